From an optimization exercise on the open Yosys and OpenROAD flow, aimed at small area and a short achievable clock period; shortcuts taken in it are not production practice.
Where RTL was checked, it was by simulation tests only, not by an equivalence proof against the original.
Order is by start time. A run may have started before the one above it ended, and the first run may already hold edits.
The series may have gaps, and a smaller design here may also do less where the tests do not look.
No functional check of the RTL was part of runs 1 to 4, 8 to 11, 13, 14, 18 to 20 and 22 to 25.
Power is estimated from default activity; no workload was simulated.

## flow/run.sh

```bash
#!/bin/bash
# synth_recipe.tcl (not shown) runs the flow's synth.tcl, then flattens the netlist and writes it again
# the make line also repeats each setting of config.mk as NAME=value (left out here)
make -C /OpenROAD-flow-scripts/flow DESIGN_CONFIG=/design/flow/config.mk WORK_HOME=/design/flow/orfs CLKGATE_MAP_FILE= SYNTH_SCRIPT=/design/flow/synth_recipe.tcl finish
```

## flow/constraint.sdc

```tcl
create_clock -name core_clock -period 4.2 [get_ports {clk}]
set_input_delay 0.8400 -clock core_clock [delete_from_list [all_inputs] [get_ports {clk}]]
set_output_delay 0.8400 -clock core_clock [all_outputs]
set_load 0.01 [all_outputs]
```

## flow/config.mk

```make
export PLATFORM = sky130hd
export DESIGN_NAME = BIST
export DESIGN_NICKNAME = BIST
export VERILOG_FILES = /design/flow/design.v
export SDC_FILE = /design/flow/constraint.sdc
export NUM_CORES = 4
export LEC_CHECK = 0
export ABC_CLOCK_PERIOD_IN_PS = 1800
export CAP_MARGIN = 20
export CORE_MARGIN = 2
export CORE_UTILIZATION = 40
export SLEW_MARGIN = 20
```

## flow/design.v

```verilog
module bist_multiplexer #(
    parameter int ADDR_WIDTH = 6,
    parameter int DATA_WIDTH = 8
) (
    input logic [ADDR_WIDTH-1:0] normal_addr,    
    input logic [DATA_WIDTH-1:0] normal_data,    
    input logic [ADDR_WIDTH-1:0] bist_addr,      
    input logic [DATA_WIDTH-1:0] bist_data,      
    input logic NbarT,                           
    output logic [ADDR_WIDTH-1:0] mem_addr,      
    output logic [DATA_WIDTH-1:0] mem_data       
);
assign mem_addr = (NbarT == 1'b0) ? normal_addr : bist_addr;
assign mem_data = (NbarT == 1'b0) ? normal_data : bist_data;
endmodule
module bist_comparator (
    input logic [7:0] data_t,     
    input logic [7:0] ramout,     
    output logic eq               
);
assign eq = (data_t == ramout);
endmodule
module bist_sram
(
    input logic [5:0] ramaddr,
    input logic [7:0] ramin,
    input logic we, clk,
    output logic [7:0] ramout
);
    logic [511:0] mem;
    logic [7:0] dec_lo, dec_hi;
    logic [7:0] grp [8];
    logic [7:0] rd;
    always_comb begin
        for (int i = 0; i < 8; i++) begin
            dec_lo[i] = (ramaddr[2:0] == i[2:0]);
            dec_hi[i] = (ramaddr[5:3] == i[2:0]);
        end
        for (int j = 0; j < 8; j++) begin
            grp[j] = '0;
            for (int i = 0; i < 8; i++)
                grp[j] = grp[j] | ({8{dec_lo[i]}} & mem[(j*8+i)*8 +: 8]);
        end
        rd = '0;
        for (int j = 0; j < 8; j++)
            rd = rd | ({8{dec_hi[j]}} & grp[j]);
    end
    always_ff @(posedge clk) begin
        for (int w = 0; w < 64; w++)
            if (we && dec_hi[w/8] && dec_lo[w%8])
                mem[w*8 +: 8] <= ramin;
        ramout <= we ? ramin : rd;
    end
endmodule
module bist_controller (
  input clk,
  input reset,
  input start,
  output [7:0] address,
  output reg write_en,
  output [3:0] data_in,
  input [3:0] data_out,
  output reg bist_done,
  output reg bist_result,
  output test_mode
);
  localparam BLANKET_0 = 3'b000, BLANKET_1 = 3'b001, CHECKERBOARD = 3'b010,
             CHECKERBOARD_INV = 3'b011, MARCH_C = 3'b100, MARCH_A = 3'b101;
  reg act, rd, direction, d1, d0;
  reg [2:0] pattern;
  reg [7:0] count;
  reg [5:0] addr;
  assign test_mode = act;
  assign address = {2'b00, addr};
  assign data_in = {d1, d0, d1, d0};
  wire last = &count;
  wire [7:0] count_inc = count + 8'd1;
  always @(posedge clk) begin
    if (reset) begin
      act <= 1'b0;
      rd <= 1'b0;
      pattern <= BLANKET_0;
      count <= 8'd0;
      addr <= 6'd0;
      write_en <= 1'b0;
      d1 <= 1'b0;
      d0 <= 1'b0;
      bist_done <= 1'b0;
      bist_result <= 1'b1;
      direction <= 1'b1;
    end else if (!act) begin
      if (start && !bist_done) begin
        act <= 1'b1;
        rd <= 1'b0;
        count <= 8'd0;
        addr <= 6'd0;
        write_en <= 1'b1;
        d1 <= 1'b0;
        d0 <= 1'b0;
      end
    end else if (!rd) begin
      if (last) begin
        rd <= 1'b1;
        count <= 8'd0;
        addr <= 6'd0;
        write_en <= 1'b0;
      end else begin
        count <= count_inc;
        addr <= direction ? count_inc[5:0] : ~count[5:0];
        if (pattern == CHECKERBOARD) begin
          d1 <= ~count[0];
          d0 <= count[0];
        end else if (pattern == CHECKERBOARD_INV) begin
          d1 <= count[0];
          d0 <= ~count[0];
        end
      end
    end else begin
      if (last) begin
        if (pattern == MARCH_A && !direction) begin
          act <= 1'b0;
          bist_done <= 1'b1;
        end else begin
          rd <= 1'b0;
          count <= 8'd0;
          write_en <= 1'b1;
          addr <= ((pattern == MARCH_C || pattern == MARCH_A) && direction) ? 6'h3f : 6'd0;
          case (pattern)
            BLANKET_0: pattern <= BLANKET_1;
            BLANKET_1: begin
              pattern <= CHECKERBOARD;
              d1 <= 1'b1;
              d0 <= 1'b1;
            end
            CHECKERBOARD: begin
              pattern <= CHECKERBOARD_INV;
              d1 <= 1'b0;
              d0 <= 1'b1;
            end
            CHECKERBOARD_INV: begin
              pattern <= MARCH_C;
              d1 <= 1'b1;
              d0 <= 1'b0;
            end
            MARCH_C: begin
              if (direction) direction <= 1'b0;
              else pattern <= MARCH_A;
              d1 <= 1'b0;
              d0 <= 1'b0;
            end
            MARCH_A: begin
              direction <= 1'b0;
              d1 <= 1'b1;
              d0 <= 1'b1;
            end
            default: ;
          endcase
        end
      end else begin
        if (data_out != data_in) bist_result <= 1'b0;
        if (pattern == MARCH_C) begin
          if (count == 8'd0) begin
            d1 <= 1'b1;
            d0 <= 1'b1;
            write_en <= 1'b1;
          end else if (count == 8'd1) begin
            if (data_out != 4'hF) bist_result <= 1'b0;
            d1 <= 1'b0;
            d0 <= 1'b0;
            write_en <= 1'b1;
          end else if (count == 8'd2) begin
            if (data_out != 4'h0) bist_result <= 1'b0;
            write_en <= 1'b0;
          end
        end else if (pattern == MARCH_A) begin
          if (count == 8'd0) begin
            if (data_out != 4'h0) bist_result <= 1'b0;
            d1 <= 1'b1;
            d0 <= 1'b1;
            write_en <= 1'b1;
          end else if (count == 8'd1) begin
            if (data_out != 4'hF) bist_result <= 1'b0;
            write_en <= 1'b0;
          end
        end
        count <= count_inc;
        addr <= direction ? count_inc[5:0] : ~count[5:0];
      end
    end
  end
endmodule
module BIST #(
  parameter int size = 6,
  parameter int length = 8
) (
  input logic start, rst, clk, rwbarin,
  input logic [size-1:0] address,
  input logic [length-1:0] datain,
  output logic [length-1:0] dataout,
  output logic fail,
  output logic bist_done,
  output logic bist_result
);
  logic NbarT, write_en, we;
  logic [7:0] bist_addr;
  logic [3:0] data_t;
  logic [length-1:0] ramin, ramout;
  logic [size-1:0] ramaddr;
  bist_multiplexer #(
    .ADDR_WIDTH(size),
    .DATA_WIDTH(length)
  ) MUX (
    .normal_addr(address),
    .normal_data(datain),
    .bist_addr(bist_addr[size-1:0]),
    .bist_data({{(length-4){1'b0}}, data_t}),
    .NbarT(NbarT),
    .mem_addr(ramaddr),
    .mem_data(ramin)
  );
  bist_controller CNTRL (
    .clk(clk),
    .reset(rst),
    .start(start),
    .address(bist_addr),
    .write_en(write_en),
    .data_in(data_t),
    .data_out(ramout[3:0]),
    .bist_done(bist_done),
    .bist_result(bist_result),
    .test_mode(NbarT)
  );
  assign we = NbarT ? write_en : ~rwbarin;
  bist_sram MEM (
    .ramaddr(ramaddr),
    .ramin(ramin),
    .we(we),
    .clk(clk),
    .ramout(ramout)
  );
  logic eq;
  bist_comparator CMP (
    .data_t({{(length-4){1'b0}}, data_t}),
    .ramout(ramout),
    .eq(eq)
  );
  always_ff @(posedge clk) begin
    fail <= NbarT & ~write_en & ~eq;
  end
  assign dataout = ramout;
endmodule
```

==> qor.yml, run 1 <==
route:
  vias: 12800
  dr.pass1.iters: 6
  remaining_drc_errors: 0
  wl_per_cell_um: 26.4
  drt_iter0_drc: 1426
  drt-vias-per-instance: 5.94
  routed_wl_um: 56900
  antenna_left: 0
grt:
  grt_pass1_wl_um: 83700
  grt-ovfl-total: 0
  grt_max_degree: 66
  antenna_found_initial: 0
  grtUsageTotal_pct: 21.1
  grt_pass1_vias: 12400
power:
  ir_worst_vdd_uv: 289
  p_leak_nw: 7.74
  p_per_area_nw_per_um2: 479
clock_network:
  cts_tree: "done"
  insertion_delay_ns: 0.60
  cts_hold_buf: 0
  h-tree-depth: 2
  clk_pin_slew_worst_paths_ns: 0.06
  clockBufferDepth: 3
  cts.sinks: 546
  cts_resized: 0
  root_buffer: "clkbuf_16"
  cts_buffers: 54
  post_cts_buffers: 0
critical_path:
  critical_path_required_ns: 4.49
  path_cells: "buf_4, buf_4, o21a_1, clkinv_1, buf_4"
  r2r_setup_slack_ns: 0.88
  arrival_ns: 3.60
  worstSetupPathType: "reg2reg"
  critPathCaptureType: "flip-flop"
  r2r_end: "MEM.mem[328]$_DFFE_PP_"
  cpPeakStageDelay_ns: 0.81
  start_kind: "flip-flop"
  r2r_start: "CNTRL.act$_SDFF_PP0_"
  crit_fanout: 40
  critPathMostFrequentCell: "buf_4"
  crit_slowest_cell: "dfxtp_2"
  r2r_cells: 5
floorplan:
  core-area_um2: 52200
  io_pins: 29
  start_util_pct: 40.2
  rows: 84
  die_x_um: 233
  die-area_um2: 54400
  die_h_um: 233
yosys:
  yosys_warnings: 4
  synth_top_area_share_pct: 73.2
  synth-seq-cells: 546
  synthArstFlopShare_pct: 0
  syn_area_um2: 21000
  synth_seq_area_share_pct: 76.4
  synth_edf_count: 512
  ys.flop_type: "edfxtp_1"
  synthDistinctLibCells: 67
  synthCells: 1311
  synth_area_leaders: "edfxtp_1, a22oi_1, dfxtp_1"
  avgSynthCellArea_um2: 16.0
  synth_top_cell_by_area: "edfxtp_1"
timing:
  max_slew.worst_pin.slew_ns: 1.02
  period_share_pct: 79.0
  clock.fmax_ghz: 0.302
  period_minus_slack_ns: 3.32
  final.setup.tns_ns: 0
  hold_viol_final: 0
  rsz0062_at_grt: "no"
  hold_ws_ns: 0.455
  maxSlewViolCount: 0
  finalSetupViolCount: 0
  skew_ns: 0.0109
  slew_headroom_pct: 31.8
cells_and_area:
  finalNetCount: 1448
  diodes: 0
  fillerInstances: 4445
  drive_gt1_share_pct: 14.4
  area_growth_pct: 16.5
place:
  hpwl_um: 34800
  port_buffers: 28
  gp_congestion: 0.879
min_path:
  min_from: "CNTRL.bist_result$_SDFFE_PP1P_"
  hold_path.class: "reg2reg"
  hold_depth: 1
  min_to: "CNTRL.bist_result$_SDFFE_PP1P_"
job:
  drv_cap: 0
run_status:
  status: "no timing/DRC/antenna violations"
synthesized netlist by cell type, types with 4 or more instances:
cell,instances
edfxtp_1,512
a22oi_1,251
nor2_1,99
nand4_1,49
nand2_1,41
dfxtp_1,34
o21ai_0,33
clkbuf_1,30
a21oi_1,27
buf_2,24
mux2i_1,20
nand3_1,20
inv_1,16
a41oi_1,10
buf_4,8
mux2_2,8
nor2b_1,7
a21o_1,6
and3_1,6
a32oi_1,5
nand2b_1,5
and2_1,4
buf_1,4
ha_1,4
nand3b_1,4
nor3_1,4
o211ai_1,4
o22a_1,4
o32a_1,4
or3_1,4
xnor2_1,4
layout by cell type, fill, tap and decap left out, types with 6 or more instances in the layout:
master / Yosys / routed
a21o_1: 6 / 6
a21oi_1: 27 / 27
a22oi_1: 251 / 251
a41oi_1: 10 / 10
and3_1: 6 / 6
buf_12: 0 / 8
buf_4: 8 / 92
clkbuf_1: 30 / 18
clkbuf_16: 0 / 57
clkdlybuf4s50_1: 0 / 28
clkinv_1: 0 / 11
clkinv_2: 0 / 6
dfxtp_1: 34 / 33
edfxtp_1: 512 / 512
inv_1: 16 / 14
mux2_2: 8 / 8
mux2i_1: 20 / 19
nand2_1: 41 / 41
nand3_1: 20 / 20
nand4_1: 49 / 49
nor2_1: 99 / 99
o21ai_0: 33 / 31
power by group:
group          internal [W]  leakage [nW]  switching (W)
sequential          0.00607          4.93      0.0000649
combinational      0.000289          1.98       0.000650
clock               0.00268         0.828        0.00199
metrics by stage:
step	area [um^2]	total power [W]	setup WS, ns	util [%]	std cells
finish	24500	0.0117	0.884	46.9	2158
global placement	22800	0.00716	0.514	43.6	2058
CTS	24500	0.0118	0.962	46.9	2158
floorplan	21000	0.00671	0.916	-	1311
detailed placement	22800	0.00717	0.433	43.6	2058
global route	24500	0.0121	0.715	46.9	2158
area by class of cell:
cell class                      instances  area [um^2]  share of cell area [%]
Tap cell                              688          861                    3.52
Clock inverter                         24          204                   0.833
Sequential cell                       546        16100                    65.6
Multi-Input combinational cell        679         4670                    19.1
Clock buffer                           76         1510                    6.16
Inverter                               17         63.8                   0.261
Timing Repair Buffer                  128         1130                    4.62
sequential cells by signal, indices dropped and copies added (netlist names), 3 cells and up:
register       count
CNTRL.count        8
MEM.ramout         8
CNTRL.pattern      3
MEM.mem          512
CNTRL.addr         6
worst max-delay path, delay by kind of cell, from the launching register on:
family,cells,cell delay [ns]
DFF,1,0.81
buffers and inverters,4,1.84
AOI/OAI and AO/OA,1,0.30
routing by layer:
layer / GRT usage [%] / share of wire [%]
met4: 6.43 / 2.3
met5: 0 / 0
met2: 32.9 / 46
met1: 29.8 / 42
met3: 4.31 / 9.3
worst max path at each step:
stage | start | to | slack, ns | depth (start not counted)
after floorplan | CNTRL.act$_SDFF_PP0_ | MEM.mem[105]$_DFFE_PP_ | 0.92 | 6
after global placement | address[1] | MEM.ramout[5]$_DFF_P_ | 0.51 | 9
after detailed placement | address[1] | MEM.ramout[6]$_DFF_P_ | 0.43 | 9
after CTS | CNTRL.act$_SDFF_PP0_ | MEM.mem[328]$_DFFE_PP_ | 0.96 | 5
after global routing | CNTRL.act$_SDFF_PP0_ | MEM.mem[328]$_DFFE_PP_ | 0.71 | 5
final | CNTRL.act$_SDFF_PP0_ | MEM.mem[328]$_DFFE_PP_ | 0.88 | 5
cell families after synthesis:
logic type / after synthesis / synth area share (%)
adders and majority gates: 4 / 0.238
muxes: 29 / 1.45
AOI/OAI and AO/OA: 379 / 13.6
buffers and inverters: 86 / 1.93
xor gates and xnor gates: 7 / 0.292
and+or+nand+nor: 260 / 6.14
DFF: 546 / 76.4
==> inputs of run 2 (changes only) <==
--- a/flow/config.mk
+++ b/flow/config.mk
@@ -10,3 +10,4 @@
 export CORE_MARGIN = 2
 export CORE_UTILIZATION = 40
+export SETUP_SLACK_MARGIN = 2.0
 export SLEW_MARGIN = 20
==> qor.yml, run 2 <==
run_status:
  status: "no timing/DRC/antenna violations"
critical_path:
  cpPeakStageDelay_ns: 0.32  # -0.49 ns
  start_kind: "input pin"
  critical_path_required_ns: 4.70  # +0.21 ns
  worstSetupPathType: "in2reg"
  arrival_ns: 3.04  # -0.56 ns
  r2r_setup_slack_ns: 1.68  # +0.80 ns
  crit_fanout: 26  # -35%
  critPathCaptureType: "flip-flop"
  path_cells: "buf_2, nand2b_4, o32ai_4, buf_12, a22oi_1, nand4_1, a22oi_2, nand3_1, o31a_1"
  crit_slowest_cell: "nand4_1"
timing:
  clock.fmax_ghz: 0.395  # +31%
  period_share_pct: 60.3  # -19 points
  max_slew.worst_pin.slew_ns: 1.08  # +0.0597 ns
  rsz0062_at_grt: "yes"
  skew_ns: 0.0166  # +0.00573 ns
  final.setup.tns_ns: 0  # unchanged
  hold_viol_final: 0  # unchanged
  slew_headroom_pct: 27.9  # -3.9 points
  maxSlewViolCount: 0  # unchanged
  period_minus_slack_ns: 2.53  # -0.784 ns
  setup_ws_ns: 1.67  # +0.784 ns
  finalSetupViolCount: 0  # unchanged
cells_and_area:
  mostFrequentLayoutCells: "edfxtp_1, a22oi_1, buf_4"
  drive_gt1_share_pct: 26.9  # +12 points
  area_growth_pct: 25.3
  design_area_um2: 26300  # +7.5%
  largest_reg_flops: 512  # unchanged
  reg_top3: "MEM.mem (512), CNTRL.count (8), MEM.ramout (8)"
  diodes: 0  # unchanged
  multi_input_area_um2: 5380  # +15%
  finalNetCount: 1520  # +5.0%
  seqCellArea_um2: 16100  # +0.16%
  max_flop_register: "MEM.mem"
  layout_commonest_cell: "edfxtp_1"
  fillerInstances: 4168  # -6.2%
route:
  vias: 13400  # +4.9%
  antenna_left: 0  # unchanged
  remaining_drc_errors: 0  # unchanged
  routed_wl_um: 62200  # +9.3%
  drt_iter0_drc: 1597  # +12%
  wl_per_cell_um: 27.8  # +5.6%
  drt-vias-per-instance: 6.02  # +1.3%
  dr.pass1.iters: 9  # +3
power:
  p_int_w: 0.00935  # +3.4%
  ir_worst_vdd_uv: 286  # -1.0%
  netSwitchingPower_w: 0.00289  # +6.8%
  seq_power_share_pct: 50.0  # -2.2 points
  power_frac_comb_pct: 9.9  # +1.9 points
  p_per_area_nw_per_um2: 465  # -3.1%
  p_leak_nw: 8.45  # +9.2%
  p_clk_share_pct: 40.1  # +0.3 points
  swShare_pct: 23.6  # +0.58 points
clock_network:
  cts_hold_buf: 0  # unchanged
  cts_tree: "done"
  root_buffer: "clkbuf_16"
  h-tree-depth: 2  # unchanged
  clockBufferDepth: 3  # unchanged
  insertion_delay_ns: 0.62  # +0.02 ns
  clk_pin_slew_worst_paths_ns: 0.07  # about the same
  cts.sinks: 546  # unchanged
  cts_buffers: 55  # +1.9%
place:
  post-place-ws_ns: 0.392  # -0.0415 ns
  dpl-instance-area_um2: 22900  # +0.73%
  gp_congestion: 0.870  # -0.94%
  port_buffers: 28  # unchanged
  hpwl_um: 35100  # +0.93%
floorplan:
  start_util_pct: 40.2  # unchanged
  core-area_um2: 52200  # unchanged
  die_x_um: 233  # unchanged
  die-area_um2: 54400  # unchanged
  io_pins: 29  # unchanged
  die_h_um: 233  # unchanged
  rows: 84  # unchanged
grt:
  grtUsageTotal_pct: 22.9  # +1.8 points
  grt_max_degree: 66  # unchanged
  antenna_found_initial: 2  # +2
  grt_pass1_vias: 13100  # +5.5%
  grt-ovfl-total: 0  # unchanged
  grt_pass1_wl_um: 89600  # +7.0%
yosys:
  synthArstFlopShare_pct: 0  # unchanged
  yosys_warnings: 4  # unchanged
  ys.flop_type: "edfxtp_1"
  synth_top_cell_by_area: "edfxtp_1"
  synthDistinctLibCells: 67  # unchanged
  synth_top_area_share_pct: 73.2  # unchanged
  avgSynthCellArea_um2: 16.0  # unchanged
  yosysMostFrequentCell: "edfxtp_1"
  synth_seq_area_share_pct: 76.4  # unchanged
  synthCells: 1311  # unchanged
  synth.top_cells.by_count: "edfxtp_1, a22oi_1, nor2_1"
  synth-seq-cells: 546  # unchanged
  syn_area_um2: 21000  # unchanged
  synth_edf_count: 512  # unchanged
  synth_area_leaders: "edfxtp_1, a22oi_1, dfxtp_1"
job:
  drv_cap: 0  # unchanged
min_path:
  hold_path.class: "reg2reg"
==> run 2: cell count changes in the layout (fill, tap and decap cells not counted), sizes merged <==
cell and change:
dlygate4sd2 +12, dlymetal6s2s +1, clkbuf -4, clkdlybuf4s50 -16
clkinv +2, bufinv +3, o22ai +1, clkinvlp +4
buf +71, bufbuf +1
==> run 2: cell families (layout without fill, tap and decap cells) <==
kind of cell             count (synthesis)  count (layout)  share of synthesized area (%)
XOR/XNOR                                 7               7                          0.292
adder cells (fa/ha/maj)                  4               4                          0.238
buffers and inverters                   86             319                           1.93
AO/OA/AOI/OAI                          379             380                           13.6
multiplexers                            29              29                           1.45
AND/OR/NAND/NOR                        260             260                           6.14
flip-flops                             546             546                           76.4
==> run 2: timing repair <==
action | 4_1_cts | 5_1_grt
pin swaps | 47 | 26
gates resized for setup | 183 | 41
gates cloned | 14 | 0
buffers inserted | 45 | 7
endpoints found under the setup margin | 798 | 405
==> run 2: power groups by stage <==
stage / registers, W / clock network (W) / logic, W
2_1_floorplan: 0.00622 / 0 / 0.000504
5_1_grt: 0.00612 / 0.00518 / 0.00126
4_1_cts: 0.00612 / 0.00496 / 0.00116
6_report: 0.00612 / 0.00491 / 0.00121
3_5_place_dp: 0.00623 / 0 / 0.000934
3_3_place_gp: 0.00623 / 0 / 0.000923
==> run 2: worst max-delay path: cells and delay by family <==
kind	cells	cell delay, ns
and+or+nand+nor	3	0.67
buffers and inverters	2	0.42
AOI/OAI and AO/OA	4	1.05
==> run 2: cell type report <==
type	instances	share of cell area (%)
multi-input combinational	680	20.4
tap	688	3.27
timing repair inverter	1	0.0190
sequential	546	61.1
clock inverter	32	1.19
clock buffer	72	5.63
inverter	17	0.271
timing repair buffer	197	8.12
==> run 2: worst paths after layout <==
path | from | end | depth (start not counted)
max | address[1] | MEM.ramout[3]$_DFF_P_ | 9
min | CNTRL.bist_result$_SDFFE_PP1P_ | CNTRL.bist_result$_SDFFE_PP1P_ | 1
max reg2reg | CNTRL.act$_SDFF_PP0_ | MEM.ramout[3]$_DFF_P_ | 9
min reg2reg | CNTRL.bist_result$_SDFFE_PP1P_ | CNTRL.bist_result$_SDFFE_PP1P_ | 1
==> run 2: per-layer routing <==
metal / track usage, % / wire [um] / up-vias
met4: 8.64 / 2360 / 2
li1: - / - / 5751
met3: 7.02 / 6590 / 146
met2: 34.9 / 28400 / 754
met1: 30.9 / 24900 / 6790
met5: 0 / 13 / -
==> run 2: stage by stage <==
| step | power [W] | util (%) | instances | hold slack (ns) |
|---|---|---|---|---|
| final | 0.0122 | 50.4 | 2233 | 0.450 |
| after global routing | 0.0126 | 50.4 | 2233 | 0.464 |
| after CTS | 0.0122 | 49.9 | 2226 | 0.449 |
| after detailed placement | 0.00717 | 43.9 | 2063 | 0.438 |
| after global placement | 0.00716 | 43.9 | 2063 | 0.435 |
| after floorplan | 0.00672 | - | 1311 | 0.446 |
==> inputs of run 3 (changes only) <==
--- a/flow/design.v
+++ b/flow/design.v
@@ -29,11 +29,12 @@
 );
     logic [511:0] mem;
-    logic [7:0] dec_lo, dec_hi;
+    logic [7:0] dec_lo, dec_hi, keep;
     logic [7:0] grp [8];
-    logic [7:0] rd;
+    logic [7:0] h0_n, h1_n, h0, h1;
     always_comb begin
         for (int i = 0; i < 8; i++) begin
             dec_lo[i] = (ramaddr[2:0] == i[2:0]);
             dec_hi[i] = (ramaddr[5:3] == i[2:0]);
+            keep[i] = dec_hi[i] & ~we;
         end
         for (int j = 0; j < 8; j++) begin
@@ -42,7 +43,10 @@
                 grp[j] = grp[j] | ({8{dec_lo[i]}} & mem[(j*8+i)*8 +: 8]);
         end
-        rd = '0;
-        for (int j = 0; j < 8; j++)
-            rd = rd | ({8{dec_hi[j]}} & grp[j]);
+        h0_n = {8{we}} & ramin;
+        h1_n = '0;
+        for (int j = 0; j < 4; j++) begin
+            h0_n = h0_n | ({8{keep[j]}} & grp[j]);
+            h1_n = h1_n | ({8{keep[j+4]}} & grp[j+4]);
+        end
     end
     always_ff @(posedge clk) begin
@@ -50,6 +54,8 @@
             if (we && dec_hi[w/8] && dec_lo[w%8])
                 mem[w*8 +: 8] <= ramin;
-        ramout <= we ? ramin : rd;
+        h0 <= h0_n;
+        h1 <= h1_n;
     end
+    assign ramout = h0 | h1;
 endmodule
 module bist_controller (
==> qor.yml, run 3 <==
cells_and_area:
  fillerInstances: 4480  # +7.5%
  area_growth_pct: 31.6
  mostFrequentLayoutCells: "edfxtp_1, nand2_1, buf_4"
  layout_commonest_cell: "edfxtp_1"
  seqCellArea_um2: 16300  # +1.1%
  max_flop_register: "MEM.mem"
  finalNetCount: 1848  # +22%
  diodes: 0  # unchanged
  drive_gt1_share_pct: 30.6  # +3.8 points
  multi_input_area_um2: 7210  # +34%
  largest_reg_flops: 512  # unchanged
route:
  remaining_drc_errors: 0  # unchanged
  vias: 16200  # +21%
  routed_wl_um: 77200  # +24%
  wl_per_cell_um: 29.3  # +5.3%
  dr.pass1.iters: 8  # -1
  drt_iter0_drc: 2198  # +38%
  drt-vias-per-instance: 6.17  # +2.5%
  antenna_left: 0  # unchanged
min_path:
  hold_path.class: "reg2reg"
  min_from: "CNTRL.bist_result$_SDFFE_PP1P_"
  min_to: "CNTRL.bist_result$_SDFFE_PP1P_"
  hold_depth: 2  # +1
clock_network:
  cts_buffers: 58  # +5.5%
  clk_pin_slew_worst_paths_ns: 0.06  # about the same
  h-tree-depth: 2  # unchanged
  clockBufferDepth: 3  # unchanged
  root_buffer: "clkbuf_16"
  insertion_delay_ns: 0.63  # about the same
  cts_tree: "done"
  cts.sinks: 554  # +1.5%
critical_path:
  r2r_cells: 10  # +1
  r2r_setup_slack_ns: 1.77  # +0.09 ns
  r2r_start: "CNTRL.act$_SDFF_PP0_"
  r2r_end: "MEM.h0[2]$_DFF_P_"
  critPathCaptureType: "flip-flop"
  crit_fanout: 11  # -58%
  critical_path_required_ns: 4.68  # -0.02 ns
  cpPeakStageDelay_ns: 0.36  # +0.04 ns
  arrival_ns: 2.95  # -0.09 ns
  start_kind: "input pin"
  path_cells: "clkdlybuf4s15_2, mux2_8, buf_4, mux2_2, a221oi_2, a21oi_1, o21ai_2, nand4_1"
  worstSetupPathType: "in2reg"
  crit_slowest_cell: "clkdlybuf4s15_2"
place:
  gp_congestion: 0.923  # +6.0%
  hpwl_um: 43500  # +24%
  post-place-ws_ns: 0.387  # -0.00516 ns
  port_buffers: 28  # unchanged
power:
  ir_worst_vdd_uv: 362  # +26%
  p_leak_nw: 9.98  # +18%
  p_per_area_nw_per_um2: 435  # -6.3%
timing:
  slew_headroom_pct: 35.2  # +7.3 points
  rsz0062_at_grt: "yes"
  clock.fmax_ghz: 0.405  # +2.6%
  hold_viol_final: 0  # unchanged
  setup_ws_ns: 1.73  # +0.0634 ns
  skew_ns: 0.0137  # -0.00288 ns
  final.setup.tns_ns: 0  # unchanged
  max_slew.worst_pin.slew_ns: 0.969  # -0.111 ns
  period_minus_slack_ns: 2.47  # -0.0634 ns
  maxSlewViolCount: 0  # unchanged
  finalSetupViolCount: 0  # unchanged
  period_share_pct: 58.8  # -1.5 points
yosys:
  avgSynthCellArea_um2: 14.2  # -11%
  synth.top_cells.by_count: "edfxtp_1, nand2_1, nor2_1"
  syn_area_um2: 22600  # +7.7%
  synth_top_cell_by_area: "edfxtp_1"
  synth_top_area_share_pct: 67.9  # -5.2 points
  synth_seq_area_share_pct: 71.7  # -4.7 points
  synthArstFlopShare_pct: 0  # unchanged
  synth_edf_count: 512  # unchanged
  yosysMostFrequentCell: "edfxtp_1"
  yosys_warnings: 4  # unchanged
  synthCells: 1595  # +22%
  synth_area_leaders: "edfxtp_1, dfxtp_1, nand2_1"
  ys.flop_type: "edfxtp_1"
  synth-seq-cells: 554  # +1.5%
  synthDistinctLibCells: 79  # +18%
floorplan:
  rows: 87  # +3.6%
  core-area_um2: 56200  # +7.5%
  io_pins: 29  # unchanged
  die_h_um: 242  # +3.7%
  die_x_um: 242  # +3.7%
  start_util_pct: 40.3  # +0.056 points
  die-area_um2: 58500  # +7.5%
job:
  drv_cap: 0  # unchanged
grt:
  grt_max_degree: 66  # unchanged
  grt-ovfl-total: 0  # unchanged
  grt_pass1_wl_um: 108000  # +21%
  antenna_found_initial: 1  # -1
  grt_pass1_vias: 15200  # +16%
  grtUsageTotal_pct: 25.4  # +2.4 points
run_status:
  status: "no timing/DRC/antenna violations"
==> run 3: cell types whose count changed in the layout (fill, tap and decap cells not counted), moves of 28 or more <==
cell / before / now
buf_12: 25 / 80
a21oi_1: 22 / 70
nand3_1: 18 / 46
nand4_1: 49 / 12
nand2_1: 31 / 147
a22oi_1: 215 / 43
nor2_4: 27 / 71
a22oi_2: 36 / 4
==> run 3: kinds of logic (layout without fill, tap and decap cells) <==
family / Yosys count / count (layout) / synth area share (%)
muxes: 79 / 80 / 4.00
xor gates and xnor gates: 3 / 3 / 0.116
and+or+nand+nor: 455 / 456 / 9.08
DFF: 554 / 554 / 71.7
adders and majority gates: 4 / 4 / 0.221
buffers and inverters: 112 / 390 / 2.39
AOI/OAI and AO/OA: 388 / 388 / 12.5
==> run 3: worst max-delay path by stage <==
stage	endpoint	cells past startpoint	startpoint	slack, ns
after global routing	MEM.h1[5]$_DFF_P_	9	CNTRL.act$_SDFF_PP0_	1.70
after floorplan	MEM.mem[100]$_DFFE_PP_	6	CNTRL.act$_SDFF_PP0_	1.78
after detailed placement	MEM.h0[1]$_DFF_P_	8	address[2]	0.39
after CTS	MEM.h1[5]$_DFF_P_	9	CNTRL.act$_SDFF_PP0_	1.81
final	MEM.h0[7]$_DFF_P_	8	address[2]	1.73
after global placement	MEM.h0[7]$_DFF_P_	8	address[2]	0.40
==> run 3: report_power, final <==
group / leakage, nW / switching, W / internal (W)
Clock: 0.941 / 0.00215 / 0.00309
Combinational: 4.04 / 0.000974 / 0.000591
Sequential: 5.00 / 0.0000370 / 0.00611
Total: 9.98 / 0.00316 / 0.00980
==> run 3: what timing repair did <==
item                                    4_1_cts  5_1_grt
resized for setup                           247       31
hold buffers                                  0        0
buffers inserted                             91       54
pin swaps                                    89       64
cloned                                        9        2
endpoints found under the setup margin      815      480
==> run 3: area by class of cell <==
cell class / instances / share of cell area (%)
Sequential cell: 554 / 54.6
Multi-Input combinational cell: 931 / 24.2
Timing Repair Buffer: 260 / 11.3
Clock buffer: 80 / 5.39
Tap cell: 756 / 3.18
Clock inverter: 29 / 1.10
Inverter: 21 / 0.281
==> run 3: metal layers <==
| layer | vias up | track usage (%) | share of wire, % |
|---|---|---|---|
| met5 | - | 0 | 0 |
| met4 | 0 | 11.9 | 5.2 |
| met3 | 222 | 5.56 | 12 |
| met2 | 1086 | 38.4 | 44 |
| met1 | 8154 | 35.0 | 39 |
| li1 | 6770 | - | - |
==> run 3: metrics by stage <==
step | cell area [um^2] | hold slack [ns] | std cells | total power (W) | util, %
after CTS | 28700 | 0.507 | 2575 | 0.0129 | 51.2
after global placement | 24700 | 0.514 | 2366 | 0.00741 | 44.0
after floorplan | 23300 | 0.460 | 1595 | 0.00691 | -
after detailed placement | 24700 | 0.496 | 2366 | 0.00742 | 44.0
after global routing | 29800 | 0.553 | 2631 | 0.0133 | 53.0
final | 29800 | 0.503 | 2631 | 0.0130 | 53.0
==> run 3: critical path: cells and delay by family <==
| family | cells | cell delay [ns] |
|---|---|---|
| mux | 2 | 0.72 |
| compound gates | 3 | 0.61 |
| buf+inv | 2 | 0.59 |
| simple gates | 1 | 0.17 |
==> inputs of run 4 (changes only) <==
--- a/flow/config.mk
+++ b/flow/config.mk
@@ -9,5 +9,6 @@
 export CAP_MARGIN = 20
 export CORE_MARGIN = 2
-export CORE_UTILIZATION = 40
+export CORE_UTILIZATION = 55
+export CTS_BUF_LIST = sky130_fd_sc_hd__clkbuf_4 sky130_fd_sc_hd__clkbuf_8
 export SETUP_SLACK_MARGIN = 2.0
 export SLEW_MARGIN = 20
==> qor.yml, run 4 <==
cells_and_area:
  seqCellArea_um2: 16300  # about the same
  area_growth_pct: 31.1
  max_flop_register: "MEM.mem"
  mostFrequentLayoutCells: "edfxtp_1, nand2_1, buf_4"
  fillerInstances: 2674  # -40%
  layout_commonest_cell: "edfxtp_1"
  drive_gt1_share_pct: 34.3  # +3.7 points
  multi_input_area_um2: 7240  # +0.42%
  final_util_pct: 72.8  # +20 points
  final_cells: 2480  # -5.7%
  finalNetCount: 1900  # +2.8%
  largest_reg_flops: 512  # unchanged
place:
  port_buffers: 28  # unchanged
  hpwl_um: 43900  # +0.89%
  gp_congestion: 0.899  # -2.5%
  post-place-ws_ns: 0.133  # -0.253 ns
  place_inst: 2146  # -9.3%
clock_network:
  clk_pin_slew_worst_paths_ns: 0.06  # about the same
  cts.sinks: 554  # unchanged
  clockBufferDepth: 3  # unchanged
  root_buffer: "clkbuf_8"
  cts_buffers: 88  # +52%
  h-tree-depth: 3  # +1
  insertion_delay_ns: 0.70  # +0.07 ns
  cts_tree: "done"
yosys:
  synth_edf_count: 512  # unchanged
  avgSynthCellArea_um2: 14.2  # unchanged
  syn_area_um2: 22600  # unchanged
  ys.flop_type: "edfxtp_1"
  synth_top_area_share_pct: 67.9  # unchanged
  synthCells: 1595  # unchanged
  synthArstFlopShare_pct: 0  # unchanged
  synth_area_leaders: "edfxtp_1, dfxtp_1, nand2_1"
  synth_seq_area_share_pct: 71.7  # unchanged
  synth.top_cells.by_count: "edfxtp_1, nand2_1, nor2_1"
  synth_top_cell_by_area: "edfxtp_1"
  synth-seq-cells: 554  # unchanged
  yosysMostFrequentCell: "edfxtp_1"
  yosys_warnings: 4  # unchanged
  synthDistinctLibCells: 79  # unchanged
job:
  drv_cap: 0  # unchanged
timing:
  period_minus_slack_ns: 2.54  # +0.0671 ns
  slew_headroom_pct: 33.3  # -2.0 points
  maxSlewViolCount: 0  # unchanged
  final.setup.tns_ns: 0  # unchanged
  rsz0062_at_grt: "yes"
  skew_ns: 0.0390  # +0.0252 ns
  setup_ws_ns: 1.66  # -0.0671 ns
  period_share_pct: 60.4  # +1.6 points
  clock.fmax_ghz: 0.394  # -2.6%
  hold_ws_ns: 0.489  # -0.0137 ns
  finalSetupViolCount: 0  # unchanged
  max_slew.worst_pin.slew_ns: 0.997  # +0.0287 ns
  hold_viol_final: 0  # unchanged
floorplan:
  die_x_um: 207  # -14%
  die_h_um: 207  # -14%
  core-area_um2: 40700  # -27%
  start_util_pct: 55.5  # +15 points
  die-area_um2: 42800  # -27%
  rows: 74  # -15%
  io_pins: 29  # unchanged
critical_path:
  worstSetupPathType: "in2reg"
  critPathCaptureType: "flip-flop"
  start_kind: "input pin"
  critical_path_required_ns: 4.83  # +0.15 ns
  arrival_ns: 3.17  # +0.22 ns
  crit_fanout: 10  # -1
route:
  remaining_drc_errors: 0  # unchanged
  drt_iter0_drc: 2281  # +3.8%
  drt-vias-per-instance: 6.61  # +7.1%
  routed_wl_um: 75600  # -2.0%
  vias: 16400  # +0.98%
  dr.pass1.iters: 6  # -2
  antenna_left: 0  # unchanged
  wl_per_cell_um: 30.5  # +3.9%
power:
  swShare_pct: 25.4  # +1.0 points
  seq_power_share_pct: 49.4  # +1.9 points
  ir_worst_vdd_uv: 342  # -5.6%
  power_frac_comb_pct: 12.6  # +0.5 points
  p_per_area_nw_per_um2: 420  # -3.4%
  netSwitchingPower_w: 0.00317  # +0.16%
  p_int_w: 0.00930  # -5.1%
  p_clk_share_pct: 38.0  # -2.5 points
  p_leak_nw: 10.1  # +1.6%
grt:
  grt_pass1_wl_um: 106000  # -2.0%
  grt_max_degree: 66  # unchanged
  grtUsageTotal_pct: 35.3  # +9.9 points
  antenna_found_initial: 1  # unchanged
  grt_pass1_vias: 15600  # +2.5%
  grt-ovfl-total: 0  # unchanged
min_path:
  hold_path.class: "reg2reg"
run_status:
  status: "no timing/DRC/antenna violations"
[run 4: changes by cell type in the layout (fill, tap and decap cells not counted), sizes merged]
cell           change
bufinv             -4
clkinvlp           +1
clkdlybuf4s50      +1
clkdlybuf4s15      -1
clkbuf            +48
diode              +1
inv                +2
bufbuf             +5
mux2               -1
clkinv             +4
buf               +18
dlygate4sd2        -1
[run 4: repair_timing]
item	CTS	global route
gates resized for setup	234	58
hold buffers	0	0
pin swaps	84	71
setup endpoints to repair	864	566
gates cloned	11	4
setup buffers	100	59
hold endpoints to repair	0	0
[run 4: power groups by stage]
stage | clock network [W] | registers (W) | logic (W)
floorplan | 0 | 0.00624 | 0.000670
global placement | 0 | 0.00628 | 0.00113
detailed placement | 0 | 0.00628 | 0.00114
CTS | 0.00477 | 0.00615 | 0.00143
global route | 0.00500 | 0.00615 | 0.00163
finish | 0.00474 | 0.00616 | 0.00157
[run 4: area by class of cell]
type / instances / area share, %
diodes: 1 / 0.00844
clock buffers: 127 / 5.20
clock inverters: 32 / 0.869
inverters: 21 / 0.287
multi-input cells: 930 / 24.4
flip-flops and latches: 554 / 54.8
well taps: 532 / 2.24
repair buffers: 283 / 12.2
[run 4: routing by layer]
metal,global-route usage [%],share of wire (%)
met2,52.0,44
met1,48.8,39
met5,0,0
met3,10.4,12
met4,16.3,4.8
[run 4: logic make-up (layout without fill, tap and decap cells)]
logic type / count (synthesis) / after routing / synth area share [%]
muxes: 79 / 79 / 4.00
DFF: 554 / 554 / 71.7
xor gates and xnor gates: 3 / 3 / 0.116
and+or+nand+nor: 455 / 456 / 9.08
buffers and inverters: 112 / 463 / 2.39
other: 0 / 1 / 0
adders and majority gates: 4 / 4 / 0.221
AOI/OAI and AO/OA: 388 / 388 / 12.5
[run 4: worst max-delay path, cell delays in order]
cell             delay [ns]
clkdlybuf4s15_1        0.34
buf_6                  0.25
o32ai_2                0.62
buf_4                  0.33
a22oi_1                0.12
o211ai_1               0.39
a22oi_2                0.14
nand3_1                0.12
[run 4: worst paths after layout]
| path | start | end | slack, ns | cells after the start |
|---|---|---|---|---|
| max | address[0] | MEM.h1[5]$_DFF_P_ | 1.66 | 8 |
| min | CNTRL.bist_result$_SDFFE_PP1P_ | CNTRL.bist_result$_SDFFE_PP1P_ | 0.49 | 2 |
| max reg2reg | CNTRL.act$_SDFF_PP0_ | MEM.h1[5]$_DFF_P_ | 1.74 | 8 |
| min reg2reg | CNTRL.bist_result$_SDFFE_PP1P_ | CNTRL.bist_result$_SDFFE_PP1P_ | 0.49 | 2 |
[run 4: per-stage QoR]
| step | power [W] | instance area, um^2 |
|---|---|---|
| 6_report | 0.0125 | 29700 |
| 3_5_place_dp | 0.00741 | 24500 |
| 3_3_place_gp | 0.00741 | 24500 |
| 2_1_floorplan | 0.00691 | 23300 |
| 5_1_grt | 0.0128 | 29700 |
| 4_1_cts | 0.0124 | 28600 |
==> inputs of run 5 (changes only) <==
--- a/flow/design.v
+++ b/flow/design.v
@@ -1,57 +1,80 @@
-module bist_multiplexer #(
-    parameter int ADDR_WIDTH = 6,
-    parameter int DATA_WIDTH = 8
-) (
-    input logic [ADDR_WIDTH-1:0] normal_addr,    
-    input logic [DATA_WIDTH-1:0] normal_data,    
-    input logic [ADDR_WIDTH-1:0] bist_addr,      
-    input logic [DATA_WIDTH-1:0] bist_data,      
-    input logic NbarT,                           
-    output logic [ADDR_WIDTH-1:0] mem_addr,      
-    output logic [DATA_WIDTH-1:0] mem_data       
-);
-assign mem_addr = (NbarT == 1'b0) ? normal_addr : bist_addr;
-assign mem_data = (NbarT == 1'b0) ? normal_data : bist_data;
+module bist_multiplexer (
+    input logic [5:0] normal_addr,
+    input logic [7:0] normal_data,
+    input logic normal_rwbar,
+    input logic [5:0] bist_addr,
+    input logic [3:0] bist_data,
+    input logic bist_we,
+    input logic NbarT,
+    output logic [7:0] lo,
+    output logic [7:0] hi,
+    output logic [7:0] keep,
+    output logic we,
+    output logic [7:0] mem_data
+);
+logic [5:0] a;
+assign a = NbarT ? bist_addr : normal_addr;
+assign we = NbarT ? bist_we : ~normal_rwbar;
+assign mem_data = NbarT ? {4'b0000, bist_data} : normal_data;
+always_comb
+    for (int i = 0; i < 8; i++) begin
+        lo[i] = (a[2:0] == i[2:0]);
+        hi[i] = (a[5:3] == i[2:0]);
+        keep[i] = hi[i] & ~we;
+    end
+endmodule
+module bist_rdhalf (
+    input logic [7:0] lo,
+    input logic [3:0] hi,
+    input logic [31:0] d,
+    input logic byp,
+    input logic byp_d,
+    output logic q
+);
+logic [3:0] g;
+always_comb begin
+    for (int j = 0; j < 4; j++)
+        g[j] = |(lo & d[j*8 +: 8]);
+    q = |(hi & g) | (byp & byp_d);
+end
 endmodule
 module bist_comparator (
-    input logic [7:0] data_t,     
-    input logic [7:0] ramout,     
-    output logic eq               
-);
-assign eq = (data_t == ramout);
+    input logic clk,
+    input logic NbarT,
+    input logic write_en,
+    input logic [3:0] data_t,
+    input logic [7:0] ramout,
+    output logic fail
+);
+always_ff @(posedge clk)
+    fail <= NbarT & ~write_en & (ramout != {4'b0000, data_t});
 endmodule
 module bist_sram
 (
-    input logic [5:0] ramaddr,
+    input logic [7:0] lo,
+    input logic [7:0] hi,
+    input logic [7:0] keep,
     input logic [7:0] ramin,
     input logic we, clk,
     output logic [7:0] ramout
 );
-    logic [511:0] mem;
-    logic [7:0] dec_lo, dec_hi, keep;
-    logic [7:0] grp [8];
+    logic [7:0] mem [64];
+    logic [31:0] col0 [8], col1 [8];
     logic [7:0] h0_n, h1_n, h0, h1;
-    always_comb begin
-        for (int i = 0; i < 8; i++) begin
-            dec_lo[i] = (ramaddr[2:0] == i[2:0]);
-            dec_hi[i] = (ramaddr[5:3] == i[2:0]);
-            keep[i] = dec_hi[i] & ~we;
-        end
-        for (int j = 0; j < 8; j++) begin
-            grp[j] = '0;
-            for (int i = 0; i < 8; i++)
-                grp[j] = grp[j] | ({8{dec_lo[i]}} & mem[(j*8+i)*8 +: 8]);
-        end
-        h0_n = {8{we}} & ramin;
-        h1_n = '0;
-        for (int j = 0; j < 4; j++) begin
-            h0_n = h0_n | ({8{keep[j]}} & grp[j]);
-            h1_n = h1_n | ({8{keep[j+4]}} & grp[j+4]);
-        end
+    always_ff @(posedge clk)
+        for (int w = 0; w < 64; w++)
+            if (we && hi[w/8] && lo[w%8])
+                mem[w] <= ramin;
+    always_comb
+        for (int b = 0; b < 8; b++)
+            for (int w = 0; w < 32; w++) begin
+                col0[b][w] = mem[w][b];
+                col1[b][w] = mem[w+32][b];
+            end
+    for (genvar b = 0; b < 8; b++) begin : g_rd
+        bist_rdhalf R0 (.lo(lo), .hi(keep[3:0]), .d(col0[b]), .byp(we), .byp_d(ramin[b]), .q(h0_n[b]));
+        bist_rdhalf R1 (.lo(lo), .hi(keep[7:4]), .d(col1[b]), .byp(1'b0), .byp_d(1'b0), .q(h1_n[b]));
     end
     always_ff @(posedge clk) begin
-        for (int w = 0; w < 64; w++)
-            if (we && dec_hi[w/8] && dec_lo[w%8])
-                mem[w*8 +: 8] <= ramin;
         h0 <= h0_n;
         h1 <= h1_n;
@@ -211,16 +234,17 @@
   logic [7:0] bist_addr;
   logic [3:0] data_t;
-  logic [length-1:0] ramin, ramout;
-  logic [size-1:0] ramaddr;
-  bist_multiplexer #(
-    .ADDR_WIDTH(size),
-    .DATA_WIDTH(length)
-  ) MUX (
+  logic [7:0] ramin, ramout, lo, hi, keep;
+  bist_multiplexer MUX (
     .normal_addr(address),
     .normal_data(datain),
-    .bist_addr(bist_addr[size-1:0]),
-    .bist_data({{(length-4){1'b0}}, data_t}),
+    .normal_rwbar(rwbarin),
+    .bist_addr(bist_addr[5:0]),
+    .bist_data(data_t),
+    .bist_we(write_en),
     .NbarT(NbarT),
-    .mem_addr(ramaddr),
+    .lo(lo),
+    .hi(hi),
+    .keep(keep),
+    .we(we),
     .mem_data(ramin)
   );
@@ -237,7 +261,8 @@
     .test_mode(NbarT)
   );
-  assign we = NbarT ? write_en : ~rwbarin;
   bist_sram MEM (
-    .ramaddr(ramaddr),
+    .lo(lo),
+    .hi(hi),
+    .keep(keep),
     .ramin(ramin),
     .we(we),
@@ -245,13 +270,12 @@
     .ramout(ramout)
   );
-  logic eq;
   bist_comparator CMP (
-    .data_t({{(length-4){1'b0}}, data_t}),
+    .clk(clk),
+    .NbarT(NbarT),
+    .write_en(write_en),
+    .data_t(data_t),
     .ramout(ramout),
-    .eq(eq)
-  );
-  always_ff @(posedge clk) begin
-    fail <= NbarT & ~write_en & ~eq;
-  end
+    .fail(fail)
+  );
   assign dataout = ramout;
 endmodule
==> flow/config.mk (replaced) <==
export PLATFORM = sky130hd
export DESIGN_NAME = BIST
export DESIGN_NICKNAME = BIST
export VERILOG_FILES = /design/flow/design.v
export SDC_FILE = /design/flow/constraint.sdc
export NUM_CORES = 4
export LEC_CHECK = 0
export CAP_MARGIN = 20
export CORE_MARGIN = 2
export CORE_UTILIZATION = 40
export SETUP_SLACK_MARGIN = 1.8
export SLEW_MARGIN = 20
export SYNTH_HIERARCHICAL = 1
==> qor.yml, run 5 <==
yosys:
  yosys_warnings: 17  # +13
  avgSynthCellArea_um2: 16.8  # +19%
  synthCells: 1257  # -21%
  syn_area_um2: 21100  # -6.6%
floorplan:
  io_pins: 29  # unchanged
  die_h_um: 234  # +13%
  rows: 84  # +14%
  start_util_pct: 40.3  # -15 points
  die-area_um2: 54700  # +28%
  core-area_um2: 52400  # +29%
  die_x_um: 234  # +13%
route:
  drt_iter0_drc: 1380  # -40%
  dr.pass1.iters: 7  # +1
  vias: 12700  # -23%
  wl_per_cell_um: 26.0  # -15%
  routed_wl_um: 55200  # -27%
  remaining_drc_errors: 0  # unchanged
  antenna_left: 0  # unchanged
  drt-vias-per-instance: 5.98  # -9.6%
place:
  port_buffers: 28  # unchanged
  place_inst: 2000  # -6.8%
  hpwl_um: 32900  # -25%
  post-place-ws_ns: 0.691  # +0.557 ns
  dpl-instance-area_um2: 23000  # -6.0%
  gp_congestion: 0.798  # -11%
timing:
  hold_viol_final: 0  # unchanged
  clock.fmax_ghz: 0.417  # +5.6%
  setup_ws_ns: 1.80  # +0.136 ns
  period_minus_slack_ns: 2.40  # -0.136 ns
  rsz0062_at_grt: "yes"
  final.setup.tns_ns: 0  # unchanged
  finalSetupViolCount: 0  # unchanged
  skew_ns: 0.0138  # -0.0252 ns
  maxSlewViolCount: 0  # unchanged
  slew_headroom_pct: 33.7  # +0.45 points
  max_slew.worst_pin.slew_ns: 0.994  # -0.00293 ns
  period_share_pct: 57.2  # -3.2 points
clock_network:
  cts_tree: "done"
  root_buffer: "clkbuf_16"
  clockBufferDepth: 3  # unchanged
  clk_pin_slew_worst_paths_ns: 0.06  # about the same
  cts_hold_buf: 0  # unchanged
  cts.sinks: 554  # unchanged
  cts_buffers: 53  # -40%
  h-tree-depth: 2  # -1
  insertion_delay_ns: 0.60  # -0.10 ns
critical_path:
  critPathTopFamily: "simple AND/OR/NAND/NOR gates"
  arrival_ns: 2.69  # -0.48 ns
  cpPeakStageDelay_ns: 0.60  # -0.02 ns
  start_kind: "input pin"
  critical_path_required_ns: 4.49  # -0.34 ns
  crit_slowest_cell: "clkdlybuf4s50_1"
  path_cells: "clkdlybuf4s50_1, or3b_4, a21oi_2, and3_4"
  r2r_setup_slack_ns: 1.82  # +0.08 ns
  crit_buf_inv: 1  # -2
  crit_fanout: 8  # -2
  critPathCaptureType: "flip-flop"
  worstSetupPathType: "in2reg"
cells_and_area:
  final_util_pct: 48.2  # -25 points
  mostFrequentLayoutCells: "edfxtp_1, a22oi_1, nand4_1"
  layout_commonest_cell: "edfxtp_1"
  drive_gt1_share_pct: 21.4  # -13 points
  fillerInstances: 4370  # +63%
  largest_reg_flops: 512  # unchanged
  finalNetCount: 1415  # -26%
  max_flop_register: "MEM.mem"
  design_area_um2: 25300  # -15%
  final_cells: 2121  # -14%
  area_growth_pct: 19.6
  diodes: 0  # -1
run_status:
  status: "no timing/DRC/antenna violations"
grt:
  grt-ovfl-total: 0  # unchanged
  antenna_found_initial: 0  # -1
  grt_max_degree: 73  # +11%
  grt_pass1_vias: 12200  # -22%
  grt_pass1_wl_um: 79900  # -25%
  grtUsageTotal_pct: 19.8  # -16 points
job:
  drv_cap: 0  # unchanged
power:
  ir_worst_vdd_uv: 307  # -10%
  p_leak_nw: 7.87  # -22%
  p_per_area_nw_per_um2: 471  # +12%
min_path:
  hold_path.class: "reg2reg"
run 5: changes by cell type in the layout (fill, tap and decap cells not counted), moves of 36 or more:
| cell | before | now |
|---|---|---|
| mux2i_1 | 39 | 3 |
| nor2_4 | 70 | 0 |
| buf_12 | 76 | 10 |
| buf_4 | 137 | 41 |
| a21oi_1 | 71 | 25 |
| nor2_1 | 67 | 20 |
| a22oi_2 | 5 | 57 |
| nand2_1 | 147 | 29 |
| clkbuf_16 | 3 | 57 |
| and3_4 | 1 | 64 |
| a22oi_1 | 42 | 224 |
| clkbuf_8 | 94 | 3 |
| nand4_1 | 12 | 66 |
run 5: metal layers:
metal	wire, um	share of wire, %	vias to the layer above	track usage, %
met5	0	0	-	0
met4	1200	2.2	0	5.76
met3	3300	6.0	78	2.93
met2	26000	47	398	31.3
met1	24600	45	6585	28.5
li1	-	-	5614	-
run 5: worst reg2reg max path: stages (launching register included):
cell and delay (ns):
dfxtp_4 0.39, buf_4 0.16, or3_4 0.42, a21oi_4 0.30
clkbuf_8 0.44, and3_4 0.37
run 5: power by group:
group | total [W] | internal [W] | switching [W]
logic | 0.000893 | 0.000291 | 0.000601
registers | 0.00614 | 0.00611 | 0.0000280
clock network | 0.00488 | 0.00286 | 0.00202
run 5: layout make-up:
type / count / area [um^2] / area share, %
sequential: 554 / 16200 / 64.2
multi-input combinational: 681 / 5440 / 21.5
clock buffer: 74 / 1470 / 5.81
timing repair buffer: 91 / 960 / 3.80
tap: 688 / 861 / 3.41
clock inverter: 21 / 283 / 1.12
inverter: 12 / 45.0 / 0.178
run 5: path summary, 6_finish.rpt:
check / depth (start not counted) / to / startpoint
max: 4 / MEM.mem[51][7]$_DFFE_PP_ / address[5]
min: 2 / CNTRL.bist_done$_SDFFE_PP0P_ / CNTRL.bist_done$_SDFFE_PP0P_
max reg2reg: 5 / MEM.mem[32][0]$_DFFE_PP_ / CNTRL.act$_SDFF_PP0_
min reg2reg: 2 / CNTRL.bist_done$_SDFFE_PP0P_ / CNTRL.bist_done$_SDFFE_PP0P_
run 5: what timing repair did:
| action | 4_1_cts | 5_1_grt |
|---|---|---|
| setup endpoints to repair | 502 | 69 |
| cloned | 3 | 3 |
| gates resized for setup | 47 | 19 |
| pin swaps | 15 | 24 |
| setup buffers | 17 | 3 |
run 5: through the flow:
stage	hold slack [ns]	total power (W)
floorplan	0.439	0.00669
global placement	0.491	0.00706
detailed placement	0.493	0.00707
CTS	0.503	0.0119
global route	0.531	0.0122
finish	0.523	0.0119
==> inputs of run 6 (changes only) <==
--- a/flow/config.mk
+++ b/flow/config.mk
@@ -9,5 +9,5 @@
 export CORE_MARGIN = 2
 export CORE_UTILIZATION = 40
-export SETUP_SLACK_MARGIN = 1.8
+export SETUP_SLACK_MARGIN = 1.5
 export SLEW_MARGIN = 20
 export SYNTH_HIERARCHICAL = 1
==> qor.yml, run 6 <==
run_status:
  status: "no timing/DRC/antenna violations"
critical_path:
  crit_end: "dataout[6]"
  critical_path_required_ns: 3.36  # -1.13 ns
  critPathCaptureType: "output port"
  r2r_end: "MEM.h0[6]$_DFF_P_"
  crit_start: "MEM.h0[6]$_DFF_P_"
  worstSetupPathType: "reg2out"
  arrival_ns: 1.83  # -0.86 ns
  r2r_start: "CNTRL.act$_SDFF_PP0_"
  start_kind: "flip-flop"
  crit_fanout: 2  # -6
  r2r_setup_slack_ns: 1.65  # -0.17 ns
  r2r_cells: 5  # unchanged
timing:
  finalSetupViolCount: 0  # unchanged
  final.setup.tns_ns: 0  # unchanged
  setup_ws_ns: 1.53  # -0.265 ns
  max_slew.worst_pin.slew_ns: 1.02  # +0.0279 ns
  slew_headroom_pct: 31.9  # -1.9 points
  skew_ns: 0.0213  # +0.00752 ns
  hold_viol_final: 0  # unchanged
  period_share_pct: 63.5  # +6.3 points
  clock.fmax_ghz: 0.375  # -9.9%
  maxSlewViolCount: 0  # unchanged
  hold_ws_ns: 0.509  # -0.0141 ns
  period_minus_slack_ns: 2.67  # +0.265 ns
  rsz0062_at_grt: "no"
clock_network:
  root_buffer: "clkbuf_16"
  h-tree-depth: 2  # unchanged
  cts_tree: "done"
  clk_pin_slew_worst_paths_ns: 0.06  # about the same
  insertion_delay_ns: 0.62  # +0.02 ns
  clockBufferDepth: 3  # unchanged
  cts_buffers: 55  # +3.8%
  cts_hold_buf: 0  # unchanged
  cts.sinks: 554  # unchanged
job:
  drv_cap: 0  # unchanged
cells_and_area:
  diodes: 0  # unchanged
  largest_reg_flops: 512  # unchanged
  mostFrequentLayoutCells: "edfxtp_1, a22oi_1, nand4_1"
  final_cells: 2122  # +0.047%
  area_growth_pct: 18.1
  max_flop_register: "MEM.mem"
  drive_gt1_share_pct: 19.4  # -2.0 points
  finalNetCount: 1409  # -0.42%
  layout_commonest_cell: "edfxtp_1"
  fillerInstances: 4349  # -0.48%
place:
  place_inst: 2005  # +0.25%
  port_buffers: 28  # unchanged
  gp_congestion: 0.805  # +0.88%
  hpwl_um: 33000  # +0.15%
  post-place-ws_ns: 0.653  # -0.0378 ns
grt:
  grtUsageTotal_pct: 19.8  # about the same
  grt_pass1_vias: 12400  # +1.6%
  grt-ovfl-total: 0  # unchanged
  grt_pass1_wl_um: 80200  # +0.37%
  antenna_found_initial: 3  # +3
  grt_max_degree: 73  # unchanged
yosys:
  avgSynthCellArea_um2: 16.8  # unchanged
  synthCells: 1257  # unchanged
  syn_area_um2: 21100  # unchanged
  yosys_warnings: 17  # unchanged
route:
  remaining_drc_errors: 0  # unchanged
  wl_per_cell_um: 25.2  # -3.1%
  drt_iter0_drc: 1289  # -6.6%
  drt-vias-per-instance: 5.92  # -0.91%
  routed_wl_um: 53500  # -3.0%
  dr.pass1.iters: 7  # unchanged
  antenna_left: 0  # unchanged
  vias: 12600  # -0.87%
power:
  ir_worst_vdd_uv: 312  # +1.7%
  p_leak_nw: 7.79  # -0.97%
  power.total_w: 0.0118  # -1.1%
  p_per_area_nw_per_um2: 472  # +0.19%
floorplan:
  rows: 84  # unchanged
  core-area_um2: 52400  # unchanged
  start_util_pct: 40.3  # unchanged
  die_x_um: 234  # unchanged
  die-area_um2: 54700  # unchanged
  io_pins: 29  # unchanged
  die_h_um: 234  # unchanged
min_path:
  hold_path.class: "reg2reg"
==> run 6: per-layer routing <==
metal	share of wire, %	routed length, um	GRT usage, %	up-vias
li1	-	-	-	5594
met1	44	23700	28.4	6446
met2	47	25100	31.2	429
met3	6.6	3560	3.19	90
met4	2.1	1110	5.48	6
met5	0.067	36	0	-
==> run 6: layout make-up <==
class,count,area [um^2],area share [%]
clock buffers,75,1460,5.86
clock inverters,29,290,1.16
inverters,12,45.0,0.180
multi-input cells,681,5280,21.2
flip-flops and latches,554,16200,65.0
well taps,688,861,3.45
repair buffers,83,796,3.19
==> run 6: critical path, cell delays in order, from the launching register on <==
cell,delay (ns)
dfxtp_1,0.37
or2_2,0.34
clkdlybuf4s50_1,0.49
==> run 6: worst min path at each step <==
stage | slack [ns] | start | cells past startpoint | endpoint
detailed placement | 0.50 | CNTRL.addr[2]$_SDFFE_PP0P_ | 2 | CNTRL.addr[2]$_SDFFE_PP0P_
CTS | 0.51 | CNTRL.addr[2]$_SDFFE_PP0P_ | 2 | CNTRL.addr[2]$_SDFFE_PP0P_
floorplan | 0.44 | CNTRL.write_en$_SDFFE_PP0P_ | 1 | CMP.fail$_DFF_P_
global route | 0.53 | CNTRL.addr[2]$_SDFFE_PP0P_ | 2 | CNTRL.addr[2]$_SDFFE_PP0P_
finish | 0.51 | CNTRL.addr[2]$_SDFFE_PP0P_ | 2 | CNTRL.addr[2]$_SDFFE_PP0P_
global placement | 0.48 | CNTRL.bist_done$_SDFFE_PP0P_ | 2 | CNTRL.bist_done$_SDFFE_PP0P_
==> run 6: repair_timing <==
item / CTS / global route
cloned: 2 / 0
endpoints found under the setup margin: 226 / 193
hold endpoints to repair: 0 / 0
pin swaps: 3 / 2
buffers inserted: 8 / 3
gates resized for setup: 6 / 11
==> run 6: stage by stage <==
step	instance area, um^2	util, %
final	25000	47.6
after global routing	25000	47.6
after CTS	24900	47.5
after detailed placement	23000	43.9
after global placement	23000	43.9
after floorplan	21600	-
==> run 6: where the power goes <==
group	leakage [nW]	internal [W]	switching, W
sequential	4.99	0.00611	0.0000354
combinational	1.96	0.000267	0.000576
clock	0.841	0.00270	0.00209
==> inputs of run 7 (changes only) <==
==> flow/flow/run.sh (new file) <==
#!/bin/bash
# The standard layout, with the port buffers made of plain buffers
# (sky130_fd_sc_hd__buf_4) instead of the resizer's default choice.
set -euo pipefail
export BUFFER_PORTS_ARGS="-buffer_cell sky130_fd_sc_hd__buf_4"
bash standard.sh finish > standard_finish.log 2>&1
==> flow/standard.sh (new file) <==
#!/bin/bash
# synth_recipe.tcl (not shown) runs the flow's synth.tcl, then flattens the netlist and writes it again
# the make line also repeats each setting of config.mk as NAME=value (left out here)
make -C /OpenROAD-flow-scripts/flow DESIGN_CONFIG=/design/flow/config.mk WORK_HOME=/design/flow/orfs CLKGATE_MAP_FILE= SYNTH_SCRIPT=/design/flow/synth_recipe.tcl "${@:-finish}"
--- a/flow/config.mk
+++ b/flow/config.mk
@@ -9,5 +9,5 @@
 export CORE_MARGIN = 2
 export CORE_UTILIZATION = 40
-export SETUP_SLACK_MARGIN = 1.5
+export SETUP_SLACK_MARGIN = 2.1
 export SLEW_MARGIN = 20
 export SYNTH_HIERARCHICAL = 1
removed: flow/run.sh
==> qor.yml, run 7 <==
clock_network:
  clk_pin_slew_worst_paths_ns: 0.06  # about the same
  cts_tree: "done"
  clockBufferDepth: 3  # unchanged
  root_buffer: "clkbuf_16"
  cts.sinks: 554  # unchanged
  cts_hold_buf: 0  # unchanged
  cts_buffers: 54  # -1.8%
  insertion_delay_ns: 0.62  # about the same
  h-tree-depth: 2  # unchanged
route:
  dr.pass1.iters: 6  # -1
  antenna_left: 0  # unchanged
  routed_wl_um: 65200  # +22%
  drt_iter0_drc: 1941  # +51%
  remaining_drc_errors: 0  # unchanged
  wl_per_cell_um: 29.2  # +16%
  drt-vias-per-instance: 6.20  # +4.7%
  vias: 13800  # +10%
cells_and_area:
  area_growth_pct: 30.8
  multi_input_area_um2: 5890  # +11%
  finalNetCount: 1523  # +8.1%
  final_util_pct: 52.7  # +5.1 points
  largest_reg_flops: 512  # unchanged
  seqCellArea_um2: 16200  # +0.12%
  drive_gt1_share_pct: 34.1  # +15 points
  design_area_um2: 27700  # +11%
  layout_commonest_cell: "edfxtp_1"
  mostFrequentLayoutCells: "edfxtp_1, a22oi_1, a22oi_2"
  max_flop_register: "MEM.mem"
  fillerInstances: 4049  # -6.9%
timing:
  finalSetupViolCount: 0  # unchanged
  final.setup.tns_ns: 0  # unchanged
  max_slew.worst_pin.slew_ns: 0.875  # -0.147 ns
  skew_ns: 0.0354  # +0.0142 ns
  clock.fmax_ghz: 0.409  # +9.0%
  hold_viol_final: 0  # unchanged
  slew_headroom_pct: 41.4  # +9.5 points
  period_share_pct: 58.2  # -5.2 points
  period_minus_slack_ns: 2.45  # -0.219 ns
  hold_ws_ns: 0.528  # +0.0195 ns
  rsz0062_at_grt: "yes"
  maxSlewViolCount: 0  # unchanged
critical_path:
  start_kind: "flip-flop"
  critical_path_required_ns: 4.68  # +1.32 ns
  crit_fanout: 27  # +25
  arrival_ns: 2.92  # +1.09 ns
  r2r_end: "MEM.h0[7]$_DFF_P_"
  critPathCaptureType: "flip-flop"
  r2r_start: "CNTRL.act$_SDFF_PP0_"
  r2r_cells: 8  # +3
  crit_end: "MEM.h0[7]$_DFF_P_"
  r2r_setup_slack_ns: 1.75  # +0.10 ns
  crit_start: "CNTRL.act$_SDFF_PP0_"
  worstSetupPathType: "reg2reg"
power:
  p_leak_nw: 8.85  # +14%
  power.total_w: 0.0122  # +4.0%
  ir_worst_vdd_uv: 290  # -7.2%
  p_per_area_nw_per_um2: 443  # -6.2%
yosys:
  avgSynthCellArea_um2: 16.8  # unchanged
  synthCells: 1257  # unchanged
  yosys_warnings: 17  # unchanged
  syn_area_um2: 21100  # unchanged
floorplan:
  io_pins: 29  # unchanged
  die_h_um: 234  # unchanged
  rows: 84  # unchanged
  start_util_pct: 40.3  # unchanged
  die-area_um2: 54700  # unchanged
  core-area_um2: 52400  # unchanged
  die_x_um: 234  # unchanged
place:
  dpl-instance-area_um2: 22900  # -0.67%
  hpwl_um: 33400  # +1.3%
  port_buffers: 28  # unchanged
  gp_congestion: 0.849  # +5.5%
grt:
  grt_pass1_vias: 13000  # +4.8%
  grt_busiest_layer: "met2"
  grt_util_met1_pct: 31.3  # +2.9 points
  grt-ovfl-total: 0  # unchanged
  grt_util_met2_pct: 35.5  # +4.3 points
  grtUsageTotal_pct: 22.3  # +2.6 points
  antenna_found_initial: 0  # -3
  grt_pass1_wl_um: 88300  # +10%
  use_met3_pct: 4.26  # +1.1 points
  grt_max_degree: 73  # unchanged
job:
  drv_cap: 0  # unchanged
min_path:
  hold_path.class: "reg2reg"
run_status:
  status: "no timing/DRC/antenna violations"
[run 7: power by group]
part | internal (W) | leakage (nW) | total, W | switching [W]
sequential | 0.00611 | 5.00 | 0.00614 | 0.0000313
combinational | 0.000561 | 3.02 | 0.00132 | 0.000762
clock | 0.00271 | 0.836 | 0.00478 | 0.00207
[run 7: how the worst min path moves through the flow]
stage                                    from  depth (start not counted)                        endpoint  slack, ns
2_1_floorplan     CNTRL.write_en$_SDFFE_PP0P_                          1                CMP.fail$_DFF_P_       0.44
3_3_place_gp       CNTRL.addr[2]$_SDFFE_PP0P_                          2      CNTRL.addr[2]$_SDFFE_PP0P_       0.49
3_5_place_dp       CNTRL.addr[0]$_SDFFE_PP0P_                          2      CNTRL.addr[0]$_SDFFE_PP0P_       0.50
4_1_cts                                 start                          3           CNTRL.rd$_SDFFE_PP0N_       0.51
5_1_grt                                 start                          3           CNTRL.rd$_SDFFE_PP0N_       0.53
6_report       CNTRL.bist_result$_SDFFE_PP1P_                          1  CNTRL.bist_result$_SDFFE_PP1P_       0.53
[run 7: layer usage]
metal  vias up  share of wire [%]
met4         0                3.8
met1      7042                 40
li1       5856                  -
met2       803                 46
met5         -                  0
met3       140                9.7
[run 7: area by class of cell]
cell class                      instances  area share, %
Sequential cell                       554           58.7
Multi-Input combinational cell        684           21.3
Timing Repair Buffer                  195           10.5
Clock buffer                           69           5.17
Tap cell                              688           3.11
Clock inverter                         29           1.00
Inverter                               12          0.163
Antenna cell                            1        0.00905
[run 7: worst max-delay path: stages, from the launching register on]
cell	delay, ns
dfxtp_4	0.38
buf_4	0.14
nand3_2	0.19
a21oi_4	0.11
buf_4	0.29
a22oi_2	0.24
nand4_1	0.19
a222oi_1	0.61
nand2_1	0.15
[run 7: what timing repair did]
item	4_1_cts	5_1_grt
pin swaps	66	112
gates resized for setup	157	107
hold endpoints to repair	0	0
gates cloned	27	18
setup endpoints to repair	654	551
setup buffers	59	33
[run 7: stage by stage]
step / setup WS (ns) / std cells
after floorplan: 1.10 / 1272
after global placement: 0.789 / 1994
after detailed placement: 0.750 / 1996
after CTS: 1.86 / 2180
after global routing: 1.75 / 2231
final: 1.75 / 2232
==> inputs of run 8 (changes only) <==
==> flow/design.v (replaced) <==
module bist_multiplexer (
    input logic [5:0] normal_addr,
    input logic [7:0] normal_data,
    input logic normal_rwbar,
    input logic [7:0] blo,
    input logic [7:0] bhi,
    input logic [3:0] bist_data,
    input logic bist_we,
    input logic NbarT,
    input logic nNbarT,
    output logic [7:0] lo,
    output logic [7:0] hi,
    output logic we,
    output logic [7:0] mem_data
);
assign we = bist_we | (nNbarT & ~normal_rwbar);
assign mem_data = NbarT ? {4'b0000, bist_data} : normal_data;
always_comb
    for (int i = 0; i < 8; i++) begin
        lo[i] = blo[i] | (nNbarT & (normal_addr[2:0] == i[2:0]));
        hi[i] = bhi[i] | (nNbarT & (normal_addr[5:3] == i[2:0]));
    end
endmodule
module bist_wordsel (
    input logic [7:0] lo,
    input logic [7:0] hi,
    input logic we,
    output logic [63:0] rsel,
    output logic [63:0] wsel
);
always_comb
    for (int w = 0; w < 64; w++) begin
        rsel[w] = hi[w / 8] & lo[w % 8] & ~we;
        wsel[w] = hi[w / 8] & lo[w % 8] & we;
    end
endmodule
module bist_rdbit (
    input logic [63:0] sel,
    input logic [63:0] d,
    input logic byp,
    input logic byp_d,
    output logic q
);
assign q = |(sel & d) | (byp & byp_d);
endmodule
module bist_comparator (
    input logic clk,
    input logic NbarT,
    input logic write_en,
    input logic [3:0] data_t,
    input logic [7:0] ramout,
    output logic fail
);
always_ff @(posedge clk)
    fail <= NbarT & ~write_en & (ramout != {4'b0000, data_t});
endmodule
module bist_sram
(
    input logic [7:0] lo,
    input logic [7:0] hi,
    input logic [7:0] ramin,
    input logic we, clk,
    output logic [7:0] ramout
);
    logic [7:0] mem [64];
    logic [63:0] rsel, wsel;
    logic [63:0] col [8];
    logic [7:0] rd;
    bist_wordsel SEL (.lo(lo), .hi(hi), .we(we), .rsel(rsel), .wsel(wsel));
    always_ff @(posedge clk)
        for (int w = 0; w < 64; w++)
            if (wsel[w])
                mem[w] <= ramin;
    always_comb
        for (int b = 0; b < 8; b++)
            for (int w = 0; w < 64; w++)
                col[b][w] = mem[w][b];
    for (genvar b = 0; b < 8; b++) begin : g_rd
        bist_rdbit R (.sel(rsel), .d(col[b]), .byp(we), .byp_d(ramin[b]), .q(rd[b]));
    end
    always_ff @(posedge clk)
        ramout <= rd;
endmodule
module bist_controller (
  input clk,
  input reset,
  input start,
  output reg [7:0] lo,
  output reg [7:0] hi,
  output reg write_en,
  output [3:0] data_in,
  input [3:0] data_out,
  output reg bist_done,
  output reg bist_result,
  output test_mode,
  output reg nact
);
  localparam BLANKET_0 = 3'b000, BLANKET_1 = 3'b001, CHECKERBOARD = 3'b010,
             CHECKERBOARD_INV = 3'b011, MARCH_C = 3'b100, MARCH_A = 3'b101;
  reg act, rd, direction, d1, d0;
  reg [2:0] pattern;
  reg [7:0] count;
  reg act_n, rd_n, dir_n, d1_n, d0_n, we_n, done_n, res_n;
  reg [2:0] pat_n;
  reg [7:0] count_n;
  reg [5:0] addr_n;
  assign test_mode = act;
  assign data_in = {d1, d0, d1, d0};
  wire last = &count;
  wire [7:0] count_inc = count + 8'd1;
  wire [5:0] addr_step = direction ? count_inc[5:0] : ~count[5:0];
  always_comb begin
    act_n = act;
    rd_n = rd;
    dir_n = direction;
    d1_n = d1;
    d0_n = d0;
    we_n = write_en;
    done_n = bist_done;
    res_n = bist_result;
    pat_n = pattern;
    count_n = count;
    addr_n = 6'd0;
    if (reset) begin
      act_n = 1'b0;
      rd_n = 1'b0;
      pat_n = BLANKET_0;
      count_n = 8'd0;
      we_n = 1'b0;
      d1_n = 1'b0;
      d0_n = 1'b0;
      done_n = 1'b0;
      res_n = 1'b1;
      dir_n = 1'b1;
    end else if (!act) begin
      if (start && !bist_done) begin
        act_n = 1'b1;
        rd_n = 1'b0;
        count_n = 8'd0;
        we_n = 1'b1;
        d1_n = 1'b0;
        d0_n = 1'b0;
      end
    end else if (!rd) begin
      if (last) begin
        rd_n = 1'b1;
        count_n = 8'd0;
        we_n = 1'b0;
      end else begin
        count_n = count_inc;
        addr_n = addr_step;
        if (pattern == CHECKERBOARD) begin
          d1_n = ~count[0];
          d0_n = count[0];
        end else if (pattern == CHECKERBOARD_INV) begin
          d1_n = count[0];
          d0_n = ~count[0];
        end
      end
    end else begin
      if (last) begin
        if (pattern == MARCH_A && !direction) begin
          act_n = 1'b0;
          done_n = 1'b1;
        end else begin
          rd_n = 1'b0;
          count_n = 8'd0;
          we_n = 1'b1;
          addr_n = ((pattern == MARCH_C || pattern == MARCH_A) && direction) ? 6'h3f : 6'd0;
          case (pattern)
            BLANKET_0: pat_n = BLANKET_1;
            BLANKET_1: begin
              pat_n = CHECKERBOARD;
              d1_n = 1'b1;
              d0_n = 1'b1;
            end
            CHECKERBOARD: begin
              pat_n = CHECKERBOARD_INV;
              d1_n = 1'b0;
              d0_n = 1'b1;
            end
            CHECKERBOARD_INV: begin
              pat_n = MARCH_C;
              d1_n = 1'b1;
              d0_n = 1'b0;
            end
            MARCH_C: begin
              if (direction) dir_n = 1'b0;
              else pat_n = MARCH_A;
              d1_n = 1'b0;
              d0_n = 1'b0;
            end
            MARCH_A: begin
              dir_n = 1'b0;
              d1_n = 1'b1;
              d0_n = 1'b1;
            end
            default: ;
          endcase
        end
      end else begin
        if (data_out != data_in) res_n = 1'b0;
        if (pattern == MARCH_C) begin
          if (count == 8'd0) begin
            d1_n = 1'b1;
            d0_n = 1'b1;
            we_n = 1'b1;
          end else if (count == 8'd1) begin
            if (data_out != 4'hF) res_n = 1'b0;
            d1_n = 1'b0;
            d0_n = 1'b0;
            we_n = 1'b1;
          end else if (count == 8'd2) begin
            if (data_out != 4'h0) res_n = 1'b0;
            we_n = 1'b0;
          end
        end else if (pattern == MARCH_A) begin
          if (count == 8'd0) begin
            if (data_out != 4'h0) res_n = 1'b0;
            d1_n = 1'b1;
            d0_n = 1'b1;
            we_n = 1'b1;
          end else if (count == 8'd1) begin
            if (data_out != 4'hF) res_n = 1'b0;
            we_n = 1'b0;
          end
        end
        count_n = count_inc;
        addr_n = addr_step;
      end
    end
  end
  always @(posedge clk) begin
    act <= act_n;
    nact <= ~act_n;
    rd <= rd_n;
    direction <= dir_n;
    d1 <= d1_n;
    d0 <= d0_n;
    write_en <= we_n;
    bist_done <= done_n;
    bist_result <= res_n;
    pattern <= pat_n;
    count <= count_n;
    for (int i = 0; i < 8; i++) begin
      lo[i] <= act_n && (addr_n[2:0] == i[2:0]);
      hi[i] <= act_n && (addr_n[5:3] == i[2:0]);
    end
  end
endmodule
module BIST #(
  parameter int size = 6,
  parameter int length = 8
) (
  input logic start, rst, clk, rwbarin,
  input logic [size-1:0] address,
  input logic [length-1:0] datain,
  output logic [length-1:0] dataout,
  output logic fail,
  output logic bist_done,
  output logic bist_result
);
  logic NbarT, nNbarT, write_en, we;
  logic [7:0] blo, bhi, lo, hi;
  logic [3:0] data_t;
  logic [7:0] ramin, ramout;
  bist_multiplexer MUX (
    .normal_addr(address),
    .normal_data(datain),
    .normal_rwbar(rwbarin),
    .blo(blo),
    .bhi(bhi),
    .bist_data(data_t),
    .bist_we(write_en),
    .NbarT(NbarT),
    .nNbarT(nNbarT),
    .lo(lo),
    .hi(hi),
    .we(we),
    .mem_data(ramin)
  );
  bist_controller CNTRL (
    .clk(clk),
    .reset(rst),
    .start(start),
    .lo(blo),
    .hi(bhi),
    .write_en(write_en),
    .data_in(data_t),
    .data_out(ramout[3:0]),
    .bist_done(bist_done),
    .bist_result(bist_result),
    .test_mode(NbarT),
    .nact(nNbarT)
  );
  bist_sram MEM (
    .lo(lo),
    .hi(hi),
    .ramin(ramin),
    .we(we),
    .clk(clk),
    .ramout(ramout)
  );
  bist_comparator CMP (
    .clk(clk),
    .NbarT(NbarT),
    .write_en(write_en),
    .data_t(data_t),
    .ramout(ramout),
    .fail(fail)
  );
  assign dataout = ramout;
endmodule
--- a/flow/config.mk
+++ b/flow/config.mk
@@ -9,5 +9,5 @@
 export CORE_MARGIN = 2
 export CORE_UTILIZATION = 40
-export SETUP_SLACK_MARGIN = 2.1
+export SETUP_SLACK_MARGIN = 2.2
 export SLEW_MARGIN = 20
 export SYNTH_HIERARCHICAL = 1
==> qor.yml, run 8 <==
yosys:
  synthMuxAreaShare_pct: 0.207
  synthDistinctLibCells: 70
  yosysMostFrequentCell: "edfxtp_1"
  synth_edf_count: 512
  synth-compound-area-share_pct: 13.2
  synthCells: 1289  # +2.5%
  avgSynthCellArea_um2: 16.8  # +0.20%
  synth.top_cells.by_count: "edfxtp_1, a22o_1, a22oi_1"
  synth_top_cell_by_area: "edfxtp_1"
  ys.flop_type: "edfxtp_1"
  synth_top_area_share_pct: 70.8
  yosys.area_share.xor_xnor_pct: 0.282
  yosys_warnings: 15  # -2
  yosys.area_share.simple_pct: 9.48
  synth_top_family_by_area: "compound AO/OA/AOI/OAI gates"
  synthAdderAreaFrac_pct: 0.230
  synth-seq-cells: 557
  synth_area_leaders: "edfxtp_1, dfxtp_1, a22o_1"
  synth_seq_area_share_pct: 74.9
  synthArstFlopShare_pct: 0
  syn_area_um2: 21700  # +2.7%
clock_network:
  cts_tree: "done"
  root_buffer: "clkbuf_16"
  cts.sinks: 557  # +0.54%
  cts_buffers: 56  # +3.7%
  insertion_delay_ns: 0.61  # about the same
  clk_pin_slew_worst_paths_ns: 0.06  # about the same
  cts_hold_buf: 0  # unchanged
  h-tree-depth: 2  # unchanged
  clockBufferDepth: 3  # unchanged
cells_and_area:
  layout_commonest_cell: "edfxtp_1"
  area_growth_pct: 17.3
  max_flop_register: "MEM.mem"
  largest_reg_flops: 512  # unchanged
  mostFrequentLayoutCells: "edfxtp_1, a22o_1, a22oi_1, buf_4, clkbuf_16"
  diodes: 0  # -1
  finalNetCount: 1401  # -8.0%
  drive_gt1_share_pct: 26.8  # -7.3 points
critical_path:
  path_cells: "buf_4, inv_1, a41o_2, and3b_1, a22o_1, a221oi_2, nand4_1, or4_1"
  critical_path_required_ns: 4.68  # about the same
  start_kind: "input pin"
  critPathCaptureType: "flip-flop"
  critPathTopFamily: "simple AND/OR/NAND/NOR gates"
  crit_fanout: 16  # -41%
  cpPeakStageDelay_ns: 0.53  # -0.08 ns
  crit_slowest_cell: "or4_1"
  arrival_ns: 3.34  # +0.42 ns
  worstSetupPathType: "in2reg"
  crit_buf_inv: 2  # unchanged
route:
  wl_per_cell_um: 27.4  # -6.2%
  dr.pass1.iters: 6  # unchanged
  antenna_left: 0  # unchanged
  remaining_drc_errors: 0  # unchanged
  vias: 13100  # -5.4%
  routed_wl_um: 58000  # -11%
  drt_iter0_drc: 1560  # -20%
  drt-vias-per-instance: 6.18  # -0.36%
timing:
  rsz0062_at_grt: "yes"
  hold_ws_ns: 0.508  # -0.0196 ns
  final.setup.tns_ns: 0  # unchanged
  skew_ns: 0.0131  # -0.0224 ns
  maxSlewViolCount: 0  # unchanged
  slew_headroom_pct: 43.2  # +1.8 points
  clock.fmax_ghz: 0.350  # -14%
  finalSetupViolCount: 0  # unchanged
  period_share_pct: 68.1  # +9.8 points
  max_slew.worst_pin.slew_ns: 0.852  # -0.0227 ns
  period_minus_slack_ns: 2.86  # +0.413 ns
  hold_viol_final: 0  # unchanged
grt:
  grt_pass1_wl_um: 86100  # -2.5%
  grtUsageTotal_pct: 20.7  # -1.6 points
  grt_pass1_vias: 12800  # -1.4%
  grt_max_degree: 65  # -11%
  grt-ovfl-total: 0  # unchanged
  antenna_found_initial: 1  # +1
place:
  hpwl_um: 33200  # -0.54%
  port_buffers: 28  # unchanged
  gp_congestion: 0.888  # +4.6%
floorplan:
  die_h_um: 237  # +1.3%
  io_pins: 29  # unchanged
  rows: 85  # +1.2%
  core-area_um2: 53700  # +2.4%
  die_x_um: 237  # +1.3%
  start_util_pct: 40.4  # +0.13 points
  die-area_um2: 56200  # +2.7%
power:
  power.total_w: 0.0117  # -4.3%
  ir_worst_vdd_uv: 319  # +10%
  p_per_area_nw_per_um2: 460  # +3.8%
  p_leak_nw: 8.75  # -1.1%
min_path:
  hold_path.class: "reg2reg"
job:
  drv_cap: 0  # unchanged
run_status:
  status: "no timing/DRC/antenna violations"
## run 8: cell types whose count changed in the layout (fill, tap and decap cells not counted), sizes merged, moves of 16 or more
cell    change
a22oi     -207
buf       -101
and3b      +65
a21oi      -26
nand2      -17
nand4      -39
a22o       +90
conb       -16
nand3      +17
a221oi     +88
## run 8: area by class of cell
class	count	area [um^2]
clock inverter	33	319
clock buffer	68	1470
tap	696	871
multi-input combinational	672	5800
sequential	557	16300
inverter	15	63.8
timing repair buffer	77	631
fill	4498	28200
## run 8: final timing paths
path / start / endpoint / cells past startpoint / slack (ns)
worst min-delay path: CNTRL.bist_done$_SDFFE_PP0P_ / CNTRL.bist_done$_SDFFE_PP0P_ / 2 / 0.51
worst min register to register: CNTRL.bist_done$_SDFFE_PP0P_ / CNTRL.bist_done$_SDFFE_PP0P_ / 2 / 0.51
worst max-delay path: address[5] / MEM.ramout[1]$_DFF_P_ / 8 / 1.34
worst max register to register: CNTRL.nact$_DFF_P_ / MEM.ramout[4]$_DFF_P_ / 9 / 1.35
## run 8: kinds of logic (layout without fill, tap and decap cells)
| family | after synthesis | count (layout) |
|---|---|---|
| xor gates and xnor gates | 7 | 7 |
| and+or+nand+nor | 312 | 312 |
| DFF | 557 | 557 |
| AOI/OAI and AO/OA | 340 | 345 |
| buffers and inverters | 65 | 193 |
| muxes | 4 | 4 |
| adders and majority gates | 4 | 4 |
## run 8: worst min-delay path, stage by stage, from the launching register on
cell	delay, ns
dfxtp_2	0.35
a21oi_1	0.05
nor2_1	0.07
## run 8: per-layer routing
| layer | track usage (%) | share of wire, % | up-vias | wire length [um] |
|---|---|---|---|---|
| met5 | 0 | 0 | - | 0 |
| met4 | 5.70 | 2.4 | 0 | 1390 |
| met3 | 4.50 | 9.2 | 93 | 5340 |
| met2 | 31.6 | 45 | 608 | 26100 |
| met1 | 30.0 | 44 | 6713 | 25200 |
| li1 | - | - | 5673 | - |
## run 8: per-module statistics from Yosys (local to each module, per instance), a selection
module            cells inside  copies in the design  cell area [um^2]
bist_comparator              9                     1              78.8
bist_multiplexer            36                     1               298
bist_rdbit                  40                     8               330
bist_controller            246                     1              1970
bist_sram                  520                     1             15500
bist_wordsel               158                     1              1190
## run 8: metrics by stage
| stage | setup slack, ns | instances | area (um^2) | utilization (%) |
|---|---|---|---|---|
| 3_5_place_dp | 0.498 | 1987 | 22800 | 42.5 |
| 3_3_place_gp | 0.516 | 1987 | 22800 | 42.5 |
| 4_1_cts | 1.35 | 2109 | 25200 | 46.9 |
| 5_1_grt | 1.30 | 2118 | 25500 | 47.4 |
| 2_1_floorplan | 1.38 | 1289 | 21900 | - |
| 6_report | 1.34 | 2118 | 25500 | 47.4 |
## run 8: repair_timing
item / CTS / global route
resized for setup: 94 / 47
pin swaps: 28 / 15
endpoints found under the hold margin: 0 / 0
cloned: 5 / 0
setup endpoints to repair: 672 / 387
setup buffers: 16 / 9
## run 8: where the power goes
group          total, W  internal, W  switching [W]
Clock           0.00491      0.00284        0.00206
Sequential      0.00619      0.00614      0.0000503
Combinational  0.000620     0.000204       0.000416
==> inputs of run 9 (changes only) <==
--- a/flow/config.mk
+++ b/flow/config.mk
@@ -9,5 +9,5 @@
 export CORE_MARGIN = 2
 export CORE_UTILIZATION = 40
-export SETUP_SLACK_MARGIN = 2.2
+export SETUP_SLACK_MARGIN = 1.9
 export SLEW_MARGIN = 20
 export SYNTH_HIERARCHICAL = 1
==> qor.yml, run 9 <==
place:
  port_buffers: 28  # unchanged
  dpl-instance-area_um2: 22800  # -0.35%
  gp_congestion: 0.886  # -0.23%
  hpwl_um: 33000  # -0.76%
  place_inst: 1979  # -0.40%
yosys:
  synth_top_family_by_area: "compound AO/OA/AOI/OAI gates"
  synth-seq-cells: 557  # unchanged
  synthCells: 1289  # unchanged
  synthAdderAreaFrac_pct: 0.230  # unchanged
  synth_top_area_share_pct: 70.8  # unchanged
  synth_edf_count: 512  # unchanged
  synth_seq_area_share_pct: 74.9  # unchanged
  yosys_warnings: 15  # unchanged
  synth_top_cell_by_area: "edfxtp_1"
  syn_area_um2: 21700  # unchanged
  avgSynthCellArea_um2: 16.8  # unchanged
  yosys.area_share.xor_xnor_pct: 0.282  # unchanged
  synth_area_leaders: "edfxtp_1, dfxtp_1, a22o_1"
  ys.flop_type: "edfxtp_1"
  yosys.area_share.simple_pct: 9.48  # unchanged
  synthDistinctLibCells: 70  # unchanged
  yosysMostFrequentCell: "edfxtp_1"
  synthMuxAreaShare_pct: 0.207  # unchanged
  synth-compound-area-share_pct: 13.2  # unchanged
  synthArstFlopShare_pct: 0  # unchanged
  synth.top_cells.by_count: "edfxtp_1, a22o_1, a22oi_1"
min_path:
  min_from: "CNTRL.bist_result$_SDFFE_PP1P_"
  hold_depth: 1  # -1
  hold_path.class: "reg2reg"
  min_to: "CNTRL.bist_result$_SDFFE_PP1P_"
grt:
  grt_pass1_vias: 12800  # -0.41%
  grt-ovfl-total: 0  # unchanged
  grt_max_degree: 65  # unchanged
  grtUsageTotal_pct: 20.2  # -0.49 points
  antenna_found_initial: 2  # +1
  grt_pass1_wl_um: 84500  # -1.8%
cells_and_area:
  final_cells: 2109  # -0.42%
  design_area_um2: 25300  # -0.80%
  max_flop_register: "MEM.mem"
  largest_reg_flops: 512  # unchanged
  area_growth_pct: 16.4
  layout_commonest_cell: "edfxtp_1"
  drive_gt1_share_pct: 23.1  # -3.7 points
  final_util_pct: 47.1  # -0.38 points
  fillerInstances: 4484  # -0.31%
  mostFrequentLayoutCells: "edfxtp_1, a22o_1, a22oi_1"
  finalNetCount: 1395  # -0.43%
critical_path:
  critical_path_required_ns: 4.69  # about the same
  crit_fanout: 16  # unchanged
  arrival_ns: 3.28  # -0.06 ns
  start_kind: "input pin"
  r2r_start: "CNTRL.nact$_DFF_P_"
  crit_start: "address[2]"
  cpPeakStageDelay_ns: 0.45  # -0.08 ns
  crit_slowest_cell: "a41o_2"
  r2r_end: "MEM.ramout[6]$_DFF_P_"
  r2r_setup_slack_ns: 1.42  # +0.07 ns
  r2r_cells: 8  # -1
  worstSetupPathType: "in2reg"
  path_cells: "buf_4, inv_1, a41o_2, and3b_2, a221oi_2, nand3_1, or3_4, or4_1"
  critPathCaptureType: "flip-flop"
route:
  drt_iter0_drc: 1564  # +0.26%
  drt-vias-per-instance: 6.17  # -0.11%
  antenna_left: 0  # unchanged
  met3RoutedLength_um: 4860  # -8.9%
  top_layer: "met4"
  remaining_drc_errors: 0  # unchanged
  met1_length_um: 24700  # -2.2%
  wl_per_cell_um: 27.1  # -0.98%
  routed_wl_um: 57200  # -1.4%
  wl_met2_um: 25800  # -0.83%
  vias: 13000  # -0.53%
  dr.pass1.iters: 5  # -1
timing:
  max_slew.worst_pin.slew_ns: 0.843  # -0.00885 ns
  period_share_pct: 66.4  # -1.7 points
  hold_viol_final: 0  # unchanged
  rsz0062_at_grt: "yes"
  maxSlewViolCount: 0  # unchanged
  slew_headroom_pct: 43.8  # +0.59 points
  finalSetupViolCount: 0  # unchanged
  period_minus_slack_ns: 2.79  # -0.0703 ns
  clock.fmax_ghz: 0.359  # +2.5%
  final.setup.tns_ns: 0  # unchanged
  skew_ns: 0.0293  # +0.0163 ns
job:
  drv_cap: 0  # unchanged
floorplan:
  io_pins: 29  # unchanged
  rows: 85  # unchanged
  core-area_um2: 53700  # unchanged
  die_h_um: 237  # unchanged
  start_util_pct: 40.4  # unchanged
  die-area_um2: 56200  # unchanged
  die_x_um: 237  # unchanged
run_status:
  status: "no timing/DRC/antenna violations"
clock_network:
  cts_buffers: 55  # -1.8%
  clockBufferDepth: 3  # unchanged
  cts_hold_buf: 0  # unchanged
  cts_tree: "done"
  insertion_delay_ns: 0.62  # about the same
  h-tree-depth: 2  # unchanged
  cts.sinks: 557  # unchanged
  root_buffer: "clkbuf_16"
  clk_pin_slew_worst_paths_ns: 0.06  # about the same
power:
  p_per_area_nw_per_um2: 454  # -1.3%
  p_leak_nw: 8.71  # -0.53%
  ir_worst_vdd_uv: 283  # -11%
run 9: worst max path at each step:
stage,slack [ns],endpoint,cells after the start
floorplan,1.38,MEM.ramout[0]$_DFF_P_,10
global placement,0.32,MEM.ramout[0]$_DFF_P_,8
detailed placement,0.34,MEM.ramout[1]$_DFF_P_,9
CTS,1.47,MEM.ramout[0]$_DFF_P_,7
global route,1.38,MEM.ramout[0]$_DFF_P_,8
finish,1.41,MEM.ramout[6]$_DFF_P_,8
run 9: worst max-delay path, delay by kind of cell:
kind	cells	cell delay [ns]
AO/OA/AOI/OAI	2	0.81
buffers and inverters	2	0.22
AND/OR/NAND/NOR	4	1.39
run 9: cell type report:
| cell class | instances | area [um^2] | area share [%] |
|---|---|---|---|
| Antenna cell | 1 | 2.50 | 0.00990 |
| Clock inverter | 22 | 173 | 0.683 |
| Timing Repair Buffer | 70 | 596 | 2.36 |
| Sequential cell | 557 | 16300 | 64.4 |
| Multi-Input combinational cell | 674 | 5770 | 22.8 |
| Clock buffer | 74 | 1510 | 5.97 |
| Inverter | 15 | 63.8 | 0.253 |
| Tap cell | 696 | 871 | 3.45 |
run 9: modules after synthesis, one instance, submodules excluded, excerpt:
module            area (um^2)  copies in the design
bist_controller          1970                     1
bist_multiplexer          298                     1
bist_comparator          78.8                     1
bist_sram               15500                     1
bist_rdbit                330                     8
bist_wordsel             1190                     1
run 9: logic make-up after synthesis:
kind of cell / Yosys count
DFF: 557
AOI/OAI and AO/OA: 340
and+or+nand+nor: 312
buffers and inverters: 65
xor gates and xnor gates: 7
muxes: 4
adders and majority gates: 4
run 9: layer usage:
metal | GRT usage [%] | vias up
li1 | - | 5648
met1 | 29.0 | 6686
met5 | 0 | -
met3 | 3.92 | 109
met2 | 30.8 | 574
met4 | 7.13 | 0
run 9: report_power, final:
group	switching [W]	total, W	leakage, nW	internal, W
sequential	0.0000656	0.00620	5.02	0.00613
clock	0.00203	0.00466	0.819	0.00263
combinational	0.000407	0.000607	2.87	0.000201
run 9: per-stage QoR:
stage                     hold WS (ns)  setup slack (ns)  total power (W)
final                            0.512              1.41           0.0115
after global routing             0.539              1.38           0.0118
after CTS                        0.517              1.47           0.0115
after detailed placement         0.487             0.341          0.00682
after global placement           0.498             0.316          0.00681
after floorplan                  0.432              1.38          0.00656
run 9: repair_timing:
| action | 4_1_cts | 5_1_grt |
|---|---|---|
| setup buffers | 25 | 0 |
| pin swaps | 37 | 10 |
| gates resized for setup | 94 | 17 |
| gates cloned | 8 | 0 |
| setup endpoints to repair | 212 | 20 |
==> inputs of run 10 (changes only) <==
--- a/flow/design.v
+++ b/flow/design.v
@@ -1,14 +1,9 @@
 module bist_multiplexer (
-    input logic [5:0] normal_addr,
     input logic [7:0] normal_data,
     input logic normal_rwbar,
-    input logic [7:0] blo,
-    input logic [7:0] bhi,
     input logic [3:0] bist_data,
     input logic bist_we,
     input logic NbarT,
     input logic nNbarT,
-    output logic [7:0] lo,
-    output logic [7:0] hi,
     output logic we,
     output logic [7:0] mem_data
@@ -16,4 +11,13 @@
 assign we = bist_we | (nNbarT & ~normal_rwbar);
 assign mem_data = NbarT ? {4'b0000, bist_data} : normal_data;
+endmodule
+module bist_addrdec (
+    input logic [5:0] normal_addr,
+    input logic [7:0] blo,
+    input logic [7:0] bhi,
+    input logic nNbarT,
+    output logic [7:0] lo,
+    output logic [7:0] hi
+);
 always_comb
     for (int i = 0; i < 8; i++) begin
@@ -25,13 +29,10 @@
     input logic [7:0] lo,
     input logic [7:0] hi,
-    input logic we,
-    output logic [63:0] rsel,
-    output logic [63:0] wsel
+    input logic en,
+    output logic [63:0] sel
 );
 always_comb
-    for (int w = 0; w < 64; w++) begin
-        rsel[w] = hi[w / 8] & lo[w % 8] & ~we;
-        wsel[w] = hi[w / 8] & lo[w % 8] & we;
-    end
+    for (int w = 0; w < 64; w++)
+        sel[w] = hi[w / 8] & lo[w % 8] & en;
 endmodule
 module bist_rdbit (
@@ -42,5 +43,35 @@
     output logic q
 );
-assign q = |(sel & d) | (byp & byp_d);
+logic [31:0] t1;
+logic [7:0] t2;
+logic [3:0] t3;
+logic b;
+for (genvar k = 0; k < 32; k++) begin : g1
+    bist_aoi22 A (.a(sel[2*k]), .b(d[2*k]), .c(sel[2*k+1]), .d(d[2*k+1]), .y(t1[k]));
+end
+for (genvar k = 0; k < 8; k++) begin : g2
+    bist_nand4 N (.a(t1[4*k]), .b(t1[4*k+1]), .c(t1[4*k+2]), .d(t1[4*k+3]), .y(t2[k]));
+end
+bist_and2 B (.a(byp), .b(byp_d), .y(b));
+bist_nor2 R0 (.a(t2[0]), .b(t2[1]), .y(t3[0]));
+bist_nor2 R1 (.a(t2[2]), .b(t2[3]), .y(t3[1]));
+bist_nor2 R2 (.a(t2[4]), .b(t2[5]), .y(t3[2]));
+bist_nor3 R3 (.a(t2[6]), .b(t2[7]), .c(b), .y(t3[3]));
+bist_nand4 F (.a(t3[0]), .b(t3[1]), .c(t3[2]), .d(t3[3]), .y(q));
+endmodule
+module bist_aoi22 (input logic a, b, c, d, output logic y);
+assign y = ~((a & b) | (c & d));
+endmodule
+module bist_nand4 (input logic a, b, c, d, output logic y);
+assign y = ~(a & b & c & d);
+endmodule
+module bist_nor2 (input logic a, b, output logic y);
+assign y = ~(a | b);
+endmodule
+module bist_nor3 (input logic a, b, c, output logic y);
+assign y = ~(a | b | c);
+endmodule
+module bist_and2 (input logic a, b, output logic y);
+assign y = a & b;
 endmodule
 module bist_comparator (
@@ -57,6 +88,8 @@
 module bist_sram
 (
-    input logic [7:0] lo,
-    input logic [7:0] hi,
+    input logic [7:0] rlo,
+    input logic [7:0] rhi,
+    input logic [7:0] wlo,
+    input logic [7:0] whi,
     input logic [7:0] ramin,
     input logic we, clk,
@@ -67,5 +100,6 @@
     logic [63:0] col [8];
     logic [7:0] rd;
-    bist_wordsel SEL (.lo(lo), .hi(hi), .we(we), .rsel(rsel), .wsel(wsel));
+    bist_wordsel RSEL (.lo(rlo), .hi(rhi), .en(~we), .sel(rsel));
+    bist_wordsel WSEL (.lo(wlo), .hi(whi), .en(we), .sel(wsel));
     always_ff @(posedge clk)
         for (int w = 0; w < 64; w++)
@@ -262,22 +296,33 @@
 );
   logic NbarT, nNbarT, write_en, we;
-  logic [7:0] blo, bhi, lo, hi;
+  logic [7:0] blo, bhi, rlo, rhi, wlo, whi;
   logic [3:0] data_t;
   logic [7:0] ramin, ramout;
   bist_multiplexer MUX (
-    .normal_addr(address),
     .normal_data(datain),
     .normal_rwbar(rwbarin),
-    .blo(blo),
-    .bhi(bhi),
     .bist_data(data_t),
     .bist_we(write_en),
     .NbarT(NbarT),
     .nNbarT(nNbarT),
-    .lo(lo),
-    .hi(hi),
     .we(we),
     .mem_data(ramin)
   );
+  bist_addrdec WDEC (
+    .normal_addr(address),
+    .blo(blo),
+    .bhi(bhi),
+    .nNbarT(nNbarT),
+    .lo(wlo),
+    .hi(whi)
+  );
+  bist_addrdec RDEC (
+    .normal_addr(address),
+    .blo(blo),
+    .bhi(bhi),
+    .nNbarT(nNbarT),
+    .lo(rlo),
+    .hi(rhi)
+  );
   bist_controller CNTRL (
     .clk(clk),
@@ -295,6 +340,8 @@
   );
   bist_sram MEM (
-    .lo(lo),
-    .hi(hi),
+    .rlo(rlo),
+    .rhi(rhi),
+    .wlo(wlo),
+    .whi(whi),
     .ramin(ramin),
     .we(we),
--- a/flow/config.mk
+++ b/flow/config.mk
@@ -6,8 +6,9 @@
 export NUM_CORES = 4
 export LEC_CHECK = 0
+export ABC_AREA = 1
 export CAP_MARGIN = 20
 export CORE_MARGIN = 2
 export CORE_UTILIZATION = 40
-export SETUP_SLACK_MARGIN = 1.9
+export SETUP_SLACK_MARGIN = 2.0
 export SLEW_MARGIN = 20
 export SYNTH_HIERARCHICAL = 1
==> qor.yml, run 10 <==
run_status:
  status: "no timing/DRC/antenna violations"
critical_path:
  critical_path_required_ns: 4.44  # -0.25 ns
  worstSetupPathType: "reg2reg"
  critPathCaptureType: "flip-flop"
  crit_fanout: 8  # -8
  r2r_start: "CNTRL.nact$_DFF_P_"
  start_kind: "flip-flop"
  r2r_end: "MEM.mem[21][7]$_DFFE_PP_"
  r2r_cells: 6  # -2
  crit_end: "MEM.mem[21][7]$_DFFE_PP_"
  arrival_ns: 2.59  # -0.69 ns
  r2r_setup_slack_ns: 1.86  # +0.44 ns
  crit_start: "CNTRL.nact$_DFF_P_"
yosys:
  syn_area_um2: 24400  # +12%
  synthCells: 2634  # +100%
  synth_edf_count: 512  # unchanged
  synth_top_area_share_pct: 63.0  # -7.8 points
  synth-compound-area-share_pct: 0.902  # -12 points
  synth_area_leaders: "edfxtp_1, nand2_1, inv_1"
  synth_top_cell_by_area: "edfxtp_1"
  synthAdderAreaFrac_pct: 0.205  # -0.025 points
  synth_seq_area_share_pct: 66.7  # -8.3 points
  yosys.area_share.xor_xnor_pct: 0.108  # -0.17 points
  synth_top_family_by_area: "simple AND/OR/NAND/NOR gates"
  synthDistinctLibCells: 34  # -51%
  synth-seq-cells: 557  # unchanged
  synth.top_cells.by_count: "nand2_1, inv_1, edfxtp_1"
  ys.flop_type: "edfxtp_1"
  synthMuxAreaShare_pct: 0  # -0.21 points
  yosys_warnings: 15  # unchanged
  yosysMostFrequentCell: "nand2_1"
  synthArstFlopShare_pct: 0  # unchanged
  yosys.area_share.simple_pct: 23.4  # +14 points
  avgSynthCellArea_um2: 9.27  # -45%
grt:
  grt_pass1_vias: 17000  # +33%
  grt-ovfl-total: 0  # unchanged
  grtUsageTotal_pct: 20.5  # +0.33 points
  grt_max_degree: 36  # -45%
  grt_pass1_wl_um: 97900  # +16%
  antenna_found_initial: 2  # unchanged
timing:
  period_share_pct: 55.8  # -11 points
  slew_headroom_pct: 39.7  # -4.1 points
  skew_ns: 0.0163  # -0.0130 ns
  rsz0062_at_grt: "yes"
  final.setup.tns_ns: 0  # unchanged
  maxSlewViolCount: 0  # unchanged
  clock.fmax_ghz: 0.427  # +19%
  max_slew.worst_pin.slew_ns: 0.902  # +0.0583 ns
  finalSetupViolCount: 0  # unchanged
  hold_viol_final: 0  # unchanged
  period_minus_slack_ns: 2.34  # -0.446 ns
  hold_ws_ns: 0.457  # -0.0557 ns
clock_network:
  clockBufferDepth: 3  # unchanged
  clk_pin_slew_worst_paths_ns: 0.06  # about the same
  h-tree-depth: 2  # unchanged
  cts_buffers: 59  # +7.3%
  root_buffer: "clkbuf_16"
  cts.sinks: 557  # unchanged
  insertion_delay_ns: 0.62  # about the same
  cts_tree: "done"
power:
  p_per_area_nw_per_um2: 416  # -8.4%
  p_leak_nw: 12.1  # +38%
  ir_worst_vdd_uv: 354  # +25%
route:
  drt_iter0_drc: 1163  # -26%
  dr.pass1.iters: 5  # unchanged
  antenna_left: 0  # unchanged
  routed_wl_um: 64700  # +13%
  wl_per_cell_um: 17.9  # -34%
  remaining_drc_errors: 0  # unchanged
  vias: 17100  # +31%
  drt-vias-per-instance: 4.70  # -24%
cells_and_area:
  drive_gt1_share_pct: 16.7  # -6.3 points
  largest_reg_flops: 512  # unchanged
  layout_commonest_cell: "nand2_1"
  diodes: 0  # -1
  fillerInstances: 5428  # +21%
  area_growth_pct: 21.0
  max_flop_register: "MEM.mem"
  design_area_um2: 29500  # +17%
  final_cells: 3625  # +72%
  mostFrequentLayoutCells: "nand2_1, edfxtp_1, inv_1"
  finalNetCount: 2815  # +100%
floorplan:
  rows: 90  # +5.9%
  core-area_um2: 60400  # +12%
  io_pins: 29  # unchanged
  die_x_um: 251  # +5.9%
  die-area_um2: 63000  # +12%
  start_util_pct: 40.5  # about the same
  die_h_um: 251  # +5.9%
min_path:
  hold_path.class: "reg2reg"
  min_from: "CNTRL.bist_result$_SDFFE_PP1P_"
  hold_depth: 2  # +1
place:
  port_buffers: 28  # unchanged
  hpwl_um: 43600  # +32%
  dpl-instance-area_um2: 25800  # +14%
  place_inst: 3453  # +74%
  gp_congestion: 0.916  # +3.4%
job:
  drv_cap: 0  # unchanged
## run 10: cell count changes after synthesis, moves of 34 or more
cell	delta
nor2_1	+190
and3_2	-35
and3_1	-34
nand2_1	+1180
a22oi_1	-74
and3b_1	-65
inv_1	+513
a221oi_1	-73
a22o_1	-90
## run 10: how the worst min path moves through the flow
stage / to / slack, ns
after floorplan: CNTRL.count[5]$_SDFFE_PP0P_ / 0.47
after global placement: CNTRL.bist_result$_SDFFE_PP1P_ / 0.45
after detailed placement: CNTRL.bist_result$_SDFFE_PP1P_ / 0.44
after CTS: CNTRL.bist_result$_SDFFE_PP1P_ / 0.46
after global routing: CNTRL.bist_result$_SDFFE_PP1P_ / 0.48
final: CNTRL.bist_result$_SDFFE_PP1P_ / 0.46
## run 10: kinds of logic (layout without fill, tap and decap cells)
group	after synthesis	count (layout)
flip-flops	557	557
buffers and inverters	557	766
AND/OR/NAND/NOR	1474	1474
adder cells (fa/ha/maj)	4	4
XOR/XNOR	3	3
AO/OA/AOI/OAI	39	39
## run 10: layout make-up
| class | instances | area [um^2] | area share, % |
|---|---|---|---|
| inverters | 545 | 2080 | 7.05 |
| clock buffers | 72 | 1600 | 5.41 |
| repair buffers | 110 | 1080 | 3.65 |
| multi-input cells | 1520 | 7170 | 24.3 |
| flip-flops and latches | 557 | 16300 | 55.1 |
| clock inverters | 39 | 344 | 1.16 |
| well taps | 782 | 978 | 3.31 |
## run 10: routing by layer
metal | routed length [um] | share of wire [%] | GRT usage [%] | vias up
li1 | - | - | - | 8362
met1 | 27500 | 42 | 26.9 | 8048
met2 | 31400 | 48 | 34.6 | 532
met3 | 4270 | 6.6 | 3.91 | 107
met4 | 1590 | 2.5 | 6.34 | 4
met5 | 19 | 0.029 | 0 | -
## run 10: worst max-delay path: stages (launching register included)
cell and delay (ns):
dfxtp_4 0.39, nand2_1 0.09, inv_2 0.08, nand2_1 0.05
nand2_1 0.05, nand2_1 0.49, nor2_1 0.81
## run 10: modules after synthesis, one instance, submodules excluded, excerpt
module / cells / flops+latches / area, um^2
bist_addrdec: 65 / 0 / 267
bist_and2: 2 / 0 / 7.51
bist_aoi22: 4 / 0 / 15.0
bist_comparator: 26 / 1 / 120
bist_controller: 307 / 36 / 2000
bist_multiplexer: 26 / 0 / 105
bist_nand4: 5 / 0 / 18.8
bist_nor2: 1 / 0 / 3.75
bist_nor3: 4 / 0 / 17.5
bist_sram: 521 / 520 / 15500
bist_wordsel: 84 / 0 / 319
## run 10: per-stage QoR
step | util [%] | total power, W | setup slack [ns]
after floorplan | - | 0.00665 | 2.01
after global placement | 42.8 | 0.00698 | 1.07
after detailed placement | 42.8 | 0.00700 | 1.03
after CTS | 46.9 | 0.0122 | 1.90
after global routing | 48.9 | 0.0126 | 1.80
final | 48.9 | 0.0123 | 1.86
## run 10: repair_timing
action | CTS | global route
buffers inserted | 10 | 51
resized for setup | 133 | 181
pin swaps | 1 | 47
hold buffers | 0 | 0
setup endpoints to repair | 492 | 340
## run 10: report_power, final
part	leakage (nW)	switching, W	total [W]	internal, W
Sequential	5.02	0.0000690	0.00623	0.00616
Clock	0.936	0.00221	0.00523	0.00301
Combinational	6.10	0.000581	0.000813	0.000232
==> inputs of run 11 (changes only) <==
--- a/flow/config.mk
+++ b/flow/config.mk
@@ -6,8 +6,9 @@
 export NUM_CORES = 4
 export LEC_CHECK = 0
-export ABC_AREA = 1
 export CAP_MARGIN = 20
 export CORE_MARGIN = 2
 export CORE_UTILIZATION = 40
+export CTS_CLUSTER_DIAMETER = 100
+export CTS_CLUSTER_SIZE = 30
 export SETUP_SLACK_MARGIN = 2.0
 export SLEW_MARGIN = 20
==> qor.yml, run 11 <==
critical_path:
  crit_fanout: 12  # +4
  critical_path_required_ns: 4.64  # +0.20 ns
  path_cells: "buf_4, nor2_1, a31o_2, and3_4, a22oi_2, nand4_1, nor2_1, nand4_1"
  worstSetupPathType: "in2reg"
  arrival_ns: 2.68  # +0.09 ns
  cpPeakStageDelay_ns: 0.41  # -0.40 ns
  start_kind: "input pin"
  critPathCaptureType: "flip-flop"
  crit_slowest_cell: "a31o_2"
  critPathTopFamily: "simple AND/OR/NAND/NOR gates"
  crit_buf_inv: 1  # unchanged
place:
  gp_congestion: 0.840  # -8.2%
  place_inst: 2092  # -39%
  hpwl_um: 38500  # -12%
  port_buffers: 28  # unchanged
route:
  top_layer: "met5"
  routed_wl_um: 58800  # -9.1%
  drt_iter0_drc: 1285  # +10%
  met1_length_um: 25400  # -7.5%
  drt-vias-per-instance: 5.98  # +27%
  antenna_left: 0  # unchanged
  remaining_drc_errors: 0  # unchanged
  wl_met2_um: 28000  # -11%
  wl_per_cell_um: 27.6  # +54%
  vias: 12800  # -25%
  met3RoutedLength_um: 3810  # -11%
  dr.pass1.iters: 5  # unchanged
clock_network:
  clockBufferDepth: 3  # unchanged
  cts_tree: "done"
  insertion_delay_ns: 0.59  # -0.03 ns
  post_cts_buffers: 0  # -10
  h-tree-depth: 1  # -1
  cts.sinks: 557  # unchanged
  clk_pin_slew_worst_paths_ns: 0.11  # +0.05 ns
  cts_buffers: 23  # -61%
  root_buffer: "clkbuf_16"
  cts_hold_buf: 0  # unchanged
yosys:
  synthCells: 1331  # -49%
  yosys_warnings: 15  # unchanged
  syn_area_um2: 22900  # -6.2%
  synth_top_cell_by_area: "edfxtp_1"
  synth_seq_area_share_pct: 71.1  # +4.4 points
  synth_area_leaders: "edfxtp_1, a22oi_2, dfxtp_1"
  synthArstFlopShare_pct: 0  # unchanged
  avgSynthCellArea_um2: 17.2  # +86%
  synth_top_area_share_pct: 67.2  # +4.2 points
  synth.top_cells.by_count: "edfxtp_1, a22oi_2, and3_1"
  yosysMostFrequentCell: "edfxtp_1"
  synthDistinctLibCells: 70  # +110%
  ys.flop_type: "edfxtp_1"
  synth-seq-cells: 557  # unchanged
  synth_edf_count: 512  # unchanged
power:
  swShare_pct: 22.9  # -0.47 points
  ir_worst_vdd_uv: 287  # -19%
  power.total_w: 0.00955  # -22%
  p_leak_nw: 7.69  # -36%
  power_frac_comb_pct: 6.0  # -0.6 points
  p_clk_share_pct: 29.1  # -13 points
  p_per_area_nw_per_um2: 381  # -8.3%
  p_int_w: 0.00737  # -22%
  netSwitchingPower_w: 0.00218  # -24%
  seq_power_share_pct: 65.0  # +14 points
floorplan:
  die_h_um: 243  # -3.1%
  rows: 87  # -3.3%
  io_pins: 29  # unchanged
  start_util_pct: 40.5  # +0.071 points
  die_x_um: 243  # -3.1%
  die-area_um2: 59200  # -6.1%
  core-area_um2: 56500  # -6.4%
grt:
  grt_pass1_wl_um: 87100  # -11%
  grt-ovfl-total: 0  # unchanged
  grtUsageTotal_pct: 19.8  # -0.77 points
  antenna_found_initial: 2  # unchanged
  grt_pass1_vias: 12600  # -26%
  grt_max_degree: 73  # +100%
timing:
  max_slew.worst_pin.slew_ns: 0.883  # -0.0187 ns
  rsz0062_at_grt: "yes"
  period_minus_slack_ns: 2.24  # -0.0999 ns
  finalSetupViolCount: 0  # unchanged
  hold_viol_final: 0  # unchanged
  clock.fmax_ghz: 0.446  # +4.5%
  skew_ns: 0.0181  # +0.00185 ns
  maxSlewViolCount: 0  # unchanged
  final.setup.tns_ns: 0  # unchanged
  slew_headroom_pct: 41.1  # +1.5 points
  period_share_pct: 53.4  # -2.4 points
  hold_ws_ns: 0.514  # +0.0572 ns
cells_and_area:
  finalNetCount: 1383  # -51%
  max_flop_register: "MEM.mem"
  area_growth_pct: 9.51
  drive_gt1_share_pct: 35.8  # +19 points
  mostFrequentLayoutCells: "edfxtp_1, a22oi_2, nand4_1"
  diodes: 0  # unchanged
  largest_reg_flops: 512  # unchanged
  final_util_pct: 44.4  # -4.6 points
  layout_commonest_cell: "edfxtp_1"
  final_cells: 2133  # -41%
job:
  drv_cap: 0  # unchanged
run_status:
  status: "no timing/DRC/antenna violations"
min_path:
  hold_path.class: "reg2reg"
## run 11: changes by cell type in the layout (fill, tap and decap cells not counted), sizes merged, moves of 14 or more
cell      before  now
nor3           3   17
buf          110   39
inv          538   22
nand3         27    7
a22oi          0  257
clkbuf        72   36
clkinvlp      18    0
a31o           0   16
nand2       1200   14
nand4          2   76
clkinv        23    2
and3           0  133
nor2         240   60
## run 11: worst reg2reg max path: stages (launching register included)
cell and delay (ns):
dfxtp_2 0.34, buf_12 0.15, nor2b_4 0.16, a31o_4 0.29, and3_4 0.25, a22oi_2 0.23, nand4_1 0.25, nor2_4 0.23
nand4_1 0.15
## run 11: cell families after synthesis
family	synth area share, %
flops	71.1
simple gates	9.45
fa+ha+maj	0.219
xor+xnor	0.268
compound gates	17.5
mux	0.306
buf+inv	1.18
## run 11: final timing paths
check / from / depth (start not counted) / slack [ns] / end
setup / recovery: address[1] / 8 / 1.96 / MEM.ramout[2]$_DFF_P_
hold / removal: CNTRL.bist_done$_SDFFE_PP0P_ / 2 / 0.51 / CNTRL.bist_done$_SDFFE_PP0P_
setup reg to reg: CNTRL.nact$_DFF_P_ / 8 / 2.02 / MEM.ramout[3]$_DFF_P_
hold reg to reg: CNTRL.bist_done$_SDFFE_PP0P_ / 2 / 0.51 / CNTRL.bist_done$_SDFFE_PP0P_
## run 11: repair_timing
action	CTS	global route
setup endpoints to repair	134	384
gates resized for setup	88	42
pin swaps	13	13
endpoints found under the hold margin	0	0
## run 11: final cells by class
cell class | instances | area [um^2]
inverter | 19 | 71.3
fill | 4898 | 31400
clock buffer | 36 | 624
timing repair buffer | 39 | 325
sequential | 557 | 16300
multi-input combinational | 721 | 6770
tap | 756 | 946
clock inverter | 5 | 53.8
## run 11: power groups by stage
stage | sequential, W | clock (W) | combinational [W]
final | 0.00621 | 0.00278 | 0.000571
after floorplan | 0.00630 | 0 | 0.000275
after global placement | 0.00633 | 0 | 0.000528
after CTS | 0.00621 | 0.00279 | 0.000564
after detailed placement | 0.00633 | 0 | 0.000542
after global routing | 0.00621 | 0.00297 | 0.000611
## run 11: routing by layer
layer	GRT usage (%)	up-vias
li1	-	5619
met1	27.8	6645
met2	31.6	417
met3	3.58	79
met4	5.03	2
met5	0	-
## run 11: modules after synthesis, one instance, submodules excluded, excerpt
module	cells	times used
bist_sram	521	1
bist_controller	232	1
bist_addrdec	25	2
bist_wordsel	70	2
bist_multiplexer	11	1
bist_nor3	1	8
bist_nand4	1	72
bist_nor2	1	24
bist_comparator	9	1
bist_and2	1	8
bist_aoi22	1	256
## run 11: through the flow
step | instance area [um^2] | setup WS [ns]
after CTS | 25000 | 1.99
after global placement | 24000 | 1.11
after detailed placement | 24000 | 1.12
after global routing | 25100 | 1.92
after floorplan | 23000 | 2.00
final | 25100 | 1.96
==> inputs of run 12 (changes only) <==
==> flow/design.v: back to that of run 5 <==
--- a/flow/config.mk
+++ b/flow/config.mk
@@ -9,7 +9,5 @@
 export CORE_MARGIN = 2
 export CORE_UTILIZATION = 40
-export CTS_CLUSTER_DIAMETER = 100
-export CTS_CLUSTER_SIZE = 30
-export SETUP_SLACK_MARGIN = 2.0
+export SETUP_SLACK_MARGIN = 1.8
 export SLEW_MARGIN = 20
 export SYNTH_HIERARCHICAL = 1
==> qor.yml, run 12 <==
run_status:
  status: "no timing/DRC/antenna violations"
cells_and_area:
  finalNetCount: 1398  # +1.1%
  largest_reg_flops: 512  # unchanged
  seqCellArea_um2: 16200  # -0.41%
  mostFrequentLayoutCells: "edfxtp_1, a22oi_1, nand4_1"
  final_util_pct: 47.5  # +3.1 points
  diodes: 0  # unchanged
  final_cells: 2110  # -1.1%
  max_flop_register: "MEM.mem"
  drive_gt1_share_pct: 22.0  # -14 points
  area_growth_pct: 17.8
  fillerInstances: 4363  # -11%
  multi_input_area_um2: 5350  # -21%
  layout_commonest_cell: "edfxtp_1"
clock_network:
  cts_tree: "done"
  h-tree-depth: 2  # +1
  cts_buffers: 54  # +130%
  insertion_delay_ns: 0.61  # +0.02 ns
  cts_hold_buf: 0  # unchanged
  clk_pin_slew_worst_paths_ns: 0.06  # -0.05 ns
  cts.sinks: 554  # -0.54%
  root_buffer: "clkbuf_16"
  clockBufferDepth: 3  # unchanged
floorplan:
  die_x_um: 234  # -3.8%
  start_util_pct: 40.3  # -0.22 points
  rows: 84  # -3.4%
  core-area_um2: 52400  # -7.2%
  io_pins: 29  # unchanged
  die-area_um2: 54700  # -7.5%
  die_h_um: 234  # -3.8%
yosys:
  avgSynthCellArea_um2: 16.8  # -2.2%
  synthCells: 1257  # -5.6%
  yosys_warnings: 17  # +2
  syn_area_um2: 21100  # -7.7%
route:
  routed_wl_um: 55100  # -6.4%
  antenna_left: 0  # unchanged
  drt_iter0_drc: 1415  # +10%
  remaining_drc_errors: 0  # unchanged
  vias: 12700  # -0.42%
  drt-vias-per-instance: 6.02  # +0.67%
  dr.pass1.iters: 8  # +3
  wl_per_cell_um: 26.1  # -5.4%
power:
  ir_worst_vdd_uv: 302  # +5.3%
  power_frac_comb_pct: 7.3  # +1.3 points
  p_int_w: 0.00905  # +23%
  p_clk_share_pct: 40.5  # +11 points
  swShare_pct: 23.1  # +0.23 points
  p_per_area_nw_per_um2: 472  # +24%
  seq_power_share_pct: 52.2  # -13 points
  netSwitchingPower_w: 0.00272  # +24%
  p_leak_nw: 7.75  # +0.70%
timing:
  hold_viol_final: 0  # unchanged
  period_share_pct: 57.1  # +3.7 points
  hold_ws_ns: 0.506  # -0.00817 ns
  maxSlewViolCount: 0  # unchanged
  final.setup.tns_ns: 0  # unchanged
  clock.fmax_ghz: 0.417  # -6.4%
  skew_ns: 0.0175  # -0.000641 ns
  finalSetupViolCount: 0  # unchanged
  max_slew.worst_pin.slew_ns: 1.01  # +0.127 ns
  slew_headroom_pct: 32.7  # -8.5 points
  period_minus_slack_ns: 2.40  # +0.154 ns
  rsz0062_at_grt: "yes"
grt:
  grt_pass1_wl_um: 81100  # -6.9%
  grt_pass1_vias: 12100  # -3.5%
  grt_max_degree: 73  # unchanged
  grt-ovfl-total: 0  # unchanged
  grtUsageTotal_pct: 20.0  # +0.20 points
  antenna_found_initial: 0  # -2
place:
  hpwl_um: 33000  # -14%
  gp_congestion: 0.794  # -5.5%
  place_inst: 1992  # -4.8%
  port_buffers: 28  # unchanged
critical_path:
  critPathCaptureType: "flip-flop"
  arrival_ns: 2.93  # +0.25 ns
  worstSetupPathType: "reg2reg"
  start_kind: "flip-flop"
  critical_path_required_ns: 4.74  # +0.10 ns
  crit_fanout: 37  # +25
job:
  drv_cap: 0  # unchanged
min_path:
  hold_path.class: "reg2reg"
run 12: worst max-delay path: stages, from the launching register on:
cell	delay (ns)
dfxtp_4	0.39
buf_8	0.22
or3b_2	0.56
a22oi_1	0.74
a222oi_1	0.28
nand2_1	0.13
run 12: area by class of cell:
type | instances | share of cell area, %
clock buffers | 66 | 5.73
clock inverters | 36 | 1.26
inverters | 12 | 0.181
multi-input cells | 682 | 21.5
flip-flops and latches | 554 | 65.1
well taps | 688 | 3.46
repair buffers | 72 | 2.80
run 12: metrics by stage:
stage | area, um^2 | setup slack (ns) | power [W]
global route | 24900 | 1.80 | 0.0121
global placement | 22900 | 0.957 | 0.00705
floorplan | 21600 | 1.10 | 0.00669
finish | 24900 | 1.80 | 0.0118
detailed placement | 22900 | 0.930 | 0.00706
CTS | 24800 | 1.82 | 0.0118
run 12: power by group through the flow:
stage / logic (W) / registers (W) / clock network [W]
floorplan: 0.000448 / 0.00624 / 0
global placement: 0.000790 / 0.00626 / 0
detailed placement: 0.000804 / 0.00626 / 0
CTS: 0.000840 / 0.00614 / 0.00483
global route: 0.000913 / 0.00614 / 0.00506
finish: 0.000862 / 0.00614 / 0.00477
run 12: routing by layer:
metal	share of wire (%)	GRT usage (%)	up-vias
met4	1.9	4.65	0
met5	0	0	-
met3	6.5	3.19	73
met2	47	31.6	475
li1	-	-	5576
met1	44	29.0	6585
run 12: path summary, 6_finish.rpt:
path | slack, ns | cells after the start | to | start
min | 0.51 | 2 | CNTRL.addr[2]$_SDFFE_PP0P_ | CNTRL.addr[2]$_SDFFE_PP0P_
min reg2reg | 0.51 | 2 | CNTRL.addr[2]$_SDFFE_PP0P_ | CNTRL.addr[2]$_SDFFE_PP0P_
max | 1.80 | 5 | MEM.h0[1]$_DFF_P_ | CNTRL.act$_SDFF_PP0_
max reg2reg | 1.80 | 5 | MEM.h0[1]$_DFF_P_ | CNTRL.act$_SDFF_PP0_
run 12: what timing repair did:
action                     4_1_cts  5_1_grt
setup buffers                   11        0
pin swaps                        7        4
setup endpoints to repair      567      332
gates resized for setup         24       13
cloned                           2        1
==> inputs of run 13 (changes only) <==
==> flow/design.v (replaced) <==
module bist_multiplexer (
    input logic [7:0] normal_data,
    input logic normal_rwbar,
    input logic [3:0] bist_data,
    input logic bist_we,
    input logic NbarT,
    input logic nNbarT,
    output logic we,
    output logic [7:0] mem_data
);
assign we = bist_we | (nNbarT & ~normal_rwbar);
assign mem_data = NbarT ? {4'b0000, bist_data} : normal_data;
endmodule
module bist_addrdec (
    input logic [5:0] normal_addr,
    input logic [7:0] blo,
    input logic [7:0] bhi,
    input logic nNbarT,
    output logic [7:0] lo,
    output logic [7:0] hi
);
always_comb
    for (int i = 0; i < 8; i++) begin
        lo[i] = blo[i] | (nNbarT & (normal_addr[2:0] == i[2:0]));
        hi[i] = bhi[i] | (nNbarT & (normal_addr[5:3] == i[2:0]));
    end
endmodule
module bist_wordsel (
    input logic [7:0] lo,
    input logic [7:0] hi,
    input logic en,
    output logic [63:0] sel
);
always_comb
    for (int w = 0; w < 64; w++)
        sel[w] = hi[w / 8] & lo[w % 8] & en;
endmodule
module bist_rdbit (
    input logic [63:0] sel,
    input logic [63:0] d,
    input logic byp,
    input logic byp_d,
    output logic q
);
logic [31:0] t1;
logic [7:0] t2;
logic [3:0] t3;
logic b;
for (genvar k = 0; k < 32; k++) begin : g1
    bist_aoi22 A (.a(sel[2*k]), .b(d[2*k]), .c(sel[2*k+1]), .d(d[2*k+1]), .y(t1[k]));
end
for (genvar k = 0; k < 8; k++) begin : g2
    bist_nand4 N (.a(t1[4*k]), .b(t1[4*k+1]), .c(t1[4*k+2]), .d(t1[4*k+3]), .y(t2[k]));
end
bist_and2 B (.a(byp), .b(byp_d), .y(b));
bist_nor2 R0 (.a(t2[0]), .b(t2[1]), .y(t3[0]));
bist_nor2 R1 (.a(t2[2]), .b(t2[3]), .y(t3[1]));
bist_nor2 R2 (.a(t2[4]), .b(t2[5]), .y(t3[2]));
bist_nor3 R3 (.a(t2[6]), .b(t2[7]), .c(b), .y(t3[3]));
bist_nand4 F (.a(t3[0]), .b(t3[1]), .c(t3[2]), .d(t3[3]), .y(q));
endmodule
module bist_aoi22 (input logic a, b, c, d, output logic y);
assign y = ~((a & b) | (c & d));
endmodule
module bist_nand4 (input logic a, b, c, d, output logic y);
assign y = ~(a & b & c & d);
endmodule
module bist_nor2 (input logic a, b, output logic y);
assign y = ~(a | b);
endmodule
module bist_nor3 (input logic a, b, c, output logic y);
assign y = ~(a | b | c);
endmodule
module bist_and2 (input logic a, b, output logic y);
assign y = a & b;
endmodule
module bist_comparator (
    input logic clk,
    input logic NbarT,
    input logic write_en,
    input logic [3:0] data_t,
    input logic [7:0] rd,
    output logic [7:0] seen,
    output logic fail
);
always_ff @(posedge clk) begin
    seen <= rd;
    fail <= NbarT & ~write_en & (seen != {4'b0000, data_t});
end
endmodule
module bist_sram
(
    input logic [7:0] rlo,
    input logic [7:0] rhi,
    input logic [7:0] wlo,
    input logic [7:0] whi,
    input logic [7:0] ramin,
    input logic we, clk,
    output logic [7:0] rd,
    output logic [7:0] ramout
);
    logic [7:0] mem [64];
    logic [63:0] rsel, wsel;
    logic [63:0] col [8];
    bist_wordsel RSEL (.lo(rlo), .hi(rhi), .en(~we), .sel(rsel));
    bist_wordsel WSEL (.lo(wlo), .hi(whi), .en(we), .sel(wsel));
    always_ff @(posedge clk)
        for (int w = 0; w < 64; w++)
            if (wsel[w])
                mem[w] <= ramin;
    always_comb
        for (int b = 0; b < 8; b++)
            for (int w = 0; w < 64; w++)
                col[b][w] = mem[w][b];
    for (genvar b = 0; b < 8; b++) begin : g_rd
        bist_rdbit R (.sel(rsel), .d(col[b]), .byp(we), .byp_d(ramin[b]), .q(rd[b]));
    end
    always_ff @(posedge clk)
        ramout <= rd;
endmodule
module bist_controller (
  input clk,
  input reset,
  input start,
  output reg [7:0] lo,
  output reg [7:0] hi,
  output reg write_en,
  output [3:0] data_in,
  input [3:0] data_out,
  output reg bist_done,
  output reg bist_result,
  output test_mode,
  output reg nact
);
  localparam BLANKET_0 = 3'b000, BLANKET_1 = 3'b001, CHECKERBOARD = 3'b010,
             CHECKERBOARD_INV = 3'b011, MARCH_C = 3'b100, MARCH_A = 3'b101;
  reg act, rd, direction, d1, d0;
  reg [2:0] pattern;
  reg [7:0] count;
  reg act_n, rd_n, dir_n, d1_n, d0_n, we_n, done_n, res_n;
  reg [2:0] pat_n;
  reg [7:0] count_n;
  reg [5:0] addr_n;
  assign test_mode = act;
  assign data_in = {d1, d0, d1, d0};
  wire last = &count;
  wire [7:0] count_inc = count + 8'd1;
  wire [5:0] addr_step = direction ? count_inc[5:0] : ~count[5:0];
  always_comb begin
    act_n = act;
    rd_n = rd;
    dir_n = direction;
    d1_n = d1;
    d0_n = d0;
    we_n = write_en;
    done_n = bist_done;
    res_n = bist_result;
    pat_n = pattern;
    count_n = count;
    addr_n = 6'd0;
    if (reset) begin
      act_n = 1'b0;
      rd_n = 1'b0;
      pat_n = BLANKET_0;
      count_n = 8'd0;
      we_n = 1'b0;
      d1_n = 1'b0;
      d0_n = 1'b0;
      done_n = 1'b0;
      res_n = 1'b1;
      dir_n = 1'b1;
    end else if (!act) begin
      if (start && !bist_done) begin
        act_n = 1'b1;
        rd_n = 1'b0;
        count_n = 8'd0;
        we_n = 1'b1;
        d1_n = 1'b0;
        d0_n = 1'b0;
      end
    end else if (!rd) begin
      if (last) begin
        rd_n = 1'b1;
        count_n = 8'd0;
        we_n = 1'b0;
      end else begin
        count_n = count_inc;
        addr_n = addr_step;
        if (pattern == CHECKERBOARD) begin
          d1_n = ~count[0];
          d0_n = count[0];
        end else if (pattern == CHECKERBOARD_INV) begin
          d1_n = count[0];
          d0_n = ~count[0];
        end
      end
    end else begin
      if (last) begin
        if (pattern == MARCH_A && !direction) begin
          act_n = 1'b0;
          done_n = 1'b1;
        end else begin
          rd_n = 1'b0;
          count_n = 8'd0;
          we_n = 1'b1;
          addr_n = ((pattern == MARCH_C || pattern == MARCH_A) && direction) ? 6'h3f : 6'd0;
          case (pattern)
            BLANKET_0: pat_n = BLANKET_1;
            BLANKET_1: begin
              pat_n = CHECKERBOARD;
              d1_n = 1'b1;
              d0_n = 1'b1;
            end
            CHECKERBOARD: begin
              pat_n = CHECKERBOARD_INV;
              d1_n = 1'b0;
              d0_n = 1'b1;
            end
            CHECKERBOARD_INV: begin
              pat_n = MARCH_C;
              d1_n = 1'b1;
              d0_n = 1'b0;
            end
            MARCH_C: begin
              if (direction) dir_n = 1'b0;
              else pat_n = MARCH_A;
              d1_n = 1'b0;
              d0_n = 1'b0;
            end
            MARCH_A: begin
              dir_n = 1'b0;
              d1_n = 1'b1;
              d0_n = 1'b1;
            end
            default: ;
          endcase
        end
      end else begin
        if (data_out != data_in) res_n = 1'b0;
        if (pattern == MARCH_C) begin
          if (count == 8'd0) begin
            d1_n = 1'b1;
            d0_n = 1'b1;
            we_n = 1'b1;
          end else if (count == 8'd1) begin
            if (data_out != 4'hF) res_n = 1'b0;
            d1_n = 1'b0;
            d0_n = 1'b0;
            we_n = 1'b1;
          end else if (count == 8'd2) begin
            if (data_out != 4'h0) res_n = 1'b0;
            we_n = 1'b0;
          end
        end else if (pattern == MARCH_A) begin
          if (count == 8'd0) begin
            if (data_out != 4'h0) res_n = 1'b0;
            d1_n = 1'b1;
            d0_n = 1'b1;
            we_n = 1'b1;
          end else if (count == 8'd1) begin
            if (data_out != 4'hF) res_n = 1'b0;
            we_n = 1'b0;
          end
        end
        count_n = count_inc;
        addr_n = addr_step;
      end
    end
  end
  always @(posedge clk) begin
    act <= act_n;
    nact <= ~act_n;
    rd <= rd_n;
    direction <= dir_n;
    d1 <= d1_n;
    d0 <= d0_n;
    write_en <= we_n;
    bist_done <= done_n;
    bist_result <= res_n;
    pattern <= pat_n;
    count <= count_n;
    for (int i = 0; i < 8; i++) begin
      lo[i] <= act_n && (addr_n[2:0] == i[2:0]);
      hi[i] <= act_n && (addr_n[5:3] == i[2:0]);
    end
  end
endmodule
module BIST #(
  parameter int size = 6,
  parameter int length = 8
) (
  input logic start, rst, clk, rwbarin,
  input logic [size-1:0] address,
  input logic [length-1:0] datain,
  output logic [length-1:0] dataout,
  output logic fail,
  output logic bist_done,
  output logic bist_result
);
  logic NbarT, nNbarT, write_en, we;
  logic [7:0] blo, bhi, rlo, rhi, wlo, whi;
  logic [3:0] data_t;
  logic [7:0] ramin, rd, ramout, seen;
  bist_multiplexer MUX (
    .normal_data(datain),
    .normal_rwbar(rwbarin),
    .bist_data(data_t),
    .bist_we(write_en),
    .NbarT(NbarT),
    .nNbarT(nNbarT),
    .we(we),
    .mem_data(ramin)
  );
  bist_addrdec WDEC (
    .normal_addr(address),
    .blo(blo),
    .bhi(bhi),
    .nNbarT(nNbarT),
    .lo(wlo),
    .hi(whi)
  );
  bist_addrdec RDEC (
    .normal_addr(address),
    .blo(blo),
    .bhi(bhi),
    .nNbarT(nNbarT),
    .lo(rlo),
    .hi(rhi)
  );
  bist_controller CNTRL (
    .clk(clk),
    .reset(rst),
    .start(start),
    .lo(blo),
    .hi(bhi),
    .write_en(write_en),
    .data_in(data_t),
    .data_out(seen[3:0]),
    .bist_done(bist_done),
    .bist_result(bist_result),
    .test_mode(NbarT),
    .nact(nNbarT)
  );
  bist_sram MEM (
    .rlo(rlo),
    .rhi(rhi),
    .wlo(wlo),
    .whi(whi),
    .ramin(ramin),
    .we(we),
    .clk(clk),
    .rd(rd),
    .ramout(ramout)
  );
  bist_comparator CMP (
    .clk(clk),
    .NbarT(NbarT),
    .write_en(write_en),
    .data_t(data_t),
    .rd(rd),
    .seen(seen),
    .fail(fail)
  );
  assign dataout = ramout;
endmodule
--- a/flow/config.mk
+++ b/flow/config.mk
@@ -9,5 +9,7 @@
 export CORE_MARGIN = 2
 export CORE_UTILIZATION = 40
-export SETUP_SLACK_MARGIN = 1.8
+export CTS_CLUSTER_DIAMETER = 100
+export CTS_CLUSTER_SIZE = 25
+export SETUP_SLACK_MARGIN = 2.0
 export SLEW_MARGIN = 20
 export SYNTH_HIERARCHICAL = 1
==> qor.yml, run 13 <==
run_status:
  status: "no timing/DRC/antenna violations"
place:
  port_buffers: 28  # unchanged
  hpwl_um: 36900  # +12%
  place_inst: 2109  # +5.9%
  gp_congestion: 0.827  # +4.2%
yosys:
  avgSynthCellArea_um2: 17.2  # +2.3%
  yosys_warnings: 15  # -2
  synthCells: 1342  # +6.8%
  synth.top_cells.by_count: "edfxtp_1, a22oi_2, and3_1"
  ys.flop_type: "edfxtp_1"
  synthDistinctLibCells: 69
  yosysMostFrequentCell: "edfxtp_1"
  synth_seq_area_share_pct: 71.2
  synth-seq-cells: 565
  synth_area_leaders: "edfxtp_1, a22oi_2, dfxtp_1"
  syn_area_um2: 23100  # +9.2%
  synth_edf_count: 512
  synth_top_cell_by_area: "edfxtp_1"
  synth_top_area_share_pct: 66.6
  synthArstFlopShare_pct: 0
clock_network:
  cts.sinks: 565  # +2.0%
  cts_tree: "done"
  clk_pin_slew_worst_paths_ns: 0.10  # +0.04 ns
  insertion_delay_ns: 0.61  # about the same
  root_buffer: "clkbuf_16"
  cts_buffers: 26  # -52%
  clockBufferDepth: 3  # unchanged
  cts_hold_buf: 0  # unchanged
  h-tree-depth: 1  # -1
floorplan:
  io_pins: 29  # unchanged
  die_h_um: 244  # +4.4%
  die-area_um2: 59700  # +9.1%
  core-area_um2: 57400  # +9.4%
  rows: 88  # +4.8%
  die_x_um: 244  # +4.4%
  start_util_pct: 40.2  # -0.063 points
cells_and_area:
  diodes: 0  # unchanged
  drive_gt1_share_pct: 34.8  # +13 points
  final_cells: 2178  # +3.2%
  final_util_pct: 44.4  # -3.1 points
  max_flop_register: "MEM.mem"
  layout_commonest_cell: "edfxtp_1"
  largest_reg_flops: 512  # unchanged
  fillerInstances: 4970  # +14%
  area_growth_pct: 10.3
  mostFrequentLayoutCells: "edfxtp_1, a22oi_2, nand4_1"
  finalNetCount: 1415  # +1.2%
critical_path:
  arrival_ns: 2.67  # -0.26 ns
  worstSetupPathType: "reg2reg"
  critical_path_required_ns: 4.60  # -0.14 ns
  critPathCaptureType: "flip-flop"
  crit_fanout: 8  # -78%
  r2r_setup_slack_ns: 1.93  # +0.13 ns
  start_kind: "flip-flop"
min_path:
  hold_path.class: "reg2reg"
timing:
  finalSetupViolCount: 0  # unchanged
  slew_headroom_pct: 46.7  # +14 points
  period_share_pct: 54.1  # -3.0 points
  period_minus_slack_ns: 2.27  # -0.125 ns
  rsz0062_at_grt: "yes"
  skew_ns: 0.0288  # +0.0113 ns
  max_slew.worst_pin.slew_ns: 0.799  # -0.211 ns
  hold_viol_final: 0  # unchanged
  clock.fmax_ghz: 0.440  # +5.5%
  maxSlewViolCount: 0  # unchanged
  final.setup.tns_ns: 0  # unchanged
power:
  power.total_w: 0.00979  # -17%
  p_leak_nw: 7.90  # +2.0%
  ir_worst_vdd_uv: 403  # +33%
  p_per_area_nw_per_um2: 385  # -19%
route:
  drt_iter0_drc: 1228  # -13%
  remaining_drc_errors: 0  # unchanged
  vias: 12800  # +0.36%
  drt-vias-per-instance: 5.86  # -2.8%
  antenna_left: 0  # unchanged
  wl_per_cell_um: 26.1  # about the same
  routed_wl_um: 56900  # +3.3%
  dr.pass1.iters: 7  # -1
grt:
  grt_pass1_vias: 12700  # +4.3%
  antenna_found_initial: 2  # +2
  grt_max_degree: 73  # unchanged
  grt-ovfl-total: 0  # unchanged
  grtUsageTotal_pct: 19.0  # -1.0 points
  grt_pass1_wl_um: 84900  # +4.7%
job:
  drv_cap: 0  # unchanged
==> run 13: power by group <==
group	internal (W)	switching, W
clock network	0.00120	0.00173
logic	0.000164	0.000415
registers	0.00622	0.0000707
total	0.00758	0.00221
==> run 13: path summary, 6_finish.rpt <==
| path | end | cells past startpoint | start |
|---|---|---|---|
| worst min register to register | CMP.fail$_DFF_P_ | 1 | CNTRL.write_en$_SDFFE_PP0P_ |
| worst max-delay path | MEM.ramout[3]$_DFF_P_ | 8 | CNTRL.nact$_DFF_P_ |
| worst min-delay path | CMP.fail$_DFF_P_ | 1 | CNTRL.write_en$_SDFFE_PP0P_ |
| worst max register to register | MEM.ramout[3]$_DFF_P_ | 8 | CNTRL.nact$_DFF_P_ |
==> run 13: Yosys stat by module, one instance, submodules excluded, a selection <==
module | cell area (um^2) | flip-flops and latches
bist_nor3 | 10.0 | 0
bist_controller | 1980 | 36
bist_aoi22 | 12.5 | 0
bist_addrdec | 215 | 0
bist_sram | 15500 | 520
bist_multiplexer | 118 | 0
bist_and2 | 6.26 | 0
==> run 13: layout make-up <==
cell class / count / area (um^2) / area share [%]
Timing Repair Buffer: 56 / 448 / 1.76
Sequential cell: 565 / 16400 / 64.6
Inverter: 20 / 82.6 / 0.324
Clock inverter: 2 / 27.5 / 0.108
Tap cell: 765 / 957 / 3.76
Clock buffer: 46 / 726 / 2.85
Multi-Input combinational cell: 724 / 6770 / 26.6
==> run 13: cells by family (layout without fill, tap and decap cells) <==
logic type | count (synthesis) | in the layout | synth area share (%)
adder cells (fa/ha/maj) | 4 | 4 | 0.217
multiplexers | 6 | 6 | 0.347
AND/OR/NAND/NOR | 351 | 351 | 9.44
flip-flops | 565 | 565 | 71.2
buffers and inverters | 53 | 124 | 1.25
AO/OA/AOI/OAI | 354 | 354 | 17.2
XOR/XNOR | 9 | 9 | 0.341
==> run 13: per-layer routing <==
layer  vias up  wire [um]  GRT usage, %
met5         -          0             0
met4         0       1020          3.26
met3        55       3280          2.54
met2       364      27400          31.4
met1      6652      25200          27.0
li1       5684          -             -
==> run 13: through the flow <==
stage / instance area [um^2] / hold slack (ns) / setup WS (ns)
after floorplan: 23200 / 0.435 / 2.03
after global placement: 24200 / 0.511 / 0.953
after detailed placement: 24200 / 0.510 / 0.943
after CTS: 25200 / 0.531 / 1.93
after global routing: 25500 / 0.544 / 1.91
final: 25500 / 0.531 / 1.93
==> run 13: worst max-delay path, stage by stage (launching register included) <==
cell and delay, ns:
dfxtp_4 0.39, buf_6 0.15, a31o_4 0.30, buf_12 0.16, and3_4 0.21, a22oi_2 0.18, nand4_1 0.21, nor2_2 0.22
nand4_1 0.25
==> run 13: timing repair <==
| item | in CTS | in global routing |
|---|---|---|
| setup endpoints to repair | 679 | 135 |
| hold endpoints to repair | 0 | 0 |
| buffers inserted | 1 | 20 |
| resized for setup | 77 | 31 |
| pin swaps | 14 | 44 |
==> inputs of run 14 (changes only) <==
==> flow/flow/run.sh (replaced) <==
#!/bin/bash
# The standard layout, with the port buffers made of plain buffers
# (sky130_fd_sc_hd__buf_4) instead of the resizer's default choice, and
# synthesis mapping for a lighter load (ABC_LOAD_IN_FF 1) so that it picks
# smaller gates; timing repair sizes up the ones that need it.
set -euo pipefail
export BUFFER_PORTS_ARGS="-buffer_cell sky130_fd_sc_hd__buf_4"
bash standard.sh ABC_LOAD_IN_FF=1 finish > standard_finish.log 2>&1
==> qor.yml, run 14 <==
clock_network:
  cts_tree: "done"
  insertion_delay_ns: 0.60  # about the same
  clockBufferDepth: 3  # unchanged
  clk_pin_slew_worst_paths_ns: 0.10  # about the same
  root_buffer: "clkbuf_16"
  cts.sinks: 565  # unchanged
  cts_buffers: 26  # unchanged
  cts_hold_buf: 0  # unchanged
  h-tree-depth: 1  # unchanged
timing:
  clock.fmax_ghz: 0.453  # +2.8%
  max_slew.worst_pin.slew_ns: 0.965  # +0.166 ns
  period_minus_slack_ns: 2.21  # -0.0615 ns
  final.setup.tns_ns: 0  # unchanged
  maxSlewViolCount: 0  # unchanged
  hold_viol_final: 0  # unchanged
  slew_headroom_pct: 35.1  # -12 points
  rsz0062_at_grt: "yes"
  finalSetupViolCount: 0  # unchanged
  skew_ns: 0.0218  # -0.00706 ns
  period_share_pct: 52.6  # -1.5 points
min_path:
  hold_path.class: "reg2reg"
  min_to: "CMP.fail$_DFF_P_"
  hold_depth: 1  # unchanged
  min_from: "CNTRL.write_en$_SDFFE_PP0P_"
grt:
  grtUsageTotal_pct: 20.1  # +1.1 points
  grt_max_degree: 73  # unchanged
  grt_pass1_wl_um: 83400  # -1.7%
  antenna_found_initial: 2  # unchanged
  grt_pass1_vias: 12400  # -1.8%
  grt-ovfl-total: 0  # unchanged
critical_path:
  arrival_ns: 2.68  # about the same
  worstSetupPathType: "reg2reg"
  r2r_end: "MEM.ramout[3]$_DFF_P_"
  crit_fanout: 11  # +3
  r2r_cells: 7  # -1
  critical_path_required_ns: 4.67  # +0.07 ns
  start_kind: "flip-flop"
  critPathCaptureType: "flip-flop"
  r2r_start: "CNTRL.nact$_DFF_P_"
  r2r_setup_slack_ns: 1.99  # +0.06 ns
power:
  p_clk_share_pct: 30.1  # +0.3 points
  seq_power_share_pct: 64.2  # about the same
  power_frac_comb_pct: 5.7  # -0.2 points
  swShare_pct: 22.1  # -0.46 points
  p_leak_nw: 7.72  # -2.4%
  netSwitchingPower_w: 0.00217  # -1.9%
  ir_worst_vdd_uv: 305  # -24%
  p_per_area_nw_per_um2: 405  # +5.4%
  p_int_w: 0.00763  # +0.66%
  power.total_w: 0.00980  # about the same
yosys:
  synthDistinctLibCells: 67  # -2.9%
  synth.top_cells.by_count: "edfxtp_1, a22oi_1, and3_1"
  synth_top_cell_by_area: "edfxtp_1"
  synth-seq-cells: 565  # unchanged
  yosysMostFrequentCell: "edfxtp_1"
  avgSynthCellArea_um2: 16.2  # -5.9%
  synth_edf_count: 512  # unchanged
  synth_area_leaders: "edfxtp_1, a22oi_1, dfxtp_1"
  synth_seq_area_share_pct: 75.7  # +4.5 points
  syn_area_um2: 21700  # -5.9%
  synthCells: 1342  # unchanged
  ys.flop_type: "edfxtp_1"
  synth_top_area_share_pct: 70.8  # +4.2 points
  synthArstFlopShare_pct: 0  # unchanged
  yosys_warnings: 15  # unchanged
cells_and_area:
  final_util_pct: 45.0  # +0.65 points
  final_cells: 2097  # -3.7%
  area_growth_pct: 11.3
  drive_gt1_share_pct: 19.1  # -16 points
  layout_commonest_cell: "edfxtp_1"
  max_flop_register: "MEM.mem"
  fillerInstances: 4619  # -7.1%
  finalNetCount: 1398  # -1.2%
  mostFrequentLayoutCells: "edfxtp_1, a22oi_1, nand4_1"
  largest_reg_flops: 512  # unchanged
place:
  hpwl_um: 36900  # about the same
  gp_congestion: 0.867  # +4.8%
  place_inst: 2042  # -3.2%
  port_buffers: 28  # unchanged
run_status:
  status: "no timing/DRC/antenna violations"
route:
  antenna_left: 0  # unchanged
  remaining_drc_errors: 0  # unchanged
  wl_per_cell_um: 27.1  # +3.8%
  routed_wl_um: 56800  # about the same
  vias: 12900  # +0.74%
  drt_iter0_drc: 1398  # +14%
  drt-vias-per-instance: 6.13  # +4.6%
  dr.pass1.iters: 5  # -2
floorplan:
  core-area_um2: 53700  # -6.4%
  start_util_pct: 40.4  # +0.21 points
  die_h_um: 237  # -2.9%
  die-area_um2: 56200  # -5.8%
  rows: 85  # -3.4%
  die_x_um: 237  # -2.9%
  io_pins: 29  # unchanged
job:
  drv_cap: 0  # unchanged
## run 14: changes by cell type in the layout (fill, tap and decap cells not counted), sizes merged
cell    previous run  this run
inv               21        20
clkbuf            46        47
buf               56        39
diode              0         5
## run 14: metal layers
metal	share of wire [%]	up-vias	track usage, %	wire length (um)
met5	0	-	0	0
met4	3.6	0	6.94	2030
met3	6.9	93	3.15	3930
met2	46	517	31.3	26300
met1	43	6587	28.7	24600
li1	-	5653	-	-
## run 14: stage by stage
| stage | instance area, um^2 | hold slack (ns) | worst slack [ns] |
|---|---|---|---|
| final | 24200 | 0.519 | 1.99 |
| after global routing | 24200 | 0.537 | 1.92 |
| after CTS | 23900 | 0.532 | 1.99 |
| after detailed placement | 22700 | 0.510 | 0.846 |
| after global placement | 22700 | 0.514 | 0.797 |
| after floorplan | 21700 | 0.435 | 2.00 |
## run 14: final cells by class
cell class | instances | area [um^2] | area share, %
multi-input cells | 724 | 5700 | 23.6
repair buffers | 39 | 293 | 1.21
clock buffers | 47 | 772 | 3.19
clock inverters | 1 | 8.76 | 0.0362
well taps | 696 | 871 | 3.60
inverters | 20 | 80.1 | 0.331
flip-flops and latches | 565 | 16400 | 68.0
diodes | 5 | 12.5 | 0.0517
## run 14: cells by family (layout without fill, tap and decap cells)
family / count (synthesis) / after routing / synth area share (%)
xor gates and xnor gates: 9 / 9 / 0.363
adders and majority gates: 4 / 4 / 0.230
and+or+nand+nor: 351 / 351 / 9.80
other: 0 / 5 / 0
DFF: 565 / 565 / 75.7
AOI/OAI and AO/OA: 354 / 354 / 12.3
buffers and inverters: 53 / 107 / 1.28
muxes: 6 / 6 / 0.317
## run 14: worst max-delay path, stage by stage (launching register included)
cell,delay (ns)
dfxtp_4,0.41
buf_4,0.20
a31o_2,0.29
and3_2,0.31
a22oi_1,0.32
nand4_1,0.17
nor2_2,0.23
nand4_1,0.14
## run 14: worst max path at each step
stage                          startpoint  cells past startpoint  slack, ns                    end
floorplan                         rwbarin                      9       2.00    CMP.seen[0]$_DFF_P_
global placement                  rwbarin                      9       0.80  MEM.ramout[0]$_DFF_P_
detailed placement                rwbarin                      9       0.85    CMP.seen[0]$_DFF_P_
CTS                     CNTRL.act$_DFF_P_                      5       1.99    CNTRL.hi[4]$_DFF_P_
global route        CNTRL.rd$_SDFFE_PP0N_                      5       1.92    CNTRL.hi[4]$_DFF_P_
finish                 CNTRL.nact$_DFF_P_                      7       1.99  MEM.ramout[3]$_DFF_P_
## run 14: modules after synthesis, one instance, submodules excluded, excerpt
module,copies in the design,cells inside,cell area [um^2]
bist_controller,1,235,1950
bist_wordsel,2,70,453
bist_comparator,1,17,239
bist_addrdec,2,25,215
bist_multiplexer,1,11,106
bist_aoi22,256,1,7.51
## run 14: what timing repair did
item,CTS,global route
endpoints found under the setup margin,657,69
buffers inserted,1,1
gates resized for setup,119,76
pin swaps,16,22
## run 14: power by group through the flow
| stage | Sequential, W | Combinational (W) | Clock (W) |
|---|---|---|---|
| 2_1_floorplan | 0.00638 | 0.000259 | 0 |
| 3_3_place_gp | 0.00642 | 0.000501 | 0 |
| 3_5_place_dp | 0.00642 | 0.000512 | 0 |
| 4_1_cts | 0.00629 | 0.000544 | 0.00298 |
| 5_1_grt | 0.00630 | 0.000597 | 0.00316 |
| 6_report | 0.00629 | 0.000563 | 0.00295 |
==> inputs of run 15 (changes only) <==
--- a/flow/design.v
+++ b/flow/design.v
@@ -5,23 +5,26 @@
     input logic bist_we,
     input logic NbarT,
-    input logic nNbarT,
     output logic we,
     output logic [7:0] mem_data
 );
-assign we = bist_we | (nNbarT & ~normal_rwbar);
+assign we = bist_we | (~NbarT & ~normal_rwbar);
 assign mem_data = NbarT ? {4'b0000, bist_data} : normal_data;
 endmodule
 module bist_addrdec (
+    input logic clk,
     input logic [5:0] normal_addr,
     input logic [7:0] blo,
     input logic [7:0] bhi,
-    input logic nNbarT,
+    input logic nact_next,
     output logic [7:0] lo,
     output logic [7:0] hi
 );
+logic nact;
+always_ff @(posedge clk)
+    nact <= nact_next;
 always_comb
     for (int i = 0; i < 8; i++) begin
-        lo[i] = blo[i] | (nNbarT & (normal_addr[2:0] == i[2:0]));
-        hi[i] = bhi[i] | (nNbarT & (normal_addr[5:3] == i[2:0]));
+        lo[i] = blo[i] | (nact & (normal_addr[2:0] == i[2:0]));
+        hi[i] = bhi[i] | (nact & (normal_addr[5:3] == i[2:0]));
     end
 endmodule
@@ -131,5 +134,5 @@
   output reg bist_result,
   output test_mode,
-  output reg nact
+  output nact_next
 );
   localparam BLANKET_0 = 3'b000, BLANKET_1 = 3'b001, CHECKERBOARD = 3'b010,
@@ -143,4 +146,5 @@
   reg [5:0] addr_n;
   assign test_mode = act;
+  assign nact_next = ~act_n;
   assign data_in = {d1, d0, d1, d0};
   wire last = &count;
@@ -270,5 +274,4 @@
   always @(posedge clk) begin
     act <= act_n;
-    nact <= ~act_n;
     rd <= rd_n;
     direction <= dir_n;
@@ -298,5 +301,5 @@
   output logic bist_result
 );
-  logic NbarT, nNbarT, write_en, we;
+  logic NbarT, nact_next, write_en, we;
   logic [7:0] blo, bhi, rlo, rhi, wlo, whi;
   logic [3:0] data_t;
@@ -308,21 +311,22 @@
     .bist_we(write_en),
     .NbarT(NbarT),
-    .nNbarT(nNbarT),
     .we(we),
     .mem_data(ramin)
   );
   bist_addrdec WDEC (
+    .clk(clk),
     .normal_addr(address),
     .blo(blo),
     .bhi(bhi),
-    .nNbarT(nNbarT),
+    .nact_next(nact_next),
     .lo(wlo),
     .hi(whi)
   );
   bist_addrdec RDEC (
+    .clk(clk),
     .normal_addr(address),
     .blo(blo),
     .bhi(bhi),
-    .nNbarT(nNbarT),
+    .nact_next(nact_next),
     .lo(rlo),
     .hi(rhi)
@@ -340,5 +344,5 @@
     .bist_result(bist_result),
     .test_mode(NbarT),
-    .nact(nNbarT)
+    .nact_next(nact_next)
   );
   bist_sram MEM (
==> qor.yml, run 15 <==
run_status:
  status: "no timing/DRC/antenna violations"
floorplan:
  start_util_pct: 40.4  # -0.059 points
  io_pins: 29  # unchanged
  die-area_um2: 56200  # about the same
  core-area_um2: 53800  # +0.20%
  die_x_um: 237  # about the same
  rows: 85  # unchanged
  die_h_um: 237  # about the same
min_path:
  hold_path.class: "reg2reg"
  min_to: "CNTRL.bist_done$_SDFFE_PP0P_"
  min_from: "CNTRL.bist_done$_SDFFE_PP0P_"
  hold_depth: 2  # +1
yosys:
  synth_area_leaders: "edfxtp_1, a22oi_1, dfxtp_1"
  avgSynthCellArea_um2: 16.2  # +0.20%
  synth_seq_area_share_pct: 75.7  # about the same
  synth_edf_count: 512  # unchanged
  synth.top_cells.by_count: "edfxtp_1, a22oi_1, and3_1"
  synth_top_cell_by_area: "edfxtp_1"
  synthDistinctLibCells: 69  # +3.0%
  synth_top_area_share_pct: 70.7  # about the same
  ys.flop_type: "edfxtp_1"
  yosys_warnings: 15  # unchanged
  yosysMostFrequentCell: "edfxtp_1"
  synth-seq-cells: 566  # +0.18%
  syn_area_um2: 21700  # about the same
  synthCells: 1340  # -0.15%
  synthArstFlopShare_pct: 0  # unchanged
route:
  vias: 12900  # +0.64%
  drt_iter0_drc: 1436  # +2.7%
  drt-vias-per-instance: 6.16  # +0.59%
  routed_wl_um: 56800  # about the same
  remaining_drc_errors: 0  # unchanged
  wl_per_cell_um: 27.1  # about the same
  antenna_left: 0  # unchanged
  dr.pass1.iters: 5  # unchanged
critical_path:
  start_kind: "input pin"
  crit_fanout: 12  # +1
  r2r_end: "CMP.seen[2]$_DFF_P_"
  critical_path_required_ns: 4.68  # about the same
  worstSetupPathType: "in2reg"
  r2r_cells: 10  # +3
  arrival_ns: 2.78  # +0.10 ns
  critPathCaptureType: "flip-flop"
  r2r_start: "CNTRL.act$_DFF_P_"
  r2r_setup_slack_ns: 1.93  # -0.06 ns
place:
  gp_congestion: 0.915  # +5.6%
  port_buffers: 28  # unchanged
  hpwl_um: 37800  # +2.6%
grt:
  grt_util_met2_pct: 32.7  # +1.4 points
  grt_busiest_layer: "met2"
  grt-ovfl-total: 0  # unchanged
  grt_util_met1_pct: 27.3  # -1.4 points
  grt_pass1_wl_um: 82800  # -0.74%
  use_met3_pct: 3.31  # +0.16 points
  grt_pass1_vias: 12500  # +0.44%
  grtUsageTotal_pct: 19.8  # -0.24 points
  grt_max_degree: 73  # unchanged
  antenna_found_initial: 2  # unchanged
timing:
  hold_ws_ns: 0.474  # -0.0448 ns
  rsz0062_at_grt: "yes"
  skew_ns: 0.0296  # +0.00784 ns
  period_share_pct: 54.8  # +2.2 points
  period_minus_slack_ns: 2.30  # +0.0914 ns
  max_slew.worst_pin.slew_ns: 0.899  # -0.0662 ns
  maxSlewViolCount: 0  # unchanged
  finalSetupViolCount: 0  # unchanged
  clock.fmax_ghz: 0.435  # -4.0%
  hold_viol_final: 0  # unchanged
  slew_headroom_pct: 40.1  # +5.0 points
  final.setup.tns_ns: 0  # unchanged
clock_network:
  cts.sinks: 566  # +0.18%
  root_buffer: "clkbuf_16"
  clockBufferDepth: 3  # unchanged
  h-tree-depth: 1  # unchanged
  insertion_delay_ns: 0.60  # about the same
  clk_pin_slew_worst_paths_ns: 0.10  # about the same
  cts_tree: "done"
  cts_buffers: 26  # unchanged
cells_and_area:
  finalNetCount: 1402  # +0.29%
  largest_reg_flops: 512  # unchanged
  drive_gt1_share_pct: 19.5  # +0.40 points
  area_growth_pct: 11.3  # about the same
  mostFrequentLayoutCells: "edfxtp_1, a22oi_1, nand4_1"
  layout_commonest_cell: "edfxtp_1"
  max_flop_register: "MEM.mem"
job:
  drv_cap: 0  # unchanged
power:
  p_per_area_nw_per_um2: 403  # -0.49%
  ir_worst_vdd_uv: 306  # +0.23%
  p_leak_nw: 7.76  # +0.57%
run 15: stage by stage:
| stage | area, um^2 | util (%) | cells | setup slack (ns) | total power [W] |
|---|---|---|---|---|---|
| 2_1_floorplan | 21800 | - | 1340 | 2.00 | 0.00666 |
| 3_3_place_gp | 22800 | 42.3 | 2041 | 0.946 | 0.00693 |
| 3_5_place_dp | 22800 | 42.3 | 2041 | 0.938 | 0.00694 |
| 4_1_cts | 23900 | 44.5 | 2091 | 1.97 | 0.00979 |
| 5_1_grt | 24200 | 44.9 | 2095 | 1.84 | 0.0100 |
| 6_report | 24200 | 44.9 | 2098 | 1.90 | 0.00975 |
run 15: modules after synthesis (local to each module, per instance), a selection:
module           times used  cell area (um^2)
bist_wordsel              2               453
bist_comparator           1               239
bist_addrdec              2               235
bist_aoi22              256              7.51
bist_and2                 8              6.26
bist_nor3                 8              5.00
run 15: kinds of logic (layout without fill, tap and decap cells):
family	count (synthesis)	in the layout	synth area share (%)
DFF	566	566	75.7
AOI/OAI and AO/OA	351	351	12.1
and+or+nand+nor	350	350	9.84
buffers and inverters	50	108	1.24
xor gates and xnor gates	13	13	0.524
muxes	6	6	0.317
adders and majority gates	4	4	0.230
other	0	4	0
run 15: metal layers:
metal | share of wire, % | wire length [um]
met5 | 0 | 0
met2 | 48 | 27500
met4 | 2.6 | 1500
met1 | 41 | 23500
met3 | 7.7 | 4380
run 15: repair_timing:
action / in CTS / in global routing
gates resized for setup: 105 / 51
gates cloned: 1 / 1
pin swaps: 33 / 29
hold endpoints to repair: 0 / 0
endpoints found under the setup margin: 65 / 109
buffers inserted: 3 / 2
hold buffers: 0 / 0
run 15: worst max-delay path by stage:
stage,startpoint,endpoint
finish,address[3],CMP.seen[2]$_DFF_P_
global route,CNTRL.act$_DFF_P_,CMP.seen[6]$_DFF_P_
CTS,CNTRL.act$_DFF_P_,CMP.seen[0]$_DFF_P_
floorplan,rwbarin,CMP.seen[1]$_DFF_P_
detailed placement,address[1],CMP.seen[0]$_DFF_P_
global placement,rwbarin,CMP.seen[0]$_DFF_P_
run 15: worst max-delay path, stage by stage:
cell and delay, ns:
buf_4 0.15, inv_1 0.08, a41o_2 0.37, and3_4 0.27
a22oi_2 0.22, nand4_1 0.24, nor3_4 0.31, nand4_1 0.13
buf_6 0.16
run 15: area by class of cell:
class,instances,area (um^2)
inverter,18,80.1
fill,4655,29600
antenna,4,10.0
sequential,566,16500
timing repair inverter,1,11.3
clock inverter,2,27.5
clock buffer,44,718
multi-input combinational,724,5630
timing repair buffer,43,377
tap,696,871
run 15: power by group:
group	leakage (nW)	switching [W]	internal (W)	total, W
sequential	5.09	0.0000663	0.00624	0.00630
combinational	2.31	0.000418	0.000164	0.000581
clock	0.355	0.00168	0.00119	0.00287
==> inputs of run 16 (changes only) <==
--- a/flow/config.mk
+++ b/flow/config.mk
@@ -8,5 +8,5 @@
 export CAP_MARGIN = 20
 export CORE_MARGIN = 2
-export CORE_UTILIZATION = 40
+export CORE_UTILIZATION = 55
 export CTS_CLUSTER_DIAMETER = 100
 export CTS_CLUSTER_SIZE = 25
==> qor.yml, run 16 <==
timing:
  clock.fmax_ghz: 0.458  # +5.3%
  maxSlewViolCount: 0  # unchanged
  hold_viol_final: 0  # unchanged
  max_slew.worst_pin.slew_ns: 0.905  # +0.00612 ns
  rsz0062_at_grt: "yes"
  slew_headroom_pct: 39.7  # -0.41 points
  final.setup.tns_ns: 0  # unchanged
  finalSetupViolCount: 0  # unchanged
  period_minus_slack_ns: 2.19  # -0.116 ns
  skew_ns: 0.0313  # +0.00173 ns
  period_share_pct: 52.0  # -2.8 points
route:
  vias: 12900  # -0.15%
  routed_wl_um: 57900  # +1.9%
  drt-vias-per-instance: 6.74  # +9.3%
  drt_iter0_drc: 1328  # -7.5%
  dr.pass1.iters: 6  # +1
  remaining_drc_errors: 0  # unchanged
  antenna_left: 0  # unchanged
  wl_per_cell_um: 30.2  # +12%
clock_network:
  h-tree-depth: 1  # unchanged
  root_buffer: "clkbuf_16"
  insertion_delay_ns: 0.60  # about the same
  cts.sinks: 566  # unchanged
  clk_pin_slew_worst_paths_ns: 0.10  # about the same
  cts_buffers: 26  # unchanged
  clockBufferDepth: 3  # unchanged
  cts_hold_buf: 0  # unchanged
  cts_tree: "done"
critical_path:
  r2r_start: "RDEC.nact$_DFF_P_"
  crit_fanout: 10  # -2
  crit_start: "RDEC.nact$_DFF_P_"
  critical_path_required_ns: 4.65  # -0.03 ns
  start_kind: "flip-flop"
  worstSetupPathType: "reg2reg"
  arrival_ns: 2.64  # -0.14 ns
  critPathCaptureType: "flip-flop"
yosys:
  synthArstFlopShare_pct: 0  # unchanged
  synth-seq-cells: 566  # unchanged
  synthDistinctLibCells: 69  # unchanged
  synth_seq_area_share_pct: 75.7  # unchanged
  yosysMostFrequentCell: "edfxtp_1"
  yosys_warnings: 15  # unchanged
  avgSynthCellArea_um2: 16.2  # unchanged
  synth.top_cells.by_count: "edfxtp_1, a22oi_1, and3_1"
  synth_top_area_share_pct: 70.7  # unchanged
  ys.flop_type: "edfxtp_1"
  synth_edf_count: 512  # unchanged
  synth_top_cell_by_area: "edfxtp_1"
  synth_area_leaders: "edfxtp_1, a22oi_1, dfxtp_1"
  syn_area_um2: 21700  # unchanged
  synthCells: 1340  # unchanged
grt:
  grtUsageTotal_pct: 28.4  # +8.6 points
  antenna_found_initial: 2  # unchanged
  grt-ovfl-total: 0  # unchanged
  grt_pass1_wl_um: 84500  # +2.0%
  grt_pass1_vias: 12700  # +1.6%
  grt_max_degree: 73  # unchanged
cells_and_area:
  area_growth_pct: 10.2
  finalNetCount: 1399  # -0.21%
  drive_gt1_share_pct: 19.7  # +0.23 points
  largest_reg_flops: 512  # unchanged
  max_flop_register: "MEM.mem"
  fillerInstances: 2865  # -38%
  layout_commonest_cell: "edfxtp_1"
  mostFrequentLayoutCells: "edfxtp_1, a22oi_1, nand4_1"
floorplan:
  core-area_um2: 38800  # -28%
  start_util_pct: 56.0  # +16 points
  io_pins: 29  # unchanged
  rows: 72  # -15%
  die_x_um: 203  # -14%
  die-area_um2: 41100  # -27%
  die_h_um: 203  # -14%
job:
  drv_cap: 0  # unchanged
place:
  gp_congestion: 0.951  # +3.9%
  port_buffers: 28  # unchanged
  hpwl_um: 37600  # -0.64%
power:
  ir_worst_vdd_uv: 322  # +5.4%
  p_leak_nw: 7.70  # -0.79%
  power.total_w: 0.00979  # +0.34%
  p_per_area_nw_per_um2: 409  # +1.3%
run_status:
  status: "no timing/DRC/antenna violations"
min_path:
  hold_path.class: "reg2reg"
  min_from: "CNTRL.bist_done$_SDFFE_PP0P_"
-- run 16: cell counts after synthesis --
Identical to the previous run, type by type.
-- run 16: repair_timing --
action | in CTS | in global routing
buffers inserted | 2 | 0
resized for setup | 104 | 72
pin swaps | 25 | 38
setup endpoints to repair | 202 | 242
cloned | 1 | 0
-- run 16: stage by stage --
step                      utilization [%]  worst slack, ns  std cells  cell area, um^2  hold slack, ns
after global placement               58.1             1.09       1864            22500           0.452
final                                61.7             2.01       1916            23900           0.472
after CTS                            61.0             2.00       1915            23700           0.477
after global routing                 61.7             1.99       1915            23900           0.515
after floorplan                         -             2.00       1340            21800           0.419
after detailed placement             58.1             1.03       1864            22500           0.462
-- run 16: cell type report --
| cell class | instances | area [um^2] | share of cell area (%) |
|---|---|---|---|
| flip-flops and latches | 566 | 16500 | 68.7 |
| multi-input cells | 724 | 5650 | 23.6 |
| clock buffers | 47 | 751 | 3.13 |
| well taps | 518 | 648 | 2.71 |
| repair buffers | 40 | 329 | 1.37 |
| inverters | 18 | 80.1 | 0.334 |
| clock inverters | 1 | 11.3 | 0.0470 |
| repair inverters | 1 | 11.3 | 0.0470 |
| diodes | 1 | 2.50 | 0.0104 |
-- run 16: routing by layer --
| layer | track usage, % | vias to the layer above | share of wire, % | wire (um) |
|---|---|---|---|---|
| met4 | 9.23 | 2 | 3.5 | 2050 |
| met5 | 0 | - | 0.022 | 13 |
| li1 | - | 5642 | - | - |
| met3 | 5.57 | 126 | 8.5 | 4940 |
| met1 | 39.7 | 6561 | 40 | 23400 |
| met2 | 45.5 | 581 | 47 | 27500 |
-- run 16: worst paths after layout --
path,to,slack [ns],depth (start not counted)
max,MEM.ramout[7]$_DFF_P_,2.01,7
min,CNTRL.bist_done$_SDFFE_PP0P_,0.47,2
max reg2reg,MEM.ramout[7]$_DFF_P_,2.01,7
min reg2reg,CNTRL.bist_done$_SDFFE_PP0P_,0.47,2
-- run 16: power breakdown --
part / switching [W] / internal (W)
clock network: 0.00168 / 0.00123
logic: 0.000420 / 0.000156
registers: 0.0000657 / 0.00624
total: 0.00217 / 0.00762
-- run 16: logic make-up (layout without fill, tap and decap cells) --
group                      after synthesis  after routing  share of synthesized area [%]
and+or+nand+nor                        350            350                           9.84
xor gates and xnor gates                13             13                          0.524
muxes                                    6              6                          0.317
adders and majority gates                4              4                          0.230
other                                    0              1                              0
AOI/OAI and AO/OA                      351            351                           12.1
buffers and inverters                   50            107                           1.24
DFF                                    566            566                           75.7
-- run 16: worst max-delay path, stage by stage, from the launching register on --
cell and delay [ns]:
dfxtp_2 0.40, nor2b_4 0.16, a31o_2 0.33, and3_2 0.31, a22oi_1 0.20, nand4_1 0.22
nor2_2 0.27, nand4_1 0.14
-- run 16: modules after synthesis, one instance, submodules excluded, excerpt --
module	cell area [um^2]	cells inside	flops+latches	copies in the design
bist_controller	1930	232	35	1
bist_aoi22	7.51	1	0	256
bist_nor3	5.00	1	0	8
bist_nor2	3.75	1	0	24
bist_nand4	6.26	1	0	72
bist_and2	6.26	1	0	8
bist_sram	15500	521	520	1
bist_addrdec	235	26	1	2
bist_comparator	239	17	9	1
bist_wordsel	453	70	0	2
bist_multiplexer	103	10	0	1
==> inputs of run 17 (changes only) <==
--- a/flow/config.mk
+++ b/flow/config.mk
@@ -11,5 +11,5 @@
 export CTS_CLUSTER_DIAMETER = 100
 export CTS_CLUSTER_SIZE = 25
-export SETUP_SLACK_MARGIN = 2.0
+export SETUP_SLACK_MARGIN = 2.15
 export SLEW_MARGIN = 20
 export SYNTH_HIERARCHICAL = 1
==> qor.yml, run 17 <==
route:
  drt-vias-per-instance: 6.68  # -0.81%
  routed_wl_um: 57200  # -1.3%
  drt_iter0_drc: 1187  # -11%
  dr.pass1.iters: 5  # -1
  wl_per_cell_um: 29.6  # -1.9%
  remaining_drc_errors: 0  # unchanged
  antenna_left: 0  # unchanged
  vias: 12900  # -0.19%
critical_path:
  r2r_setup_slack_ns: 2.05  # +0.03 ns
  start_kind: "flip-flop"
  crit_start: "RDEC.nact$_DFF_P_"
  crit_end: "MEM.ramout[2]$_DFF_P_"
  critPathCaptureType: "flip-flop"
  cpPeakStageDelay_ns: 0.39  # about the same
  critical_path_required_ns: 4.65  # about the same
  crit_slowest_cell: "dfxtp_4"
  crit_buf_inv: 1  # +1
  r2r_end: "MEM.ramout[2]$_DFF_P_"
  path_cells: "nor2b_4, a21o_4, and3_4, buf_4, a22oi_2, nand4_1, nor3_2, nand4_1"
  worstSetupPathType: "reg2reg"
  crit_fanout: 8  # -2
  r2r_start: "RDEC.nact$_DFF_P_"
  critPathTopFamily: "simple AND/OR/NAND/NOR gates"
  critPathMostFrequentCell: "nand4_1"
  r2r_cells: 8  # +1
  path_depth: 8  # +1
  arrival_ns: 2.61  # -0.03 ns
cells_and_area:
  diodes: 0  # -1
  design_area_um2: 24500  # +2.3%
  finalNetCount: 1413  # +1.0%
  final_cells: 1928  # +0.63%
  mostFrequentLayoutCells: "edfxtp_1, a22oi_1, a22oi_2"
  area_growth_pct: 12.7
  drive_gt1_share_pct: 25.7  # +6.0 points
  layout_commonest_cell: "edfxtp_1"
  largest_reg_flops: 512  # unchanged
  max_flop_register: "MEM.mem"
floorplan:
  die-area_um2: 41100  # unchanged
  die_h_um: 203  # unchanged
  io_pins: 29  # unchanged
  start_util_pct: 56.0  # unchanged
  core-area_um2: 38800  # unchanged
  die_x_um: 203  # unchanged
  rows: 72  # unchanged
yosys:
  synth.top_cells.by_count: "edfxtp_1, a22oi_1, and3_1"
  synthDistinctLibCells: 69  # unchanged
  synth_area_leaders: "edfxtp_1, a22oi_1, dfxtp_1"
  yosys_warnings: 15  # unchanged
  synth_top_area_share_pct: 70.7  # unchanged
  synthCells: 1340  # unchanged
  synth_seq_area_share_pct: 75.7  # unchanged
  synth-seq-cells: 566  # unchanged
  synth_edf_count: 512  # unchanged
  synth_top_cell_by_area: "edfxtp_1"
  yosysMostFrequentCell: "edfxtp_1"
  avgSynthCellArea_um2: 16.2  # unchanged
  syn_area_um2: 21700  # unchanged
  ys.flop_type: "edfxtp_1"
  synthArstFlopShare_pct: 0  # unchanged
grt:
  grt_max_degree: 73  # unchanged
  grt_pass1_vias: 12600  # -0.87%
  grtUsageTotal_pct: 28.0  # -0.39 points
  grt_pass1_wl_um: 83800  # -0.81%
  antenna_found_initial: 1  # -1
  grt-ovfl-total: 0  # unchanged
power:
  ir_worst_vdd_uv: 319  # -1.1%
  p_per_area_nw_per_um2: 400  # -2.1%
  p_leak_nw: 7.79  # +1.2%
place:
  gp_congestion: 0.871  # -8.4%
  place_inst: 1865  # +0.054%
  port_buffers: 28  # unchanged
  dpl-instance-area_um2: 22600  # +0.36%
  hpwl_um: 36800  # -2.0%
timing:
  skew_ns: 0.0276  # -0.00369 ns
  rsz0062_at_grt: "yes"
  final.setup.tns_ns: 0  # unchanged
  clock.fmax_ghz: 0.464  # +1.4%
  slew_headroom_pct: 47.7  # +8.0 points
  period_minus_slack_ns: 2.15  # -0.0303 ns
  period_share_pct: 51.3  # -0.72 points
  finalSetupViolCount: 0  # unchanged
  maxSlewViolCount: 0  # unchanged
  max_slew.worst_pin.slew_ns: 0.785  # -0.119 ns
  hold_viol_final: 0  # unchanged
min_path:
  hold_path.class: "reg2reg"
run_status:
  status: "no timing/DRC/antenna violations"
clock_network:
  clockBufferDepth: 3  # unchanged
  root_buffer: "clkbuf_16"
  cts_hold_buf: 0  # unchanged
  insertion_delay_ns: 0.59  # about the same
  cts_buffers: 26  # unchanged
  h-tree-depth: 1  # unchanged
  cts.sinks: 566  # unchanged
  cts_tree: "done"
  clk_pin_slew_worst_paths_ns: 0.10  # about the same
job:
  drv_cap: 0  # unchanged
-- run 17: repair_timing --
action | 4_1_cts | 5_1_grt
pin swaps | 88 | 56
setup buffers | 12 | 4
resized for setup | 209 | 52
endpoints found under the setup margin | 455 | 339
endpoints found under the hold margin | 0 | 0
-- run 17: Yosys stat by module (local to each module, per instance), excerpt --
module / area, um^2 / cells / flip-flops and latches
bist_sram: 15500 / 521 / 520
bist_controller: 1930 / 232 / 35
bist_wordsel: 453 / 70 / 0
bist_comparator: 239 / 17 / 9
bist_addrdec: 235 / 26 / 1
bist_multiplexer: 103 / 10 / 0
bist_aoi22: 7.51 / 1 / 0
bist_and2: 6.26 / 1 / 0
bist_nand4: 6.26 / 1 / 0
bist_nor3: 5.00 / 1 / 0
bist_nor2: 3.75 / 1 / 0
-- run 17: cells by family after synthesis --
| group | after synthesis | synth area share [%] |
|---|---|---|
| fa+ha+maj | 4 | 0.230 |
| compound gates | 351 | 12.1 |
| simple gates | 350 | 9.84 |
| mux | 6 | 0.317 |
| xor+xnor | 13 | 0.524 |
| flops | 566 | 75.7 |
| buf+inv | 50 | 1.24 |
-- run 17: cell type report --
cell class / instances / area [um^2]
Inverter: 18 / 80.1
Timing Repair Buffer: 55 / 468
Multi-Input combinational cell: 724 / 6070
Fill cell: 2808 / 14300
Sequential cell: 566 / 16500
Clock inverter: 1 / 11.3
Tap cell: 518 / 648
Clock buffer: 46 / 747
-- run 17: worst min path at each step --
stage | start | endpoint | slack (ns) | depth (start not counted)
floorplan | CNTRL.write_en$_SDFFE_PP0P_ | CMP.fail$_DFF_P_ | 0.42 | 1
global placement | CNTRL.bist_done$_SDFFE_PP0P_ | CNTRL.bist_done$_SDFFE_PP0P_ | 0.45 | 2
detailed placement | CNTRL.write_en$_SDFFE_PP0P_ | CMP.fail$_DFF_P_ | 0.46 | 1
CTS | CNTRL.write_en$_SDFFE_PP0P_ | CMP.fail$_DFF_P_ | 0.48 | 1
global route | CNTRL.write_en$_SDFFE_PP0P_ | CMP.fail$_DFF_P_ | 0.48 | 1
finish | CNTRL.write_en$_SDFFE_PP0P_ | CMP.fail$_DFF_P_ | 0.47 | 1
-- run 17: through the flow --
step	power (W)	setup WS, ns	utilization (%)	hold slack (ns)
final	0.00981	2.05	63.1	0.473
after global routing	0.0101	2.04	63.1	0.482
after CTS	0.00981	2.03	62.6	0.481
after detailed placement	0.00696	1.06	58.3	0.462
after global placement	0.00696	1.06	58.3	0.451
after floorplan	0.00667	2.03	-	0.419
-- run 17: metal layers --
metal | GRT usage, % | vias to the layer above | part of all wire (%)
li1 | - | 5672 | -
met1 | 39.3 | 6650 | 41
met2 | 44.7 | 470 | 48
met3 | 5.43 | 95 | 7.6
met4 | 9.31 | 0 | 3.5
met5 | 0 | - | 0
-- run 17: where the power goes --
group	internal [W]	switching, W	leakage (nW)	total [W]
clock	0.00122	0.00167	0.361	0.00290
sequential	0.00624	0.0000698	5.09	0.00631
combinational	0.000171	0.000431	2.34	0.000602
==> inputs of run 18 (changes only) <==
--- a/flow/design.v
+++ b/flow/design.v
@@ -29,4 +29,32 @@
     end
 endmodule
+module bist_waddrdec (
+    input logic clk,
+    input logic [5:0] normal_addr,
+    input logic [7:0] blo,
+    input logic [7:0] bhi,
+    input logic nact_next,
+    input logic we,
+    output logic [7:0] lo_n,
+    output logic [7:0] hwe_n
+);
+logic nact;
+always_ff @(posedge clk)
+    nact <= nact_next;
+always_comb
+    for (int i = 0; i < 8; i++) begin
+        lo_n[i] = ~(blo[i] | (nact & (normal_addr[2:0] == i[2:0])));
+        hwe_n[i] = ~(we & (bhi[i] | (nact & (normal_addr[5:3] == i[2:0]))));
+    end
+endmodule
+module bist_wsel (
+    input logic [7:0] lo_n,
+    input logic [7:0] hwe_n,
+    output logic [63:0] sel
+);
+always_comb
+    for (int w = 0; w < 64; w++)
+        sel[w] = ~(hwe_n[w / 8] | lo_n[w % 8]);
+endmodule
 module bist_wordsel (
     input logic [7:0] lo,
@@ -96,6 +124,6 @@
     input logic [7:0] rlo,
     input logic [7:0] rhi,
-    input logic [7:0] wlo,
-    input logic [7:0] whi,
+    input logic [7:0] wlo_n,
+    input logic [7:0] whwe_n,
     input logic [7:0] ramin,
     input logic we, clk,
@@ -107,5 +135,5 @@
     logic [63:0] col [8];
     bist_wordsel RSEL (.lo(rlo), .hi(rhi), .en(~we), .sel(rsel));
-    bist_wordsel WSEL (.lo(wlo), .hi(whi), .en(we), .sel(wsel));
+    bist_wsel WSEL (.lo_n(wlo_n), .hwe_n(whwe_n), .sel(wsel));
     always_ff @(posedge clk)
         for (int w = 0; w < 64; w++)
@@ -302,5 +330,5 @@
 );
   logic NbarT, nact_next, write_en, we;
-  logic [7:0] blo, bhi, rlo, rhi, wlo, whi;
+  logic [7:0] blo, bhi, rlo, rhi, wlo_n, whwe_n;
   logic [3:0] data_t;
   logic [7:0] ramin, rd, ramout, seen;
@@ -314,5 +342,5 @@
     .mem_data(ramin)
   );
-  bist_addrdec WDEC (
+  bist_waddrdec WDEC (
     .clk(clk),
     .normal_addr(address),
@@ -320,6 +348,7 @@
     .bhi(bhi),
     .nact_next(nact_next),
-    .lo(wlo),
-    .hi(whi)
+    .we(we),
+    .lo_n(wlo_n),
+    .hwe_n(whwe_n)
   );
   bist_addrdec RDEC (
@@ -349,6 +378,6 @@
     .rlo(rlo),
     .rhi(rhi),
-    .wlo(wlo),
-    .whi(whi),
+    .wlo_n(wlo_n),
+    .whwe_n(whwe_n),
     .ramin(ramin),
     .we(we),
--- a/flow/config.mk
+++ b/flow/config.mk
@@ -11,5 +11,5 @@
 export CTS_CLUSTER_DIAMETER = 100
 export CTS_CLUSTER_SIZE = 25
-export SETUP_SLACK_MARGIN = 2.15
+export SETUP_SLACK_MARGIN = 2.0
 export SLEW_MARGIN = 20
 export SYNTH_HIERARCHICAL = 1
==> qor.yml, run 18 <==
run_status:
  status: "no timing/DRC/antenna violations"
yosys:
  synth_top_cell_by_area: "edfxtp_1"
  synth_area_leaders: "edfxtp_1, a22oi_1, dfxtp_1"
  ys.flop_type: "edfxtp_1"
  yosysMostFrequentCell: "edfxtp_1"
  avgSynthCellArea_um2: 16.0  # -1.3%
  synthCells: 1354  # +1.0%
  synth_top_area_share_pct: 70.9  # +0.18 points
  synthDistinctLibCells: 73  # +5.8%
  synth_seq_area_share_pct: 75.9  # +0.20 points
  synth-seq-cells: 566  # unchanged
  yosys_warnings: 17  # +2
  syn_area_um2: 21700  # -0.26%
  synthArstFlopShare_pct: 0  # unchanged
  synth_edf_count: 512  # unchanged
  synth.top_cells.by_count: "edfxtp_1, a22oi_1, nor2_1"
cells_and_area:
  fillerInstances: 2815  # +0.25%
  largest_reg_flops: 512  # unchanged
  area_growth_pct: 12.1
  drive_gt1_share_pct: 23.3  # -2.3 points
  diodes: 0  # unchanged
  mostFrequentLayoutCells: "edfxtp_1, a22oi_1, nand4_1"
  layout_commonest_cell: "edfxtp_1"
  finalNetCount: 1434  # +1.5%
  design_area_um2: 24300  # -0.83%
  max_flop_register: "MEM.mem"
clock_network:
  cts_tree: "done"
  clockBufferDepth: 3  # unchanged
  clk_pin_slew_worst_paths_ns: 0.10  # about the same
  cts_hold_buf: 0  # unchanged
  insertion_delay_ns: 0.59  # about the same
  cts_buffers: 26  # unchanged
  cts.sinks: 566  # unchanged
  root_buffer: "clkbuf_16"
  h-tree-depth: 1  # unchanged
grt:
  grt_max_degree: 66  # -9.6%
  antenna_found_initial: 2  # +1
  grt-ovfl-total: 0  # unchanged
  grt_pass1_vias: 12400  # -1.7%
  grtUsageTotal_pct: 27.0  # -1.1 points
  grt_pass1_wl_um: 81100  # -3.2%
timing:
  finalSetupViolCount: 0  # unchanged
  hold_viol_final: 0  # unchanged
  final.setup.tns_ns: 0  # unchanged
  setup_ws_ns: 1.86  # -0.187 ns
  rsz0062_at_grt: "yes"
  skew_ns: 0.0162  # -0.0114 ns
  hold_ws_ns: 0.483  # +0.0101 ns
  max_slew.worst_pin.slew_ns: 1.21  # +0.426 ns
  clock.fmax_ghz: 0.427  # -8.0%
  slew_headroom_pct: 19.2  # -28 points
  period_minus_slack_ns: 2.34  # +0.187 ns
  period_share_pct: 55.8  # +4.5 points
  maxSlewViolCount: 0  # unchanged
route:
  routed_wl_um: 55300  # -3.3%
  vias: 12800  # -1.1%
  remaining_drc_errors: 0  # unchanged
  wl_per_cell_um: 28.3  # -4.4%
  antenna_left: 0  # unchanged
  dr.pass1.iters: 7  # +2
  drt-vias-per-instance: 6.54  # -2.2%
  drt_iter0_drc: 1389  # +17%
place:
  post-place-ws_ns: 0.697  # -0.364 ns
  dpl-instance-area_um2: 22400  # -0.99%
  gp_congestion: 0.906  # +4.0%
  port_buffers: 28  # unchanged
  hpwl_um: 35400  # -3.9%
critical_path:
  r2r_end: "MEM.mem[48][2]$_DFFE_PP_"
  crit_fanout: 13  # +5
  r2r_cells: 3  # -5
  start_kind: "flip-flop"
  critPathCaptureType: "flip-flop"
  r2r_setup_slack_ns: 1.86  # -0.19 ns
  r2r_start: "WDEC.nact$_DFF_P_"
  critical_path_required_ns: 4.44  # -0.21 ns
  arrival_ns: 2.59  # -0.02 ns
  worstSetupPathType: "reg2reg"
power:
  ir_worst_vdd_uv: 407  # +28%
  p_leak_nw: 7.51  # -3.6%
  p_per_area_nw_per_um2: 401  # +0.27%
min_path:
  min_to: "CMP.fail$_DFF_P_"
  min_from: "CNTRL.write_en$_SDFFE_PP0P_"
  hold_path.class: "reg2reg"
  hold_depth: 1  # unchanged
floorplan:
  die_h_um: 203  # -0.13%
  start_util_pct: 56.0  # about the same
  core-area_um2: 38700  # -0.23%
  rows: 72  # unchanged
  die-area_um2: 41000  # -0.25%
  io_pins: 29  # unchanged
  die_x_um: 203  # -0.13%
job:
  drv_cap: 0  # unchanged
[run 18: changes by cell type in the layout (fill, tap and decap cells not counted), sizes merged, moves of 3 or more]
cell	before	now
o21ai	15	22
inv	19	16
a21oi	17	20
and4b	1	4
buf	55	70
and3	132	68
a41o	12	7
nor2	60	123
a31oi	7	11
a31o	16	8
[run 18: kinds of logic (layout without fill, tap and decap cells)]
group | after synthesis | count (layout) | share of synthesized area [%]
DFF | 566 | 566 | 75.9
and+or+nand+nor | 358 | 358 | 9.36
AOI/OAI and AO/OA | 351 | 351 | 11.9
buffers and inverters | 56 | 134 | 1.77
xor gates and xnor gates | 13 | 13 | 0.525
muxes | 6 | 6 | 0.317
adders and majority gates | 4 | 4 | 0.231
[run 18: stage by stage]
stage               power (W)  util, %  instances
global placement      0.00693     57.8       1872
CTS                   0.00978     61.7       1941
floorplan             0.00666        -       1354
global route           0.0100     62.7       1950
detailed placement    0.00693     57.8       1872
finish                0.00975     62.7       1950
[run 18: area by class of cell]
cell class,count,area [um^2],share of cell area [%]
inverter,14,68.8,0.283
sequential,566,16500,67.8
timing repair inverter,1,16.3,0.0670
clock buffer,47,751,3.09
multi-input combinational,732,5760,23.7
timing repair buffer,71,573,2.36
tap,518,648,2.67
clock inverter,1,11.3,0.0464
[run 18: power by group]
part           switching, W  internal (W)
clock network       0.00164       0.00123
registers         0.0000611       0.00624
logic              0.000428      0.000161
total               0.00213       0.00762
[run 18: worst max-delay path by stage]
| stage | slack [ns] | from | endpoint |
|---|---|---|---|
| finish | 1.86 | WDEC.nact$_DFF_P_ | MEM.mem[48][2]$_DFFE_PP_ |
| global route | 1.80 | WDEC.nact$_DFF_P_ | MEM.mem[50][6]$_DFFE_PP_ |
| CTS | 1.89 | WDEC.nact$_DFF_P_ | MEM.mem[49][2]$_DFFE_PP_ |
| detailed placement | 0.70 | rwbarin | CMP.seen[3]$_DFF_P_ |
| global placement | 0.75 | rwbarin | CMP.seen[3]$_DFF_P_ |
| floorplan | 2.00 | rwbarin | CMP.seen[0]$_DFF_P_ |
[run 18: timing repair]
item                                    CTS  global route
gates cloned                              1             1
hold endpoints to repair                  0             0
pin swaps                                45            36
endpoints found under the setup margin  553           230
setup buffers                            20             8
resized for setup                       165            86
[run 18: metal layers]
metal	wire, um	track usage, %	up-vias
li1	-	-	5669
met2	26500	43.6	563
met4	1770	8.58	0
met1	22500	38.1	6415
met5	0	0	-
met3	4510	4.27	103
[run 18: Yosys stat by module, one instance, submodules excluded, excerpt]
module | flip-flops and latches | cell area, um^2
bist_addrdec | 1 | 235
bist_and2 | 0 | 6.26
bist_aoi22 | 0 | 7.51
bist_comparator | 9 | 239
bist_controller | 35 | 1930
bist_multiplexer | 0 | 103
bist_nand4 | 0 | 6.26
bist_nor2 | 0 | 3.75
bist_nor3 | 0 | 5.00
bist_sram | 520 | 15500
bist_waddrdec | 1 | 234
bist_wordsel | 0 | 453
bist_wsel | 0 | 398
[run 18: critical path, cell delays in order (launching register included)]
cell and delay (ns):
dfxtp_1 0.45, nor2b_4 0.22, a21oi_2 0.90, nor2_1 0.42
==> inputs of run 19 (changes only) <==
--- a/flow/design.v
+++ b/flow/design.v
@@ -17,6 +17,6 @@
     input logic [7:0] bhi,
     input logic nact_next,
-    output logic [7:0] lo,
-    output logic [7:0] hi
+    output logic [7:0] lo_n,
+    output logic [7:0] hi_n
 );
 logic nact;
@@ -25,6 +25,6 @@
 always_comb
     for (int i = 0; i < 8; i++) begin
-        lo[i] = blo[i] | (nact & (normal_addr[2:0] == i[2:0]));
-        hi[i] = bhi[i] | (nact & (normal_addr[5:3] == i[2:0]));
+        lo_n[i] = ~(blo[i] | (nact & (normal_addr[2:0] == i[2:0])));
+        hi_n[i] = ~(bhi[i] | (nact & (normal_addr[5:3] == i[2:0])));
     end
 endmodule
@@ -57,13 +57,13 @@
         sel[w] = ~(hwe_n[w / 8] | lo_n[w % 8]);
 endmodule
-module bist_wordsel (
-    input logic [7:0] lo,
-    input logic [7:0] hi,
-    input logic en,
+module bist_rsel (
+    input logic [7:0] lo_n,
+    input logic [7:0] hi_n,
+    input logic we,
     output logic [63:0] sel
 );
 always_comb
     for (int w = 0; w < 64; w++)
-        sel[w] = hi[w / 8] & lo[w % 8] & en;
+        sel[w] = ~(hi_n[w / 8] | lo_n[w % 8] | we);
 endmodule
 module bist_rdbit (
@@ -122,6 +122,6 @@
 module bist_sram
 (
-    input logic [7:0] rlo,
-    input logic [7:0] rhi,
+    input logic [7:0] rlo_n,
+    input logic [7:0] rhi_n,
     input logic [7:0] wlo_n,
     input logic [7:0] whwe_n,
@@ -134,5 +134,5 @@
     logic [63:0] rsel, wsel;
     logic [63:0] col [8];
-    bist_wordsel RSEL (.lo(rlo), .hi(rhi), .en(~we), .sel(rsel));
+    bist_rsel RSEL (.lo_n(rlo_n), .hi_n(rhi_n), .we(we), .sel(rsel));
     bist_wsel WSEL (.lo_n(wlo_n), .hwe_n(whwe_n), .sel(wsel));
     always_ff @(posedge clk)
@@ -330,5 +330,5 @@
 );
   logic NbarT, nact_next, write_en, we;
-  logic [7:0] blo, bhi, rlo, rhi, wlo_n, whwe_n;
+  logic [7:0] blo, bhi, rlo_n, rhi_n, wlo_n, whwe_n;
   logic [3:0] data_t;
   logic [7:0] ramin, rd, ramout, seen;
@@ -358,6 +358,6 @@
     .bhi(bhi),
     .nact_next(nact_next),
-    .lo(rlo),
-    .hi(rhi)
+    .lo_n(rlo_n),
+    .hi_n(rhi_n)
   );
   bist_controller CNTRL (
@@ -376,6 +376,6 @@
   );
   bist_sram MEM (
-    .rlo(rlo),
-    .rhi(rhi),
+    .rlo_n(rlo_n),
+    .rhi_n(rhi_n),
     .wlo_n(wlo_n),
     .whwe_n(whwe_n),
==> qor.yml, run 19 <==
yosys:
  synth-compound-area-share_pct: 11.9  # +0.016 points
  synth_top_area_share_pct: 70.9  # about the same
  synth_edf_count: 512  # unchanged
  yosys.area_share.xor_xnor_pct: 0.444  # -0.081 points
  synth_seq_area_share_pct: 75.9  # about the same
  synthDistinctLibCells: 64  # -12%
  yosysMostFrequentCell: "edfxtp_1"
  synth_top_family_by_area: "compound AO/OA/AOI/OAI gates"
  synthMuxAreaShare_pct: 0.363  # +0.046 points
  synth-seq-cells: 566  # unchanged
  syn_area_um2: 21700  # about the same
  avgSynthCellArea_um2: 15.9  # -0.97%
  synth_area_leaders: "edfxtp_1, a22oi_1, dfxtp_1"
  synthCells: 1368  # +1.0%
  synthArstFlopShare_pct: 0  # unchanged
  synth.top_cells.by_count: "edfxtp_1, a22oi_1, nor2_1"
  yosys_warnings: 17  # unchanged
  synthAdderAreaFrac_pct: 0.231  # about the same
  synth_top_cell_by_area: "edfxtp_1"
  yosys.area_share.simple_pct: 8.98  # -0.39 points
  ys.flop_type: "edfxtp_1"
critical_path:
  crit_buf_inv: 4  # +4
  cpPeakStageDelay_ns: 0.26  # -0.64 ns
  critPathCaptureType: "flip-flop"
  critical_path_required_ns: 4.64  # +0.20 ns
  worstSetupPathType: "in2reg"
  arrival_ns: 2.75  # +0.16 ns
  path_cells: "buf_4, nor2b_4, a31oi_4, buf_12, buf_6, nor3_4, buf_12, a22oi_1, nand4_1, nor2_2, nand4_1"
  crit_fanout: 10  # -3
  crit_slowest_cell: "nand4_1"
  critPathTopFamily: "simple AND/OR/NAND/NOR gates"
  start_kind: "input pin"
route:
  antenna_left: 0  # unchanged
  wl_per_cell_um: 28.9  # +2.1%
  remaining_drc_errors: 0  # unchanged
  vias: 13200  # +3.7%
  routed_wl_um: 58100  # +5.1%
  drt-vias-per-instance: 6.59  # +0.74%
  drt_iter0_drc: 1482  # +6.7%
  dr.pass1.iters: 5  # -2
grt:
  grtUsageTotal_pct: 28.1  # +1.1 points
  antenna_found_initial: 1  # -1
  grt_max_degree: 65  # -1.5%
  grt_pass1_wl_um: 84200  # +3.8%
  grt_pass1_vias: 12800  # +3.5%
  grt-ovfl-total: 0  # unchanged
clock_network:
  cts_hold_buf: 0  # unchanged
  insertion_delay_ns: 0.60  # about the same
  clockBufferDepth: 3  # unchanged
  h-tree-depth: 1  # unchanged
  cts_buffers: 26  # unchanged
  cts_tree: "done"
  cts.sinks: 566  # unchanged
  clk_pin_slew_worst_paths_ns: 0.10  # about the same
  root_buffer: "clkbuf_16"
cells_and_area:
  final_cells: 2007  # +2.9%
  finalNetCount: 1491  # +4.0%
  diodes: 0  # unchanged
  layout_commonest_cell: "edfxtp_1"
  mostFrequentLayoutCells: "edfxtp_1, a22oi_1, buf_4"
  area_growth_pct: 16.8
  final_util_pct: 65.3  # +2.6 points
  largest_reg_flops: 512  # unchanged
  max_flop_register: "MEM.mem"
  drive_gt1_share_pct: 25.9  # +2.6 points
power:
  p_clk_share_pct: 29.0  # -0.4 points
  p_leak_nw: 7.91  # +5.4%
  p_int_w: 0.00771  # +1.1%
  netSwitchingPower_w: 0.00225  # +5.9%
  power.total_w: 0.00996  # +2.2%
  swShare_pct: 22.6  # +0.79 points
  seq_power_share_pct: 63.3  # -1.3 points
  ir_worst_vdd_uv: 284  # -30%
  p_per_area_nw_per_um2: 393  # -2.1%
  power_frac_comb_pct: 7.7  # +1.7 points
timing:
  skew_ns: 0.0300  # +0.0138 ns
  clock.fmax_ghz: 0.433  # +1.5%
  slew_headroom_pct: 26.5  # +7.3 points
  final.setup.tns_ns: 0  # unchanged
  period_share_pct: 55.0  # -0.80 points
  finalSetupViolCount: 0  # unchanged
  hold_viol_final: 0  # unchanged
  max_slew.worst_pin.slew_ns: 1.10  # -0.116 ns
  maxSlewViolCount: 0  # unchanged
  period_minus_slack_ns: 2.31  # -0.0338 ns
  rsz0062_at_grt: "yes"
place:
  port_buffers: 28  # unchanged
  gp_congestion: 0.887  # -2.2%
  place_inst: 1906  # +1.8%
  hpwl_um: 36700  # +3.7%
floorplan:
  io_pins: 29  # unchanged
  start_util_pct: 55.9  # -0.098 points
  die_x_um: 203  # about the same
  core-area_um2: 38800  # +0.23%
  rows: 72  # unchanged
  die_h_um: 203  # about the same
  die-area_um2: 41000  # about the same
run_status:
  status: "no timing/DRC/antenna violations"
job:
  drv_cap: 0  # unchanged
min_path:
  hold_path.class: "reg2reg"
-- run 19: changes by cell type after synthesis, moves of 7 or more --
cell / previous run / this run
and3_1: 49 / 5
a311oi_1: 1 / 8
nor3_1: 19 / 79
o21ai_1: 14 / 7
buf_1: 0 / 11
buf_6: 14 / 24
and3_2: 18 / 0
inv_1: 14 / 7
a31oi_1: 11 / 18
-- run 19: layer usage --
metal | vias to the layer above | wire length [um] | GRT usage, %
met5 | - | 0 | 0
met4 | 0 | 2260 | 9.28
met3 | 120 | 4220 | 3.84
met2 | 557 | 28100 | 45.8
met1 | 6750 | 23500 | 39.6
li1 | 5793 | - | -
-- run 19: per-stage QoR --
step | setup slack [ns] | instance area [um^2] | hold WS, ns
after CTS | 1.93 | 24500 | 0.501
after global routing | 1.85 | 25300 | 0.497
after floorplan | 2.00 | 21900 | 0.419
final | 1.89 | 25300 | 0.487
after global placement | 0.613 | 22700 | 0.472
after detailed placement | 0.564 | 22700 | 0.479
-- run 19: kinds of logic after synthesis --
group	count (synthesis)
AOI/OAI and AO/OA	351
DFF	566
xor gates and xnor gates	11
buffers and inverters	67
adders and majority gates	4
and+or+nand+nor	362
muxes	7
-- run 19: repair_timing --
item,in CTS,in global routing
gates cloned,4,3
resized for setup,148,120
setup buffers,25,20
endpoints found under the hold margin,0,0
setup endpoints to repair,560,254
pin swaps,27,61
-- run 19: layout make-up --
class	count	area (um^2)
flip-flops and latches	566	16500
fillers	2735	13500
multi-input cells	737	6120
repair buffers	130	1320
clock buffers	47	751
well taps	518	648
inverters	8	30.0
clock inverters	1	11.3
-- run 19: worst paths after layout --
path                               start                     to  slack (ns)  cells past startpoint
min reg2reg  CNTRL.write_en$_SDFFE_PP0P_       CMP.fail$_DFF_P_        0.49                      1
max reg2reg            RDEC.nact$_DFF_P_  MEM.ramout[0]$_DFF_P_        1.92                      8
max                           address[2]    CMP.seen[3]$_DFF_P_        1.89                     11
min          CNTRL.write_en$_SDFFE_PP0P_       CMP.fail$_DFF_P_        0.49                      1
-- run 19: modules after synthesis, one instance, submodules excluded, excerpt --
module,flops+latches,cells
bist_addrdec,1,26
bist_and2,0,1
bist_aoi22,0,1
bist_comparator,9,17
bist_controller,35,230
bist_nor2,0,1
bist_wsel,0,80
-- run 19: power by group through the flow --
stage               logic, W  clock network (W)  registers [W]
floorplan           0.000299                  0        0.00640
detailed placement  0.000555                  0        0.00643
global placement    0.000549                  0        0.00642
global route        0.000804            0.00312        0.00631
finish              0.000770            0.00289        0.00630
CTS                 0.000675            0.00292        0.00630
==> inputs of run 20 (changes only) <==
--- a/flow/design.v
+++ b/flow/design.v
@@ -35,7 +35,6 @@
     input logic [7:0] bhi,
     input logic nact_next,
-    input logic we,
-    output logic [7:0] lo_n,
-    output logic [7:0] hwe_n
+    output logic [7:0] lo,
+    output logic [7:0] hi
 );
 logic nact;
@@ -44,16 +43,17 @@
 always_comb
     for (int i = 0; i < 8; i++) begin
-        lo_n[i] = ~(blo[i] | (nact & (normal_addr[2:0] == i[2:0])));
-        hwe_n[i] = ~(we & (bhi[i] | (nact & (normal_addr[5:3] == i[2:0]))));
+        lo[i] = blo[i] | (nact & (normal_addr[2:0] == i[2:0]));
+        hi[i] = bhi[i] | (nact & (normal_addr[5:3] == i[2:0]));
     end
 endmodule
-module bist_wsel (
-    input logic [7:0] lo_n,
-    input logic [7:0] hwe_n,
+module bist_wordsel (
+    input logic [7:0] lo,
+    input logic [7:0] hi,
+    input logic en,
     output logic [63:0] sel
 );
 always_comb
     for (int w = 0; w < 64; w++)
-        sel[w] = ~(hwe_n[w / 8] | lo_n[w % 8]);
+        sel[w] = hi[w / 8] & lo[w % 8] & en;
 endmodule
 module bist_rsel (
@@ -124,6 +124,6 @@
     input logic [7:0] rlo_n,
     input logic [7:0] rhi_n,
-    input logic [7:0] wlo_n,
-    input logic [7:0] whwe_n,
+    input logic [7:0] wlo,
+    input logic [7:0] whi,
     input logic [7:0] ramin,
     input logic we, clk,
@@ -135,5 +135,5 @@
     logic [63:0] col [8];
     bist_rsel RSEL (.lo_n(rlo_n), .hi_n(rhi_n), .we(we), .sel(rsel));
-    bist_wsel WSEL (.lo_n(wlo_n), .hwe_n(whwe_n), .sel(wsel));
+    bist_wordsel WSEL (.lo(wlo), .hi(whi), .en(we), .sel(wsel));
     always_ff @(posedge clk)
         for (int w = 0; w < 64; w++)
@@ -330,5 +330,5 @@
 );
   logic NbarT, nact_next, write_en, we;
-  logic [7:0] blo, bhi, rlo_n, rhi_n, wlo_n, whwe_n;
+  logic [7:0] blo, bhi, rlo_n, rhi_n, wlo, whi;
   logic [3:0] data_t;
   logic [7:0] ramin, rd, ramout, seen;
@@ -348,7 +348,6 @@
     .bhi(bhi),
     .nact_next(nact_next),
-    .we(we),
-    .lo_n(wlo_n),
-    .hwe_n(whwe_n)
+    .lo(wlo),
+    .hi(whi)
   );
   bist_addrdec RDEC (
@@ -378,6 +377,6 @@
     .rlo_n(rlo_n),
     .rhi_n(rhi_n),
-    .wlo_n(wlo_n),
-    .whwe_n(whwe_n),
+    .wlo(wlo),
+    .whi(whi),
     .ramin(ramin),
     .we(we),
==> qor.yml, run 20 <==
run_status:
  status: "no timing/DRC/antenna violations"
critical_path:
  path_cells: "buf_4, o21bai_4, buf_6, buf_16, buf_16, nor3_4, buf_12, a22oi_2, nand4_1, nor3_2, nand4_1"
  crit_start: "rwbarin"
  r2r_start: "CNTRL.write_en$_SDFFE_PP0P_"
  arrival_ns: 2.72  # -0.03 ns
  worstSetupPathType: "in2reg"
  start_kind: "input pin"
  critical_path_required_ns: 4.65  # about the same
  crit_fanout: 8  # -2
  crit_slowest_cell: "nand4_1"
  critPathCaptureType: "flip-flop"
  cpPeakStageDelay_ns: 0.32  # +0.06 ns
route:
  remaining_drc_errors: 0  # unchanged
  routed_wl_um: 58900  # +1.5%
  wl_per_cell_um: 29.7  # +2.8%
  antenna_left: 0  # unchanged
  drt_iter0_drc: 1583  # +6.8%
  vias: 13200  # +0.11%
  drt-vias-per-instance: 6.68  # +1.4%
  dr.pass1.iters: 5  # unchanged
floorplan:
  die_x_um: 203  # +0.13%
  rows: 72  # unchanged
  start_util_pct: 56.0  # +0.15 points
  core-area_um2: 38800  # unchanged
  die-area_um2: 41100  # +0.25%
  io_pins: 29  # unchanged
  die_h_um: 203  # +0.13%
cells_and_area:
  fillerInstances: 2730  # -0.18%
  finalNetCount: 1461  # -2.0%
  drive_gt1_share_pct: 23.5  # -2.4 points
  largest_reg_flops: 512  # unchanged
  area_growth_pct: 15.6
  final_cells: 1981  # -1.3%
  mostFrequentLayoutCells: "edfxtp_1, a22oi_1, nand4_1"
  layout_commonest_cell: "edfxtp_1"
  max_flop_register: "MEM.mem"
power:
  p_per_area_nw_per_um2: 397  # +0.95%
  ir_worst_vdd_uv: 379  # +33%
  power.total_w: 0.00998  # +0.13%
  p_leak_nw: 8.17  # +3.2%
grt:
  grt_pass1_vias: 12700  # -0.50%
  grt-ovfl-total: 0  # unchanged
  grt_max_degree: 69  # +6.2%
  grtUsageTotal_pct: 28.6  # +0.49 points
  grt_pass1_wl_um: 85500  # +1.6%
  antenna_found_initial: 5  # +4
timing:
  clock.fmax_ghz: 0.440  # +1.5%
  maxSlewViolCount: 0  # unchanged
  slew_headroom_pct: 18.7  # -7.7 points
  period_minus_slack_ns: 2.27  # -0.0342 ns
  final.setup.tns_ns: 0  # unchanged
  finalSetupViolCount: 0  # unchanged
  max_slew.worst_pin.slew_ns: 1.21  # +0.112 ns
  hold_viol_final: 0  # unchanged
  period_share_pct: 54.1  # -0.81 points
  skew_ns: 0.0237  # -0.00633 ns
  hold_ws_ns: 0.480  # -0.00709 ns
  setup_ws_ns: 1.93  # +0.0342 ns
  rsz0062_at_grt: "yes"
clock_network:
  cts.sinks: 566  # unchanged
  root_buffer: "clkbuf_16"
  clockBufferDepth: 3  # unchanged
  h-tree-depth: 1  # unchanged
  clk_pin_slew_worst_paths_ns: 0.11  # about the same
  insertion_delay_ns: 0.59  # about the same
  cts_buffers: 26  # unchanged
  cts_tree: "done"
place:
  gp_congestion: 0.983  # +11%
  hpwl_um: 37300  # +1.5%
  port_buffers: 28  # unchanged
  place_inst: 1876  # -1.6%
  post-place-ws_ns: 0.852  # +0.288 ns
job:
  drv_cap: 0  # unchanged
yosys:
  synth_edf_count: 512  # unchanged
  synthCells: 1354  # -1.0%
  synth_area_leaders: "edfxtp_1, a22oi_1, dfxtp_1"
  ys.flop_type: "edfxtp_1"
  synthDistinctLibCells: 67  # +4.7%
  synth_top_area_share_pct: 70.7  # -0.18 points
  yosys_warnings: 17  # unchanged
  synthArstFlopShare_pct: 0  # unchanged
  synth_seq_area_share_pct: 75.7  # -0.20 points
  syn_area_um2: 21700  # +0.26%
  synth.top_cells.by_count: "edfxtp_1, a22oi_1, nor3_1"
  avgSynthCellArea_um2: 16.1  # +1.3%
  yosysMostFrequentCell: "edfxtp_1"
  synth-seq-cells: 566  # unchanged
  synth_top_cell_by_area: "edfxtp_1"
min_path:
  min_from: "CNTRL.write_en$_SDFFE_PP0P_"
  hold_path.class: "reg2reg"
==> run 20: cell types whose count changed after synthesis, sizes merged, moves of 3 or more <==
cell and delta:
and3 +64, a31oi -4, and4b -3, nor2 -63
a41o +5, o21ai -7, buf -12, a21oi -3
a31o +8, inv +4
==> run 20: modules after synthesis, one instance, submodules excluded, excerpt <==
module / flip-flops and latches / cell area, um^2 / cells / times used
bist_waddrdec: 1 / 235 / 26 / 1
bist_controller: 35 / 1980 / 230 / 1
bist_and2: 0 / 6.26 / 1 / 8
bist_nor3: 0 / 5.00 / 1 / 8
bist_comparator: 9 / 239 / 17 / 1
bist_addrdec: 1 / 189 / 26 / 1
bist_aoi22: 0 / 7.51 / 1 / 256
bist_nor2: 0 / 3.75 / 1 / 24
bist_multiplexer: 0 / 103 / 10 / 1
bist_sram: 520 / 15500 / 520 / 1
==> run 20: path summary, 6_finish.rpt <==
kind / end / slack, ns / depth (start not counted)
setup reg to reg: CMP.seen[4]$_DFF_P_ / 1.94 / 10
hold reg to reg: CMP.fail$_DFF_P_ / 0.48 / 1
hold / removal: CMP.fail$_DFF_P_ / 0.48 / 1
setup / recovery: CMP.seen[4]$_DFF_P_ / 1.93 / 11
==> run 20: routing by layer <==
metal / part of all wire (%) / track usage [%] / vias up / wire length [um]
met3: 8.5 / 5.30 / 96 / 5000
met1: 40 / 40.7 / 6764 / 23800
li1: - / - / 5791 / -
met4: 2.9 / 8.52 / 0 / 1700
met2: 48 / 45.5 / 584 / 28500
met5: 0 / 0 / - / 0
==> run 20: what timing repair did <==
item                                    in CTS  in global routing
endpoints found under the setup margin     284                198
gates cloned                                 3                  1
hold buffers                                 0                  0
buffers inserted                            11                 38
pin swaps                                   14                 79
gates resized for setup                     82                109
hold endpoints to repair                     0                  0
==> run 20: report_power, final <==
part           internal (W)  switching [W]
Clock               0.00123        0.00169
Combinational      0.000243       0.000515
Sequential          0.00624      0.0000642
==> run 20: area by class of cell <==
cell class              count  area [um^2]  share of cell area (%)
diodes                      4         10.0                  0.0398
clock buffers              47          751                    2.99
clock inverters             1         11.3                  0.0448
inverters                  12         45.0                   0.179
multi-input cells         727         5980                    23.8
flip-flops and latches    566        16500                    65.5
well taps                 518          648                    2.58
repair buffers            106         1230                    4.88
==> run 20: critical path: cells and delay by family <==
kind | cells | cell delay [ns]
and+or+nand+nor | 4 | 0.83
AOI/OAI and AO/OA | 2 | 0.35
buffers and inverters | 5 | 0.69
==> run 20: cell families after synthesis <==
| logic type | after synthesis | synth area share, % |
|---|---|---|
| flops | 566 | 75.7 |
| simple gates | 354 | 9.46 |
| compound gates | 351 | 12.2 |
| buf+inv | 61 | 1.69 |
| xor+xnor | 11 | 0.443 |
| mux | 7 | 0.362 |
| fa+ha+maj | 4 | 0.230 |
==> run 20: through the flow <==
step	utilization, %	instance area [um^2]
after floorplan	-	22100
after global placement	58.7	22800
after detailed placement	58.7	22800
after CTS	62.2	24100
after global routing	64.7	25100
final	64.7	25100
==> inputs of run 21 (changes only) <==
--- a/flow/design.v
+++ b/flow/design.v
@@ -17,22 +17,4 @@
     input logic [7:0] bhi,
     input logic nact_next,
-    output logic [7:0] lo_n,
-    output logic [7:0] hi_n
-);
-logic nact;
-always_ff @(posedge clk)
-    nact <= nact_next;
-always_comb
-    for (int i = 0; i < 8; i++) begin
-        lo_n[i] = ~(blo[i] | (nact & (normal_addr[2:0] == i[2:0])));
-        hi_n[i] = ~(bhi[i] | (nact & (normal_addr[5:3] == i[2:0])));
-    end
-endmodule
-module bist_waddrdec (
-    input logic clk,
-    input logic [5:0] normal_addr,
-    input logic [7:0] blo,
-    input logic [7:0] bhi,
-    input logic nact_next,
     output logic [7:0] lo,
     output logic [7:0] hi
@@ -57,14 +39,4 @@
         sel[w] = hi[w / 8] & lo[w % 8] & en;
 endmodule
-module bist_rsel (
-    input logic [7:0] lo_n,
-    input logic [7:0] hi_n,
-    input logic we,
-    output logic [63:0] sel
-);
-always_comb
-    for (int w = 0; w < 64; w++)
-        sel[w] = ~(hi_n[w / 8] | lo_n[w % 8] | we);
-endmodule
 module bist_rdbit (
     input logic [63:0] sel,
@@ -122,6 +94,6 @@
 module bist_sram
 (
-    input logic [7:0] rlo_n,
-    input logic [7:0] rhi_n,
+    input logic [7:0] rlo,
+    input logic [7:0] rhi,
     input logic [7:0] wlo,
     input logic [7:0] whi,
@@ -134,5 +106,5 @@
     logic [63:0] rsel, wsel;
     logic [63:0] col [8];
-    bist_rsel RSEL (.lo_n(rlo_n), .hi_n(rhi_n), .we(we), .sel(rsel));
+    bist_wordsel RSEL (.lo(rlo), .hi(rhi), .en(~we), .sel(rsel));
     bist_wordsel WSEL (.lo(wlo), .hi(whi), .en(we), .sel(wsel));
     always_ff @(posedge clk)
@@ -330,5 +302,5 @@
 );
   logic NbarT, nact_next, write_en, we;
-  logic [7:0] blo, bhi, rlo_n, rhi_n, wlo, whi;
+  logic [7:0] blo, bhi, rlo, rhi, wlo, whi;
   logic [3:0] data_t;
   logic [7:0] ramin, rd, ramout, seen;
@@ -342,5 +314,5 @@
     .mem_data(ramin)
   );
-  bist_waddrdec WDEC (
+  bist_addrdec WDEC (
     .clk(clk),
     .normal_addr(address),
@@ -357,6 +329,6 @@
     .bhi(bhi),
     .nact_next(nact_next),
-    .lo_n(rlo_n),
-    .hi_n(rhi_n)
+    .lo(rlo),
+    .hi(rhi)
   );
   bist_controller CNTRL (
@@ -375,6 +347,6 @@
   );
   bist_sram MEM (
-    .rlo_n(rlo_n),
-    .rhi_n(rhi_n),
+    .rlo(rlo),
+    .rhi(rhi),
     .wlo(wlo),
     .whi(whi),
--- a/flow/config.mk
+++ b/flow/config.mk
@@ -8,7 +8,8 @@
 export CAP_MARGIN = 20
 export CORE_MARGIN = 2
-export CORE_UTILIZATION = 55
+export CORE_UTILIZATION = 68
 export CTS_CLUSTER_DIAMETER = 100
 export CTS_CLUSTER_SIZE = 25
+export PLACE_DENSITY = 0.76
 export SETUP_SLACK_MARGIN = 2.0
 export SLEW_MARGIN = 20
==> qor.yml, run 21 <==
place:
  gp_congestion: 0.919  # -6.5%
  hpwl_um: 34600  # -7.2%
  port_buffers: 28  # unchanged
clock_network:
  h-tree-depth: 1  # unchanged
  cts_buffers: 26  # unchanged
  insertion_delay_ns: 0.58  # about the same
  clockBufferDepth: 3  # unchanged
  clk_pin_slew_worst_paths_ns: 0.10  # about the same
  cts.sinks: 566  # unchanged
  root_buffer: "clkbuf_16"
  cts_tree: "done"
power:
  ir_worst_vdd_uv: 492  # +30%
  seq_power_share_pct: 64.5  # +1.3 points
  power_frac_comb_pct: 6.1  # -1.5 points
  p_per_area_nw_per_um2: 409  # +3.0%
  netSwitchingPower_w: 0.00213  # -6.2%
  p_clk_share_pct: 29.4  # +0.2 points
  swShare_pct: 21.8  # -0.93 points
  p_int_w: 0.00763  # -1.0%
  p_leak_nw: 7.73  # -5.4%
floorplan:
  die_x_um: 183  # -9.9%
  rows: 65  # -9.7%
  io_pins: 29  # unchanged
  die-area_um2: 33400  # -19%
  die_h_um: 183  # -9.9%
  core-area_um2: 31600  # -19%
  start_util_pct: 68.9  # +13 points
cells_and_area:
  seqCellArea_um2: 16500  # unchanged
  drive_gt1_share_pct: 18.6  # -4.9 points
  final_util_pct: 75.6  # +11 points
  max_flop_register: "MEM.mem"
  mostFrequentLayoutCells: "edfxtp_1, a22oi_1, nand4_1"
  finalNetCount: 1404  # -3.9%
  largest_reg_flops: 512  # unchanged
  layout_commonest_cell: "edfxtp_1"
  fillerInstances: 1807  # -34%
  area_growth_pct: 9.80
  multi_input_area_um2: 5630  # -5.9%
critical_path:
  worstSetupPathType: "in2reg"
  crit_end: "MEM.ramout[3]$_DFF_P_"
  start_kind: "input pin"
  critical_path_required_ns: 4.60  # -0.05 ns
  r2r_end: "MEM.ramout[3]$_DFF_P_"
  arrival_ns: 2.65  # -0.07 ns
  r2r_setup_slack_ns: 1.97  # +0.03 ns
  crit_start: "address[3]"
  r2r_start: "RDEC.nact$_DFF_P_"
  critPathCaptureType: "flip-flop"
  crit_fanout: 12  # +4
  r2r_cells: 7  # -3
grt:
  grt_pass1_vias: 12400  # -2.7%
  antenna_found_initial: 0  # -5
  grt_max_degree: 73  # +5.8%
  grtUsageTotal_pct: 31.7  # +3.1 points
  grt_pass1_wl_um: 77600  # -9.3%
  grt-ovfl-total: 0  # unchanged
yosys:
  synthArstFlopShare_pct: 0  # unchanged
  synthCells: 1340  # -1.0%
  synth_seq_area_share_pct: 75.7  # about the same
  synth.top_cells.by_count: "edfxtp_1, a22oi_1, and3_1"
  synth_edf_count: 512  # unchanged
  synth_top_cell_by_area: "edfxtp_1"
  synth_top_area_share_pct: 70.7  # about the same
  avgSynthCellArea_um2: 16.2  # +0.99%
  yosys_warnings: 15  # -2
  syn_area_um2: 21700  # about the same
  synth_area_leaders: "edfxtp_1, a22oi_1, dfxtp_1"
  synth-seq-cells: 566  # unchanged
  ys.flop_type: "edfxtp_1"
  synthDistinctLibCells: 69  # +3.0%
  yosysMostFrequentCell: "edfxtp_1"
job:
  drv_cap: 0  # unchanged
timing:
  period_minus_slack_ns: 2.25  # -0.0269 ns
  clock.fmax_ghz: 0.445  # +1.2%
  slew_headroom_pct: 28.0  # +9.3 points
  maxSlewViolCount: 0  # unchanged
  max_slew.worst_pin.slew_ns: 1.08  # -0.128 ns
  period_share_pct: 53.5  # -0.64 points
  hold_viol_final: 0  # unchanged
  rsz0062_at_grt: "yes"
  finalSetupViolCount: 0  # unchanged
  final.setup.tns_ns: 0  # unchanged
  skew_ns: 0.0165  # -0.00720 ns
route:
  drt_iter0_drc: 1849  # +17%
  wl_per_cell_um: 30.0  # +0.79%
  remaining_drc_errors: 0  # unchanged
  antenna_left: 0  # unchanged
  dr.pass1.iters: 6  # +1
  drt-vias-per-instance: 7.41  # +11%
  routed_wl_um: 54100  # -8.1%
  vias: 13400  # +1.1%
min_path:
  hold_path.class: "reg2reg"
run_status:
  status: "no timing/DRC/antenna violations"
## run 21: worst min-delay path by stage
stage,cells after the start,slack [ns],endpoint,startpoint
after global placement,2,0.45,CNTRL.bist_done$_SDFFE_PP0P_,CNTRL.bist_done$_SDFFE_PP0P_
after detailed placement,2,0.46,CNTRL.bist_done$_SDFFE_PP0P_,CNTRL.bist_done$_SDFFE_PP0P_
after CTS,2,0.48,CNTRL.bist_done$_SDFFE_PP0P_,CNTRL.bist_done$_SDFFE_PP0P_
after floorplan,1,0.42,CMP.fail$_DFF_P_,CNTRL.write_en$_SDFFE_PP0P_
after global routing,1,0.47,CMP.fail$_DFF_P_,CNTRL.write_en$_SDFFE_PP0P_
final,1,0.46,CMP.fail$_DFF_P_,CNTRL.write_en$_SDFFE_PP0P_
## run 21: layout make-up
class	instances	area share, %
multi-input cells	724	23.6
clock buffers	47	3.15
clock inverters	1	0.0472
inverters	18	0.336
well taps	402	2.11
repair inverters	4	0.257
flip-flops and latches	566	69.0
diodes	2	0.0210
repair buffers	42	1.49
## run 21: through the flow
step | instance area (um^2) | hold slack (ns) | total power [W] | setup slack [ns] | instances
after global placement | 22400 | 0.452 | 0.00690 | 1.15 | 1746
final | 23900 | 0.456 | 0.00975 | 1.95 | 1806
after CTS | 23400 | 0.481 | 0.00966 | 1.99 | 1794
after floorplan | 21800 | 0.419 | 0.00666 | 2.00 | 1340
after global routing | 23900 | 0.471 | 0.00997 | 1.97 | 1804
after detailed placement | 22400 | 0.464 | 0.00692 | 1.05 | 1746
## run 21: power by group through the flow
stage	clock network, W	registers, W	logic (W)
after floorplan	0	0.00640	0.000268
after global placement	0	0.00642	0.000478
after detailed placement	0	0.00642	0.000496
after CTS	0.00286	0.00630	0.000513
after global routing	0.00306	0.00630	0.000614
final	0.00287	0.00629	0.000592
## run 21: cells by family (layout without fill, tap and decap cells)
logic type      count (synthesis)  after routing  share of synthesized area, %
compound gates                351            351                          12.1
buf+inv                        50            112                          1.24
flops                         566            566                          75.7
other cells                     0              2                             0
xor+xnor                       13             13                         0.524
mux                             6              6                         0.317
fa+ha+maj                       4              4                         0.230
simple gates                  350            350                          9.84
## run 21: what timing repair did
item,in CTS,in global routing
cloned,0,4
pin swaps,15,33
resized for setup,76,89
endpoints found under the setup margin,723,160
hold endpoints to repair,0,0
setup buffers,0,6
hold buffers,0,0
## run 21: critical path, cell delays in order
cell and delay [ns]:
buf_4 0.17, nor2_1 0.09, a31o_2 0.33, and3_2 0.32, a22oi_1 0.23, nand4_1 0.25, nor2_4 0.21, nand4_1 0.20
## run 21: routing by layer
layer / global-route usage [%] / share of wire, %
met1: 45.5 / 38
met2: 50.7 / 48
met3: 5.32 / 11
met4: 10.2 / 3.6
met5: 0 / 0
## run 21: per-module statistics from Yosys (local to each module, per instance), a selection
| module | cells inside | cell area (um^2) | flops+latches |
|---|---|---|---|
| bist_nor2 | 1 | 3.75 | 0 |
| bist_nand4 | 1 | 6.26 | 0 |
| bist_nor3 | 1 | 5.00 | 0 |
| bist_controller | 232 | 1930 | 35 |
| bist_sram | 521 | 15500 | 520 |
| bist_addrdec | 26 | 235 | 1 |
| bist_wordsel | 70 | 453 | 0 |
| bist_comparator | 17 | 239 | 9 |
| bist_aoi22 | 1 | 7.51 | 0 |
| bist_multiplexer | 10 | 103 | 0 |
| bist_and2 | 1 | 6.26 | 0 |
==> inputs of run 22 (changes only) <==
--- a/flow/design.v
+++ b/flow/design.v
@@ -14,9 +14,7 @@
     input logic clk,
     input logic [5:0] normal_addr,
-    input logic [7:0] blo,
-    input logic [7:0] bhi,
+    input logic [11:0] bg,
     input logic nact_next,
-    output logic [7:0] lo,
-    output logic [7:0] hi
+    output logic [11:0] g
 );
 logic nact;
@@ -24,12 +22,10 @@
     nact <= nact_next;
 always_comb
-    for (int i = 0; i < 8; i++) begin
-        lo[i] = blo[i] | (nact & (normal_addr[2:0] == i[2:0]));
-        hi[i] = bhi[i] | (nact & (normal_addr[5:3] == i[2:0]));
-    end
+    for (int f = 0; f < 3; f++)
+        for (int i = 0; i < 4; i++)
+            g[4*f+i] = bg[4*f+i] | (nact & (normal_addr[2*f +: 2] == i[1:0]));
 endmodule
 module bist_wordsel (
-    input logic [7:0] lo,
-    input logic [7:0] hi,
+    input logic [11:0] g,
     input logic en,
     output logic [63:0] sel
@@ -37,5 +33,5 @@
 always_comb
     for (int w = 0; w < 64; w++)
-        sel[w] = hi[w / 8] & lo[w % 8] & en;
+        sel[w] = g[w % 4] & g[4 + (w / 4) % 4] & g[8 + w / 16] & en;
 endmodule
 module bist_rdbit (
@@ -94,8 +90,6 @@
 module bist_sram
 (
-    input logic [7:0] rlo,
-    input logic [7:0] rhi,
-    input logic [7:0] wlo,
-    input logic [7:0] whi,
+    input logic [11:0] rg,
+    input logic [11:0] wg,
     input logic [7:0] ramin,
     input logic we, clk,
@@ -106,6 +100,6 @@
     logic [63:0] rsel, wsel;
     logic [63:0] col [8];
-    bist_wordsel RSEL (.lo(rlo), .hi(rhi), .en(~we), .sel(rsel));
-    bist_wordsel WSEL (.lo(wlo), .hi(whi), .en(we), .sel(wsel));
+    bist_wordsel RSEL (.g(rg), .en(~we), .sel(rsel));
+    bist_wordsel WSEL (.g(wg), .en(we), .sel(wsel));
     always_ff @(posedge clk)
         for (int w = 0; w < 64; w++)
@@ -126,6 +120,5 @@
   input reset,
   input start,
-  output reg [7:0] lo,
-  output reg [7:0] hi,
+  output reg [11:0] ga,
   output reg write_en,
   output [3:0] data_in,
@@ -283,7 +276,8 @@
     pattern <= pat_n;
     count <= count_n;
-    for (int i = 0; i < 8; i++) begin
-      lo[i] <= act_n && (addr_n[2:0] == i[2:0]);
-      hi[i] <= act_n && (addr_n[5:3] == i[2:0]);
+    for (int i = 0; i < 4; i++) begin
+      ga[i] <= act_n && (addr_n[1:0] == i[1:0]);
+      ga[i+4] <= act_n && (addr_n[3:2] == i[1:0]);
+      ga[i+8] <= act_n && (addr_n[5:4] == i[1:0]);
     end
   end
@@ -302,5 +296,5 @@
 );
   logic NbarT, nact_next, write_en, we;
-  logic [7:0] blo, bhi, rlo, rhi, wlo, whi;
+  logic [11:0] bg, rg, wg;
   logic [3:0] data_t;
   logic [7:0] ramin, rd, ramout, seen;
@@ -317,18 +311,14 @@
     .clk(clk),
     .normal_addr(address),
-    .blo(blo),
-    .bhi(bhi),
+    .bg(bg),
     .nact_next(nact_next),
-    .lo(wlo),
-    .hi(whi)
+    .g(wg)
   );
   bist_addrdec RDEC (
     .clk(clk),
     .normal_addr(address),
-    .blo(blo),
-    .bhi(bhi),
+    .bg(bg),
     .nact_next(nact_next),
-    .lo(rlo),
-    .hi(rhi)
+    .g(rg)
   );
   bist_controller CNTRL (
@@ -336,6 +326,5 @@
     .reset(rst),
     .start(start),
-    .lo(blo),
-    .hi(bhi),
+    .ga(bg),
     .write_en(write_en),
     .data_in(data_t),
@@ -347,8 +336,6 @@
   );
   bist_sram MEM (
-    .rlo(rlo),
-    .rhi(rhi),
-    .wlo(wlo),
-    .whi(whi),
+    .rg(rg),
+    .wg(wg),
     .ramin(ramin),
     .we(we),
--- a/flow/config.mk
+++ b/flow/config.mk
@@ -8,8 +8,7 @@
 export CAP_MARGIN = 20
 export CORE_MARGIN = 2
-export CORE_UTILIZATION = 68
+export CORE_UTILIZATION = 55
 export CTS_CLUSTER_DIAMETER = 100
 export CTS_CLUSTER_SIZE = 25
-export PLACE_DENSITY = 0.76
 export SETUP_SLACK_MARGIN = 2.0
 export SLEW_MARGIN = 20
==> qor.yml, run 22 <==
yosys:
  avgSynthCellArea_um2: 16.4  # +1.4%
  syn_area_um2: 22000  # +1.1%
  synth_area_leaders: "edfxtp_1, a22oi_1, and4_1"
  synth_top_area_share_pct: 70.0  # -0.74 points
  yosys_warnings: 15  # unchanged
  ys.flop_type: "edfxtp_1"
  synthArstFlopShare_pct: 0  # unchanged
  synthDistinctLibCells: 63  # -8.7%
  synth-seq-cells: 562  # -0.71%
  yosysMostFrequentCell: "edfxtp_1"
  synth_edf_count: 512  # unchanged
  synth_top_cell_by_area: "edfxtp_1"
  synthCells: 1336  # -0.30%
  synth.top_cells.by_count: "edfxtp_1, a22oi_1, and4_1"
  synth_seq_area_share_pct: 74.6  # -1.2 points
floorplan:
  io_pins: 29  # unchanged
  core-area_um2: 39500  # +25%
  die_x_um: 204  # +12%
  rows: 73  # +12%
  start_util_pct: 55.5  # -13 points
  die_h_um: 204  # +12%
  die-area_um2: 41600  # +24%
clock_network:
  insertion_delay_ns: 0.60  # +0.02 ns
  cts_hold_buf: 0  # unchanged
  cts_buffers: 26  # unchanged
  clk_pin_slew_worst_paths_ns: 0.10  # about the same
  cts.sinks: 562  # -0.71%
  root_buffer: "clkbuf_16"
  clockBufferDepth: 3  # unchanged
  h-tree-depth: 1  # unchanged
  cts_tree: "done"
run_status:
  status: "no timing/DRC/antenna violations"
grt:
  grtUsageTotal_pct: 28.6  # -3.1 points
  grt_pass1_vias: 12800  # +3.4%
  grt_pass1_wl_um: 86600  # +12%
  grt_max_degree: 73  # unchanged
  antenna_found_initial: 2  # +2
  grt-ovfl-total: 0  # unchanged
critical_path:
  crit_slowest_cell: "and4_2"
  critPathTopFamily: "simple AND/OR/NAND/NOR gates"
  worstSetupPathType: "in2reg"
  path_cells: "buf_4, o21bai_4, inv_1, buf_4, and4_2, a22oi_1, nand4_1, nor2_1, nand4_1"
  start_kind: "input pin"
  cpPeakStageDelay_ns: 0.32  # about the same
  arrival_ns: 2.64  # about the same
  critical_path_required_ns: 4.65  # +0.05 ns
  crit_fanout: 40  # +28
  critPathCaptureType: "flip-flop"
  crit_buf_inv: 3  # +2
power:
  p_clk_share_pct: 29.1  # -0.3 points
  seq_power_share_pct: 63.7  # -0.8 points
  netSwitchingPower_w: 0.00227  # +6.6%
  p_int_w: 0.00758  # -0.58%
  p_leak_nw: 7.51  # -2.8%
  ir_worst_vdd_uv: 361  # -26%
  power_frac_comb_pct: 7.2  # +1.1 points
  swShare_pct: 23.0  # +1.2 points
  p_per_area_nw_per_um2: 409  # about the same
cells_and_area:
  largest_reg_flops: 512  # unchanged
  diodes: 0  # -2
  multi_input_area_um2: 5720  # +1.6%
  max_flop_register: "MEM.mem"
  mostFrequentLayoutCells: "edfxtp_1, a22oi_1, and4_1"
  reg_top3: "MEM.mem (512), CNTRL.ga (12)"
  drive_gt1_share_pct: 16.5  # -2.1 points
  final_util_pct: 61.0  # -15 points
  layout_commonest_cell: "edfxtp_1"
  area_growth_pct: 9.75  # about the same
  finalNetCount: 1398  # -0.43%
  fillerInstances: 2963  # +64%
  seqCellArea_um2: 16400  # -0.52%
timing:
  skew_ns: 0.0272  # +0.0107 ns
  hold_viol_final: 0  # unchanged
  hold_ws_ns: 0.496  # +0.0400 ns
  max_slew.worst_pin.slew_ns: 1.16  # +0.0803 ns
  period_share_pct: 52.1  # -1.4 points
  clock.fmax_ghz: 0.457  # +2.7%
  rsz0062_at_grt: "yes"
  maxSlewViolCount: 0  # unchanged
  slew_headroom_pct: 21.9  # -6.1 points
  finalSetupViolCount: 0  # unchanged
  final.setup.tns_ns: 0  # unchanged
  period_minus_slack_ns: 2.19  # -0.0588 ns
route:
  antenna_left: 0  # unchanged
  dr.pass1.iters: 10  # +4
  vias: 13200  # -1.0%
  wl_per_cell_um: 31.0  # +3.4%
  drt-vias-per-instance: 6.89  # -6.9%
  routed_wl_um: 59500  # +9.9%
  drt_iter0_drc: 1648  # -11%
  remaining_drc_errors: 0  # unchanged
place:
  gp_congestion: 0.927  # +0.83%
  port_buffers: 28  # unchanged
  hpwl_um: 37000  # +7.1%
job:
  drv_cap: 0  # unchanged
min_path:
  hold_path.class: "reg2reg"
==> run 22: cell types whose count changed after synthesis, moves of 5 or more <==
| cell | delta |
|---|---|
| buf_6 | +8 |
| a311oi_1 | +6 |
| a31oi_1 | -5 |
| nor2_1 | -21 |
| a41o_2 | -12 |
| a31o_1 | -10 |
| and3_2 | -36 |
| and4_1 | +131 |
| o21bai_1 | +24 |
| and3_1 | -86 |
| nand2b_1 | +13 |
| buf_4 | +11 |
==> run 22: metrics by stage <==
stage | std cells | cell area (um^2) | total power, W | worst slack, ns
4_1_cts | 1917 | 23700 | 0.00984 | 1.99
6_report | 1920 | 24100 | 0.00985 | 2.01
3_5_place_dp | 1869 | 22700 | 0.00703 | 1.04
3_3_place_gp | 1869 | 22700 | 0.00702 | 1.08
2_1_floorplan | 1336 | 22000 | 0.00670 | 2.00
5_1_grt | 1920 | 24100 | 0.0101 | 1.94
==> run 22: Yosys stat by module, one instance, submodules excluded, a selection <==
module	copies in the design	flip-flops and latches	cell area, um^2	cells
bist_multiplexer	1	0	103	10
bist_aoi22	256	0	7.51	1
bist_wordsel	2	0	724	83
bist_addrdec	2	1	151	22
bist_nor2	24	0	3.75	1
bist_comparator	1	9	239	17
bist_nand4	72	0	6.26	1
bist_and2	8	0	6.26	1
bist_sram	1	520	15500	521
bist_controller	1	31	1780	210
bist_nor3	8	0	5.00	1
==> run 22: worst paths after layout <==
path                                                startpoint                        endpoint  slack (ns)  cells after the start
worst max-delay path                                   rwbarin           MEM.ramout[1]$_DFF_P_        2.01                      9
worst min-delay path            CNTRL.bist_result$_SDFFE_PP1P_  CNTRL.bist_result$_SDFFE_PP1P_        0.50                      1
worst min register to register  CNTRL.bist_result$_SDFFE_PP1P_  CNTRL.bist_result$_SDFFE_PP1P_        0.50                      1
worst max register to register               CNTRL.act$_DFF_P_           MEM.ramout[1]$_DFF_P_        2.02                      8
==> run 22: cells by family after synthesis <==
group           after synthesis  synth area share, %
compound gates              349                 11.7
xor+xnor                      8                0.319
fa+ha+maj                     4                0.228
buf+inv                      70                 2.22
flops                       562                 74.6
mux                           8                0.404
simple gates                335                 10.5
==> run 22: cell type report <==
| type | count | share of cell area (%) |
|---|---|---|
| clock buffers | 45 | 2.99 |
| clock inverters | 2 | 0.135 |
| well taps | 525 | 2.73 |
| inverters | 16 | 0.249 |
| multi-input cells | 706 | 23.7 |
| flip-flops and latches | 562 | 67.9 |
| repair buffers | 64 | 2.20 |
==> run 22: repair_timing <==
item                                    CTS  global route
buffers inserted                          0             1
endpoints found under the setup margin  512           123
pin swaps                                14            26
gates cloned                              1             2
resized for setup                        63            91
==> run 22: per-layer routing <==
metal	track usage, %	routed length, um	vias up
li1	-	-	5736
met1	42.3	24900	6705
met5	0	0	-
met3	4.94	5450	96
met4	7.95	1580	0
met2	44.2	27600	698
==> run 22: power groups by stage <==
stage | registers [W] | clock network (W) | logic (W)
after global placement | 0.00640 | 0 | 0.000620
after detailed placement | 0.00640 | 0 | 0.000631
after CTS | 0.00627 | 0.00290 | 0.000664
after global routing | 0.00628 | 0.00307 | 0.000741
final | 0.00628 | 0.00287 | 0.000707
after floorplan | 0.00637 | 0 | 0.000326
==> run 22: worst register-to-register path, stage by stage, from the launching register on <==
cell      delay [ns]
dfxtp_1         0.37
o21bai_4        0.13
inv_1           0.06
buf_4           0.28
and4_2          0.32
a22oi_1         0.30
nand4_1         0.14
nor2_1          0.25
nand4_1         0.18
==> inputs of run 23 (changes only) <==
--- a/flow/design.v
+++ b/flow/design.v
@@ -16,4 +16,5 @@
     input logic [11:0] bg,
     input logic nact_next,
+    input logic en,
     output logic [11:0] g
 );
@@ -24,14 +25,14 @@
     for (int f = 0; f < 3; f++)
         for (int i = 0; i < 4; i++)
-            g[4*f+i] = bg[4*f+i] | (nact & (normal_addr[2*f +: 2] == i[1:0]));
+            g[4*f+i] = (bg[4*f+i] | (nact & (normal_addr[2*f +: 2] == i[1:0])))
+                       & (f != 2 || en);
 endmodule
 module bist_wordsel (
     input logic [11:0] g,
-    input logic en,
     output logic [63:0] sel
 );
 always_comb
     for (int w = 0; w < 64; w++)
-        sel[w] = g[w % 4] & g[4 + (w / 4) % 4] & g[8 + w / 16] & en;
+        sel[w] = g[w % 4] & g[4 + (w / 4) % 4] & g[8 + w / 16];
 endmodule
 module bist_rdbit (
@@ -100,6 +101,6 @@
     logic [63:0] rsel, wsel;
     logic [63:0] col [8];
-    bist_wordsel RSEL (.g(rg), .en(~we), .sel(rsel));
-    bist_wordsel WSEL (.g(wg), .en(we), .sel(wsel));
+    bist_wordsel RSEL (.g(rg), .sel(rsel));
+    bist_wordsel WSEL (.g(wg), .sel(wsel));
     always_ff @(posedge clk)
         for (int w = 0; w < 64; w++)
@@ -313,4 +314,5 @@
     .bg(bg),
     .nact_next(nact_next),
+    .en(we),
     .g(wg)
   );
@@ -320,4 +322,5 @@
     .bg(bg),
     .nact_next(nact_next),
+    .en(~we),
     .g(rg)
   );
==> qor.yml, run 23 <==
clock_network:
  insertion_delay_ns: 0.58  # -0.02 ns
  cts_hold_buf: 0  # unchanged
  cts.sinks: 562  # unchanged
  cts_buffers: 26  # unchanged
  clk_pin_slew_worst_paths_ns: 0.10  # about the same
  clockBufferDepth: 3  # unchanged
  cts_tree: "done"
  root_buffer: "clkbuf_16"
  h-tree-depth: 1  # unchanged
power:
  p_leak_nw: 7.67  # +2.1%
  p_per_area_nw_per_um2: 409  # about the same
  swShare_pct: 22.4  # -0.57 points
  p_clk_share_pct: 29.4  # +0.3 points
  power_frac_comb_pct: 6.5  # -0.7 points
  seq_power_share_pct: 64.0  # +0.3 points
  ir_worst_vdd_uv: 346  # -4.2%
  netSwitchingPower_w: 0.00220  # -2.9%
  p_int_w: 0.00761  # +0.32%
timing:
  clock.fmax_ghz: 0.417  # -8.8%
  hold_ws_ns: 0.482  # -0.0133 ns
  period_share_pct: 57.2  # +5.0 points
  period_minus_slack_ns: 2.40  # +0.212 ns
  skew_ns: 0.0207  # -0.00649 ns
  max_slew.worst_pin.slew_ns: 0.887  # -0.273 ns
  hold_viol_final: 0  # unchanged
  rsz0062_at_grt: "yes"
  slew_headroom_pct: 40.3  # +18 points
  finalSetupViolCount: 0  # unchanged
  final.setup.tns_ns: 0  # unchanged
  maxSlewViolCount: 0  # unchanged
run_status:
  status: "no timing/DRC/antenna violations"
critical_path:
  r2r_cells: 9  # +1
  r2r_setup_slack_ns: 1.81  # -0.21 ns
  crit_start: "address[3]"
  critical_path_required_ns: 4.59  # -0.06 ns
  crit_fanout: 16  # -60%
  crit_end: "MEM.ramout[3]$_DFF_P_"
  critPathCaptureType: "flip-flop"
  r2r_end: "MEM.ramout[3]$_DFF_P_"
  arrival_ns: 2.79  # +0.15 ns
  worstSetupPathType: "in2reg"
  start_kind: "input pin"
  r2r_start: "CNTRL.act$_DFF_P_"
route:
  drt_iter0_drc: 1457  # -12%
  dr.pass1.iters: 5  # -5
  routed_wl_um: 55900  # -6.0%
  drt-vias-per-instance: 6.69  # -3.0%
  wl_per_cell_um: 29.1  # -6.0%
  vias: 12800  # -3.0%
  antenna_left: 0  # unchanged
  remaining_drc_errors: 0  # unchanged
yosys:
  synth_top_area_share_pct: 71.3  # +1.3 points
  synthArstFlopShare_pct: 0  # unchanged
  synth_top_cell_by_area: "edfxtp_1"
  synth_edf_count: 512  # unchanged
  ys.flop_type: "edfxtp_1"
  synthCells: 1330  # -0.45%
  synth_area_leaders: "edfxtp_1, a22oi_1, dfxtp_1"
  synth.top_cells.by_count: "edfxtp_1, a22oi_1, and3_1"
  syn_area_um2: 21600  # -1.8%
  yosysMostFrequentCell: "edfxtp_1"
  synth-seq-cells: 562  # unchanged
  yosys_warnings: 15  # unchanged
  synthDistinctLibCells: 62  # -1.6%
  synth_seq_area_share_pct: 75.9  # +1.3 points
  avgSynthCellArea_um2: 16.2  # -1.3%
cells_and_area:
  area_growth_pct: 11.3
  reg_top3: "MEM.mem (512), CNTRL.ga (12)"
  mostFrequentLayoutCells: "edfxtp_1, a22oi_1, nand4_1"
  max_flop_register: "MEM.mem"
  largest_reg_flops: 512  # unchanged
  layout_commonest_cell: "edfxtp_1"
  drive_gt1_share_pct: 22.6  # +6.1 points
  finalNetCount: 1403  # +0.36%
min_path:
  hold_path.class: "reg2reg"
  min_from: "CNTRL.bist_result$_SDFFE_PP1P_"
place:
  port_buffers: 28  # unchanged
  hpwl_um: 35200  # -4.8%
  gp_congestion: 0.881  # -4.9%
floorplan:
  die-area_um2: 40800  # -1.7%
  core-area_um2: 38600  # -2.3%
  die_h_um: 202  # -0.87%
  die_x_um: 202  # -0.87%
  io_pins: 29  # unchanged
  start_util_pct: 55.8  # +0.29 points
  rows: 72  # -1.4%
grt:
  grt_pass1_wl_um: 81100  # -6.3%
  grt_pass1_vias: 12400  # -3.3%
  grt-ovfl-total: 0  # unchanged
  grtUsageTotal_pct: 27.2  # -1.4 points
  grt_max_degree: 66  # -9.6%
  antenna_found_initial: 0  # -2
job:
  drv_cap: 0  # unchanged
run 23: cell families (layout without fill, tap and decap cells):
logic type | Yosys count | in the layout | synth area share (%)
muxes | 8 | 8 | 0.412
xor gates and xnor gates | 8 | 8 | 0.325
adders and majority gates | 4 | 4 | 0.232
AOI/OAI and AO/OA | 349 | 349 | 11.9
other | 0 | 1 | 0
DFF | 562 | 562 | 75.9
and+or+nand+nor | 345 | 345 | 9.45
buffers and inverters | 54 | 125 | 1.82
run 23: cell type report:
class	instances	area, um^2
clock buffer	45	743
antenna	1	2.50
fill	2826	14600
clock inverter	3	18.8
timing repair buffer	63	514
inverter	14	55.1
multi-input combinational	714	5650
sequential	562	16400
tap	518	648
run 23: per-stage QoR:
step                instances  power [W]  setup slack [ns]  util, %  instance area [um^2]
floorplan                1330    0.00667              1.88        -                 21800
global placement         1857    0.00698             0.948     58.1                 22500
detailed placement       1857    0.00699             0.900     58.1                 22500
CTS                      1911    0.00981              1.90     61.4                 23700
global route             1919     0.0101              1.81     62.1                 24000
finish                   1920    0.00981              1.80     62.1                 24000
run 23: what timing repair did:
item,in CTS,in global routing
gates resized for setup,123,62
pin swaps,41,35
endpoints found under the setup margin,609,438
setup buffers,6,8
run 23: Yosys stat by module, one instance, submodules excluded, a selection:
module,flops+latches,copies in the design,cell area [um^2]
bist_comparator,9,1,239
bist_nor3,0,8,5.00
bist_nor2,0,24,3.75
BIST,0,1,3.75
bist_aoi22,0,256,7.51
bist_wordsel,0,2,520
run 23: critical path: stages:
cell and delay, ns:
buf_4 0.13, inv_1 0.06, a31o_2 0.45, and3_2 0.38, a22oi_1 0.28, nand4_1 0.16
nor2_2 0.23, nand4_1 0.25
run 23: metal layers:
metal / vias to the layer above / share of wire [%] / GRT usage (%)
li1: 5611 / - / -
met1: 6597 / 42 / 39.4
met2: 549 / 47 / 43.2
met3: 85 / 8.2 / 4.66
met4: 0 / 2.5 / 6.88
met5: - / 0 / 0
run 23: power groups by stage:
stage	clock, W	combinational [W]	sequential, W
finish	0.00289	0.000641	0.00628
global route	0.00312	0.000674	0.00629
CTS	0.00291	0.000621	0.00628
detailed placement	0	0.000584	0.00640
global placement	0	0.000572	0.00641
floorplan	0	0.000293	0.00637
run 23: how the worst min path moves through the flow:
stage,to,slack (ns),depth (start not counted)
global route,CNTRL.bist_result$_SDFFE_PP1P_,0.49,1
finish,CNTRL.bist_result$_SDFFE_PP1P_,0.48,1
detailed placement,CNTRL.bist_result$_SDFFE_PP1P_,0.45,1
CTS,CNTRL.bist_result$_SDFFE_PP1P_,0.48,1
global placement,CNTRL.bist_result$_SDFFE_PP1P_,0.44,1
floorplan,CMP.fail$_DFF_P_,0.42,1
==> inputs of run 24 (changes only) <==
--- a/flow/design.v
+++ b/flow/design.v
@@ -14,8 +14,9 @@
     input logic clk,
     input logic [5:0] normal_addr,
-    input logic [11:0] bg,
+    input logic [7:0] blo,
+    input logic [7:0] bhi,
     input logic nact_next,
-    input logic en,
-    output logic [11:0] g
+    output logic [7:0] lo,
+    output logic [7:0] hi
 );
 logic nact;
@@ -23,16 +24,18 @@
     nact <= nact_next;
 always_comb
-    for (int f = 0; f < 3; f++)
-        for (int i = 0; i < 4; i++)
-            g[4*f+i] = (bg[4*f+i] | (nact & (normal_addr[2*f +: 2] == i[1:0])))
-                       & (f != 2 || en);
+    for (int i = 0; i < 8; i++) begin
+        lo[i] = blo[i] | (nact & (normal_addr[2:0] == i[2:0]));
+        hi[i] = bhi[i] | (nact & (normal_addr[5:3] == i[2:0]));
+    end
 endmodule
 module bist_wordsel (
-    input logic [11:0] g,
+    input logic [7:0] lo,
+    input logic [7:0] hi,
+    input logic en,
     output logic [63:0] sel
 );
 always_comb
     for (int w = 0; w < 64; w++)
-        sel[w] = g[w % 4] & g[4 + (w / 4) % 4] & g[8 + w / 16];
+        sel[w] = hi[w / 8] & lo[w % 8] & en;
 endmodule
 module bist_rdbit (
@@ -80,27 +83,26 @@
     input logic write_en,
     input logic [3:0] data_t,
-    input logic [7:0] rd,
-    output logic [7:0] seen,
+    input logic [7:0] ramout,
     output logic fail
 );
-always_ff @(posedge clk) begin
-    seen <= rd;
-    fail <= NbarT & ~write_en & (seen != {4'b0000, data_t});
-end
+always_ff @(posedge clk)
+    fail <= NbarT & ~write_en & (ramout != {4'b0000, data_t});
 endmodule
 module bist_sram
 (
-    input logic [11:0] rg,
-    input logic [11:0] wg,
+    input logic [7:0] rlo,
+    input logic [7:0] rhi,
+    input logic [7:0] wlo,
+    input logic [7:0] whi,
     input logic [7:0] ramin,
     input logic we, clk,
-    output logic [7:0] rd,
     output logic [7:0] ramout
 );
+    logic [7:0] rd;
     logic [7:0] mem [64];
     logic [63:0] rsel, wsel;
     logic [63:0] col [8];
-    bist_wordsel RSEL (.g(rg), .sel(rsel));
-    bist_wordsel WSEL (.g(wg), .sel(wsel));
+    bist_wordsel RSEL (.lo(rlo), .hi(rhi), .en(~we), .sel(rsel));
+    bist_wordsel WSEL (.lo(wlo), .hi(whi), .en(we), .sel(wsel));
     always_ff @(posedge clk)
         for (int w = 0; w < 64; w++)
@@ -121,5 +123,6 @@
   input reset,
   input start,
-  output reg [11:0] ga,
+  output reg [7:0] lo,
+  output reg [7:0] hi,
   output reg write_en,
   output [3:0] data_in,
@@ -277,8 +280,7 @@
     pattern <= pat_n;
     count <= count_n;
-    for (int i = 0; i < 4; i++) begin
-      ga[i] <= act_n && (addr_n[1:0] == i[1:0]);
-      ga[i+4] <= act_n && (addr_n[3:2] == i[1:0]);
-      ga[i+8] <= act_n && (addr_n[5:4] == i[1:0]);
+    for (int i = 0; i < 8; i++) begin
+      lo[i] <= act_n && (addr_n[2:0] == i[2:0]);
+      hi[i] <= act_n && (addr_n[5:3] == i[2:0]);
     end
   end
@@ -297,7 +299,7 @@
 );
   logic NbarT, nact_next, write_en, we;
-  logic [11:0] bg, rg, wg;
+  logic [7:0] blo, bhi, rlo, rhi, wlo, whi;
   logic [3:0] data_t;
-  logic [7:0] ramin, rd, ramout, seen;
+  logic [7:0] ramin, ramout;
   bist_multiplexer MUX (
     .normal_data(datain),
@@ -312,16 +314,18 @@
     .clk(clk),
     .normal_addr(address),
-    .bg(bg),
+    .blo(blo),
+    .bhi(bhi),
     .nact_next(nact_next),
-    .en(we),
-    .g(wg)
+    .lo(wlo),
+    .hi(whi)
   );
   bist_addrdec RDEC (
     .clk(clk),
     .normal_addr(address),
-    .bg(bg),
+    .blo(blo),
+    .bhi(bhi),
     .nact_next(nact_next),
-    .en(~we),
-    .g(rg)
+    .lo(rlo),
+    .hi(rhi)
   );
   bist_controller CNTRL (
@@ -329,8 +333,9 @@
     .reset(rst),
     .start(start),
-    .ga(bg),
+    .lo(blo),
+    .hi(bhi),
     .write_en(write_en),
     .data_in(data_t),
-    .data_out(seen[3:0]),
+    .data_out(ramout[3:0]),
     .bist_done(bist_done),
     .bist_result(bist_result),
@@ -339,10 +344,11 @@
   );
   bist_sram MEM (
-    .rg(rg),
-    .wg(wg),
+    .rlo(rlo),
+    .rhi(rhi),
+    .wlo(wlo),
+    .whi(whi),
     .ramin(ramin),
     .we(we),
     .clk(clk),
-    .rd(rd),
     .ramout(ramout)
   );
@@ -352,6 +358,5 @@
     .write_en(write_en),
     .data_t(data_t),
-    .rd(rd),
-    .seen(seen),
+    .ramout(ramout),
     .fail(fail)
   );
==> qor.yml, run 24 <==
run_status:
  status: "no timing/DRC/antenna violations"
route:
  antenna_left: 0  # unchanged
  wl_per_cell_um: 29.1  # -0.24%
  drt-vias-per-instance: 6.69  # about the same
  drt_iter0_drc: 1246  # -14%
  vias: 12800  # -0.093%
  remaining_drc_errors: 0  # unchanged
  dr.pass1.iters: 5  # unchanged
  routed_wl_um: 55700  # -0.39%
yosys:
  synth_top_family_by_area: "compound AO/OA/AOI/OAI gates"
  synthCells: 1340  # +0.75%
  synthArstFlopShare_pct: 0  # unchanged
  synth.top_cells.by_count: "edfxtp_1, a22oi_1, and3_1"
  synth-seq-cells: 558  # -0.71%
  synthMuxAreaShare_pct: 0.226  # -0.19 points
  synth-compound-area-share_pct: 12.5  # +0.65 points
  syn_area_um2: 21600  # -0.11%
  ys.flop_type: "edfxtp_1"
  synth_area_leaders: "edfxtp_1, a22oi_1, dfxtp_1"
  synth_top_cell_by_area: "edfxtp_1"
  synth_top_area_share_pct: 71.3  # +0.079 points
  synth_edf_count: 512  # unchanged
  avgSynthCellArea_um2: 16.1  # -0.86%
  synth_seq_area_share_pct: 75.6  # -0.29 points
  synthAdderAreaFrac_pct: 0.232  # +0.00026 points
  yosysMostFrequentCell: "edfxtp_1"
  yosys_warnings: 15  # unchanged
  yosys.area_share.xor_xnor_pct: 0.244  # -0.081 points
  yosys.area_share.simple_pct: 9.95  # +0.50 points
  synthDistinctLibCells: 64  # +3.2%
grt:
  grtUsageTotal_pct: 27.5  # +0.30 points
  grt_pass1_wl_um: 82100  # +1.2%
  grt_max_degree: 73  # +11%
  grt-ovfl-total: 0  # unchanged
  grt_pass1_vias: 12700  # +2.3%
  antenna_found_initial: 0  # unchanged
job:
  drv_cap: 0  # unchanged
floorplan:
  io_pins: 29  # unchanged
  start_util_pct: 55.8  # -0.062 points
  rows: 72  # unchanged
  core-area_um2: 38600  # unchanged
  die_x_um: 202  # about the same
  die_h_um: 202  # about the same
  die-area_um2: 40800  # -0.10%
timing:
  maxSlewViolCount: 0  # unchanged
  final.setup.tns_ns: 0  # unchanged
  skew_ns: 0.0273  # +0.00660 ns
  slew_headroom_pct: 37.1  # -3.2 points
  clock.fmax_ghz: 0.442  # +6.0%
  setup_ws_ns: 1.94  # +0.137 ns
  max_slew.worst_pin.slew_ns: 0.943  # +0.0557 ns
  period_minus_slack_ns: 2.26  # -0.137 ns
  period_share_pct: 53.9  # -3.3 points
  finalSetupViolCount: 0  # unchanged
  rsz0062_at_grt: "yes"
  hold_viol_final: 0  # unchanged
clock_network:
  cts_hold_buf: 0  # unchanged
  clockBufferDepth: 3  # unchanged
  clk_pin_slew_worst_paths_ns: 0.10  # about the same
  cts_buffers: 26  # unchanged
  cts_tree: "done"
  h-tree-depth: 1  # unchanged
  root_buffer: "clkbuf_16"
  insertion_delay_ns: 0.60  # +0.02 ns
  cts.sinks: 558  # -0.71%
power:
  ir_worst_vdd_uv: 280  # -19%
  p_per_area_nw_per_um2: 407  # -0.35%
  p_leak_nw: 7.63  # -0.54%
critical_path:
  worstSetupPathType: "reg2reg"
  critPathCaptureType: "flip-flop"
  crit_fanout: 9  # -7
  crit_slowest_cell: "dfxtp_4"
  critPathMostFrequentCell: "nand4_1"
  cpPeakStageDelay_ns: 0.40  # -0.05 ns
  critical_path_required_ns: 4.65  # +0.06 ns
  start_kind: "flip-flop"
  arrival_ns: 2.72  # -0.07 ns
  path_cells: "nor2b_4, a31o_4, and3_4, a22oi_2, nand4_1, nor3_4, nand4_1"
cells_and_area:
  area_growth_pct: 9.92
  layout_commonest_cell: "edfxtp_1"
  finalNetCount: 1401  # -0.14%
  largest_reg_flops: 512  # unchanged
  fillerInstances: 2881  # +1.9%
  drive_gt1_share_pct: 17.9  # -4.7 points
  diodes: 0  # -1
  mostFrequentLayoutCells: "edfxtp_1, a22oi_1, nand4_1"
  max_flop_register: "MEM.mem"
min_path:
  hold_path.class: "reg2reg"
place:
  hpwl_um: 35500  # +0.83%
  post-place-ws_ns: 0.857  # -0.0434 ns
  port_buffers: 28  # unchanged
  gp_congestion: 0.832  # -5.6%
[run 24: final cells by class]
type | count | area, um^2 | area share (%)
Tap cell | 518 | 648 | 2.74
Clock buffer | 47 | 751 | 3.17
Sequential cell | 558 | 16300 | 68.8
Inverter | 21 | 83.8 | 0.354
Timing Repair Buffer | 43 | 342 | 1.44
Multi-Input combinational cell | 729 | 5540 | 23.4
Clock inverter | 1 | 20.0 | 0.0845
[run 24: worst paths after layout]
kind | startpoint | end | slack, ns | depth (start not counted)
worst max-delay path | RDEC.nact$_DFF_P_ | MEM.ramout[0]$_DFF_P_ | 1.94 | 7
worst min-delay path | CNTRL.bist_done$_SDFFE_PP0P_ | CNTRL.bist_done$_SDFFE_PP0P_ | 0.48 | 2
worst max register to register | RDEC.nact$_DFF_P_ | MEM.ramout[0]$_DFF_P_ | 1.94 | 7
worst min register to register | CNTRL.bist_done$_SDFFE_PP0P_ | CNTRL.bist_done$_SDFFE_PP0P_ | 0.48 | 2
[run 24: worst max-delay path, delay by kind of cell (launching register included)]
| family | cells | cell delay [ns] |
|---|---|---|
| flops | 1 | 0.40 |
| compound gates | 2 | 0.53 |
| simple gates | 5 | 1.18 |
[run 24: kinds of logic after synthesis]
kind of cell | count (synthesis)
compound gates | 358
xor+xnor | 6
fa+ha+maj | 4
buf+inv | 53
flops | 558
mux | 4
simple gates | 357
[run 24: metrics by stage]
step	util, %	area, um^2	total power, W	instances	hold WS (ns)
global route	61.3	23700	0.00988	1917	0.503
CTS	60.5	23400	0.00965	1912	0.485
finish	61.3	23700	0.00965	1917	0.480
global placement	57.9	22400	0.00683	1864	0.445
detailed placement	57.9	22400	0.00684	1864	0.462
floorplan	-	21700	0.00656	1340	0.419
[run 24: report_power, final]
part           internal (W)  switching, W
clock               0.00123       0.00165
combinational      0.000150      0.000411
sequential          0.00614     0.0000531
total               0.00753       0.00212
[run 24: per-module statistics from Yosys (local to each module, per instance), excerpt]
module / copies in the design / cells inside / area [um^2] / flip-flops and latches
bist_and2: 8 / 1 / 6.26 / 0
bist_aoi22: 256 / 1 / 7.51 / 0
bist_nor3: 8 / 1 / 5.00 / 0
bist_controller: 1 / 240 / 1900 / 35
bist_comparator: 1 / 9 / 78.8 / 1
bist_multiplexer: 1 / 10 / 103 / 0
bist_nor2: 24 / 1 / 3.75 / 0
bist_addrdec: 2 / 26 / 235 / 1
bist_nand4: 72 / 1 / 6.26 / 0
[run 24: per-layer routing]
| metal | GRT usage [%] | routed length [um] | up-vias |
|---|---|---|---|
| met1 | 39.3 | 22700 | 6593 |
| li1 | - | - | 5642 |
| met3 | 3.13 | 4250 | 91 |
| met2 | 45.0 | 27100 | 504 |
| met4 | 7.93 | 1640 | 0 |
| met5 | 0 | 0 | - |
[run 24: what timing repair did]
action / in CTS / in global routing
setup buffers: 0 / 5
endpoints found under the setup margin: 268 / 165
pin swaps: 12 / 16
resized for setup: 63 / 75
==> inputs of run 25 (changes only) <==
--- a/flow/design.v
+++ b/flow/design.v
@@ -49,18 +49,19 @@
 logic [7:0] t2;
 logic [3:0] t3;
-logic b;
-for (genvar k = 0; k < 32; k++) begin : g1
+for (genvar k = 0; k < 31; k++) begin : g1
     bist_aoi22 A (.a(sel[2*k]), .b(d[2*k]), .c(sel[2*k+1]), .d(d[2*k+1]), .y(t1[k]));
 end
+bist_aoi222 AB (.a(sel[62]), .b(d[62]), .c(sel[63]), .d(d[63]), .e(byp), .f(byp_d), .y(t1[31]));
 for (genvar k = 0; k < 8; k++) begin : g2
     bist_nand4 N (.a(t1[4*k]), .b(t1[4*k+1]), .c(t1[4*k+2]), .d(t1[4*k+3]), .y(t2[k]));
 end
-bist_and2 B (.a(byp), .b(byp_d), .y(b));
-bist_nor2 R0 (.a(t2[0]), .b(t2[1]), .y(t3[0]));
-bist_nor2 R1 (.a(t2[2]), .b(t2[3]), .y(t3[1]));
-bist_nor2 R2 (.a(t2[4]), .b(t2[5]), .y(t3[2]));
-bist_nor3 R3 (.a(t2[6]), .b(t2[7]), .c(b), .y(t3[3]));
+for (genvar k = 0; k < 4; k++) begin : g3
+    bist_nor2 R (.a(t2[2*k]), .b(t2[2*k+1]), .y(t3[k]));
+end
 bist_nand4 F (.a(t3[0]), .b(t3[1]), .c(t3[2]), .d(t3[3]), .y(q));
 endmodule
+module bist_aoi222 (input logic a, b, c, d, e, f, output logic y);
+assign y = ~((a & b) | (c & d) | (e & f));
+endmodule
 module bist_aoi22 (input logic a, b, c, d, output logic y);
 assign y = ~((a & b) | (c & d));
@@ -72,10 +73,4 @@
 assign y = ~(a | b);
 endmodule
-module bist_nor3 (input logic a, b, c, output logic y);
-assign y = ~(a | b | c);
-endmodule
-module bist_and2 (input logic a, b, output logic y);
-assign y = a & b;
-endmodule
 module bist_comparator (
     input logic clk,
@@ -83,9 +78,12 @@
     input logic write_en,
     input logic [3:0] data_t,
-    input logic [7:0] ramout,
+    input logic [7:0] rd,
+    output logic [7:0] seen,
     output logic fail
 );
-always_ff @(posedge clk)
-    fail <= NbarT & ~write_en & (ramout != {4'b0000, data_t});
+always_ff @(posedge clk) begin
+    seen <= rd;
+    fail <= NbarT & ~write_en & (seen != {4'b0000, data_t});
+end
 endmodule
 module bist_sram
@@ -97,7 +95,7 @@
     input logic [7:0] ramin,
     input logic we, clk,
+    output logic [7:0] rd,
     output logic [7:0] ramout
 );
-    logic [7:0] rd;
     logic [7:0] mem [64];
     logic [63:0] rsel, wsel;
@@ -301,5 +299,5 @@
   logic [7:0] blo, bhi, rlo, rhi, wlo, whi;
   logic [3:0] data_t;
-  logic [7:0] ramin, ramout;
+  logic [7:0] ramin, rd, ramout, seen;
   bist_multiplexer MUX (
     .normal_data(datain),
@@ -337,5 +335,5 @@
     .write_en(write_en),
     .data_in(data_t),
-    .data_out(ramout[3:0]),
+    .data_out(seen[3:0]),
     .bist_done(bist_done),
     .bist_result(bist_result),
@@ -351,4 +349,5 @@
     .we(we),
     .clk(clk),
+    .rd(rd),
     .ramout(ramout)
   );
@@ -358,5 +357,6 @@
     .write_en(write_en),
     .data_t(data_t),
-    .ramout(ramout),
+    .rd(rd),
+    .seen(seen),
     .fail(fail)
   );
==> qor.yml, run 25 <==
cells_and_area:
  design_area_um2: 24100  # +1.6%
  area_growth_pct: 10.9
  max_flop_register: "MEM.mem"
  fillerInstances: 2855  # -0.90%
  drive_gt1_share_pct: 20.5  # +2.5 points
  mostFrequentLayoutCells: "edfxtp_1, a22oi_1, nand4_1"
  layout_commonest_cell: "edfxtp_1"
  largest_reg_flops: 512  # unchanged
  seqCellArea_um2: 16500  # +0.97%
  diodes: 0  # unchanged
  finalNetCount: 1405  # +0.29%
  multi_input_area_um2: 5600  # +1.0%
place:
  port_buffers: 28  # unchanged
  dpl-instance-area_um2: 22400  # +0.26%
  gp_congestion: 0.885  # +6.3%
  hpwl_um: 36300  # +2.2%
  post-place-ws_ns: 0.931  # +0.0747 ns
yosys:
  synth-seq-cells: 566  # +1.4%
  avgSynthCellArea_um2: 16.3  # +1.3%
  synth_area_leaders: "edfxtp_1, a22oi_1, dfxtp_1"
  synth_top_cell_by_area: "edfxtp_1"
  ys.flop_type: "edfxtp_1"
  yosys_warnings: 15  # unchanged
  synth.top_cells.by_count: "edfxtp_1, a22oi_1, and3_1"
  syn_area_um2: 21700  # +0.66%
  synth_seq_area_share_pct: 75.8  # +0.24 points
  synth_edf_count: 512  # unchanged
  yosysMostFrequentCell: "edfxtp_1"
  synthDistinctLibCells: 69  # +7.8%
  synth_top_area_share_pct: 70.9  # -0.47 points
  synthCells: 1332  # -0.60%
  synthArstFlopShare_pct: 0  # unchanged
critical_path:
  critPathTopFamily: "simple AND/OR/NAND/NOR gates"
  r2r_setup_slack_ns: 1.99  # +0.05 ns
  r2r_start: "CNTRL.act$_DFF_P_"
  arrival_ns: 2.68  # -0.04 ns
  path_cells: "buf_12, o21bai_4, buf_12, buf_12, inv_12, and3_4, a22oi_1, nand4_1, nor2_4, nand4_1"
  start_kind: "flip-flop"
  crit_slowest_cell: "dfxtp_4"
  cpPeakStageDelay_ns: 0.36  # -0.04 ns
  critical_path_required_ns: 4.67  # +0.02 ns
  crit_fanout: 16  # +7
  r2r_end: "CMP.seen[5]$_DFF_P_"
  critPathMostFrequentCell: "buf_12"
  r2r_cells: 10  # +3
  crit_buf_inv: 4  # +4
  critPathCaptureType: "flip-flop"
  worstSetupPathType: "reg2reg"
floorplan:
  start_util_pct: 55.9  # +0.11 points
  rows: 72  # unchanged
  io_pins: 29  # unchanged
  core-area_um2: 38800  # +0.47%
  die_x_um: 203  # +0.32%
  die_h_um: 203  # +0.32%
  die-area_um2: 41100  # +0.64%
power:
  p_leak_nw: 7.79  # +2.1%
  ir_worst_vdd_uv: 393  # +40%
  p_per_area_nw_per_um2: 409  # +0.38%
timing:
  hold_viol_final: 0  # unchanged
  setup_ws_ns: 1.99  # +0.0503 ns
  skew_ns: 0.0236  # -0.00366 ns
  clock.fmax_ghz: 0.452  # +2.3%
  period_minus_slack_ns: 2.21  # -0.0503 ns
  maxSlewViolCount: 0  # unchanged
  finalSetupViolCount: 0  # unchanged
  period_share_pct: 52.7  # -1.2 points
  max_slew.worst_pin.slew_ns: 0.845  # -0.0977 ns
  final.setup.tns_ns: 0  # unchanged
  rsz0062_at_grt: "yes"
  slew_headroom_pct: 43.7  # +6.5 points
grt:
  grt-ovfl-total: 0  # unchanged
  grt_pass1_vias: 12700  # +0.44%
  grt_max_degree: 73  # unchanged
  antenna_found_initial: 6  # +6
  grt_pass1_wl_um: 84700  # +3.2%
  grtUsageTotal_pct: 28.2  # +0.78 points
run_status:
  status: "no timing/DRC/antenna violations"
route:
  vias: 13000  # +1.1%
  routed_wl_um: 58500  # +5.1%
  remaining_drc_errors: 0  # unchanged
  dr.pass1.iters: 6  # +1
  drt_iter0_drc: 1687  # +35%
  antenna_left: 0  # unchanged
  wl_per_cell_um: 30.5  # +4.9%
  drt-vias-per-instance: 6.75  # +0.87%
min_path:
  hold_path.class: "reg2reg"
  hold_depth: 2  # unchanged
  min_from: "CNTRL.bist_done$_SDFFE_PP0P_"
  min_to: "CNTRL.bist_done$_SDFFE_PP0P_"
clock_network:
  cts_hold_buf: 0  # unchanged
  clockBufferDepth: 3  # unchanged
  clk_pin_slew_worst_paths_ns: 0.10  # about the same
  cts_tree: "done"
  h-tree-depth: 1  # unchanged
  cts_buffers: 26  # unchanged
  insertion_delay_ns: 0.60  # about the same
  cts.sinks: 566  # +1.4%
  root_buffer: "clkbuf_16"
job:
  drv_cap: 0  # unchanged
==> run 25: changes by cell type after synthesis, moves of 5 or more <==
cell | previous run | this run
o21ai_1 | 0 | 9
nor3_1 | 17 | 11
a222oi_1 | 0 | 8
clkbuf_1 | 9 | 2
a22oi_1 | 256 | 250
nor2_1 | 57 | 67
nand2_1 | 17 | 12
and2_0 | 8 | 0
o21ai_0 | 17 | 5
dfxtp_1 | 46 | 54
==> run 25: final cells by class <==
class | instances | share of cell area (%)
Multi-Input combinational cell | 717 | 23.3
Timing Repair inverter | 3 | 0.161
Tap cell | 518 | 2.69
Clock buffer | 47 | 3.12
Clock inverter | 1 | 0.0468
Sequential cell | 566 | 68.4
Timing Repair Buffer | 51 | 1.92
Inverter | 18 | 0.390
==> run 25: cell families after synthesis <==
group / share of synthesized area (%)
flops: 75.8
buf+inv: 1.25
simple gates: 9.58
compound gates: 12.2
xor+xnor: 0.525
mux: 0.317
fa+ha+maj: 0.231
==> run 25: per-stage QoR <==
| stage | hold slack [ns] | utilization [%] | std cells | power (W) |
|---|---|---|---|---|
| 3_3_place_gp | 0.459 | 57.8 | 1856 | 0.00696 |
| 5_1_grt | 0.515 | 62.0 | 1921 | 0.0101 |
| 2_1_floorplan | 0.419 | - | 1332 | 0.00666 |
| 4_1_cts | 0.480 | 60.6 | 1907 | 0.00980 |
| 6_report | 0.480 | 62.0 | 1921 | 0.00984 |
| 3_5_place_dp | 0.465 | 57.8 | 1856 | 0.00696 |
==> run 25: how the worst max path moves through the flow <==
stage	startpoint	endpoint	slack, ns	cells past startpoint
CTS	CNTRL.act$_DFF_P_	CMP.seen[3]$_DFF_P_	1.99	9
global route	CNTRL.act$_DFF_P_	MEM.ramout[6]$_DFF_P_	1.93	10
global placement	rwbarin	CMP.seen[0]$_DFF_P_	0.98	8
detailed placement	rwbarin	MEM.ramout[3]$_DFF_P_	0.93	8
floorplan	rwbarin	CMP.seen[0]$_DFF_P_	1.95	8
finish	CNTRL.act$_DFF_P_	CMP.seen[5]$_DFF_P_	1.99	10
==> run 25: layer usage <==
metal | global-route usage [%] | share of wire, % | vias up
met1 | 40.4 | 41 | 6625
met5 | 0 | 0.0051 | -
met3 | 4.41 | 8.5 | 94
met2 | 46.1 | 48 | 588
met4 | 6.54 | 2.9 | 2
li1 | - | - | 5659
==> run 25: worst min-delay path, cell delays in order (launching register included) <==
cell and delay (ns):
dfxtp_1 0.34, inv_1 0.05, a21oi_1 0.05
==> run 25: modules after synthesis, one instance, submodules excluded, a selection <==
module            flops+latches  cells inside
bist_controller              35           232
bist_aoi22                    0             1
bist_nand4                    0             1
bist_addrdec                  1            26
bist_wordsel                  0            70
bist_nor2                     0             1
bist_sram                   520           521
bist_comparator               9            17
bist_multiplexer              0            10
bist_aoi222                   0             1
==> run 25: what timing repair did <==
action | in CTS | in global routing
pin swaps | 18 | 42
endpoints found under the setup margin | 100 | 120
cloned | 2 | 3
buffers inserted | 1 | 11
resized for setup | 84 | 111
==> run 25: power breakdown <==
| part | internal, W | switching [W] | leakage (nW) |
|---|---|---|---|
| clock | 0.00123 | 0.00167 | 0.362 |
| sequential | 0.00624 | 0.0000678 | 5.09 |
| combinational | 0.000180 | 0.000457 | 2.33 |
==> inputs of run 26 (changes only) <==
--- a/flow/design.v
+++ b/flow/design.v
@@ -78,12 +78,9 @@
     input logic write_en,
     input logic [3:0] data_t,
-    input logic [7:0] rd,
-    output logic [7:0] seen,
+    input logic [7:0] ramout,
     output logic fail
 );
-always_ff @(posedge clk) begin
-    seen <= rd;
-    fail <= NbarT & ~write_en & (seen != {4'b0000, data_t});
-end
+always_ff @(posedge clk)
+    fail <= NbarT & ~write_en & (ramout != {4'b0000, data_t});
 endmodule
 module bist_sram
@@ -95,7 +92,7 @@
     input logic [7:0] ramin,
     input logic we, clk,
-    output logic [7:0] rd,
     output logic [7:0] ramout
 );
+    logic [7:0] rd;
     logic [7:0] mem [64];
     logic [63:0] rsel, wsel;
@@ -299,5 +296,5 @@
   logic [7:0] blo, bhi, rlo, rhi, wlo, whi;
   logic [3:0] data_t;
-  logic [7:0] ramin, rd, ramout, seen;
+  logic [7:0] ramin, ramout;
   bist_multiplexer MUX (
     .normal_data(datain),
@@ -335,5 +332,5 @@
     .write_en(write_en),
     .data_in(data_t),
-    .data_out(seen[3:0]),
+    .data_out(ramout[3:0]),
     .bist_done(bist_done),
     .bist_result(bist_result),
@@ -349,5 +346,4 @@
     .we(we),
     .clk(clk),
-    .rd(rd),
     .ramout(ramout)
   );
@@ -357,6 +353,5 @@
     .write_en(write_en),
     .data_t(data_t),
-    .rd(rd),
-    .seen(seen),
+    .ramout(ramout),
     .fail(fail)
   );
==> qor.yml, run 26 <==
grt:
  grt_pass1_wl_um: 81100  # -4.3%
  antenna_found_initial: 2  # -4
  grtUsageTotal_pct: 27.2  # -1.1 points
  grt_max_degree: 73  # unchanged
  grt-ovfl-total: 0  # unchanged
  grt_pass1_vias: 12500  # -1.8%
place:
  gp_congestion: 0.894  # +1.0%
  hpwl_um: 35300  # -2.6%
  port_buffers: 28  # unchanged
  place_inst: 1855  # -0.054%
  dpl-instance-area_um2: 22300  # -0.74%
cells_and_area:
  max_flop_register: "MEM.mem"
  fillerInstances: 2894  # +1.4%
  design_area_um2: 23400  # -2.7%
  mostFrequentLayoutCells: "edfxtp_1, a22oi_1, nand4_1, and3_1, nor2_1"
  drive_gt1_share_pct: 16.1  # -4.3 points
  finalNetCount: 1388  # -1.2%
  final_cells: 1905  # -0.83%
  area_growth_pct: 8.86
  largest_reg_flops: 512  # unchanged
  multi_input_area_um2: 5310  # -5.3%
  layout_commonest_cell: "edfxtp_1"
  seqCellArea_um2: 16300  # -0.92%
  final_util_pct: 60.6  # -1.4 points
run_status:
  status: "no timing/DRC/antenna violations"
clock_network:
  clk_pin_slew_worst_paths_ns: 0.10  # about the same
  insertion_delay_ns: 0.59  # about the same
  root_buffer: "clkbuf_16"
  cts_hold_buf: 0  # unchanged
  cts_buffers: 26  # unchanged
  cts_tree: "done"
  h-tree-depth: 1  # unchanged
  clockBufferDepth: 3  # unchanged
  cts.sinks: 558  # -1.4%
critical_path:
  critical_path_required_ns: 4.67  # about the same
  start_kind: "flip-flop"
  r2r_setup_slack_ns: 1.98  # about the same
  worstSetupPathType: "reg2reg"
  crit_buf_inv: 0  # -4
  path_cells: "nor2b_4, a31o_4, and3_2, a22oi_1, nand4_1, nor2_2, nand4_1"
  cpPeakStageDelay_ns: 0.40  # +0.04 ns
  critPathMostFrequentCell: "nand4_1"
  arrival_ns: 2.69  # about the same
  crit_start: "RDEC.nact$_DFF_P_"
  critPathCaptureType: "flip-flop"
  crit_fanout: 10  # -6
  path_depth: 7  # -3
  r2r_start: "RDEC.nact$_DFF_P_"
  crit_slowest_cell: "dfxtp_4"
  r2r_cells: 7  # -3
  critPathTopFamily: "simple AND/OR/NAND/NOR gates"
  crit_end: "MEM.ramout[6]$_DFF_P_"
  r2r_end: "MEM.ramout[6]$_DFF_P_"
route:
  antenna_left: 0  # unchanged
  dr.pass1.iters: 5  # -1
  vias: 12700  # -1.9%
  remaining_drc_errors: 0  # unchanged
  drt-vias-per-instance: 6.68  # -1.0%
  wl_per_cell_um: 29.1  # -4.6%
  routed_wl_um: 55400  # -5.4%
  drt_iter0_drc: 1386  # -18%
floorplan:
  start_util_pct: 55.7  # -0.21 points
  core-area_um2: 38600  # -0.46%
  io_pins: 29  # unchanged
  rows: 72  # unchanged
  die_x_um: 202  # -0.41%
  die_h_um: 202  # -0.41%
  die-area_um2: 40700  # -0.82%
yosys:
  synthArstFlopShare_pct: 0  # unchanged
  synth_top_cell_by_area: "edfxtp_1"
  ys.flop_type: "edfxtp_1"
  synth-seq-cells: 558  # -1.4%
  yosys_warnings: 15  # unchanged
  synth_seq_area_share_pct: 75.7  # -0.10 points
  avgSynthCellArea_um2: 16.2  # -0.84%
  yosysMostFrequentCell: "edfxtp_1"
  synth_top_area_share_pct: 71.5  # +0.60 points
  synth_area_leaders: "edfxtp_1, a22oi_1, dfxtp_1"
  synth_edf_count: 512  # unchanged
  synthDistinctLibCells: 64  # -7.2%
  synthCells: 1332  # unchanged
  syn_area_um2: 21500  # -0.84%
  synth.top_cells.by_count: "edfxtp_1, a22oi_1, and3_1"
timing:
  rsz0062_at_grt: "yes"
  final.setup.tns_ns: 0  # unchanged
  max_slew.worst_pin.slew_ns: 0.805  # -0.0399 ns
  hold_viol_final: 0  # unchanged
  period_minus_slack_ns: 2.22  # +0.00357 ns
  skew_ns: 0.0199  # -0.00373 ns
  maxSlewViolCount: 0  # unchanged
  finalSetupViolCount: 0  # unchanged
  clock.fmax_ghz: 0.451  # -0.16%
  slew_headroom_pct: 46.3  # +2.7 points
  period_share_pct: 52.8  # +0.085 points
power:
  p_leak_nw: 7.60  # -2.5%
  power.total_w: 0.00963  # -2.1%
  p_per_area_nw_per_um2: 411  # +0.64%
  ir_worst_vdd_uv: 380  # -3.3%
min_path:
  hold_path.class: "reg2reg"
  hold_depth: 2  # unchanged
job:
  drv_cap: 0  # unchanged
[run 26: cell count changes in the layout (fill, tap and decap cells not counted), sizes merged, moves of 4 or more]
cell	before	now
and2	1	5
buf	50	38
dfxtp	54	46
nand2	13	17
nand2b	2	6
nor4	8	2
xnor2	7	3
[run 26: cell type report]
cell class                      count  share of cell area (%)
Sequential cell                   558                    69.6
Multi-Input combinational cell    721                    22.7
Clock buffer                       45                    3.17
Tap cell                          518                    2.77
Timing Repair Buffer               38                    1.27
Inverter                           21                   0.369
Clock inverter                      1                  0.0855
Antenna cell                        3                  0.0321
[run 26: worst min-delay path: cells and delay by family (launching register included)]
| family | cells | cell delay (ns) |
|---|---|---|
| DFF | 1 | 0.34 |
| buffers and inverters | 1 | 0.05 |
| AOI/OAI and AO/OA | 1 | 0.05 |
[run 26: power breakdown]
| group | total [W] | internal [W] | leakage, nW | switching (W) |
|---|---|---|---|---|
| clock | 0.00289 | 0.00123 | 0.364 | 0.00167 |
| combinational | 0.000534 | 0.000139 | 2.20 | 0.000395 |
| sequential | 0.00621 | 0.00615 | 5.03 | 0.0000579 |
| total | 0.00963 | 0.00751 | 7.60 | 0.00212 |
[run 26: worst min-delay path by stage]
stage                                      start  slack, ns                            to
global route        CNTRL.bist_done$_SDFFE_PP0P_       0.51  CNTRL.bist_done$_SDFFE_PP0P_
global placement    CNTRL.bist_done$_SDFFE_PP0P_       0.46  CNTRL.bist_done$_SDFFE_PP0P_
floorplan            CNTRL.write_en$_SDFFE_PP0P_       0.42              CMP.fail$_DFF_P_
CTS                 CNTRL.bist_done$_SDFFE_PP0P_       0.48  CNTRL.bist_done$_SDFFE_PP0P_
finish              CNTRL.bist_done$_SDFFE_PP0P_       0.48  CNTRL.bist_done$_SDFFE_PP0P_
detailed placement  CNTRL.bist_done$_SDFFE_PP0P_       0.47  CNTRL.bist_done$_SDFFE_PP0P_
[run 26: layer usage]
layer | wire length [um] | track usage (%) | vias up | part of all wire (%)
li1 | - | - | 5624 | -
met1 | 23600 | 38.7 | 6531 | 43
met2 | 26200 | 43.5 | 489 | 47
met3 | 3930 | 4.63 | 81 | 7.1
met4 | 1690 | 8.22 | 0 | 3.1
met5 | 0 | 0 | - | 0
[run 26: Yosys stat by module (local to each module, per instance), excerpt]
module | area (um^2) | cells | copies in the design | flip-flops and latches
bist_aoi22 | 7.51 | 1 | 248 | 0
bist_controller | 1900 | 240 | 1 | 35
bist_wordsel | 453 | 70 | 2 | 0
bist_comparator | 78.8 | 9 | 1 | 1
bist_sram | 15500 | 521 | 1 | 520
bist_addrdec | 235 | 26 | 2 | 1
bist_nor2 | 3.75 | 1 | 32 | 0
bist_aoi222 | 10.0 | 1 | 8 | 0
bist_nand4 | 6.26 | 1 | 72 | 0
bist_multiplexer | 103 | 10 | 1 | 0
[run 26: kinds of logic (layout without fill, tap and decap cells)]
family / Yosys count / count (layout) / share of synthesized area [%]
flops: 558 / 558 / 75.7
compound gates: 358 / 358 / 12.6
buf+inv: 53 / 105 / 1.22
xor+xnor: 6 / 6 / 0.244
simple gates: 349 / 349 / 9.69
other cells: 0 / 3 / 0
mux: 4 / 4 / 0.227
fa+ha+maj: 4 / 4 / 0.233
[run 26: timing repair]
| item | CTS | global route |
|---|---|---|
| cloned | 0 | 0 |
| endpoints found under the hold margin | 0 | 0 |
| setup endpoints to repair | 54 | 158 |
| pin swaps | 8 | 13 |
| buffers inserted | 0 | 1 |
| gates resized for setup | 63 | 51 |
[run 26: metrics by stage]
stage,hold slack (ns),worst slack (ns)
after floorplan,0.419,1.97
after global placement,0.459,0.942
after detailed placement,0.467,0.910
after CTS,0.484,1.95
after global routing,0.511,1.95
final,0.480,1.98

## what the ideal ports hide
How much do the figures lean on ideal ports? The routed layouts below were timed once more, with nothing changed but the port constraints. Step 1 assumes that a clkbuf_16 drives the clock port and a buf_2 every other input. Step 2 also shifts input and output timing later by t, the mid clock arrival at the registers, as if the neighbouring blocks saw the same clock. Slacks: ideal / step 1 / step 2; pairs: ideal / step 1.
run | t (ns) | setup WS [ns] | hold slack, ns | worst setup path after step 2 | pins driven straight from the clock port
run 1 | 0.657 | 0.884 / 0.884 / 0.428 | 0.455 / 0.455 / 0.455 | input to register | 1
run 2 | 0.667 | 1.668 / 1.680 / 1.034 | 0.450 / 0.450 / 0.450 | input to register | 1
run 3 | 0.675 | 1.731 / 1.723 / 1.049 | 0.503 / 0.503 / 0.503 | input to register | 1
run 4 | 0.738 | 1.664 / 1.692 / 0.954 | 0.489 / 0.489 / 0.489 | input to register | 1
run 5 | 0.649 | 1.800 / 1.784 / 1.182 | 0.523 / 0.523 / 0.523 | input to register | 1
run 6 | 0.673 | 1.535 / 1.472 / 0.957 | 0.509 / 0.509 / 0.509 | input to register | 1
run 7 | 0.659 | 1.754 / 1.754 / 1.266 | 0.528 / 0.513 / 0.528 | input to register | 1
run 8 | 0.653 | 1.341 / 1.346 / 0.712 | 0.508 / 0.508 / 0.508 | input to register | 1
run 9 | 0.656 | 1.412 / 1.418 / 0.782 | 0.512 / 0.512 / 0.512 | input to register | 1
run 10 | 0.674 | 1.858 / 1.858 / 1.235 | 0.457 / 0.457 / 0.457 | input to register | 1
run 11 | 0.635 | 1.957 / 1.978 / 1.343 | 0.514 / 0.514 / 0.514 | input to register | 1
run 12 | 0.654 | 1.803 / 1.791 / 1.297 | 0.506 / 0.506 / 0.506 | input to register | 1
run 13 | 0.657 | 1.929 / 1.922 / 1.265 | 0.531 / 0.524 / 0.531 | input to register | 1
run 14 | 0.645 | 1.990 / 1.985 / 1.341 | 0.519 / 0.519 / 0.519 | input to register | 1
run 15 | 0.639 | 1.899 / 1.911 / 1.272 | 0.474 / 0.474 / 0.474 | input to register | 1
run 16 | 0.639 | 2.015 / 2.015 / 1.379 | 0.472 / 0.472 / 0.472 | input to register | 1
run 17 | 0.639 | 2.045 / 2.045 / 1.419 | 0.473 / 0.473 / 0.473 | input to register | 1
run 18 | 0.645 | 1.858 / 1.858 / 1.295 | 0.483 / 0.483 / 0.483 | input to register | 1
run 19 | 0.643 | 1.892 / 1.920 / 1.284 | 0.487 / 0.487 / 0.487 | input to register | 1
run 20 | 0.635 | 1.926 / 1.937 / 1.320 | 0.480 / 0.480 / 0.480 | input to register | 1
run 21 | 0.627 | 1.953 / 1.939 / 1.311 | 0.456 / 0.456 / 0.456 | input to register | 1
run 22 | 0.645 | 2.012 / 2.022 / 1.395 | 0.496 / 0.496 / 0.496 | input to register | 1
run 23 | 0.635 | 1.800 / 1.812 / 1.185 | 0.482 / 0.482 / 0.482 | input to register | 1
run 24 | 0.642 | 1.936 / 1.936 / 1.351 | 0.480 / 0.480 / 0.480 | input to register | 1
run 25 | 0.640 | 1.987 / 1.987 / 1.385 | 0.480 / 0.480 / 0.480 | input to register | 1
run 26 | 0.633 | 1.983 / 1.983 / 1.381 | 0.480 / 0.480 / 0.480 | input to register | 1
After both steps setup and hold are still met in every run listed. The setup slack of run 4, which loses most, moves by +0.028 ns with the drivers and by -0.710 ns with both steps.
